This design comes from an exercise in tuning for small area, a short achievable clock period and few clock cycles per item on the open sky130 flow, not from production work.
In this exercise RTL edits were held to simulation tests only and were not proved equivalent to the original.
Runs are listed by start time; runs that overlapped did not see each other's results, and the first one shown may already differ from the original design.
The series may have gaps, and a smaller design here may also do less where the tests do not look.
No activity file was given, so power comes from the tool's default toggle rates.

--- config.mk ---
export PLATFORM = sky130hd
export DESIGN_NAME = exprgrad_matmul
export DESIGN_NICKNAME = exprgrad_matmul
export VERILOG_FILES = /design/flow/design.v
export SDC_FILE = /design/flow/constraint.sdc
export NUM_CORES = 4
export LEC_CHECK = 0
export CAP_MARGIN = 20
export CORE_MARGIN = 2
export CORE_UTILIZATION = 40
export PLACE_DENSITY = 0.6
export SLEW_MARGIN = 20
--- constraint.sdc ---
create_clock -name core_clock -period 11.0 [get_ports {clock}]
set_input_delay 2.2000 -clock core_clock [delete_from_list [all_inputs] [get_ports {clock}]]
set_output_delay 2.2000 -clock core_clock [all_outputs]
set_load 0.01 [all_outputs]
--- design.v ---
module exprgrad_matmul(
  input  wire        clock,
  input  wire        reset,
  input  wire        start,
  input  wire        wr_en,
  input  wire        wr_sel,
  input  wire [3:0]  wr_addr,
  input  wire [15:0] wr_data,
  input  wire [3:0]  rd_addr,
  output wire [15:0] rd_data,
  output wire        done
);
  wire [0:0] value35;
  wire [1:0] value37;
  wire [0:0] value38;
  wire [15:0] value39;
  wire [0:0] value40;
  wire [15:0] value41;
  wire [0:0] value42;
  wire [15:0] value43;
  wire [0:0] value44;
  wire [0:0] value45;
  wire [0:0] value46;
  wire [0:0] value47;
  wire [0:0] value48;
  wire [1:0] value49;
  wire [1:0] value50;
  wire [1:0] value51;
  wire [15:0] value52;
  wire [15:0] value53;
  wire [15:0] value54;
  wire [15:0] value55;
  wire [15:0] value56;
  wire [15:0] value57;
  wire [15:0] value58;
  wire [15:0] value59;
  wire [0:0] value60;
  wire [31:0] value61;
  wire [15:0] value62;
  wire [15:0] value63;
  wire [31:0] value64;
  wire [15:0] value65;
  wire [15:0] value66;
  wire [15:0] value67;
  wire [31:0] value68;
  wire [15:0] value69;
  wire [15:0] value70;
  wire [15:0] value71;
  wire [31:0] value72;
  wire [31:0] value73;
  wire [15:0] value74;
  wire [15:0] value75;
  wire [15:0] value76;
  wire [0:0] value78;
  wire [0:0] value79;
  wire [0:0] value81;
  reg [1:0] value80;
  reg [15:0] value82_iter2;
  reg [15:0] value84_iter0;
  reg [15:0] value86_iter1;
  reg [15:0] mem0[15:0];
  reg [15:0] mem1[15:0];
  reg [15:0] mem2[15:0];
  integer i;
  assign value35 = (value80 == 2'b00);
  assign value81 = (value80 == 2'b10);
  assign value37 = (start ? 2'b01 : value80);
  assign value38 = (value80 == 2'b11);
  assign value39 = (value84_iter0 + 16'b0000000000000001);
  assign value40 = (value39 == 16'b0000000000000100);
  assign value41 = (value86_iter1 + 16'b0000000000000001);
  assign value42 = (value41 == 16'b0000000000000100);
  assign value43 = (value82_iter2 + 16'b0000000000000001);
  assign value44 = (value43 == 16'b0000000000000100);
  assign value45 = (value42 & value44);
  assign value46 = (value40 & value45);
  assign value47 = (value38 & value46);
  assign value48 = (value80 == 2'b01);
  assign value49 = (value48 ? 2'b11 : value80);
  assign value50 = (value47 ? 2'b10 : value49);
  assign value51 = ((value35 | value81) ? value37 : value50);
  assign value52 = (value44 ? 16'b0000000000000000 : value43);
  assign value53 = (value38 ? value52 : value82_iter2);
  assign value54 = (value40 ? 16'b0000000000000000 : value39);
  assign value55 = (value45 ? value54 : value84_iter0);
  assign value56 = (value38 ? value55 : value84_iter0);
  assign value57 = (value42 ? 16'b0000000000000000 : value41);
  assign value58 = (value44 ? value57 : value86_iter1);
  assign value59 = (value38 ? value58 : value86_iter1);
  assign value60 = (value80 == 2'b11);
  assign value61 = ($signed(value84_iter0) * $signed(16'b0000000000000100));
  assign value62 = value61[15:0];
  assign value63 = (value82_iter2 + value62);
  assign value64 = ($signed(value84_iter0) * $signed(16'b0000000000000100));
  assign value65 = value64[15:0];
  assign value66 = (value86_iter1 + value65);
  assign value67 = mem1[value66[3:0]];
  assign value68 = ($signed(value86_iter1) * $signed(16'b0000000000000100));
  assign value69 = value68[15:0];
  assign value70 = (value82_iter2 + value69);
  assign value71 = mem2[value70[3:0]];
  assign value72 = ($signed(value67) * $signed(value71));
  assign value73 = (value72 >> 8);
  assign value74 = value73[15:0];
  assign value75 = mem0[value63[3:0]];
  assign value76 = (value74 + value75);
  assign value78 = (wr_en & (value35 | value81) & ~wr_sel);
  assign value79 = (wr_en & (value35 | value81) & wr_sel);
  always @(posedge clock) begin
    if (reset) begin
      value80 <= 2'b00;
      value82_iter2 <= 16'b0000000000000000;
      value84_iter0 <= 16'b0000000000000000;
      value86_iter1 <= 16'b0000000000000000;
    end else begin
      value80 <= value51;
      value82_iter2 <= value53;
      value84_iter0 <= value56;
      value86_iter1 <= value59;
    end
  end
  always @(posedge clock) begin
    if (value48) begin
      for (i = 0; i < 16; i = i + 1)
        mem0[i] <= 16'b0000000000000000;
    end else if (value60) begin
      mem0[value63[3:0]] <= value76;
    end
    if (value78) begin
      mem1[wr_addr] <= wr_data;
    end
    if (value79) begin
      mem2[wr_addr] <= wr_data;
    end
  end
  assign rd_data = mem0[rd_addr];
  assign done = value81;
endmodule
--- run.sh ---
#!/bin/bash
# synth_recipe.tcl (not shown) runs the flow's synth.tcl, then flattens the netlist and writes it again
# the make line also repeats each setting of config.mk as NAME=value (left out here)
make -C /OpenROAD-flow-scripts/flow DESIGN_CONFIG=/design/flow/config.mk WORK_HOME=/design/flow/orfs CLKGATE_MAP_FILE= SYNTH_SCRIPT=/design/flow/synth_recipe.tcl finish
==> impl_results.html, run 1 <==
<table>
<tr><th>Metric</th><th>Value</th></tr>
<tr><th colspan="2">Outcome</th></tr>
<tr><td>Result of the run</td><td>timing/DRC/antenna clean</td></tr>
<tr><th colspan="2">Setup path</th></tr>
<tr><td>Max FO, Critical Path</td><td>28</td></tr>
<tr><td>Largest stage delay on the critical path</td><td>about 0.65 ns</td></tr>
<tr><td>Slowest library cell on the worst path</td><td>mux4_2</td></tr>
<tr><td>CP Data Required Time</td><td>11.40 ns</td></tr>
<tr><td>Worst Setup End Kind</td><td>register</td></tr>
<tr><td>Critical path buffers and inverters</td><td>9</td></tr>
<tr><td>Arrival time of the worst setup path</td><td>10.43 ns</td></tr>
<tr><td>Gate family responsible for the most delay along the worst path</td><td>adder cells</td></tr>
<tr><td>Critical Path Start Type</td><td>register</td></tr>
<tr><td>Crit Path Category</td><td>reg -&gt; reg</td></tr>
<tr><th colspan="2">Logic synthesis</th></tr>
<tr><td>Count of cell types in the netlist</td><td>approximately 70</td></tr>
<tr><td>Post-synthesis xor/xnor area fraction</td><td>1.66%</td></tr>
<tr><td>Proportion of synthesized area in mux cells</td><td>about 17%</td></tr>
<tr><td>Share of synthesized area occupied by flip-flops and latches</td><td>55.3%</td></tr>
<tr><td>Cells after synthesis</td><td>2950</td></tr>
<tr><td>Top FF cell, synth</td><td>edfxtp_1</td></tr>
<tr><td>Area fraction in compound gates after synthesis</td><td>2.43%</td></tr>
<tr><td>Post-synthesis adder-cell area fraction</td><td>11.3%</td></tr>
<tr><td>Synthesized area</td><td>0.0435 sq mm</td></tr>
<tr><td>Post-synth EDFFs</td><td>between 700 and 800</td></tr>
<tr><td>Number of synthesized register bits</td><td>818</td></tr>
<tr><td>Nets in the synthesized netlist</td><td>3260</td></tr>
<tr><td>Simple-gate portion of the synthesized area</td><td>between 8 and 9%</td></tr>
<tr><td>Largest family of logic cells by synthesized area</td><td>multiplexers</td></tr>
<tr><td>Count of warnings emitted by yosys</td><td>1</td></tr>
<tr><td>Async set-or-reset flop fraction in the synthesized netlist</td><td>0%</td></tr>
<tr><td>Mean Syn Cell Area</td><td>14.7 sq um</td></tr>
<tr><th colspan="2">Clock network</th></tr>
<tr><td># hold bufs at CTS</td><td>0</td></tr>
<tr><td>Cts bufs inserted</td><td>87</td></tr>
<tr><td># resized after CTS</td><td>0</td></tr>
<tr><td>CTS sink cnt</td><td>818</td></tr>
<tr><td>Root Buffer Master</td><td>clkbuf_16</td></tr>
<tr><td>Clock tree buffer depth</td><td>3</td></tr>
<tr><td>TritonCTS clock tree</td><td>built</td></tr>
<tr><td>Post-CTS Setup Repair Bufs</td><td>0</td></tr>
<tr><td>Clock latency of the later-clocked register in the worst-skew pair</td><td>0.68 ns</td></tr>
<tr><td>H-tree depth reported by CTS</td><td>3</td></tr>
<tr><td>Register clock-pin slew on the reported worst setup and hold paths</td><td>around 0.06 ns</td></tr>
<tr><th colspan="2">Timing</th></tr>
<tr><td>Post-route clock skew</td><td>0.0475 ns</td></tr>
<tr><td>Actual transition at the worst max-transition pin</td><td>1.12 ns</td></tr>
<tr><td>Number of endpoints with negative hold slack in the final report</td><td>0</td></tr>
<tr><td>Max Clk Rate</td><td>99.7 MHz</td></tr>
<tr><td>Number of endpoints failing setup at the final stage</td><td>0</td></tr>
<tr><td>Worst-case headroom to the max-slew limit</td><td>24.9%</td></tr>
<tr><td>Crit path time final</td><td>10.03 ns</td></tr>
<tr><td>Unrepaired setup endpoints after global routing</td><td>false</td></tr>
<tr><td>Portion of the clock cycle consumed by the worst path in the final layout</td><td>91.2%</td></tr>
<tr><td>Final count of pins violating max slew</td><td>0</td></tr>
<tr><td>Sum of negative setup slack</td><td>0 ns</td></tr>
<tr><th colspan="2">Routing</th></tr>
<tr><td>Remaining antenna violation count</td><td>0</td></tr>
<tr><td>WL met3</td><td>about 8500 um</td></tr>
<tr><td>Top sig layer</td><td>met5</td></tr>
<tr><td>Detailed Route WL</td><td>112000 um</td></tr>
<tr><td>Number of vias per cell after detailed routing</td><td>5.63</td></tr>
<tr><td>M1 wire length</td><td>45800 um</td></tr>
<tr><td>Routed via count</td><td>~25000</td></tr>
<tr><td>Met2 layer wire length in the routed design</td><td>54600 um</td></tr>
<tr><td>Drt first-iter violations</td><td>2877</td></tr>
<tr><td>DRC</td><td>0</td></tr>
<tr><td>Avg WL per Cell</td><td>24.7 um</td></tr>
<tr><td>Number of iterations in the first detailed-routing pass</td><td>7</td></tr>
<tr><th colspan="2">Global route</th></tr>
<tr><td>Remaining global-route overflow</td><td>0</td></tr>
<tr><td>Initial antenna violation count</td><td>1</td></tr>
<tr><td>Vias in the first global route</td><td>between 20000 and 30000</td></tr>
<tr><td>Wire length of the first global-routing pass</td><td>168000 um</td></tr>
<tr><td>Global router's overall resource usage</td><td>20.2%</td></tr>
<tr><td>Largest net degree at the start of global routing</td><td>69</td></tr>
<tr><th colspan="2">Run</th></tr>
<tr><td>Max capacitance violation total</td><td>0</td></tr>
<tr><th colspan="2">Cells and area</th></tr>
<tr><td>Count of fill cells added during filler insertion</td><td>between 9000 and 10000</td></tr>
<tr><td>Number of antenna cells inserted</td><td>0</td></tr>
<tr><td>Fraction of final layout cells sized beyond drive strength 1</td><td>about a fifth</td></tr>
<tr><td>Combined area of the multi-input logic cells</td><td>0.0177 sq mm</td></tr>
<tr><td>Area overhead of the layout relative to synthesis</td><td>11.8%</td></tr>
<tr><td>Register area</td><td>between 0.02 and 0.025 sq mm</td></tr>
<tr><td>Final nets</td><td>3344</td></tr>
<tr><td>Most frequent standard cell in the layout excluding fill and tap cells</td><td>edfxtp_1</td></tr>
<tr><td>Most used cells in the layout excluding fill and tap cells</td><td>768 x edfxtp_1, 419 x nor2_1, 281 x inv_1</td></tr>
<tr><th colspan="2">Place</th></tr>
<tr><td>Routability Congestion</td><td>a little under 0.9</td></tr>
<tr><td>HPWL Detailed</td><td>71900 um</td></tr>
<tr><td># port buffers</td><td>45</td></tr>
<tr><th colspan="2">Floorplanning</th></tr>
<tr><td>Boundary Pins</td><td>46</td></tr>
<tr><td>Die ar.</td><td>0.111 sq mm</td></tr>
<tr><td>Placement Rows</td><td>120</td></tr>
<tr><td>Total core area</td><td>0.108 sq mm</td></tr>
<tr><td>Die Y-Extent</td><td>roughly 330 um</td></tr>
<tr><td>Width of the chip</td><td>around 330 um</td></tr>
<tr><td>Initial cell density of the core</td><td>40.4%</td></tr>
<tr><th colspan="2">Power and ir drop</th></tr>
<tr><td>Post-layout total power</td><td>11.4 mW</td></tr>
<tr><td>Cell Pwr Density</td><td>234 mW/mm^2</td></tr>
<tr><td>Worst ir drop on vdd</td><td>0.931 mV</td></tr>
<tr><td>Leakage power figure</td><td>17.3 nW</td></tr>
<tr><th colspan="2">Min path</th></tr>
<tr><td>Tightest Hold Check Type</td><td>reg -&gt; reg</td></tr>
</table>
cells in the mapped netlist (all sizes together) (4+ instances only):
library cell | number | area [sq um]
nor4 | 7 | 43.8
or2 | 8 | 50.1
nand2 | 184 | 691
a21oi | 43 | 219
and3 | 30 | 188
mux4 | 298 | 6790
xnor2 | 43 | 399
nor2 | 441 | 1680
nand3 | 26 | 135
fa | 187 | 3740
mux2i | 27 | 270
nand4 | 11 | 68.8
a31oi | 7 | 43.8
or3 | 9 | 56.3
edfxtp | 768 | 23100
xor2 | 29 | 254
and2 | 14 | 87.6
nand2b | 30 | 188
nor2b | 25 | 156
dfxtp | 50 | 1000
mux2 | 23 | 259
nand3b | 4 | 30.0
a211oi | 8 | 65.1
o211ai | 6 | 45.0
buf | 62 | 392
o31ai | 5 | 37.5
o21ai | 63 | 338
nor3 | 16 | 85.1
clkbuf | 96 | 362
a2111oi | 4 | 41.3
ha | 94 | 1180
inv | 281 | 1050
a21o | 7 | 52.6
o21a | 13 | 97.6
path summary, 6_finish.rpt:
path,slack (ns),depth (start not counted),end,from
worst max-delay path,0.97,34,mem0[4][15],value86_iter1[1]
worst min-delay path,0.51,2,value86_iter1[7],value86_iter1[7]
worst max register to register,0.97,34,mem0[4][15],value86_iter1[1]
worst min register to register,0.51,2,value86_iter1[7],value86_iter1[7]
per-stage QoR:
stage / worst slack [ns] / instances / instance area (sq um) / hold slack [ns] / util (%)
2_1_floorplan: 1.12 / 2950 / 43500 / 0.470 / -
3_3_place_gp: 1.20 / 4343 / 45800 / 0.485 / 42.6
3_5_place_dp: 1.04 / 4346 / 45900 / 0.497 / 42.7
4_1_cts: 1.01 / 4504 / 48600 / 0.504 / 45.2
5_1_grt: 0.563 / 4506 / 48600 / 0.551 / 45.2
6_report: 0.970 / 4506 / 48600 / 0.509 / 45.2
final cells by class:
class	instances	share of cell area (%)
clock inverters	44	0.906
clock buffers	114	4.77
repair buffers	153	2.63
inverters	281	2.17
well taps	1403	3.61
flip-flops and latches	818	49.5
multi-input cells	1693	36.4
per-layer routing:
metal,up-vias,GRT usage (%)
met3,183,3.12
met5,-,0
met4,2,5.61
met2,1121,33.9
met1,13170,27.5
li1,10914,-
where the power goes:
part           switching [mW]  leakage, nW  internal, mW
Combinational            3.37         8.46          1.67
Clock                    1.23         1.33          1.62
Sequential             0.0365         7.51          3.48
Total                    4.64         17.3          6.76
state kept, by name, indices dropped and copies added (netlist names):
register and count:
mem0 256, mem1 256, mem2 256, value80 2
value82_iter2 16, value84_iter0 16, value86_iter1 16
cell families (layout without fill, tap and decap cells):
family | count (synthesis) | count (layout)
and+or+nand+nor | 820 | 820
DFF | 818 | 818
buffers and inverters | 439 | 592
muxes | 348 | 348
adders and majority gates | 281 | 281
AOI/OAI and AO/OA | 169 | 169
xor gates and xnor gates | 75 | 75
worst min-delay path, cell delays in order, from the launching register on:
cell	delay (ns)
dfxtp_1	0.34
nand2_1	0.06
o21ai_0	0.06
Testbench counts, summed over its fixed seeds: cycles 4,812, jobs 48.
==> run 2: changes to the inputs <==
==> design.v (replaced) <==
module exprgrad_matmul(
  input  wire        clock,
  input  wire        reset,
  input  wire        start,
  input  wire        wr_en,
  input  wire        wr_sel,
  input  wire [3:0]  wr_addr,
  input  wire [15:0] wr_data,
  input  wire [3:0]  rd_addr,
  output wire [15:0] rd_data,
  output wire        done
);
  reg [15:0] ma  [0:15];    
  reg [15:0] mb  [0:15];    
  reg [15:0] mc  [0:15];    
  reg [15:0] acc [0:15];    
  reg        busy;          
  reg        done_r;
  reg        slow;          
  reg [3:0]  rp;            
  reg [15:0] mask;          
  reg        poison;        
  reg [3:0]  empty;         
  reg        v0;
  reg [1:0]  k0, j0;
  reg [15:0] d0;
  reg        fin0;
  reg        v1;
  reg [1:0]  j1;
  reg [15:0] p1 [0:3];
  reg        fin1;
  wire ready = ~busy;
  wire we    = wr_en & ready;
  wire we_a  = we & ~wr_sel;
  wire we_b  = we & wr_sel;
  wire go    = start & ready;
  wire fast  = ~poison & (&mask);
  wire copy  = fin1;
  integer i, n;
  function [15:0] fxmul(input [15:0] a, input [15:0] b);
    reg [31:0] p;
    begin
      p = $signed(a) * $signed(b);
      fxmul = p[23:8];
    end
  endfunction
  reg [15:0] acc_d [0:15];
  always @* begin
    for (n = 0; n < 16; n = n + 1)
      acc_d[n] = acc[n];
    if (v1)
      for (i = 0; i < 4; i = i + 1)
        acc_d[i*4+j1] = (empty[j1] ? 16'd0 : acc[i*4+j1]) + p1[i];
  end
  always @(posedge clock) begin
    if (reset) begin
      busy <= 1'b0;
      done_r <= 1'b0;
      slow <= 1'b0;
      mask <= 16'd0;
      poison <= 1'b0;
      empty <= 4'hf;
      v0 <= 1'b0;
      v1 <= 1'b0;
      fin0 <= 1'b0;
      fin1 <= 1'b0;
    end else begin
      v0 <= we_b | slow;
      fin0 <= slow & (rp == 4'd15);
      v1 <= v0;
      fin1 <= fin0;
      if (v1) empty[j1] <= 1'b0;
      if (we_a && (mask[{wr_addr[1:0], 2'b00} +: 4] != 4'd0)) poison <= 1'b1;
      if (we_b) begin
        if (mask[wr_addr]) poison <= 1'b1;
        mask[wr_addr] <= 1'b1;
      end
      if (slow && rp == 4'd15) slow <= 1'b0;
      if (go) begin
        busy <= 1'b1;
        done_r <= 1'b0;
        if (fast) begin
          fin1 <= 1'b1;
        end else begin
          slow <= 1'b1;
          v1 <= 1'b0;
          empty <= 4'hf;
        end
      end
      if (copy) begin
        busy <= 1'b0;
        done_r <= 1'b1;
        mask <= 16'd0;
        poison <= 1'b0;
        empty <= 4'hf;
      end
    end
  end
  always @(posedge clock) begin
    if (go) rp <= 4'd0;
    else if (slow) rp <= rp + 4'd1;
  end
  always @(posedge clock) begin
    if (slow) begin
      k0 <= rp[3:2];
      j0 <= rp[1:0];
      d0 <= mb[rp];
    end else begin
      k0 <= wr_addr[3:2];
      j0 <= wr_addr[1:0];
      d0 <= wr_data;
    end
  end
  always @(posedge clock) begin
    j1 <= j0;
    for (i = 0; i < 4; i = i + 1)
      p1[i] <= fxmul(ma[i*4+k0], d0);
  end
  always @(posedge clock) begin
    if (we_a) ma[wr_addr] <= wr_data;
    if (we_b) mb[wr_addr] <= wr_data;
    for (n = 0; n < 16; n = n + 1) begin
      acc[n] <= acc_d[n];
      if (copy) mc[n] <= acc_d[n];
    end
  end
  assign rd_data = mc[rd_addr];
  assign done = done_r;
endmodule
==> run 2 against run 1 <==
Net effect:
- still clean on timing, DRC and antenna
- routed wire length grew 76%
- synthesized cell count grew 110%
- critical path depth shrank 10
- via count grew 82%
- clock skew shrank 0.0073 ns
==> impl_results.html, run 2 <==
<table>
<tr><th>Metric</th><th>Value</th></tr>
<tr><th colspan="2">Cells and area</th></tr>
<tr><td>Register area</td><td>0.0307 sq mm (+27%)</td></tr>
<tr><td>Fraction of final layout cells sized beyond drive strength 1</td><td>8.79% (-10 points)</td></tr>
<tr><td>Combined area of the multi-input logic cells</td><td>0.0383 sq mm (+120%)</td></tr>
<tr><td>Final nets</td><td>7396 (+120%)</td></tr>
<tr><td>Post-layout util</td><td>44.0% (-1.2 points)</td></tr>
<tr><td>Count of fill cells added during filler insertion</td><td>16841 (+80%)</td></tr>
<tr><td>Area overhead of the layout relative to synthesis</td><td>9.33%</td></tr>
<tr><td>Most used cells in the layout excluding fill and tap cells</td><td>1009 x inv_1, 776 x nand2_1, 768 x edfxtp_1</td></tr>
<tr><td>Most frequent standard cell in the layout excluding fill and tap cells</td><td>inv_1</td></tr>
<tr><th colspan="2">Timing</th></tr>
<tr><td>Unrepaired setup endpoints after global routing</td><td>false</td></tr>
<tr><td>Crit path time final</td><td>8.01 ns (-2.03 ns)</td></tr>
<tr><td>Max Clk Rate</td><td>125 MHz (+25%)</td></tr>
<tr><td>Number of endpoints with negative hold slack in the final report</td><td>0 (unchanged)</td></tr>
<tr><td>Actual transition at the worst max-transition pin</td><td>1.19 ns (+0.0652 ns)</td></tr>
<tr><td>Post-route clock skew</td><td>0.0402 ns (-0.00731 ns)</td></tr>
<tr><td>Worst-case headroom to the max-slew limit</td><td>20.7% (-4.2 points)</td></tr>
<tr><td>Sum of negative setup slack</td><td>0 ns (unchanged)</td></tr>
<tr><td>Final count of pins violating max slew</td><td>0 (unchanged)</td></tr>
<tr><td>Portion of the clock cycle consumed by the worst path in the final layout</td><td>72.8% (-18 points)</td></tr>
<tr><td>Number of endpoints failing setup at the final stage</td><td>0 (unchanged)</td></tr>
<tr><th colspan="2">Floorplanning</th></tr>
<tr><td>Initial cell density of the core</td><td>40.3% (-0.18 points)</td></tr>
<tr><td>Boundary Pins</td><td>46 (unchanged)</td></tr>
<tr><td>Width of the chip</td><td>434 um (+30%)</td></tr>
<tr><td>Die Y-Extent</td><td>434 um (+30%)</td></tr>
<tr><td>Placement Rows</td><td>157 (+31%)</td></tr>
<tr><td>Total core area</td><td>0.183 sq mm (+70%)</td></tr>
<tr><td>Die ar.</td><td>0.188 sq mm (+69%)</td></tr>
<tr><th colspan="2">Setup path</th></tr>
<tr><td>Arrival time of the worst setup path</td><td>8.64 ns (-1.79 ns)</td></tr>
<tr><td>Crit Path Category</td><td>reg -&gt; reg</td></tr>
<tr><td>Critical Path Start Type</td><td>register</td></tr>
<tr><td>Start point of the critical path</td><td>k0[0]</td></tr>
<tr><td>CP Data Required Time</td><td>11.63 ns (+0.23 ns)</td></tr>
<tr><td>Max FO, Critical Path</td><td>37 (+32%)</td></tr>
<tr><td>Worst Setup End Kind</td><td>register</td></tr>
<tr><td>Reg-to-Reg Start</td><td>k0[0]</td></tr>
<tr><th colspan="2">Routing</th></tr>
<tr><td>WL met3</td><td>11500 um (+36%)</td></tr>
<tr><td>Routed via count</td><td>46145 (+82%)</td></tr>
<tr><td>Avg WL per Cell</td><td>22.2 um (-10%)</td></tr>
<tr><td>Met2 layer wire length in the routed design</td><td>95100 um (+74%)</td></tr>
<tr><td>Remaining antenna violation count</td><td>0 (unchanged)</td></tr>
<tr><td>Detailed Route WL</td><td>196000 um (+76%)</td></tr>
<tr><td>Number of iterations in the first detailed-routing pass</td><td>5 (-2)</td></tr>
<tr><td>DRC</td><td>0 (unchanged)</td></tr>
<tr><td>M1 wire length</td><td>83100 um (+81%)</td></tr>
<tr><td>Top sig layer</td><td>met5</td></tr>
<tr><td>Drt first-iter violations</td><td>3693 (+28%)</td></tr>
<tr><td>Number of vias per cell after detailed routing</td><td>5.22 (-7.3%)</td></tr>
<tr><th colspan="2">Clock network</th></tr>
<tr><td># hold bufs at CTS</td><td>0 (unchanged)</td></tr>
<tr><td>Post-CTS Setup Repair Bufs</td><td>0 (unchanged)</td></tr>
<tr><td>CTS sink cnt</td><td>1146 (+40%)</td></tr>
<tr><td>Clock tree buffer depth</td><td>3 (unchanged)</td></tr>
<tr><td>Clock latency of the later-clocked register in the worst-skew pair</td><td>0.76 ns (+0.08 ns)</td></tr>
<tr><td># resized after CTS</td><td>0 (unchanged)</td></tr>
<tr><td>Register clock-pin slew on the reported worst setup and hold paths</td><td>0.07 ns (about the same)</td></tr>
<tr><td>Cts bufs inserted</td><td>113 (+30%)</td></tr>
<tr><td>H-tree depth reported by CTS</td><td>3 (unchanged)</td></tr>
<tr><td>TritonCTS clock tree</td><td>built</td></tr>
<tr><td>Root Buffer Master</td><td>clkbuf_16</td></tr>
<tr><th colspan="2">Global route</th></tr>
<tr><td>Wire length of the first global-routing pass</td><td>299000 um (+78%)</td></tr>
<tr><td>Global router's overall resource usage</td><td>21.2% (+0.96 points)</td></tr>
<tr><td>Vias in the first global route</td><td>48563 (+83%)</td></tr>
<tr><td>Largest net degree at the start of global routing</td><td>144 (+110%)</td></tr>
<tr><td>Initial antenna violation count</td><td>9 (+8)</td></tr>
<tr><td>Remaining global-route overflow</td><td>0 (unchanged)</td></tr>
<tr><th colspan="2">Run</th></tr>
<tr><td>Max capacitance violation total</td><td>0 (unchanged)</td></tr>
<tr><th colspan="2">Min path</th></tr>
<tr><td>Worst Hold Launch</td><td>j0[0]</td></tr>
<tr><td>Tightest Hold Check Type</td><td>reg -&gt; reg</td></tr>
<tr><th colspan="2">Place</th></tr>
<tr><td>HPWL Detailed</td><td>134000 um (+86%)</td></tr>
<tr><td>Routability Congestion</td><td>0.844 (-3.4%)</td></tr>
<tr><td># port buffers</td><td>45 (unchanged)</td></tr>
<tr><th colspan="2">Logic synthesis</th></tr>
<tr><td>Area share of the largest cell type after synthesis</td><td>31.2% (-22 points)</td></tr>
<tr><td>Dominant cell by count in the synthesized netlist</td><td>inv_1</td></tr>
<tr><td>Count of cell types in the netlist</td><td>72 (+1.4%)</td></tr>
<tr><td>Mean Syn Cell Area</td><td>11.7 sq um (-21%)</td></tr>
<tr><td>Number of synthesized register bits</td><td>1146 (+40%)</td></tr>
<tr><td>Post-synth EDFFs</td><td>768 (unchanged)</td></tr>
<tr><td>Cell type with the largest total area after synthesis</td><td>edfxtp_1</td></tr>
<tr><td>Top FF cell, synth</td><td>edfxtp_1</td></tr>
<tr><td>Top cells by area in the synthesized netlist</td><td>edfxtp_1 31%, fa_1 20%, dfxtp_1 10%</td></tr>
<tr><td>Count of warnings emitted by yosys</td><td>5 (+4)</td></tr>
<tr><td>Share of synthesized area occupied by flip-flops and latches</td><td>41.5% (-14 points)</td></tr>
<tr><td>Async set-or-reset flop fraction in the synthesized netlist</td><td>0% (unchanged)</td></tr>
<tr><td>Commonest cells post-synth</td><td>1007 x inv_1, 776 x nand2_1, 768 x edfxtp_1</td></tr>
<tr><td>Synthesized area</td><td>0.0738 sq mm (+70%)</td></tr>
<tr><td>Cells after synthesis</td><td>6320 (+110%)</td></tr>
<tr><td>Nets in the synthesized netlist</td><td>7443 (+130%)</td></tr>
<tr><th colspan="2">Outcome</th></tr>
<tr><td>Result of the run</td><td>timing/DRC/antenna clean</td></tr>
</table>
[run 2: final cells by class]
| type | count | area share [%] |
|---|---|---|
| tap | 2464 | 3.82 |
| clock inverter | 52 | 0.516 |
| sequential | 1146 | 38.0 |
| inverter | 1009 | 4.69 |
| timing repair buffer | 142 | 1.48 |
| antenna | 2 | 0.00620 |
| multi-input combinational | 3861 | 47.5 |
| clock buffer | 159 | 4.00 |
[run 2: worst paths after layout]
| path | to | slack [ns] | depth (start not counted) |
|---|---|---|---|
| setup / recovery | p1[2][15] | 2.99 | 24 |
| hold / removal | j1[0] | 0.34 | 0 |
| hold reg to reg | j1[0] | 0.34 | 0 |
| setup reg to reg | p1[2][15] | 2.99 | 24 |
[run 2: worst max-delay path: stages (launching register included)]
cell and delay, ns:
dfxtp_4 0.85, buf_4 0.53, mux4_2 0.75, and2_1 0.25, fa_1 0.53, inv_1 0.05
fa_1 0.46, fa_1 0.51, fa_1 0.56, inv_1 0.05, fa_1 0.47, inv_1 0.05
fa_1 0.47, inv_1 0.04, ha_1 0.35, a21o_1 0.18, a221o_1 0.37, a41o_1 0.24
nand2_1 0.08, nand3_1 0.16, a311oi_1 0.37, nor2b_1 0.11, o21a_1 0.20, nor2_1 0.11
xnor2_1 0.07
[run 2: layer usage]
| layer | vias to the layer above | GRT usage, % |
|---|---|---|
| met5 | - | 0 |
| met4 | 2 | 6.92 |
| met3 | 298 | 2.77 |
| met2 | 1469 | 35.6 |
| met1 | 23697 | 28.3 |
| li1 | 20679 | - |
[run 2: cells by family after synthesis]
logic type / share of synthesized area (%)
mux: 6.80
xor+xnor: 2.21
buf+inv: 6.70
simple gates: 11.2
flops: 41.5
fa+ha+maj: 26.2
compound gates: 5.48
[run 2: stage by stage]
step | hold slack, ns | worst slack, ns | cell area (sq um) | instances
after detailed placement | 0.331 | 2.91 | 77000 | 8621
after global routing | 0.347 | 2.51 | 80700 | 8833
final | 0.344 | 2.99 | 80700 | 8835
after global placement | 0.316 | 2.95 | 77000 | 8621
after CTS | 0.340 | 2.90 | 80700 | 8832
after floorplan | 0.310 | 3.30 | 73800 | 6320
Testbench counts for the RTL of run 2, summed over its fixed seeds: cycles 1,740, jobs 48.
Power of run 2 is not shown: default switching activity piles up to over one toggle a cycle in this logic, so the estimate is an artifact.
==> run 3: changes to the inputs <==
--- a/design.v
+++ b/design.v
@@ -25,32 +25,51 @@
   reg [1:0]  k0, j0;
   reg [15:0] d0;
   reg        fin0;
-  reg        v1;
-  reg [1:0]  j1;
-  reg [15:0] p1 [0:3];
-  reg        fin1;
+  reg        copy;          
   wire ready = ~busy;
   wire we    = wr_en & ready;
   wire we_a  = we & ~wr_sel;
   wire we_b  = we & wr_sel;
   wire go    = start & ready;
   wire fast  = ~poison & (&mask);
-  wire copy  = fin1;
   integer i, n;
-  function [15:0] fxmul(input [15:0] a, input [15:0] b);
-    reg [31:0] p;
+  reg [7:0] b_one, b_two, b_neg;
+  always @* begin
+    for (i = 0; i < 8; i = i + 1) begin : enc
+      reg bm1, bb0, bb1;
+      bm1 = (i == 0) ? 1'b0 : d0[2*i-1];
+      bb0 = d0[2*i];
+      bb1 = d0[2*i+1];
+      b_one[i] = bb0 ^ bm1;
+      b_two[i] = (bb1 & ~bb0 & ~bm1) | (~bb1 & bb0 & bm1);
+      b_neg[i] = bb1 & ~(bb0 & bm1);
+    end
+  end
+  localparam [23:0] SIGN_K = 24'd0 - 24'd5570560;  
+  function [15:0] mac(input [15:0] a, input [15:0] c,
+                      input [7:0] one, input [7:0] two, input [7:0] neg);
+    reg [16:0] ae;
+    reg [16:0] r;
+    reg [23:0] s;
+    integer p, q;
     begin
-      p = $signed(a) * $signed(b);
-      fxmul = p[23:8];
+      ae = {a[15], a};
+      s = SIGN_K + {c, 8'd0};
+      for (p = 0; p < 8; p = p + 1) begin
+        for (q = 0; q < 17; q = q + 1)
+          r[q] = ((one[p] & ae[q]) | (two[p] & ((q == 0) ? 1'b0 : ae[q-1]))) ^ neg[p];
+        s = s + ({7'd0, ~r[16], r[15:0]} << (2*p)) + ({23'd0, neg[p]} << (2*p));
+      end
+      mac = s[23:8];
     end
   endfunction
   reg [15:0] acc_d [0:15];
   always @* begin
     for (n = 0; n < 16; n = n + 1)
       acc_d[n] = acc[n];
-    if (v1)
+    if (v0)
       for (i = 0; i < 4; i = i + 1)
-        acc_d[i*4+j1] = (empty[j1] ? 16'd0 : acc[i*4+j1]) + p1[i];
+        acc_d[i*4+j0] = mac(ma[i*4+k0], empty[j0] ? 16'd0 : acc[i*4+j0], b_one, b_two, b_neg);
   end
   always @(posedge clock) begin
     if (reset) begin
@@ -61,15 +80,13 @@
       poison <= 1'b0;
       empty <= 4'hf;
       v0 <= 1'b0;
-      v1 <= 1'b0;
       fin0 <= 1'b0;
-      fin1 <= 1'b0;
+      copy <= 1'b0;
     end else begin
       v0 <= we_b | slow;
       fin0 <= slow & (rp == 4'd15);
-      v1 <= v0;
-      fin1 <= fin0;
-      if (v1) empty[j1] <= 1'b0;
+      copy <= fin0;
+      if (v0) empty[j0] <= 1'b0;
       if (we_a && (mask[{wr_addr[1:0], 2'b00} +: 4] != 4'd0)) poison <= 1'b1;
       if (we_b) begin
         if (mask[wr_addr]) poison <= 1'b1;
@@ -80,10 +97,9 @@
         busy <= 1'b1;
         done_r <= 1'b0;
         if (fast) begin
-          fin1 <= 1'b1;
+          copy <= 1'b1;
         end else begin
           slow <= 1'b1;
-          v1 <= 1'b0;
           empty <= 4'hf;
         end
       end
@@ -112,16 +128,11 @@
     end
   end
   always @(posedge clock) begin
-    j1 <= j0;
-    for (i = 0; i < 4; i = i + 1)
-      p1[i] <= fxmul(ma[i*4+k0], d0);
-  end
-  always @(posedge clock) begin
     if (we_a) ma[wr_addr] <= wr_data;
     if (we_b) mb[wr_addr] <= wr_data;
     for (n = 0; n < 16; n = n + 1) begin
       acc[n] <= acc_d[n];
-      if (copy) mc[n] <= acc_d[n];
+      if (copy) mc[n] <= acc[n];
     end
   end
   assign rd_data = mc[rd_addr];
==> run 3 against run 2 <==
Net effect:
- hold slack gained 0.070 ns
- first-iteration DRC count grew 14%
- still clean
- synthesized cell count shrank 28%
- sequential cell count shrank 67
- die area shrank 14%
==> impl_results.html, run 3 <==
<table>
<tr><th>Metric</th><th>Value</th></tr>
<tr><th colspan="2">Place</th></tr>
<tr><td>Worst setup timing slack at the placement stage</td><td>3.26 ns (+0.347 ns)</td></tr>
<tr><td># port buffers</td><td>45 (unchanged)</td></tr>
<tr><td>HPWL Detailed</td><td>124000 um (-7.7%)</td></tr>
<tr><td>Routability Congestion</td><td>0.886 (+4.9%)</td></tr>
<tr><th colspan="2">Cells and area</th></tr>
<tr><td>Most frequent standard cell in the layout excluding fill and tap cells</td><td>edfxtp_1</td></tr>
<tr><td>Fraction of final layout cells sized beyond drive strength 1</td><td>13.1% (+4.3 points)</td></tr>
<tr><td>Final nets</td><td>5170 (-30%)</td></tr>
<tr><td>Count of fill cells added during filler insertion</td><td>13912 (-17%)</td></tr>
<tr><td>Most used cells in the layout excluding fill and tap cells</td><td>1024 x edfxtp_1, 462 x a22oi_1, 368 x fa_1</td></tr>
<tr><td>Area overhead of the layout relative to synthesis</td><td>10.1%</td></tr>
<tr><th colspan="2">Timing</th></tr>
<tr><td>Unrepaired setup endpoints after global routing</td><td>false</td></tr>
<tr><td>Setup ws final</td><td>3.33 ns (+0.339 ns)</td></tr>
<tr><td>Worst-case headroom to the max-slew limit</td><td>27.0% (+6.3 points)</td></tr>
<tr><td>Actual transition at the worst max-transition pin</td><td>1.09 ns (-0.0989 ns)</td></tr>
<tr><td>Final count of pins violating max slew</td><td>0 (unchanged)</td></tr>
<tr><td>Number of endpoints with negative hold slack in the final report</td><td>0 (unchanged)</td></tr>
<tr><td>Worst hold slack across all endpoints</td><td>0.414 ns (+0.0702 ns)</td></tr>
<tr><td>Crit path time final</td><td>7.67 ns (-0.339 ns)</td></tr>
<tr><td>Post-route clock skew</td><td>0.0553 ns (+0.0151 ns)</td></tr>
<tr><td>Max Clk Rate</td><td>130 MHz (+4.4%)</td></tr>
<tr><td>Sum of negative setup slack</td><td>0 ns (unchanged)</td></tr>
<tr><td>Number of endpoints failing setup at the final stage</td><td>0 (unchanged)</td></tr>
<tr><td>Portion of the clock cycle consumed by the worst path in the final layout</td><td>69.7% (-3.1 points)</td></tr>
<tr><th colspan="2">Global route</th></tr>
<tr><td>Vias in the first global route</td><td>39462 (-19%)</td></tr>
<tr><td>Initial antenna violation count</td><td>5 (-4)</td></tr>
<tr><td>Largest net degree at the start of global routing</td><td>86 (-40%)</td></tr>
<tr><td>Remaining global-route overflow</td><td>0 (unchanged)</td></tr>
<tr><td>Global router's overall resource usage</td><td>22.6% (+1.5 points)</td></tr>
<tr><td>Wire length of the first global-routing pass</td><td>271000 um (-9.6%)</td></tr>
<tr><th colspan="2">Clock network</th></tr>
<tr><td>H-tree depth reported by CTS</td><td>3 (unchanged)</td></tr>
<tr><td># resized after CTS</td><td>0 (unchanged)</td></tr>
<tr><td>Clock tree buffer depth</td><td>3 (unchanged)</td></tr>
<tr><td>Register clock-pin slew on the reported worst setup and hold paths</td><td>0.06 ns (about the same)</td></tr>
<tr><td>Clock latency of the later-clocked register in the worst-skew pair</td><td>0.75 ns (about the same)</td></tr>
<tr><td>Root Buffer Master</td><td>clkbuf_16</td></tr>
<tr><td>TritonCTS clock tree</td><td>built</td></tr>
<tr><td>CTS sink cnt</td><td>1079 (-5.8%)</td></tr>
<tr><td>Post-CTS Setup Repair Bufs</td><td>0 (unchanged)</td></tr>
<tr><td>Cts bufs inserted</td><td>106 (-6.2%)</td></tr>
<tr><td># hold bufs at CTS</td><td>0 (unchanged)</td></tr>
<tr><th colspan="2">Logic synthesis</th></tr>
<tr><td>Cell type with the largest total area after synthesis</td><td>edfxtp_1</td></tr>
<tr><td>Mean Syn Cell Area</td><td>13.8 sq um (+18%)</td></tr>
<tr><td>Share of synthesized area occupied by flip-flops and latches</td><td>50.4% (+8.9 points)</td></tr>
<tr><td>Dominant cell by count in the synthesized netlist</td><td>edfxtp_1</td></tr>
<tr><td>Commonest cells post-synth</td><td>1024 x edfxtp_1, 462 x a22oi_1, 368 x fa_1</td></tr>
<tr><td>Post-synth EDFFs</td><td>1024 (+33%)</td></tr>
<tr><td>Count of cell types in the netlist</td><td>76 (+5.6%)</td></tr>
<tr><td>Area share of the largest cell type after synthesis</td><td>48.6% (+17 points)</td></tr>
<tr><td>Async set-or-reset flop fraction in the synthesized netlist</td><td>0% (unchanged)</td></tr>
<tr><td>Number of synthesized register bits</td><td>1079 (-5.8%)</td></tr>
<tr><td>Top cells by area in the synthesized netlist</td><td>edfxtp_1 49%, fa_1 12%, mux4_2 7.5%</td></tr>
<tr><td>Cells after synthesis</td><td>4574 (-28%)</td></tr>
<tr><td>Count of warnings emitted by yosys</td><td>4 (-1)</td></tr>
<tr><td>Nets in the synthesized netlist</td><td>5204 (-30%)</td></tr>
<tr><td>Synthesized area</td><td>0.0633 sq mm (-14%)</td></tr>
<tr><td>Top FF cell, synth</td><td>edfxtp_1</td></tr>
<tr><th colspan="2">Floorplanning</th></tr>
<tr><td>Total core area</td><td>0.157 sq mm (-15%)</td></tr>
<tr><td>Boundary Pins</td><td>46 (unchanged)</td></tr>
<tr><td>Placement Rows</td><td>145 (-7.6%)</td></tr>
<tr><td>Die Y-Extent</td><td>402 um (-7.4%)</td></tr>
<tr><td>Initial cell density of the core</td><td>40.4% (+0.13 points)</td></tr>
<tr><td>Width of the chip</td><td>402 um (-7.4%)</td></tr>
<tr><td>Die ar.</td><td>0.161 sq mm (-14%)</td></tr>
<tr><th colspan="2">Setup path</th></tr>
<tr><td>Reg2Reg Capture Point</td><td>acc[11][12]</td></tr>
<tr><td>CP Data Required Time</td><td>11.41 ns (-0.22 ns)</td></tr>
<tr><td>Setup slack, reg-to-reg</td><td>3.33 ns (+0.34 ns)</td></tr>
<tr><td>Depth of the worst register-to-register path</td><td>20 (-17%)</td></tr>
<tr><td>Start point of the critical path</td><td>j0[0]</td></tr>
<tr><td>Reg-to-Reg Start</td><td>j0[0]</td></tr>
<tr><td>Worst Setup End Kind</td><td>register</td></tr>
<tr><td>Crit path to</td><td>acc[11][12]</td></tr>
<tr><td>Arrival time of the worst setup path</td><td>8.08 ns (-0.56 ns)</td></tr>
<tr><td>Max FO, Critical Path</td><td>31 (-16%)</td></tr>
<tr><td>Critical Path Start Type</td><td>register</td></tr>
<tr><td>Crit Path Category</td><td>reg -&gt; reg</td></tr>
<tr><th colspan="2">Routing</th></tr>
<tr><td>DRC</td><td>0 (unchanged)</td></tr>
<tr><td>Number of vias per cell after detailed routing</td><td>5.80 (+11%)</td></tr>
<tr><td>Number of iterations in the first detailed-routing pass</td><td>6 (+1)</td></tr>
<tr><td>Remaining antenna violation count</td><td>0 (unchanged)</td></tr>
<tr><td>Routed via count</td><td>38800 (-16%)</td></tr>
<tr><td>Drt first-iter violations</td><td>4212 (+14%)</td></tr>
<tr><td>Avg WL per Cell</td><td>27.4 um (+23%)</td></tr>
<tr><td>Detailed Route WL</td><td>183000 um (-6.8%)</td></tr>
<tr><th colspan="2">Outcome</th></tr>
<tr><td>Result of the run</td><td>timing/DRC/antenna clean</td></tr>
<tr><th colspan="2">Min path</th></tr>
<tr><td>Tightest Hold Check Type</td><td>reg -&gt; reg</td></tr>
<tr><td>Worst Hold Launch</td><td>acc[7][11]</td></tr>
<tr><th colspan="2">Run</th></tr>
<tr><td>Max capacitance violation total</td><td>0 (unchanged)</td></tr>
</table>
run 3: changes by cell type after synthesis, sizes merged, moves of 109 or more:
cell / previous run / this run
a22oi: 94 / 464
and2: 450 / 42
dfxtp: 378 / 55
edfxtp: 768 / 1024
fa: 748 / 368
ha: 346 / 233
inv: 1007 / 334
nand2: 776 / 279
xnor2: 130 / 325
xor2: 56 / 165
run 3: final cells by class:
| class | count | area (sq um) | area share (%) |
|---|---|---|---|
| tap | 2058 | 2570 | 3.70 |
| timing repair buffer | 180 | 1470 | 2.11 |
| inverter | 334 | 1260 | 1.80 |
| clock inverter | 63 | 576 | 0.827 |
| antenna | 1 | 2.50 | 0.00359 |
| clock buffer | 132 | 2810 | 4.04 |
| multi-input combinational | 2839 | 29100 | 41.7 |
| sequential | 1079 | 31900 | 45.8 |
run 3: metal layers:
| metal | global-route usage (%) | part of all wire [%] | routed length [um] |
|---|---|---|---|
| met1 | 31.4 | 42 | 76900 |
| met2 | 36.6 | 47 | 86700 |
| met3 | 3.68 | 7.5 | 13700 |
| met4 | 6.76 | 3.1 | 5660 |
| met5 | 0 | 0.015 | 28 |
run 3: kinds of logic after synthesis:
group                    Yosys count  synth area share, %
buffers and inverters            656                 4.02
XOR/XNOR                         492                 6.87
adder cells (fa/ha/maj)          601                 16.3
AO/OA/AOI/OAI                    848                 9.36
flip-flops                      1079                 50.4
multiplexers                     273                 8.60
AND/OR/NAND/NOR                  625                 4.54
run 3: worst min-delay path by stage:
| stage | slack, ns | cells past startpoint | endpoint |
|---|---|---|---|
| floorplan | 0.41 | 2 | copy |
| global placement | 0.41 | 2 | copy |
| detailed placement | 0.43 | 0 | mc[12][3] |
| CTS | 0.41 | 0 | mc[7][11] |
| global route | 0.43 | 0 | mc[10][2] |
| finish | 0.41 | 0 | mc[7][11] |
run 3: metrics by stage:
stage               area, sq um  std cells  utilization (%)
floorplan                 63300       4574                -
global placement          66200       6489             42.3
detailed placement        66200       6489             42.3
CTS                       69600       6684             44.5
global route              69600       6685             44.5
finish                    69600       6686             44.5
run 3: worst max-delay path, stage by stage (launching register included):
cell and delay, ns:
dfxtp_4 0.63, buf_4 0.55, buf_4 0.54, mux4_2 0.57, and2_1 0.27, fa_1 0.54, fa_1 0.55, inv_1 0.05
fa_1 0.35, inv_1 0.08, fa_1 0.41, ha_1 0.30, ha_1 0.32, a21oi_1 0.19, o21ai_0 0.12, o21ai_0 0.37
a211oi_4 0.08, o21ai_0 0.23, nand2_1 0.10, xnor2_1 0.76, o221ai_1 0.24
Testbench counts for the RTL of run 3, summed over its fixed seeds: cycles 1,740, jobs 48.
Power of run 3 is left out for the same reason.
==> run 4: changes to the inputs <==
--- a/config.mk
+++ b/config.mk
@@ -7,6 +7,7 @@
 export LEC_CHECK = 0
 export CAP_MARGIN = 20
 export CORE_MARGIN = 2
-export CORE_UTILIZATION = 40
-export PLACE_DENSITY = 0.6
+export CORE_UTILIZATION = 55
+export PLACE_DENSITY = 0.7
+export SETUP_SLACK_MARGIN = 4.8
 export SLEW_MARGIN = 20
==> run 4 against run 3 <==
Net effect:
- largest cell class unchanged
- critical path type unchanged
- first-iteration DRC count up 55%
- cell count shrank 3.7%
- non-clock buffer count up 279
- final area up 7.2%
- utilization rose by 21 points
- routed wire length rose by 8.5%
- highest routed layer is now met4
- synthesized cell count stayed put
==> impl_results.html, run 4 <==
<table>
<tr><th>Metric</th><th>Value</th></tr>
<tr><th colspan="2">Logic synthesis</th></tr>
<tr><td>Post-synthesis adder-cell area fraction</td><td>16.3% (unchanged)</td></tr>
<tr><td>Count of cell types in the netlist</td><td>76 (unchanged)</td></tr>
<tr><td>Cells after synthesis</td><td>4574 (unchanged)</td></tr>
<tr><td>Proportion of synthesized area in mux cells</td><td>8.60% (unchanged)</td></tr>
<tr><td>Count of warnings emitted by yosys</td><td>4 (unchanged)</td></tr>
<tr><td>Async set-or-reset flop fraction in the synthesized netlist</td><td>0% (unchanged)</td></tr>
<tr><td>Top FF cell, synth</td><td>edfxtp_1</td></tr>
<tr><td>Share of synthesized area occupied by flip-flops and latches</td><td>50.4% (unchanged)</td></tr>
<tr><td>Top cells by area in the synthesized netlist</td><td>edfxtp_1 49%, fa_1 12%, mux4_2 7.5%</td></tr>
<tr><td>Post-synthesis xor/xnor area fraction</td><td>6.87% (unchanged)</td></tr>
<tr><td>Number of synthesized register bits</td><td>1079 (unchanged)</td></tr>
<tr><td>Mean Syn Cell Area</td><td>13.8 sq um (unchanged)</td></tr>
<tr><td>Cell type with the largest total area after synthesis</td><td>edfxtp_1</td></tr>
<tr><td>Largest family of logic cells by synthesized area</td><td>adder cells</td></tr>
<tr><td>Synthesized area</td><td>0.0633 sq mm (unchanged)</td></tr>
<tr><td>Commonest cells post-synth</td><td>1024 x edfxtp_1, 462 x a22oi_1, 368 x fa_1</td></tr>
<tr><td>Simple-gate portion of the synthesized area</td><td>4.54% (unchanged)</td></tr>
<tr><td>Area fraction in compound gates after synthesis</td><td>9.36% (unchanged)</td></tr>
<tr><td>Dominant cell by count in the synthesized netlist</td><td>edfxtp_1</td></tr>
<tr><td>Area share of the largest cell type after synthesis</td><td>48.6% (unchanged)</td></tr>
<tr><td>Post-synth EDFFs</td><td>1024 (unchanged)</td></tr>
<tr><td>Nets in the synthesized netlist</td><td>5204 (unchanged)</td></tr>
<tr><th colspan="2">Floorplanning</th></tr>
<tr><td>Die Y-Extent</td><td>343 um (-15%)</td></tr>
<tr><td>Boundary Pins</td><td>46 (unchanged)</td></tr>
<tr><td>Die ar.</td><td>0.118 sq mm (-27%)</td></tr>
<tr><td>Width of the chip</td><td>343 um (-15%)</td></tr>
<tr><td>Placement Rows</td><td>124 (-14%)</td></tr>
<tr><td>Initial cell density of the core</td><td>55.4% (+15 points)</td></tr>
<tr><td>Total core area</td><td>0.114 sq mm (-27%)</td></tr>
<tr><th colspan="2">Timing</th></tr>
<tr><td>Max Clk Rate</td><td>154 MHz (+18%)</td></tr>
<tr><td>Sum of negative setup slack</td><td>0 ns (unchanged)</td></tr>
<tr><td>Actual transition at the worst max-transition pin</td><td>1.11 ns (+0.0184 ns)</td></tr>
<tr><td>Crit path time final</td><td>6.48 ns (-1.19 ns)</td></tr>
<tr><td>Worst-case headroom to the max-slew limit</td><td>26.1% (-0.95 points)</td></tr>
<tr><td>Number of endpoints with negative hold slack in the final report</td><td>0 (unchanged)</td></tr>
<tr><td>Unrepaired setup endpoints after global routing</td><td>true</td></tr>
<tr><td>Post-route clock skew</td><td>0.0525 ns (-0.00276 ns)</td></tr>
<tr><td>Number of endpoints failing setup at the final stage</td><td>0 (unchanged)</td></tr>
<tr><td>Portion of the clock cycle consumed by the worst path in the final layout</td><td>58.9% (-11 points)</td></tr>
<tr><td>Final count of pins violating max slew</td><td>0 (unchanged)</td></tr>
<tr><th colspan="2">Setup path</th></tr>
<tr><td>Reg-to-Reg Start</td><td>d0[13]</td></tr>
<tr><td>Worst Setup End Kind</td><td>register</td></tr>
<tr><td>Start point of the critical path</td><td>d0[13]</td></tr>
<tr><td>Max FO, Critical Path</td><td>25 (-19%)</td></tr>
<tr><td>CP Data Required Time</td><td>11.46 ns (+0.05 ns)</td></tr>
<tr><td>CP cell instances</td><td>ha_1 -&gt; buf_4 -&gt; buf_4 -&gt; a22oi_1 -&gt; xor2_1 -&gt; fa_2 -&gt; fa_1 -&gt; fa_2 -&gt; fa_1 -&gt; inv_1 -&gt; fa_1 -&gt; inv_1 -&gt; ha_4 -&gt; nand4_1 -&gt; a211oi_4 -&gt; o2111ai_4 -&gt; and2_4 -&gt; o31a_1 -&gt; mux2_2</td></tr>
<tr><td>Slowest library cell on the worst path</td><td>fa_2</td></tr>
<tr><td>Critical Path Start Type</td><td>register</td></tr>
<tr><td>Largest stage delay on the critical path</td><td>0.59 ns (-0.17 ns)</td></tr>
<tr><td>Crit Path Category</td><td>reg -&gt; reg</td></tr>
<tr><td>Arrival time of the worst setup path</td><td>6.94 ns (-1.14 ns)</td></tr>
<tr><td>Crit path top cell by count</td><td>fa_1</td></tr>
<tr><td>Reg2Reg Capture Point</td><td>acc[12][13]</td></tr>
<tr><td>Setup slack, reg-to-reg</td><td>4.52 ns (+1.19 ns)</td></tr>
<tr><td>Depth of the worst register-to-register path</td><td>19 (-5.0%)</td></tr>
<tr><td>Crit path to</td><td>acc[12][13]</td></tr>
<tr><th colspan="2">Global route</th></tr>
<tr><td>Remaining global-route overflow</td><td>0 (unchanged)</td></tr>
<tr><td>Vias in the first global route</td><td>41872 (+6.1%)</td></tr>
<tr><td>Initial antenna violation count</td><td>3 (-2)</td></tr>
<tr><td>Largest net degree at the start of global routing</td><td>83 (-3.5%)</td></tr>
<tr><td>Wire length of the first global-routing pass</td><td>282000 um (+4.2%)</td></tr>
<tr><td>Global router's overall resource usage</td><td>32.9% (+10 points)</td></tr>
<tr><th colspan="2">Routing</th></tr>
<tr><td>Met2 layer wire length in the routed design</td><td>90700 um (+4.5%)</td></tr>
<tr><td>Number of iterations in the first detailed-routing pass</td><td>7 (+1)</td></tr>
<tr><td>Avg WL per Cell</td><td>30.8 um (+13%)</td></tr>
<tr><td>Drt first-iter violations</td><td>6523 (+55%)</td></tr>
<tr><td>Detailed Route WL</td><td>199000 um (+8.5%)</td></tr>
<tr><td>Routed via count</td><td>42763 (+10%)</td></tr>
<tr><td>Remaining antenna violation count</td><td>0 (unchanged)</td></tr>
<tr><td>Number of vias per cell after detailed routing</td><td>6.64 (+14%)</td></tr>
<tr><td>Top sig layer</td><td>met4</td></tr>
<tr><td>DRC</td><td>0 (unchanged)</td></tr>
<tr><td>M1 wire length</td><td>73200 um (-4.9%)</td></tr>
<tr><td>WL met3</td><td>24400 um (+79%)</td></tr>
<tr><th colspan="2">Clock network</th></tr>
<tr><td>Clock tree buffer depth</td><td>3 (unchanged)</td></tr>
<tr><td>Root Buffer Master</td><td>clkbuf_16</td></tr>
<tr><td>Cts bufs inserted</td><td>103 (-2.8%)</td></tr>
<tr><td>CTS sink cnt</td><td>1079 (unchanged)</td></tr>
<tr><td>Clock latency of the later-clocked register in the worst-skew pair</td><td>0.72 ns (-0.03 ns)</td></tr>
<tr><td>Register clock-pin slew on the reported worst setup and hold paths</td><td>0.06 ns (about the same)</td></tr>
<tr><td># hold bufs at CTS</td><td>0 (unchanged)</td></tr>
<tr><td>H-tree depth reported by CTS</td><td>3 (unchanged)</td></tr>
<tr><td>TritonCTS clock tree</td><td>built</td></tr>
<tr><th colspan="2">Place</th></tr>
<tr><td># port buffers</td><td>45 (unchanged)</td></tr>
<tr><td>HPWL Detailed</td><td>119000 um (-3.5%)</td></tr>
<tr><td>Routability Congestion</td><td>0.896 (+1.2%)</td></tr>
<tr><th colspan="2">Cells and area</th></tr>
<tr><td>Area overhead of the layout relative to synthesis</td><td>18.0%</td></tr>
<tr><td>Count of fill cells added during filler insertion</td><td>8018 (-42%)</td></tr>
<tr><td>Most used cells in the layout excluding fill and tap cells</td><td>1024 x edfxtp_1, 389 x a22oi_1, 355 x fa_1</td></tr>
<tr><td>Fraction of final layout cells sized beyond drive strength 1</td><td>24.1% (+11 points)</td></tr>
<tr><td>Most frequent standard cell in the layout excluding fill and tap cells</td><td>edfxtp_1</td></tr>
<tr><td>Final nets</td><td>5471 (+5.8%)</td></tr>
<tr><th colspan="2">Min path</th></tr>
<tr><td>Tightest Hold Check Type</td><td>reg -&gt; reg</td></tr>
<tr><th colspan="2">Outcome</th></tr>
<tr><td>Result of the run</td><td>timing/DRC/antenna clean</td></tr>
<tr><th colspan="2">Run</th></tr>
<tr><td>Max capacitance violation total</td><td>0 (unchanged)</td></tr>
</table>
run 4: cell types whose count changed in the layout (fill, tap and decap cells not counted), sizes merged:
cell	change
buf	+274
bufinv	+1
clkbuf	+7
clkdlybuf4s50	-17
clkinv	-8
clkinvlp	+2
diode	+2
dlygate4sd2	+10
dlymetal6s2s	+4
mux4	+21
nand2b	+2
o31a	+1
xnor2	+1
run 4: worst min path at each step:
stage | from | end | cells past startpoint
after detailed placement | acc[6][2] | mc[6][2] | 0
after CTS | acc[4][5] | mc[4][5] | 0
after global placement | acc[8][10] | mc[8][10] | 0
final | acc[4][5] | mc[4][5] | 0
after global routing | acc[4][5] | mc[4][5] | 0
after floorplan | fin0 | copy | 2
run 4: final cells by class:
type                       count  area, sq um  area share, %
clock inverter                58          593          0.794
tap                         1512         1890           2.53
antenna                        3         7.51         0.0101
inverter                     334         1280           1.72
timing repair buffer         459         4680           6.26
multi-input combinational   2864        31600           42.4
sequential                  1079        31900           42.7
clock buffer                 131         2690           3.61
run 4: cell families after synthesis:
family                   Yosys count
flip-flops                      1079
adder cells (fa/ha/maj)          601
buffers and inverters            656
AO/OA/AOI/OAI                    848
multiplexers                     273
AND/OR/NAND/NOR                  625
XOR/XNOR                         492
run 4: metrics by stage:
step                      setup slack (ns)  instances  util (%)  cell area, sq um  hold WS [ns]
after floorplan                       4.55       4574         -             63900         0.413
after global placement                3.41       5939      57.8             66000         0.425
after detailed placement              3.29       5940      57.8             66000         0.427
after CTS                             4.62       6333      63.4             72400         0.423
after global routing                  4.29       6437      65.4             74700         0.447
final                                 4.52       6440      65.4             74700         0.426
run 4: timing repair:
| action | 4_1_cts | 5_1_grt |
|---|---|---|
| buffers inserted | 183 | 90 |
| endpoints found under the setup margin | 268 | 231 |
| gates cloned | 21 | 14 |
| endpoints found under the hold margin | 0 | 0 |
| gates resized for setup | 246 | 247 |
| pin swaps | 24 | 78 |
run 4: layer usage:
layer / GRT usage, % / vias to the layer above
met5: 0 / -
met1: 45.4 / 21537
met4: 13.3 / 0
li1: - / 17495
met3: 7.35 / 610
met2: 51.1 / 3121
run 4: critical path, delay by kind of cell, from the launching register on:
family	cells	cell delay, ns
fa+ha+maj	7	3.00
compound gates	4	0.87
buf+inv	4	0.84
flops	1	0.57
simple gates	2	0.41
mux	1	0.31
xor+xnor	1	0.19
Power of run 4 is left out for the same reason.
==> run 5: changes to the inputs <==
--- a/design.v
+++ b/design.v
@@ -22,8 +22,9 @@
   reg        poison;        
   reg [3:0]  empty;         
   reg        v0;
-  reg [1:0]  k0, j0;
+  reg [1:0]  j0;
   reg [15:0] d0;
+  reg [15:0] a0 [0:3];      
   reg        fin0;
   reg        copy;          
   wire ready = ~busy;
@@ -32,6 +33,7 @@
   wire we_b  = we & wr_sel;
   wire go    = start & ready;
   wire fast  = ~poison & (&mask);
+  wire [3:0] sel = slow ? rp : wr_addr;    
   integer i, n;
   reg [7:0] b_one, b_two, b_neg;
   always @* begin
@@ -45,31 +47,21 @@
       b_neg[i] = bb1 & ~(bb0 & bm1);
     end
   end
-  localparam [23:0] SIGN_K = 24'd0 - 24'd5570560;  
-  function [15:0] mac(input [15:0] a, input [15:0] c,
-                      input [7:0] one, input [7:0] two, input [7:0] neg);
-    reg [16:0] ae;
-    reg [16:0] r;
-    reg [23:0] s;
-    integer p, q;
-    begin
-      ae = {a[15], a};
-      s = SIGN_K + {c, 8'd0};
-      for (p = 0; p < 8; p = p + 1) begin
-        for (q = 0; q < 17; q = q + 1)
-          r[q] = ((one[p] & ae[q]) | (two[p] & ((q == 0) ? 1'b0 : ae[q-1]))) ^ neg[p];
-        s = s + ({7'd0, ~r[16], r[15:0]} << (2*p)) + ({23'd0, neg[p]} << (2*p));
-      end
-      mac = s[23:8];
+  wire [15:0] mac_y [0:3];
+  genvar g;
+  generate
+    for (g = 0; g < 4; g = g + 1) begin : unit
+      fxmac m(.a(a0[g]), .c(empty[j0] ? 16'd0 : acc[g*4+j0]),
+              .one(b_one), .two(b_two), .neg(b_neg), .y(mac_y[g]));
     end
-  endfunction
+  endgenerate
   reg [15:0] acc_d [0:15];
   always @* begin
     for (n = 0; n < 16; n = n + 1)
       acc_d[n] = acc[n];
     if (v0)
       for (i = 0; i < 4; i = i + 1)
-        acc_d[i*4+j0] = mac(ma[i*4+k0], empty[j0] ? 16'd0 : acc[i*4+j0], b_one, b_two, b_neg);
+        acc_d[i*4+j0] = mac_y[i];
   end
   always @(posedge clock) begin
     if (reset) begin
@@ -117,15 +109,10 @@
     else if (slow) rp <= rp + 4'd1;
   end
   always @(posedge clock) begin
-    if (slow) begin
-      k0 <= rp[3:2];
-      j0 <= rp[1:0];
-      d0 <= mb[rp];
-    end else begin
-      k0 <= wr_addr[3:2];
-      j0 <= wr_addr[1:0];
-      d0 <= wr_data;
-    end
+    j0 <= sel[1:0];
+    d0 <= slow ? mb[rp] : wr_data;
+    for (i = 0; i < 4; i = i + 1)
+      a0[i] <= ma[i*4+sel[3:2]];
   end
   always @(posedge clock) begin
     if (we_a) ma[wr_addr] <= wr_data;
@@ -138,3 +125,720 @@
   assign rd_data = mc[rd_addr];
   assign done = done_r;
 endmodule
+module fxmac(
+  input  wire [15:0] a,
+  input  wire [15:0] c,
+  input  wire [7:0]  one,
+  input  wire [7:0]  two,
+  input  wire [7:0]  neg,
+  output wire [15:0] y
+);
+  wire pp0_0;
+  wire pp0_1;
+  wire pp0_2;
+  wire pp0_3;
+  wire pp0_4;
+  wire pp0_5;
+  wire pp0_6;
+  wire pp0_7;
+  wire pp0_8;
+  wire pp0_9;
+  wire pp0_10;
+  wire pp0_11;
+  wire pp0_12;
+  wire pp0_13;
+  wire pp0_14;
+  wire pp0_15;
+  wire pp0_16;
+  wire pp1_0;
+  wire pp1_1;
+  wire pp1_2;
+  wire pp1_3;
+  wire pp1_4;
+  wire pp1_5;
+  wire pp1_6;
+  wire pp1_7;
+  wire pp1_8;
+  wire pp1_9;
+  wire pp1_10;
+  wire pp1_11;
+  wire pp1_12;
+  wire pp1_13;
+  wire pp1_14;
+  wire pp1_15;
+  wire pp1_16;
+  wire pp2_0;
+  wire pp2_1;
+  wire pp2_2;
+  wire pp2_3;
+  wire pp2_4;
+  wire pp2_5;
+  wire pp2_6;
+  wire pp2_7;
+  wire pp2_8;
+  wire pp2_9;
+  wire pp2_10;
+  wire pp2_11;
+  wire pp2_12;
+  wire pp2_13;
+  wire pp2_14;
+  wire pp2_15;
+  wire pp2_16;
+  wire pp3_0;
+  wire pp3_1;
+  wire pp3_2;
+  wire pp3_3;
+  wire pp3_4;
+  wire pp3_5;
+  wire pp3_6;
+  wire pp3_7;
+  wire pp3_8;
+  wire pp3_9;
+  wire pp3_10;
+  wire pp3_11;
+  wire pp3_12;
+  wire pp3_13;
+  wire pp3_14;
+  wire pp3_15;
+  wire pp3_16;
+  wire pp4_0;
+  wire pp4_1;
+  wire pp4_2;
+  wire pp4_3;
+  wire pp4_4;
+  wire pp4_5;
+  wire pp4_6;
+  wire pp4_7;
+  wire pp4_8;
+  wire pp4_9;
+  wire pp4_10;
+  wire pp4_11;
+  wire pp4_12;
+  wire pp4_13;
+  wire pp4_14;
+  wire pp4_15;
+  wire pp5_0;
+  wire pp5_1;
+  wire pp5_2;
+  wire pp5_3;
+  wire pp5_4;
+  wire pp5_5;
+  wire pp5_6;
+  wire pp5_7;
+  wire pp5_8;
+  wire pp5_9;
+  wire pp5_10;
+  wire pp5_11;
+  wire pp5_12;
+  wire pp5_13;
+  wire pp6_0;
+  wire pp6_1;
+  wire pp6_2;
+  wire pp6_3;
+  wire pp6_4;
+  wire pp6_5;
+  wire pp6_6;
+  wire pp6_7;
+  wire pp6_8;
+  wire pp6_9;
+  wire pp6_10;
+  wire pp6_11;
+  wire pp7_0;
+  wire pp7_1;
+  wire pp7_2;
+  wire pp7_3;
+  wire pp7_4;
+  wire pp7_5;
+  wire pp7_6;
+  wire pp7_7;
+  wire pp7_8;
+  wire pp7_9;
+  wire s1;
+  wire k2;
+  wire s3;
+  wire k4;
+  wire s5;
+  wire k6;
+  wire s7;
+  wire k8;
+  wire s9;
+  wire k10;
+  wire s11;
+  wire k12;
+  wire s13;
+  wire k14;
+  wire s15;
+  wire k16;
+  wire s17;
+  wire k18;
+  wire s19;
+  wire k20;
+  wire s21;
+  wire k22;
+  wire s23;
+  wire k24;
+  wire s25;
+  wire k26;
+  wire s27;
+  wire k28;
+  wire s29;
+  wire k30;
+  wire s31;
+  wire k32;
+  wire s33;
+  wire k34;
+  wire s35;
+  wire k36;
+  wire s37;
+  wire k38;
+  wire s39;
+  wire k40;
+  wire s41;
+  wire k42;
+  wire s43;
+  wire k44;
+  wire s45;
+  wire k46;
+  wire s47;
+  wire k48;
+  wire s49;
+  wire k50;
+  wire s51;
+  wire k52;
+  wire s53;
+  wire k54;
+  wire s55;
+  wire k56;
+  wire s57;
+  wire k58;
+  wire s59;
+  wire k60;
+  wire s61;
+  wire k62;
+  wire s63;
+  wire k64;
+  wire s65;
+  wire k66;
+  wire s67;
+  wire k68;
+  wire s69;
+  wire k70;
+  wire s71;
+  wire k72;
+  wire s73;
+  wire k74;
+  wire s75;
+  wire k76;
+  wire s77;
+  wire k78;
+  wire s79;
+  wire k80;
+  wire s81;
+  wire k82;
+  wire s83;
+  wire k84;
+  wire s85;
+  wire k86;
+  wire s87;
+  wire k88;
+  wire s89;
+  wire k90;
+  wire s91;
+  wire k92;
+  wire s93;
+  wire k94;
+  wire s95;
+  wire k96;
+  wire s97;
+  wire k98;
+  wire s99;
+  wire k100;
+  wire s101;
+  wire k102;
+  wire s103;
+  wire k104;
+  wire s105;
+  wire k106;
+  wire s107;
+  wire k108;
+  wire s109;
+  wire k110;
+  wire s111;
+  wire k112;
+  wire s113;
+  wire k114;
+  wire s115;
+  wire k116;
+  wire s117;
+  wire k118;
+  wire s119;
+  wire k120;
+  wire s121;
+  wire k122;
+  wire s123;
+  wire k124;
+  wire s125;
+  wire k126;
+  wire s127;
+  wire k128;
+  wire s129;
+  wire k130;
+  wire s131;
+  wire k132;
+  wire s133;
+  wire k134;
+  wire s135;
+  wire k136;
+  wire s137;
+  wire k138;
+  wire s139;
+  wire k140;
+  wire s141;
+  wire k142;
+  wire s143;
+  wire k144;
+  wire s145;
+  wire k146;
+  wire s147;
+  wire k148;
+  wire s149;
+  wire k150;
+  wire s151;
+  wire k152;
+  wire s153;
+  wire k154;
+  wire s155;
+  wire k156;
+  wire s157;
+  wire k158;
+  wire s159;
+  wire k160;
+  wire s161;
+  wire k162;
+  wire s163;
+  wire k164;
+  wire s165;
+  wire k166;
+  wire s167;
+  wire k168;
+  wire s169;
+  wire k170;
+  wire s171;
+  wire k172;
+  wire s173;
+  wire k174;
+  wire s175;
+  wire k176;
+  wire s177;
+  wire k178;
+  wire s179;
+  wire k180;
+  wire s181;
+  wire k182;
+  wire s183;
+  wire k184;
+  wire s185;
+  wire k186;
+  wire s187;
+  wire k188;
+  wire s189;
+  wire k190;
+  wire s191;
+  wire k192;
+  wire s193;
+  wire k194;
+  wire s195;
+  wire k196;
+  wire s197;
+  wire k198;
+  wire s199;
+  wire k200;
+  wire s201;
+  wire k202;
+  wire s203;
+  wire k204;
+  wire s205;
+  wire k206;
+  wire s207;
+  wire k208;
+  wire s209;
+  wire k210;
+  wire s211;
+  wire k212;
+  wire s213;
+  wire k214;
+  wire s215;
+  wire k216;
+  wire s217;
+  wire k218;
+  wire s219;
+  wire k220;
+  wire s221;
+  wire k222;
+  wire s223;
+  wire k224;
+  wire s225;
+  wire k226;
+  wire s227;
+  wire k228;
+  wire s229;
+  wire k230;
+  wire s231;
+  wire k232;
+  assign pp0_0 = ((one[0] & a[0]) ^ neg[0]);
+  assign pp0_1 = (((one[0] & a[1]) | (two[0] & a[0])) ^ neg[0]);
+  assign pp0_2 = (((one[0] & a[2]) | (two[0] & a[1])) ^ neg[0]);
+  assign pp0_3 = (((one[0] & a[3]) | (two[0] & a[2])) ^ neg[0]);
+  assign pp0_4 = (((one[0] & a[4]) | (two[0] & a[3])) ^ neg[0]);
+  assign pp0_5 = (((one[0] & a[5]) | (two[0] & a[4])) ^ neg[0]);
+  assign pp0_6 = (((one[0] & a[6]) | (two[0] & a[5])) ^ neg[0]);
+  assign pp0_7 = (((one[0] & a[7]) | (two[0] & a[6])) ^ neg[0]);
+  assign pp0_8 = (((one[0] & a[8]) | (two[0] & a[7])) ^ neg[0]);
+  assign pp0_9 = (((one[0] & a[9]) | (two[0] & a[8])) ^ neg[0]);
+  assign pp0_10 = (((one[0] & a[10]) | (two[0] & a[9])) ^ neg[0]);
+  assign pp0_11 = (((one[0] & a[11]) | (two[0] & a[10])) ^ neg[0]);
+  assign pp0_12 = (((one[0] & a[12]) | (two[0] & a[11])) ^ neg[0]);
+  assign pp0_13 = (((one[0] & a[13]) | (two[0] & a[12])) ^ neg[0]);
+  assign pp0_14 = (((one[0] & a[14]) | (two[0] & a[13])) ^ neg[0]);
+  assign pp0_15 = (((one[0] & a[15]) | (two[0] & a[14])) ^ neg[0]);
+  assign pp0_16 = ~(((one[0] | two[0]) & a[15]) ^ neg[0]);
+  assign pp1_0 = ((one[1] & a[0]) ^ neg[1]);
+  assign pp1_1 = (((one[1] & a[1]) | (two[1] & a[0])) ^ neg[1]);
+  assign pp1_2 = (((one[1] & a[2]) | (two[1] & a[1])) ^ neg[1]);
+  assign pp1_3 = (((one[1] & a[3]) | (two[1] & a[2])) ^ neg[1]);
+  assign pp1_4 = (((one[1] & a[4]) | (two[1] & a[3])) ^ neg[1]);
+  assign pp1_5 = (((one[1] & a[5]) | (two[1] & a[4])) ^ neg[1]);
+  assign pp1_6 = (((one[1] & a[6]) | (two[1] & a[5])) ^ neg[1]);
+  assign pp1_7 = (((one[1] & a[7]) | (two[1] & a[6])) ^ neg[1]);
+  assign pp1_8 = (((one[1] & a[8]) | (two[1] & a[7])) ^ neg[1]);
+  assign pp1_9 = (((one[1] & a[9]) | (two[1] & a[8])) ^ neg[1]);
+  assign pp1_10 = (((one[1] & a[10]) | (two[1] & a[9])) ^ neg[1]);
+  assign pp1_11 = (((one[1] & a[11]) | (two[1] & a[10])) ^ neg[1]);
+  assign pp1_12 = (((one[1] & a[12]) | (two[1] & a[11])) ^ neg[1]);
+  assign pp1_13 = (((one[1] & a[13]) | (two[1] & a[12])) ^ neg[1]);
+  assign pp1_14 = (((one[1] & a[14]) | (two[1] & a[13])) ^ neg[1]);
+  assign pp1_15 = (((one[1] & a[15]) | (two[1] & a[14])) ^ neg[1]);
+  assign pp1_16 = ~(((one[1] | two[1]) & a[15]) ^ neg[1]);
+  assign pp2_0 = ((one[2] & a[0]) ^ neg[2]);
+  assign pp2_1 = (((one[2] & a[1]) | (two[2] & a[0])) ^ neg[2]);
+  assign pp2_2 = (((one[2] & a[2]) | (two[2] & a[1])) ^ neg[2]);
+  assign pp2_3 = (((one[2] & a[3]) | (two[2] & a[2])) ^ neg[2]);
+  assign pp2_4 = (((one[2] & a[4]) | (two[2] & a[3])) ^ neg[2]);
+  assign pp2_5 = (((one[2] & a[5]) | (two[2] & a[4])) ^ neg[2]);
+  assign pp2_6 = (((one[2] & a[6]) | (two[2] & a[5])) ^ neg[2]);
+  assign pp2_7 = (((one[2] & a[7]) | (two[2] & a[6])) ^ neg[2]);
+  assign pp2_8 = (((one[2] & a[8]) | (two[2] & a[7])) ^ neg[2]);
+  assign pp2_9 = (((one[2] & a[9]) | (two[2] & a[8])) ^ neg[2]);
+  assign pp2_10 = (((one[2] & a[10]) | (two[2] & a[9])) ^ neg[2]);
+  assign pp2_11 = (((one[2] & a[11]) | (two[2] & a[10])) ^ neg[2]);
+  assign pp2_12 = (((one[2] & a[12]) | (two[2] & a[11])) ^ neg[2]);
+  assign pp2_13 = (((one[2] & a[13]) | (two[2] & a[12])) ^ neg[2]);
+  assign pp2_14 = (((one[2] & a[14]) | (two[2] & a[13])) ^ neg[2]);
+  assign pp2_15 = (((one[2] & a[15]) | (two[2] & a[14])) ^ neg[2]);
+  assign pp2_16 = ~(((one[2] | two[2]) & a[15]) ^ neg[2]);
+  assign pp3_0 = ((one[3] & a[0]) ^ neg[3]);
+  assign pp3_1 = (((one[3] & a[1]) | (two[3] & a[0])) ^ neg[3]);
+  assign pp3_2 = (((one[3] & a[2]) | (two[3] & a[1])) ^ neg[3]);
+  assign pp3_3 = (((one[3] & a[3]) | (two[3] & a[2])) ^ neg[3]);
+  assign pp3_4 = (((one[3] & a[4]) | (two[3] & a[3])) ^ neg[3]);
+  assign pp3_5 = (((one[3] & a[5]) | (two[3] & a[4])) ^ neg[3]);
+  assign pp3_6 = (((one[3] & a[6]) | (two[3] & a[5])) ^ neg[3]);
+  assign pp3_7 = (((one[3] & a[7]) | (two[3] & a[6])) ^ neg[3]);
+  assign pp3_8 = (((one[3] & a[8]) | (two[3] & a[7])) ^ neg[3]);
+  assign pp3_9 = (((one[3] & a[9]) | (two[3] & a[8])) ^ neg[3]);
+  assign pp3_10 = (((one[3] & a[10]) | (two[3] & a[9])) ^ neg[3]);
+  assign pp3_11 = (((one[3] & a[11]) | (two[3] & a[10])) ^ neg[3]);
+  assign pp3_12 = (((one[3] & a[12]) | (two[3] & a[11])) ^ neg[3]);
+  assign pp3_13 = (((one[3] & a[13]) | (two[3] & a[12])) ^ neg[3]);
+  assign pp3_14 = (((one[3] & a[14]) | (two[3] & a[13])) ^ neg[3]);
+  assign pp3_15 = (((one[3] & a[15]) | (two[3] & a[14])) ^ neg[3]);
+  assign pp3_16 = ~(((one[3] | two[3]) & a[15]) ^ neg[3]);
+  assign pp4_0 = ((one[4] & a[0]) ^ neg[4]);
+  assign pp4_1 = (((one[4] & a[1]) | (two[4] & a[0])) ^ neg[4]);
+  assign pp4_2 = (((one[4] & a[2]) | (two[4] & a[1])) ^ neg[4]);
+  assign pp4_3 = (((one[4] & a[3]) | (two[4] & a[2])) ^ neg[4]);
+  assign pp4_4 = (((one[4] & a[4]) | (two[4] & a[3])) ^ neg[4]);
+  assign pp4_5 = (((one[4] & a[5]) | (two[4] & a[4])) ^ neg[4]);
+  assign pp4_6 = (((one[4] & a[6]) | (two[4] & a[5])) ^ neg[4]);
+  assign pp4_7 = (((one[4] & a[7]) | (two[4] & a[6])) ^ neg[4]);
+  assign pp4_8 = (((one[4] & a[8]) | (two[4] & a[7])) ^ neg[4]);
+  assign pp4_9 = (((one[4] & a[9]) | (two[4] & a[8])) ^ neg[4]);
+  assign pp4_10 = (((one[4] & a[10]) | (two[4] & a[9])) ^ neg[4]);
+  assign pp4_11 = (((one[4] & a[11]) | (two[4] & a[10])) ^ neg[4]);
+  assign pp4_12 = (((one[4] & a[12]) | (two[4] & a[11])) ^ neg[4]);
+  assign pp4_13 = (((one[4] & a[13]) | (two[4] & a[12])) ^ neg[4]);
+  assign pp4_14 = (((one[4] & a[14]) | (two[4] & a[13])) ^ neg[4]);
+  assign pp4_15 = (((one[4] & a[15]) | (two[4] & a[14])) ^ neg[4]);
+  assign pp5_0 = ((one[5] & a[0]) ^ neg[5]);
+  assign pp5_1 = (((one[5] & a[1]) | (two[5] & a[0])) ^ neg[5]);
+  assign pp5_2 = (((one[5] & a[2]) | (two[5] & a[1])) ^ neg[5]);
+  assign pp5_3 = (((one[5] & a[3]) | (two[5] & a[2])) ^ neg[5]);
+  assign pp5_4 = (((one[5] & a[4]) | (two[5] & a[3])) ^ neg[5]);
+  assign pp5_5 = (((one[5] & a[5]) | (two[5] & a[4])) ^ neg[5]);
+  assign pp5_6 = (((one[5] & a[6]) | (two[5] & a[5])) ^ neg[5]);
+  assign pp5_7 = (((one[5] & a[7]) | (two[5] & a[6])) ^ neg[5]);
+  assign pp5_8 = (((one[5] & a[8]) | (two[5] & a[7])) ^ neg[5]);
+  assign pp5_9 = (((one[5] & a[9]) | (two[5] & a[8])) ^ neg[5]);
+  assign pp5_10 = (((one[5] & a[10]) | (two[5] & a[9])) ^ neg[5]);
+  assign pp5_11 = (((one[5] & a[11]) | (two[5] & a[10])) ^ neg[5]);
+  assign pp5_12 = (((one[5] & a[12]) | (two[5] & a[11])) ^ neg[5]);
+  assign pp5_13 = (((one[5] & a[13]) | (two[5] & a[12])) ^ neg[5]);
+  assign pp6_0 = ((one[6] & a[0]) ^ neg[6]);
+  assign pp6_1 = (((one[6] & a[1]) | (two[6] & a[0])) ^ neg[6]);
+  assign pp6_2 = (((one[6] & a[2]) | (two[6] & a[1])) ^ neg[6]);
+  assign pp6_3 = (((one[6] & a[3]) | (two[6] & a[2])) ^ neg[6]);
+  assign pp6_4 = (((one[6] & a[4]) | (two[6] & a[3])) ^ neg[6]);
+  assign pp6_5 = (((one[6] & a[5]) | (two[6] & a[4])) ^ neg[6]);
+  assign pp6_6 = (((one[6] & a[6]) | (two[6] & a[5])) ^ neg[6]);
+  assign pp6_7 = (((one[6] & a[7]) | (two[6] & a[6])) ^ neg[6]);
+  assign pp6_8 = (((one[6] & a[8]) | (two[6] & a[7])) ^ neg[6]);
+  assign pp6_9 = (((one[6] & a[9]) | (two[6] & a[8])) ^ neg[6]);
+  assign pp6_10 = (((one[6] & a[10]) | (two[6] & a[9])) ^ neg[6]);
+  assign pp6_11 = (((one[6] & a[11]) | (two[6] & a[10])) ^ neg[6]);
+  assign pp7_0 = ((one[7] & a[0]) ^ neg[7]);
+  assign pp7_1 = (((one[7] & a[1]) | (two[7] & a[0])) ^ neg[7]);
+  assign pp7_2 = (((one[7] & a[2]) | (two[7] & a[1])) ^ neg[7]);
+  assign pp7_3 = (((one[7] & a[3]) | (two[7] & a[2])) ^ neg[7]);
+  assign pp7_4 = (((one[7] & a[4]) | (two[7] & a[3])) ^ neg[7]);
+  assign pp7_5 = (((one[7] & a[5]) | (two[7] & a[4])) ^ neg[7]);
+  assign pp7_6 = (((one[7] & a[6]) | (two[7] & a[5])) ^ neg[7]);
+  assign pp7_7 = (((one[7] & a[7]) | (two[7] & a[6])) ^ neg[7]);
+  assign pp7_8 = (((one[7] & a[8]) | (two[7] & a[7])) ^ neg[7]);
+  assign pp7_9 = (((one[7] & a[9]) | (two[7] & a[8])) ^ neg[7]);
+  assign s1 = neg[7] ^ c[6];
+  assign k2 = neg[7] & c[6];
+  assign s3 = c[7] ^ pp0_15;
+  assign k4 = c[7] & pp0_15;
+  assign s5 = 1'b1 ^ c[8] ^ pp0_16;
+  assign k6 = (1'b1 & c[8]) | (1'b1 & pp0_16) | (c[8] & pp0_16);
+  assign s7 = 1'b1 ^ c[9];
+  assign k8 = 1'b1 & c[9];
+  assign s9 = neg[4] ^ c[0];
+  assign k10 = neg[4] & c[0];
+  assign s11 = c[1] ^ pp0_9;
+  assign k12 = c[1] & pp0_9;
+  assign s13 = neg[5] ^ c[2] ^ pp0_10;
+  assign k14 = (neg[5] & c[2]) | (neg[5] & pp0_10) | (c[2] & pp0_10);
+  assign s15 = pp1_8 ^ pp2_6;
+  assign k16 = pp1_8 & pp2_6;
+  assign s17 = c[3] ^ pp0_11 ^ pp1_9;
+  assign k18 = (c[3] & pp0_11) | (c[3] & pp1_9) | (pp0_11 & pp1_9);
+  assign s19 = pp2_7 ^ pp3_5;
+  assign k20 = pp2_7 & pp3_5;
+  assign s21 = neg[6] ^ c[4] ^ pp0_12;
+  assign k22 = (neg[6] & c[4]) | (neg[6] & pp0_12) | (c[4] & pp0_12);
+  assign s23 = pp1_10 ^ pp2_8 ^ pp3_6;
+  assign k24 = (pp1_10 & pp2_8) | (pp1_10 & pp3_6) | (pp2_8 & pp3_6);
+  assign s25 = pp4_4 ^ pp5_2;
+  assign k26 = pp4_4 & pp5_2;
+  assign s27 = c[5] ^ pp0_13 ^ pp1_11;
+  assign k28 = (c[5] & pp0_13) | (c[5] & pp1_11) | (pp0_13 & pp1_11);
+  assign s29 = pp2_9 ^ pp3_7 ^ pp4_5;
+  assign k30 = (pp2_9 & pp3_7) | (pp2_9 & pp4_5) | (pp3_7 & pp4_5);
+  assign s31 = pp5_3 ^ pp6_1;
+  assign k32 = pp5_3 & pp6_1;
+  assign s33 = pp0_14 ^ pp1_12 ^ pp2_10;
+  assign k34 = (pp0_14 & pp1_12) | (pp0_14 & pp2_10) | (pp1_12 & pp2_10);
+  assign s35 = pp3_8 ^ pp4_6 ^ pp5_4;
+  assign k36 = (pp3_8 & pp4_6) | (pp3_8 & pp5_4) | (pp4_6 & pp5_4);
+  assign s37 = pp6_2 ^ pp7_0 ^ s1;
+  assign k38 = (pp6_2 & pp7_0) | (pp6_2 & s1) | (pp7_0 & s1);
+  assign s39 = k2 ^ pp1_13 ^ pp2_11;
+  assign k40 = (k2 & pp1_13) | (k2 & pp2_11) | (pp1_13 & pp2_11);
+  assign s41 = pp3_9 ^ pp4_7 ^ pp5_5;
+  assign k42 = (pp3_9 & pp4_7) | (pp3_9 & pp5_5) | (pp4_7 & pp5_5);
+  assign s43 = pp6_3 ^ pp7_1 ^ s3;
+  assign k44 = (pp6_3 & pp7_1) | (pp6_3 & s3) | (pp7_1 & s3);
+  assign s45 = pp1_14 ^ pp2_12 ^ pp3_10;
+  assign k46 = (pp1_14 & pp2_12) | (pp1_14 & pp3_10) | (pp2_12 & pp3_10);
+  assign s47 = pp4_8 ^ pp5_6 ^ pp6_4;
+  assign k48 = (pp4_8 & pp5_6) | (pp4_8 & pp6_4) | (pp5_6 & pp6_4);
+  assign s49 = pp7_2 ^ k4 ^ s5;
+  assign k50 = (pp7_2 & k4) | (pp7_2 & s5) | (k4 & s5);
+  assign s51 = pp1_15 ^ pp2_13 ^ pp3_11;
+  assign k52 = (pp1_15 & pp2_13) | (pp1_15 & pp3_11) | (pp2_13 & pp3_11);
+  assign s53 = pp4_9 ^ pp5_7 ^ pp6_5;
+  assign k54 = (pp4_9 & pp5_7) | (pp4_9 & pp6_5) | (pp5_7 & pp6_5);
+  assign s55 = pp7_3 ^ s7 ^ k6;
+  assign k56 = (pp7_3 & s7) | (pp7_3 & k6) | (s7 & k6);
+  assign s57 = c[10] ^ k8 ^ pp1_16;
+  assign k58 = (c[10] & k8) | (c[10] & pp1_16) | (k8 & pp1_16);
+  assign s59 = pp2_14 ^ pp3_12 ^ pp4_10;
+  assign k60 = (pp2_14 & pp3_12) | (pp2_14 & pp4_10) | (pp3_12 & pp4_10);
+  assign s61 = pp5_8 ^ pp6_6 ^ pp7_4;
+  assign k62 = (pp5_8 & pp6_6) | (pp5_8 & pp7_4) | (pp6_6 & pp7_4);
+  assign s63 = 1'b1 ^ c[11] ^ pp2_15;
+  assign k64 = (1'b1 & c[11]) | (1'b1 & pp2_15) | (c[11] & pp2_15);
+  assign s65 = pp3_13 ^ pp4_11 ^ pp5_9;
+  assign k66 = (pp3_13 & pp4_11) | (pp3_13 & pp5_9) | (pp4_11 & pp5_9);
+  assign s67 = pp6_7 ^ pp7_5;
+  assign k68 = pp6_7 & pp7_5;
+  assign s69 = c[12] ^ pp2_16 ^ pp3_14;
+  assign k70 = (c[12] & pp2_16) | (c[12] & pp3_14) | (pp2_16 & pp3_14);
+  assign s71 = pp4_12 ^ pp5_10 ^ pp6_8;
+  assign k72 = (pp4_12 & pp5_10) | (pp4_12 & pp6_8) | (pp5_10 & pp6_8);
+  assign s73 = 1'b1 ^ c[13] ^ pp3_15;
+  assign k74 = (1'b1 & c[13]) | (1'b1 & pp3_15) | (c[13] & pp3_15);
+  assign s75 = pp4_13 ^ pp5_11;
+  assign k76 = pp4_13 & pp5_11;
+  assign s77 = c[14] ^ pp3_16 ^ pp4_14;
+  assign k78 = (c[14] & pp3_16) | (c[14] & pp4_14) | (pp3_16 & pp4_14);
+  assign s79 = 1'b1 ^ c[15];
+  assign k80 = 1'b1 & c[15];
+  assign s81 = neg[3] ^ pp0_6;
+  assign k82 = neg[3] & pp0_6;
+  assign s83 = pp0_7 ^ pp1_5;
+  assign k84 = pp0_7 & pp1_5;
+  assign s85 = pp0_8 ^ pp1_6 ^ pp2_4;
+  assign k86 = (pp0_8 & pp1_6) | (pp0_8 & pp2_4) | (pp1_6 & pp2_4);
+  assign s87 = pp3_2 ^ pp4_0;
+  assign k88 = pp3_2 & pp4_0;
+  assign s89 = k10 ^ pp1_7 ^ pp2_5;
+  assign k90 = (k10 & pp1_7) | (k10 & pp2_5) | (pp1_7 & pp2_5);
+  assign s91 = pp3_3 ^ pp4_1 ^ s11;
+  assign k92 = (pp3_3 & pp4_1) | (pp3_3 & s11) | (pp4_1 & s11);
+  assign s93 = pp3_4 ^ pp4_2 ^ pp5_0;
+  assign k94 = (pp3_4 & pp4_2) | (pp3_4 & pp5_0) | (pp4_2 & pp5_0);
+  assign s95 = k12 ^ s15 ^ s13;
+  assign k96 = (k12 & s15) | (k12 & s13) | (s15 & s13);
+  assign s97 = pp4_3 ^ pp5_1 ^ k16;
+  assign k98 = (pp4_3 & pp5_1) | (pp4_3 & k16) | (pp5_1 & k16);
+  assign s99 = s19 ^ k14 ^ s17;
+  assign k100 = (s19 & k14) | (s19 & s17) | (k14 & s17);
+  assign s101 = pp6_0 ^ k20 ^ s25;
+  assign k102 = (pp6_0 & k20) | (pp6_0 & s25) | (k20 & s25);
+  assign s103 = k18 ^ s21 ^ s23;
+  assign k104 = (k18 & s21) | (k18 & s23) | (s21 & s23);
+  assign s105 = k26 ^ s31 ^ k22;
+  assign k106 = (k26 & s31) | (k26 & k22) | (s31 & k22);
+  assign s107 = k24 ^ s27 ^ s29;
+  assign k108 = (k24 & s27) | (k24 & s29) | (s27 & s29);
+  assign s109 = k32 ^ k28 ^ k30;
+  assign k110 = (k32 & k28) | (k32 & k30) | (k28 & k30);
+  assign s111 = s33 ^ s35 ^ s37;
+  assign k112 = (s33 & s35) | (s33 & s37) | (s35 & s37);
+  assign s113 = k34 ^ k36 ^ k38;
+  assign k114 = (k34 & k36) | (k34 & k38) | (k36 & k38);
+  assign s115 = s39 ^ s41 ^ s43;
+  assign k116 = (s39 & s41) | (s39 & s43) | (s41 & s43);
+  assign s117 = k40 ^ k42 ^ s45;
+  assign k118 = (k40 & k42) | (k40 & s45) | (k42 & s45);
+  assign s119 = s47 ^ k44 ^ s49;
+  assign k120 = (s47 & k44) | (s47 & s49) | (k44 & s49);
+  assign s121 = k46 ^ k48 ^ s51;
+  assign k122 = (k46 & k48) | (k46 & s51) | (k48 & s51);
+  assign s123 = s53 ^ k50 ^ s55;
+  assign k124 = (s53 & k50) | (s53 & s55) | (k50 & s55);
+  assign s125 = k52 ^ k54 ^ s57;
+  assign k126 = (k52 & k54) | (k52 & s57) | (k54 & s57);
+  assign s127 = s59 ^ s61 ^ k56;
+  assign k128 = (s59 & s61) | (s59 & k56) | (s61 & k56);
+  assign s129 = s67 ^ k58 ^ k60;
+  assign k130 = (s67 & k58) | (s67 & k60) | (k58 & k60);
+  assign s131 = k62 ^ s63 ^ s65;
+  assign k132 = (k62 & s63) | (k62 & s65) | (s63 & s65);
+  assign s133 = pp7_6 ^ k68 ^ k64;
+  assign k134 = (pp7_6 & k68) | (pp7_6 & k64) | (k68 & k64);
+  assign s135 = k66 ^ s69 ^ s71;
+  assign k136 = (k66 & s69) | (k66 & s71) | (s69 & s71);
+  assign s137 = pp6_9 ^ pp7_7 ^ s75;
+  assign k138 = (pp6_9 & pp7_7) | (pp6_9 & s75) | (pp7_7 & s75);
+  assign s139 = k70 ^ k72 ^ s73;
+  assign k140 = (k70 & k72) | (k70 & s73) | (k72 & s73);
+  assign s141 = pp5_12 ^ pp6_10 ^ pp7_8;
+  assign k142 = (pp5_12 & pp6_10) | (pp5_12 & pp7_8) | (pp6_10 & pp7_8);
+  assign s143 = k76 ^ k74 ^ s77;
+  assign k144 = (k76 & k74) | (k76 & s77) | (k74 & s77);
+  assign s145 = pp4_15 ^ pp5_13 ^ pp6_11;
+  assign k146 = (pp4_15 & pp5_13) | (pp4_15 & pp6_11) | (pp5_13 & pp6_11);
+  assign s147 = pp7_9 ^ s79 ^ k78;
+  assign k148 = (pp7_9 & s79) | (pp7_9 & k78) | (s79 & k78);
+  assign s149 = neg[2] ^ pp0_4;
+  assign k150 = neg[2] & pp0_4;
+  assign s151 = pp0_5 ^ pp1_3;
+  assign k152 = pp0_5 & pp1_3;
+  assign s153 = pp1_4 ^ pp2_2 ^ pp3_0;
+  assign k154 = (pp1_4 & pp2_2) | (pp1_4 & pp3_0) | (pp2_2 & pp3_0);
+  assign s155 = pp2_3 ^ pp3_1 ^ k82;
+  assign k156 = (pp2_3 & pp3_1) | (pp2_3 & k82) | (pp3_1 & k82);
+  assign s157 = s9 ^ k84 ^ s87;
+  assign k158 = (s9 & k84) | (s9 & s87) | (k84 & s87);
+  assign s159 = k88 ^ k86 ^ s89;
+  assign k160 = (k88 & k86) | (k88 & s89) | (k86 & s89);
+  assign s161 = k90 ^ s93 ^ k92;
+  assign k162 = (k90 & s93) | (k90 & k92) | (s93 & k92);
+  assign s163 = k94 ^ s97 ^ k96;
+  assign k164 = (k94 & s97) | (k94 & k96) | (s97 & k96);
+  assign s165 = k98 ^ s101 ^ k100;
+  assign k166 = (k98 & s101) | (k98 & k100) | (s101 & k100);
+  assign s167 = k102 ^ k104 ^ s105;
+  assign k168 = (k102 & k104) | (k102 & s105) | (k104 & s105);
+  assign s169 = k106 ^ k108 ^ s109;
+  assign k170 = (k106 & k108) | (k106 & s109) | (k108 & s109);
+  assign s171 = k110 ^ k112 ^ s113;
+  assign k172 = (k110 & k112) | (k110 & s113) | (k112 & s113);
+  assign s173 = k114 ^ s117 ^ k116;
+  assign k174 = (k114 & s117) | (k114 & k116) | (s117 & k116);
+  assign s175 = k118 ^ s121 ^ k120;
+  assign k176 = (k118 & s121) | (k118 & k120) | (s121 & k120);
+  assign s177 = k122 ^ s125 ^ k124;
+  assign k178 = (k122 & s125) | (k122 & k124) | (s125 & k124);
+  assign s179 = k126 ^ s129 ^ s131;
+  assign k180 = (k126 & s129) | (k126 & s131) | (s129 & s131);
+  assign s181 = k130 ^ k132 ^ s133;
+  assign k182 = (k130 & k132) | (k130 & s133) | (k132 & s133);
+  assign s183 = s137 ^ k134 ^ k136;
+  assign k184 = (s137 & k134) | (s137 & k136) | (k134 & k136);
+  assign s185 = s141 ^ k138 ^ k140;
+  assign k186 = (s141 & k138) | (s141 & k140) | (k138 & k140);
+  assign s187 = k142 ^ s145 ^ k144;
+  assign k188 = (k142 & s145) | (k142 & k144) | (s145 & k144);
+  assign s189 = neg[1] ^ pp0_2;
+  assign k190 = neg[1] & pp0_2;
+  assign s191 = pp0_3 ^ pp1_1;
+  assign k192 = pp0_3 & pp1_1;
+  assign s193 = pp1_2 ^ pp2_0 ^ s149;
+  assign k194 = (pp1_2 & pp2_0) | (pp1_2 & s149) | (pp2_0 & s149);
+  assign s195 = pp2_1 ^ k150 ^ s151;
+  assign k196 = (pp2_1 & k150) | (pp2_1 & s151) | (k150 & s151);
+  assign s197 = k152 ^ s81 ^ s153;
+  assign k198 = (k152 & s81) | (k152 & s153) | (s81 & s153);
+  assign s199 = s83 ^ k154 ^ s155;
+  assign k200 = (s83 & k154) | (s83 & s155) | (k154 & s155);
+  assign s201 = s85 ^ k156 ^ s157;
+  assign k202 = (s85 & k156) | (s85 & s157) | (k156 & s157);
+  assign s203 = k158 ^ s91 ^ s159;
+  assign k204 = (k158 & s91) | (k158 & s159) | (s91 & s159);
+  assign s205 = k160 ^ s95 ^ s161;
+  assign k206 = (k160 & s95) | (k160 & s161) | (s95 & s161);
+  assign s207 = s99 ^ k162 ^ s163;
+  assign k208 = (s99 & k162) | (s99 & s163) | (k162 & s163);
+  assign s209 = s103 ^ k164 ^ s165;
+  assign k210 = (s103 & k164) | (s103 & s165) | (k164 & s165);
+  assign s211 = s107 ^ k166 ^ s167;
+  assign k212 = (s107 & k166) | (s107 & s167) | (k166 & s167);
+  assign s213 = s111 ^ k168 ^ s169;
+  assign k214 = (s111 & k168) | (s111 & s169) | (k168 & s169);
+  assign s215 = s115 ^ k170 ^ s171;
+  assign k216 = (s115 & k170) | (s115 & s171) | (k170 & s171);
+  assign s217 = k172 ^ s119 ^ s173;
+  assign k218 = (k172 & s119) | (k172 & s173) | (s119 & s173);
+  assign s219 = s123 ^ k174 ^ s175;
+  assign k220 = (s123 & k174) | (s123 & s175) | (k174 & s175);
+  assign s221 = s127 ^ k176 ^ s177;
+  assign k222 = (s127 & k176) | (s127 & s177) | (k176 & s177);
+  assign s223 = k128 ^ s179 ^ k178;
+  assign k224 = (k128 & s179) | (k128 & k178) | (s179 & k178);
+  assign s225 = s135 ^ k180 ^ s181;
+  assign k226 = (s135 & k180) | (s135 & s181) | (k180 & s181);
+  assign s227 = s139 ^ k182 ^ s183;
+  assign k228 = (s139 & k182) | (s139 & s183) | (k182 & s183);
+  assign s229 = s143 ^ k184 ^ s185;
+  assign k230 = (s143 & k184) | (s143 & s185) | (k184 & s185);
+  assign s231 = s147 ^ k186 ^ s187;
+  assign k232 = (s147 & k186) | (s147 & s187) | (k186 & s187);
+  wire [23:0] rx = {s231, s229, s227, s225, s223, s221, s219, s217, s215, s213, s211, s209, s207, s205, s203, s201, s199, s197, s195, s193, s191, pp1_0, pp0_1, neg[0]};
+  wire [23:0] ry = {k230, k228, k226, k224, k222, k220, k218, k216, k214, k212, k210, k208, k206, k204, k202, k200, k198, k196, k194, k192, k190, s189, 1'b0, pp0_0};
+  wire [23:0] sum = rx + ry;
+  assign y = sum[23:8];
+endmodule
==> run 5 against run 4 <==
Net effect:
- still clean
- sequential cell count is 62 higher
- final area is 1.5% lower
- non-clock buffer count is 186 lower
- maximum frequency is 4.1% higher
- first-iteration DRC count is 11% lower
- routed wire length is 4.8% lower
- area after synthesis is 3.3% higher
- utilization is 3.0 points lower
==> impl_results.html, run 5 <==
<table>
<tr><th>Metric</th><th>Value</th></tr>
<tr><th colspan="2">Timing</th></tr>
<tr><td>Post-route clock skew</td><td>0.0588 ns (+0.00628 ns)</td></tr>
<tr><td>Worst-case headroom to the max-slew limit</td><td>27.0% (+0.86 points)</td></tr>
<tr><td>Sum of negative setup slack</td><td>0 ns (unchanged)</td></tr>
<tr><td>Actual transition at the worst max-transition pin</td><td>1.09 ns (-0.0207 ns)</td></tr>
<tr><td>Number of endpoints with negative hold slack in the final report</td><td>0 (unchanged)</td></tr>
<tr><td>Portion of the clock cycle consumed by the worst path in the final layout</td><td>56.6% (-2.3 points)</td></tr>
<tr><td>Max Clk Rate</td><td>161 MHz (+4.1%)</td></tr>
<tr><td>Final count of pins violating max slew</td><td>0 (unchanged)</td></tr>
<tr><td>Number of endpoints failing setup at the final stage</td><td>0 (unchanged)</td></tr>
<tr><td>Unrepaired setup endpoints after global routing</td><td>true</td></tr>
<tr><td>Crit path time final</td><td>6.22 ns (-0.255 ns)</td></tr>
<tr><th colspan="2">Logic synthesis</th></tr>
<tr><td>Simple-gate portion of the synthesized area</td><td>4.04% (-0.49 points)</td></tr>
<tr><td>Largest family of logic cells by synthesized area</td><td>adder cells</td></tr>
<tr><td>Dominant cell by count in the synthesized netlist</td><td>edfxtp_1</td></tr>
<tr><td>Nets in the synthesized netlist</td><td>5437 (+4.5%)</td></tr>
<tr><td>Post-synth EDFFs</td><td>1024 (unchanged)</td></tr>
<tr><td>Count of cell types in the netlist</td><td>83 (+9.2%)</td></tr>
<tr><td>Top FF cell, synth</td><td>edfxtp_1</td></tr>
<tr><td>Cells after synthesis</td><td>4871 (+6.5%)</td></tr>
<tr><td>Top cells by area in the synthesized netlist</td><td>edfxtp_1 47%, fa_1 11%, mux4_2 7.2%</td></tr>
<tr><td>Count of warnings emitted by yosys</td><td>9 (+5)</td></tr>
<tr><td>Commonest cells post-synth</td><td>1024 x edfxtp_1, 541 x inv_1, 437 x a22oi_1</td></tr>
<tr><td>Area share of the largest cell type after synthesis</td><td>47.0% (-1.6 points)</td></tr>
<tr><td>Cell type with the largest total area after synthesis</td><td>edfxtp_1</td></tr>
<tr><td>Mean Syn Cell Area</td><td>13.4 sq um (-3.0%)</td></tr>
<tr><td>Post-synthesis adder-cell area fraction</td><td>14.4% (-1.8 points)</td></tr>
<tr><td>Async set-or-reset flop fraction in the synthesized netlist</td><td>0% (unchanged)</td></tr>
<tr><td>Share of synthesized area occupied by flip-flops and latches</td><td>50.6% (+0.27 points)</td></tr>
<tr><td>Area fraction in compound gates after synthesis</td><td>9.29% (-0.067 points)</td></tr>
<tr><td>Number of synthesized register bits</td><td>1141 (+5.7%)</td></tr>
<tr><td>Post-synthesis xor/xnor area fraction</td><td>7.55% (+0.68 points)</td></tr>
<tr><td>Proportion of synthesized area in mux cells</td><td>8.78% (+0.19 points)</td></tr>
<tr><td>Synthesized area</td><td>0.0654 sq mm (+3.3%)</td></tr>
<tr><th colspan="2">Min path</th></tr>
<tr><td>Worst Hold Launch</td><td>acc[1][0]</td></tr>
<tr><td>Tightest Hold Check Type</td><td>reg -&gt; reg</td></tr>
<tr><td>Endpoint, Worst Hold</td><td>mc[1][0]</td></tr>
<tr><td>Number of cells traversed by the worst hold path</td><td>0 (unchanged)</td></tr>
<tr><th colspan="2">Floorplanning</th></tr>
<tr><td>Die ar.</td><td>0.122 sq mm (+3.3%)</td></tr>
<tr><td>Placement Rows</td><td>126 (+1.6%)</td></tr>
<tr><td>Die Y-Extent</td><td>349 um (+1.6%)</td></tr>
<tr><td>Total core area</td><td>0.118 sq mm (+3.3%)</td></tr>
<tr><td>Initial cell density of the core</td><td>55.4% (about the same)</td></tr>
<tr><td>Boundary Pins</td><td>46 (unchanged)</td></tr>
<tr><td>Width of the chip</td><td>349 um (+1.6%)</td></tr>
<tr><th colspan="2">Cells and area</th></tr>
<tr><td>Combined area of the multi-input logic cells</td><td>0.0297 sq mm (-6.0%)</td></tr>
<tr><td>Most frequent standard cell in the layout excluding fill and tap cells</td><td>edfxtp_1</td></tr>
<tr><td>Most used cells in the layout excluding fill and tap cells</td><td>1024 x edfxtp_1, 540 x inv_1, 430 x a22oi_1</td></tr>
<tr><td>Final nets</td><td>5459 (-0.22%)</td></tr>
<tr><td>Area overhead of the layout relative to synthesis</td><td>12.6%</td></tr>
<tr><td>Register area</td><td>0.0331 sq mm (+3.9%)</td></tr>
<tr><td>Count of fill cells added during filler insertion</td><td>8751 (+9.1%)</td></tr>
<tr><td>Fraction of final layout cells sized beyond drive strength 1</td><td>17.1% (-7.1 points)</td></tr>
<tr><td>Design Area, Final</td><td>0.0736 sq mm (-1.5%)</td></tr>
<tr><th colspan="2">Place</th></tr>
<tr><td>HPWL Detailed</td><td>124000 um (+3.7%)</td></tr>
<tr><td># port buffers</td><td>45 (unchanged)</td></tr>
<tr><td>Placed Instance Area</td><td>0.0675 sq mm (+2.2%)</td></tr>
<tr><td>Routability Congestion</td><td>0.942 (+5.1%)</td></tr>
<tr><th colspan="2">Setup path</th></tr>
<tr><td>Crit Path Category</td><td>in -&gt; out</td></tr>
<tr><td>Crit path top cell by count</td><td>buf_12</td></tr>
<tr><td>Critical path buffers and inverters</td><td>5 (+1)</td></tr>
<tr><td>Setup slack, reg-to-reg</td><td>4.93 ns (+0.41 ns)</td></tr>
<tr><td>CP cell instances</td><td>buf_12 -&gt; buf_12 -&gt; buf_4 -&gt; nand2b_4 -&gt; nor2_1 -&gt; buf_6 -&gt; a22oi_2 -&gt; nand4_1 -&gt; a211oi_4 -&gt; nor2_2 -&gt; buf_2</td></tr>
<tr><td>Gate family responsible for the most delay along the worst path</td><td>buffers and inverters</td></tr>
<tr><td>CP Data Required Time</td><td>8.80 ns (-2.66 ns)</td></tr>
<tr><td>Max FO, Critical Path</td><td>5 (-80%)</td></tr>
<tr><td>Slowest library cell on the worst path</td><td>a211oi_4</td></tr>
<tr><td>Reg2Reg Capture Point</td><td>acc[10][14]</td></tr>
<tr><td>Largest stage delay on the critical path</td><td>0.42 ns (-0.17 ns)</td></tr>
<tr><td>Arrival time of the worst setup path</td><td>4.02 ns (-2.92 ns)</td></tr>
<tr><td>Reg-to-Reg Start</td><td>j0[0]</td></tr>
<tr><td>Worst Setup End Kind</td><td>primary output</td></tr>
<tr><td>Depth of the worst register-to-register path</td><td>20 (+1)</td></tr>
<tr><td>Critical Path Start Type</td><td>input pin</td></tr>
<tr><th colspan="2">Global route</th></tr>
<tr><td>Largest net degree at the start of global routing</td><td>83 (unchanged)</td></tr>
<tr><td>Vias in the first global route</td><td>40940 (-2.2%)</td></tr>
<tr><td>Initial antenna violation count</td><td>2 (-1)</td></tr>
<tr><td>Remaining global-route overflow</td><td>0 (unchanged)</td></tr>
<tr><td>Most congested layer reported by global routing</td><td>met2</td></tr>
<tr><td>Met3 global-route usage</td><td>5.34% (-2.0 points)</td></tr>
<tr><td>Met1 Use GR</td><td>43.5% (-1.9 points)</td></tr>
<tr><td>Met2 track demand over resource</td><td>49.6% (-1.5 points)</td></tr>
<tr><td>Global router's overall resource usage</td><td>31.2% (-1.7 points)</td></tr>
<tr><td>Wire length of the first global-routing pass</td><td>278000 um (-1.4%)</td></tr>
<tr><th colspan="2">Clock network</th></tr>
<tr><td>Clock latency of the later-clocked register in the worst-skew pair</td><td>0.75 ns (+0.03 ns)</td></tr>
<tr><td>Root Buffer Master</td><td>clkbuf_16</td></tr>
<tr><td>Clock tree buffer depth</td><td>3 (unchanged)</td></tr>
<tr><td>H-tree depth reported by CTS</td><td>3 (unchanged)</td></tr>
<tr><td>Register clock-pin slew on the reported worst setup and hold paths</td><td>0.06 ns (about the same)</td></tr>
<tr><td>CTS sink cnt</td><td>1141 (+5.7%)</td></tr>
<tr><td>TritonCTS clock tree</td><td>built</td></tr>
<tr><td>Cts bufs inserted</td><td>113 (+9.7%)</td></tr>
<tr><th colspan="2">Routing</th></tr>
<tr><td>Avg WL per Cell</td><td>28.9 um (-6.2%)</td></tr>
<tr><td>Remaining antenna violation count</td><td>0 (unchanged)</td></tr>
<tr><td>Routed via count</td><td>41246 (-3.5%)</td></tr>
<tr><td>Drt first-iter violations</td><td>5787 (-11%)</td></tr>
<tr><td>DRC</td><td>0 (unchanged)</td></tr>
<tr><td>Detailed Route WL</td><td>189000 um (-4.8%)</td></tr>
<tr><td>Number of iterations in the first detailed-routing pass</td><td>6 (-1)</td></tr>
<tr><td>Number of vias per cell after detailed routing</td><td>6.31 (-4.9%)</td></tr>
<tr><th colspan="2">Run</th></tr>
<tr><td>Max capacitance violation total</td><td>0 (unchanged)</td></tr>
<tr><th colspan="2">Outcome</th></tr>
<tr><td>Result of the run</td><td>timing/DRC/antenna clean</td></tr>
</table>
[run 5: changes by cell type after synthesis, moves of 31 or more]
cell,change
nor2_1,+31
xnor2_1,-37
clkbuf_1,+55
xor2_1,+87
o21ai_0,-74
a21oi_1,+95
inv_1,+210
dfxtp_1,+62
ha_1,-56
nand2_1,-62
[run 5: worst max-delay path by stage]
stage                     startpoint           to  cells after the start
final                     rd_addr[3]   rd_data[4]                     11
after global routing           j0[0]   acc[9][14]                     18
after CTS                 rd_addr[3]  rd_data[11]                     10
after detailed placement  rd_addr[3]  rd_data[11]                     10
after global placement    rd_addr[3]  rd_data[11]                     10
after floorplan                j0[1]  acc[12][11]                     21
[run 5: cells by family (layout without fill, tap and decap cells)]
family,after synthesis,after routing
xor+xnor,550,550
compound gates,867,868
simple gates,563,564
fa+ha+maj,537,537
buf+inv,910,1028
mux,303,303
flops,1141,1141
other cells,0,5
[run 5: cell type report]
| cell class | instances | share of cell area, % |
|---|---|---|
| well taps | 1536 | 2.61 |
| repair buffers | 273 | 4.06 |
| clock inverters | 75 | 1.08 |
| inverters | 542 | 2.77 |
| multi-input cells | 2822 | 40.4 |
| clock buffers | 138 | 4.03 |
| diodes | 5 | 0.0170 |
| flip-flops and latches | 1141 | 45.0 |
[run 5: layer usage]
metal / up-vias / part of all wire [%]
met2: 2343 / 47
met1: 20947 / 39
li1: 17537 / -
met3: 419 / 9.5
met5: - / 0
met4: 0 / 4.6
[run 5: worst reg2reg max path, stage by stage, from the launching register on]
cell and delay (ns):
dfxtp_4 0.42, buf_12 0.16, buf_4 0.11, mux4_2 0.54, and2_1 0.26, ha_1 0.36, fa_1 0.53, inv_1 0.05
fa_1 0.44, fa_1 0.55, inv_1 0.07, fa_1 0.63, ha_4 0.24, a21o_1 0.16, a21o_1 0.18, a21oi_2 0.23
o211ai_1 0.10, o21bai_1 0.24, a21oi_2 0.19, xnor2_1 0.13, mux2_2 0.29
[run 5: through the flow]
stage | worst slack [ns] | cells | util (%) | hold slack [ns]
after floorplan | 4.84 | 4871 | - | 0.413
after global placement | 2.96 | 6207 | 57.2 | 0.415
after detailed placement | 3.01 | 6207 | 57.2 | 0.427
after CTS | 4.66 | 6495 | 61.8 | 0.405
after global routing | 4.75 | 6527 | 62.4 | 0.426
final | 4.78 | 6532 | 62.4 | 0.412
[run 5: timing repair]
item                                    in CTS  in global routing
hold buffers                                 0                  0
cloned                                       9                  4
gates resized for setup                    221                102
setup buffers                               66                 27
pin swaps                                   33                 39
endpoints found under the setup margin     188                127
Testbench counts for the RTL of run 5, summed over its fixed seeds: cycles 1,740, jobs 48.
Power of run 5 is left out for the same reason.
==> run 6: changes to the inputs <==
--- a/design.v
+++ b/design.v
@@ -23,7 +23,7 @@
   reg [3:0]  empty;         
   reg        v0;
   reg [1:0]  j0;
-  reg [15:0] d0;
+  reg [7:0]  b_one, b_two, b_neg;    
   reg [15:0] a0 [0:3];      
   reg        fin0;
   reg        copy;          
@@ -35,16 +35,17 @@
   wire fast  = ~poison & (&mask);
   wire [3:0] sel = slow ? rp : wr_addr;    
   integer i, n;
-  reg [7:0] b_one, b_two, b_neg;
+  wire [15:0] din = slow ? mb[rp] : wr_data;
+  reg  [7:0]  e_one, e_two, e_neg;
   always @* begin
     for (i = 0; i < 8; i = i + 1) begin : enc
       reg bm1, bb0, bb1;
-      bm1 = (i == 0) ? 1'b0 : d0[2*i-1];
-      bb0 = d0[2*i];
-      bb1 = d0[2*i+1];
-      b_one[i] = bb0 ^ bm1;
-      b_two[i] = (bb1 & ~bb0 & ~bm1) | (~bb1 & bb0 & bm1);
-      b_neg[i] = bb1 & ~(bb0 & bm1);
+      bm1 = (i == 0) ? 1'b0 : din[2*i-1];
+      bb0 = din[2*i];
+      bb1 = din[2*i+1];
+      e_one[i] = bb0 ^ bm1;
+      e_two[i] = (bb1 & ~bb0 & ~bm1) | (~bb1 & bb0 & bm1);
+      e_neg[i] = bb1 & ~(bb0 & bm1);
     end
   end
   wire [15:0] mac_y [0:3];
@@ -110,7 +111,9 @@
   end
   always @(posedge clock) begin
     j0 <= sel[1:0];
-    d0 <= slow ? mb[rp] : wr_data;
+    b_one <= e_one;
+    b_two <= e_two;
+    b_neg <= e_neg;
     for (i = 0; i < 4; i = i + 1)
       a0[i] <= ma[i*4+sel[3:2]];
   end
--- a/config.mk
+++ b/config.mk
@@ -8,6 +8,7 @@
 export CAP_MARGIN = 20
 export CORE_MARGIN = 2
 export CORE_UTILIZATION = 55
+export CTS_BUF_LIST = sky130_fd_sc_hd__clkbuf_4 sky130_fd_sc_hd__clkbuf_8
 export PLACE_DENSITY = 0.7
-export SETUP_SLACK_MARGIN = 4.8
+export SETUP_SLACK_MARGIN = 5.0
 export SLEW_MARGIN = 20
==> run 6 against run 5 <==
Net effect:
- still clean
- critical path depth rose by 11
- clock skew grew 0.014 ns
- utilization rose by 0.18 points
- count of clock-buffer cells in the layout up 104
- area after synthesis shrank 1.0%
- via count is 0.61% lower
- sequential share of layout area is 0.75 points higher
- non-clock buffer count fell by 15
- synthesized cell count fell by 2.9%
- global-route usage shrank 0.44 points
==> impl_results.html, run 6 <==
<table>
<tr><th>Metric</th><th>Value</th></tr>
<tr><th colspan="2">Outcome</th></tr>
<tr><td>Result of the run</td><td>timing/DRC/antenna clean</td></tr>
<tr><th colspan="2">Global route</th></tr>
<tr><td>Wire length of the first global-routing pass</td><td>272000 um (-2.1%)</td></tr>
<tr><td>Global router's overall resource usage</td><td>30.7% (-0.44 points)</td></tr>
<tr><td>Remaining global-route overflow</td><td>0 (unchanged)</td></tr>
<tr><td>Initial antenna violation count</td><td>3 (+1)</td></tr>
<tr><td>Vias in the first global route</td><td>40771 (-0.41%)</td></tr>
<tr><td>Largest net degree at the start of global routing</td><td>199 (+140%)</td></tr>
<tr><th colspan="2">Clock network</th></tr>
<tr><td>Clock tree buffer depth</td><td>3 (unchanged)</td></tr>
<tr><td>H-tree depth reported by CTS</td><td>4 (+1)</td></tr>
<tr><td>Root Buffer Master</td><td>clkbuf_8</td></tr>
<tr><td>CTS sink cnt</td><td>1149 (+0.70%)</td></tr>
<tr><td>TritonCTS clock tree</td><td>built</td></tr>
<tr><td>Cts bufs inserted</td><td>177 (+57%)</td></tr>
<tr><td>Register clock-pin slew on the reported worst setup and hold paths</td><td>0.08 ns (+0.02 ns)</td></tr>
<tr><td>Clock latency of the later-clocked register in the worst-skew pair</td><td>0.92 ns (+0.17 ns)</td></tr>
<tr><th colspan="2">Timing</th></tr>
<tr><td>Number of endpoints with negative hold slack in the final report</td><td>0 (unchanged)</td></tr>
<tr><td>Portion of the clock cycle consumed by the worst path in the final layout</td><td>55.2% (-1.4 points)</td></tr>
<tr><td>Worst-case headroom to the max-slew limit</td><td>16.6% (-10 points)</td></tr>
<tr><td>Actual transition at the worst max-transition pin</td><td>1.25 ns (+0.163 ns)</td></tr>
<tr><td>Unrepaired setup endpoints after global routing</td><td>true</td></tr>
<tr><td>Max Clk Rate</td><td>165 MHz (+2.4%)</td></tr>
<tr><td>Final count of pins violating max slew</td><td>0 (unchanged)</td></tr>
<tr><td>Crit path time final</td><td>6.07 ns (-0.149 ns)</td></tr>
<tr><td>Post-route clock skew</td><td>0.0730 ns (+0.0141 ns)</td></tr>
<tr><td>Sum of negative setup slack</td><td>0 ns (unchanged)</td></tr>
<tr><td>Number of endpoints failing setup at the final stage</td><td>0 (unchanged)</td></tr>
<tr><th colspan="2">Logic synthesis</th></tr>
<tr><td>Nets in the synthesized netlist</td><td>5294 (-2.6%)</td></tr>
<tr><td>Number of synthesized register bits</td><td>1149 (+0.70%)</td></tr>
<tr><td>Area share of the largest cell type after synthesis</td><td>47.5% (+0.50 points)</td></tr>
<tr><td>Post-synthesis adder-cell area fraction</td><td>14.6% (+0.15 points)</td></tr>
<tr><td>Post-synth EDFFs</td><td>1024 (unchanged)</td></tr>
<tr><td>Dominant cell by count in the synthesized netlist</td><td>edfxtp_1</td></tr>
<tr><td>Count of warnings emitted by yosys</td><td>9 (unchanged)</td></tr>
<tr><td>Mean Syn Cell Area</td><td>13.7 sq um (+1.9%)</td></tr>
<tr><td>Simple-gate portion of the synthesized area</td><td>3.62% (-0.43 points)</td></tr>
<tr><td>Cells after synthesis</td><td>4728 (-2.9%)</td></tr>
<tr><td>Share of synthesized area occupied by flip-flops and latches</td><td>51.4% (+0.78 points)</td></tr>
<tr><td>Post-synthesis xor/xnor area fraction</td><td>7.65% (+0.094 points)</td></tr>
<tr><td>Cell type with the largest total area after synthesis</td><td>edfxtp_1</td></tr>
<tr><td>Async set-or-reset flop fraction in the synthesized netlist</td><td>0% (unchanged)</td></tr>
<tr><td>Top FF cell, synth</td><td>edfxtp_1</td></tr>
<tr><td>Synthesized area</td><td>0.0647 sq mm (-1.0%)</td></tr>
<tr><td>Commonest cells post-synth</td><td>1024 x edfxtp_1, 515 x a22oi_1, 495 x inv_1</td></tr>
<tr><td>Largest family of logic cells by synthesized area</td><td>adder cells</td></tr>
<tr><td>Top cells by area in the synthesized netlist</td><td>edfxtp_1 48%, fa_1 11%, mux4_2 7.3%</td></tr>
<tr><td>Area fraction in compound gates after synthesis</td><td>9.30% (+0.0095 points)</td></tr>
<tr><td>Proportion of synthesized area in mux cells</td><td>8.37% (-0.41 points)</td></tr>
<tr><td>Count of cell types in the netlist</td><td>79 (-4.8%)</td></tr>
<tr><th colspan="2">Floorplanning</th></tr>
<tr><td>Width of the chip</td><td>347 um (-0.52%)</td></tr>
<tr><td>Die ar.</td><td>0.120 sq mm (-1.0%)</td></tr>
<tr><td>Boundary Pins</td><td>46 (unchanged)</td></tr>
<tr><td>Die Y-Extent</td><td>347 um (-0.52%)</td></tr>
<tr><td>Placement Rows</td><td>125 (-0.79%)</td></tr>
<tr><td>Total core area</td><td>0.116 sq mm (-1.3%)</td></tr>
<tr><td>Initial cell density of the core</td><td>55.6% (+0.15 points)</td></tr>
<tr><th colspan="2">Routing</th></tr>
<tr><td>Detailed Route WL</td><td>186000 um (-1.3%)</td></tr>
<tr><td>Number of iterations in the first detailed-routing pass</td><td>6 (unchanged)</td></tr>
<tr><td>Remaining antenna violation count</td><td>0 (unchanged)</td></tr>
<tr><td>Drt first-iter violations</td><td>5312 (-8.2%)</td></tr>
<tr><td>Routed via count</td><td>40995 (-0.61%)</td></tr>
<tr><td>Number of vias per cell after detailed routing</td><td>6.32 (+0.14%)</td></tr>
<tr><td>Avg WL per Cell</td><td>28.8 um (-0.59%)</td></tr>
<tr><td>DRC</td><td>0 (unchanged)</td></tr>
<tr><th colspan="2">Cells and area</th></tr>
<tr><td>Fraction of final layout cells sized beyond drive strength 1</td><td>20.1% (+3.0 points)</td></tr>
<tr><td>Area overhead of the layout relative to synthesis</td><td>12.6% (about the same)</td></tr>
<tr><td>Final nets</td><td>5372 (-1.6%)</td></tr>
<tr><td>Combined area of the multi-input logic cells</td><td>0.0292 sq mm (-1.8%)</td></tr>
<tr><td>Count of fill cells added during filler insertion</td><td>8519 (-2.7%)</td></tr>
<tr><td>Register area</td><td>0.0333 sq mm (+0.62%)</td></tr>
<tr><td>Most used cells in the layout excluding fill and tap cells</td><td>1024 x edfxtp_1, 511 x a22oi_1, 487 x inv_1</td></tr>
<tr><td>Most frequent standard cell in the layout excluding fill and tap cells</td><td>edfxtp_1</td></tr>
<tr><td>Post-layout util</td><td>62.6% (+0.18 points)</td></tr>
<tr><th colspan="2">Setup path</th></tr>
<tr><td>Worst Setup End Kind</td><td>register</td></tr>
<tr><td>Start point of the critical path</td><td>j0[0]</td></tr>
<tr><td>Crit Path Category</td><td>reg -&gt; reg</td></tr>
<tr><td>Critical Path Start Type</td><td>register</td></tr>
<tr><td>Max FO, Critical Path</td><td>20 (+15)</td></tr>
<tr><td>Arrival time of the worst setup path</td><td>6.68 ns (+2.66 ns)</td></tr>
<tr><td>Reg-to-Reg Start</td><td>j0[0]</td></tr>
<tr><td>CP Data Required Time</td><td>11.60 ns (+2.80 ns)</td></tr>
<tr><th colspan="2">Place</th></tr>
<tr><td>HPWL Detailed</td><td>117000 um (-5.3%)</td></tr>
<tr><td>Routability Congestion</td><td>0.909 (-3.5%)</td></tr>
<tr><td># port buffers</td><td>45 (unchanged)</td></tr>
<tr><th colspan="2">Min path</th></tr>
<tr><td>Tightest Hold Check Type</td><td>reg -&gt; reg</td></tr>
<tr><td>Worst Hold Launch</td><td>acc[1][0]</td></tr>
<tr><th colspan="2">Run</th></tr>
<tr><td>Max capacitance violation total</td><td>0 (unchanged)</td></tr>
</table>
-- run 6: cell types whose count changed in the layout (fill, tap and decap cells not counted), moves of 41 or more --
cell / delta
clkbuf_8: +178
clkbuf_16: -116
a21oi_1: -92
a22oi_1: +81
clkbuf_4: +61
inv_1: -53
xnor2_1: +41
-- run 6: critical path, stage by stage (launching register included) --
cell,delay [ns]
dfxtp_4,0.40
buf_6,0.14
buf_12,0.11
buf_4,0.12
bufbuf_16,0.34
mux2_2,0.37
o21ai_2,0.24
nor2_1,0.13
fa_1,0.54
inv_1,0.06
fa_1,0.53
inv_1,0.06
fa_1,0.49
fa_1,0.55
ha_2,0.33
o21ai_1,0.20
nand2b_1,0.13
a21oi_2,0.25
nor2_4,0.08
buf_6,0.13
xor2_4,0.15
buf_6,0.15
mux2_2,0.26
-- run 6: cells by family after synthesis --
kind of cell             after synthesis
flip-flops                          1149
adder cells (fa/ha/maj)              537
buffers and inverters                857
XOR/XNOR                             562
AND/OR/NAND/NOR                      503
AO/OA/AOI/OAI                        847
multiplexers                         273
-- run 6: timing repair --
item,CTS,global route
hold buffers,0,0
setup endpoints to repair,240,154
pin swaps,38,81
gates cloned,6,2
resized for setup,198,163
setup buffers,55,36
-- run 6: area by class of cell --
type | instances | area share [%]
flip-flops and latches | 1149 | 45.8
multi-input cells | 2722 | 40.1
clock buffers | 242 | 4.05
repair buffers | 258 | 3.68
well taps | 1524 | 2.62
inverters | 498 | 2.57
clock inverters | 88 | 1.19
diodes | 2 | 0.00687
-- run 6: through the flow --
step	hold slack (ns)	worst slack, ns	instance area [sq um]	instances
after global placement	0.424	3.50	66600	6048
after detailed placement	0.428	3.45	66700	6049
final	0.394	4.93	72800	6483
after global routing	0.399	4.79	72800	6482
after floorplan	0.413	5.03	64700	4728
after CTS	0.388	4.85	71800	6440
-- run 6: final timing paths --
check             slack, ns          to  depth (start not counted)
setup / recovery       4.93  acc[9][13]                         22
setup reg to reg       4.93  acc[9][13]                         22
hold / removal         0.39    mc[1][0]                          0
hold reg to reg        0.39    mc[1][0]                          0
-- run 6: routing by layer --
layer / track usage (%) / share of wire (%) / vias to the layer above
li1: - / - / 17241
met1: 42.5 / 39 / 20811
met2: 47.2 / 46 / 2491
met3: 6.51 / 10 / 450
met4: 13.7 / 4.9 / 2
met5: 0 / 0.0064 / -
Testbench counts for the RTL of run 6, summed over its fixed seeds: cycles 1,740, jobs 48.
Power of run 6 is left out for the same reason.
==> run 7: changes to the inputs <==
--- a/config.mk
+++ b/config.mk
@@ -12,3 +12,4 @@
 export PLACE_DENSITY = 0.7
 export SETUP_SLACK_MARGIN = 5.0
 export SLEW_MARGIN = 20
+export TNS_END_PERCENT = 5
==> run 7 against run 6 <==
Net effect:
- sequential share of layout area up 0.52 points
- routed wire length down 2.8%
- non-clock buffer count down 31
- synthesized cell count unchanged
- global-route usage down 0.75 points
- largest cell class unchanged
==> impl_results.html, run 7 <==
<table>
<tr><th>Metric</th><th>Value</th></tr>
<tr><th colspan="2">Routing</th></tr>
<tr><td>WL met3</td><td>18300 um (-5.4%)</td></tr>
<tr><td>Remaining antenna violation count</td><td>0 (unchanged)</td></tr>
<tr><td>Avg WL per Cell</td><td>28.1 um (-2.2%)</td></tr>
<tr><td>Drt first-iter violations</td><td>5343 (+0.58%)</td></tr>
<tr><td>Met2 layer wire length in the routed design</td><td>84600 um (-1.6%)</td></tr>
<tr><td>Number of iterations in the first detailed-routing pass</td><td>6 (unchanged)</td></tr>
<tr><td>Detailed Route WL</td><td>181000 um (-2.8%)</td></tr>
<tr><td>Top sig layer</td><td>met5</td></tr>
<tr><td>DRC</td><td>0 (unchanged)</td></tr>
<tr><td>Routed via count</td><td>40546 (-1.1%)</td></tr>
<tr><td>Number of vias per cell after detailed routing</td><td>6.29 (-0.48%)</td></tr>
<tr><td>M1 wire length</td><td>70400 um (-2.4%)</td></tr>
<tr><th colspan="2">Logic synthesis</th></tr>
<tr><td>Mean Syn Cell Area</td><td>13.7 sq um (unchanged)</td></tr>
<tr><td>Cells after synthesis</td><td>4728 (unchanged)</td></tr>
<tr><td>Top FF cell, synth</td><td>edfxtp_1</td></tr>
<tr><td>Nets in the synthesized netlist</td><td>5294 (unchanged)</td></tr>
<tr><td>Number of synthesized register bits</td><td>1149 (unchanged)</td></tr>
<tr><td>Share of synthesized area occupied by flip-flops and latches</td><td>51.4% (unchanged)</td></tr>
<tr><td>Cell type with the largest total area after synthesis</td><td>edfxtp_1</td></tr>
<tr><td>Area share of the largest cell type after synthesis</td><td>47.5% (unchanged)</td></tr>
<tr><td>Post-synth EDFFs</td><td>1024 (unchanged)</td></tr>
<tr><td>Commonest cells post-synth</td><td>1024 x edfxtp_1, 515 x a22oi_1, 495 x inv_1</td></tr>
<tr><td>Synthesized area</td><td>0.0647 sq mm (unchanged)</td></tr>
<tr><td>Async set-or-reset flop fraction in the synthesized netlist</td><td>0% (unchanged)</td></tr>
<tr><td>Count of warnings emitted by yosys</td><td>9 (unchanged)</td></tr>
<tr><td>Top cells by area in the synthesized netlist</td><td>edfxtp_1 48%, fa_1 11%, mux4_2 7.3%</td></tr>
<tr><td>Count of cell types in the netlist</td><td>79 (unchanged)</td></tr>
<tr><td>Dominant cell by count in the synthesized netlist</td><td>edfxtp_1</td></tr>
<tr><th colspan="2">Global route</th></tr>
<tr><td>Initial antenna violation count</td><td>6 (+3)</td></tr>
<tr><td>Largest net degree at the start of global routing</td><td>79 (-60%)</td></tr>
<tr><td>Vias in the first global route</td><td>40498 (-0.67%)</td></tr>
<tr><td>Remaining global-route overflow</td><td>0 (unchanged)</td></tr>
<tr><td>Global router's overall resource usage</td><td>30.0% (-0.75 points)</td></tr>
<tr><td>Wire length of the first global-routing pass</td><td>267000 um (-2.0%)</td></tr>
<tr><th colspan="2">Timing</th></tr>
<tr><td>Post-route clock skew</td><td>0.0671 ns (-0.00587 ns)</td></tr>
<tr><td>Portion of the clock cycle consumed by the worst path in the final layout</td><td>56.8% (+1.6 points)</td></tr>
<tr><td>Final count of pins violating max slew</td><td>0 (unchanged)</td></tr>
<tr><td>Sum of negative setup slack</td><td>0 ns (unchanged)</td></tr>
<tr><td>Worst-case headroom to the max-slew limit</td><td>21.2% (+4.6 points)</td></tr>
<tr><td>Number of endpoints with negative hold slack in the final report</td><td>0 (unchanged)</td></tr>
<tr><td>Number of endpoints failing setup at the final stage</td><td>0 (unchanged)</td></tr>
<tr><td>Crit path time final</td><td>6.25 ns (+0.176 ns)</td></tr>
<tr><td>Actual transition at the worst max-transition pin</td><td>1.17 ns (-0.0817 ns)</td></tr>
<tr><td>Max Clk Rate</td><td>160 MHz (-2.8%)</td></tr>
<tr><td>Unrepaired setup endpoints after global routing</td><td>true</td></tr>
<tr><th colspan="2">Setup path</th></tr>
<tr><td>Crit Path Category</td><td>in -&gt; out</td></tr>
<tr><td>CP Data Required Time</td><td>8.80 ns (-2.80 ns)</td></tr>
<tr><td>Depth of the worst register-to-register path</td><td>20 (-9.1%)</td></tr>
<tr><td>Max FO, Critical Path</td><td>11 (-45%)</td></tr>
<tr><td>Worst Setup End Kind</td><td>primary output</td></tr>
<tr><td>Arrival time of the worst setup path</td><td>4.05 ns (-2.63 ns)</td></tr>
<tr><td>Critical Path Start Type</td><td>input pin</td></tr>
<tr><th colspan="2">Clock network</th></tr>
<tr><td>H-tree depth reported by CTS</td><td>4 (unchanged)</td></tr>
<tr><td>Clock tree buffer depth</td><td>3 (unchanged)</td></tr>
<tr><td>CTS sink cnt</td><td>1149 (unchanged)</td></tr>
<tr><td>Root Buffer Master</td><td>clkbuf_8</td></tr>
<tr><td>Register clock-pin slew on the reported worst setup and hold paths</td><td>0.06 ns (-0.02 ns)</td></tr>
<tr><td>TritonCTS clock tree</td><td>built</td></tr>
<tr><td>Clock latency of the later-clocked register in the worst-skew pair</td><td>0.88 ns (-0.04 ns)</td></tr>
<tr><td># hold bufs at CTS</td><td>0 (unchanged)</td></tr>
<tr><td>Cts bufs inserted</td><td>178 (+0.56%)</td></tr>
<tr><th colspan="2">Floorplanning</th></tr>
<tr><td>Initial cell density of the core</td><td>55.6% (unchanged)</td></tr>
<tr><td>Total core area</td><td>0.116 sq mm (unchanged)</td></tr>
<tr><td>Boundary Pins</td><td>46 (unchanged)</td></tr>
<tr><td>Die ar.</td><td>0.120 sq mm (unchanged)</td></tr>
<tr><td>Placement Rows</td><td>125 (unchanged)</td></tr>
<tr><td>Die Y-Extent</td><td>347 um (unchanged)</td></tr>
<tr><td>Width of the chip</td><td>347 um (unchanged)</td></tr>
<tr><th colspan="2">Cells and area</th></tr>
<tr><td>Register area</td><td>0.0333 sq mm (about the same)</td></tr>
<tr><td>Most used cells in the layout excluding fill and tap cells</td><td>1024 x edfxtp_1, 514 x a22oi_1, 487 x inv_1</td></tr>
<tr><td>Final nets</td><td>5342 (-0.56%)</td></tr>
<tr><td>Combined area of the multi-input logic cells</td><td>0.0289 sq mm (-0.91%)</td></tr>
<tr><td>Count of fill cells added during filler insertion</td><td>8716 (+2.3%)</td></tr>
<tr><td>Fraction of final layout cells sized beyond drive strength 1</td><td>18.5% (-1.6 points)</td></tr>
<tr><td>Most frequent standard cell in the layout excluding fill and tap cells</td><td>edfxtp_1</td></tr>
<tr><td>Area overhead of the layout relative to synthesis</td><td>11.3%</td></tr>
<tr><th colspan="2">Place</th></tr>
<tr><td># port buffers</td><td>45 (unchanged)</td></tr>
<tr><td>Routability Congestion</td><td>0.915 (+0.62%)</td></tr>
<tr><td>HPWL Detailed</td><td>116000 um (-0.84%)</td></tr>
<tr><th colspan="2">Min path</th></tr>
<tr><td>Number of cells traversed by the worst hold path</td><td>0 (unchanged)</td></tr>
<tr><td>Tightest Hold Check Type</td><td>reg -&gt; reg</td></tr>
<tr><th colspan="2">Run</th></tr>
<tr><td>Max capacitance violation total</td><td>0 (unchanged)</td></tr>
<tr><th colspan="2">Outcome</th></tr>
<tr><td>Result of the run</td><td>timing/DRC/antenna clean</td></tr>
</table>
==> run 7: cell counts after synthesis <==
Identical to the previous run, type by type.
==> run 7: layout make-up <==
type	instances	share of cell area, %
sequential	1149	46.3
multi-input combinational	2722	40.2
clock buffer	246	4.18
timing repair buffer	227	3.23
tap	1524	2.65
inverter	498	2.60
clock inverter	75	0.841
antenna	2	0.00695
==> run 7: final timing paths <==
check,start,endpoint,slack [ns]
worst min-delay path,acc[4][15],mc[4][15],0.42
worst max register to register,j0[1],acc[3][15],4.90
worst min register to register,acc[4][15],mc[4][15],0.42
worst max-delay path,rd_addr[2],rd_data[3],4.75
==> run 7: layer usage <==
metal | up-vias | GRT usage, %
met4 | 8 | 11.9
met5 | - | 0
li1 | 17171 | -
met2 | 2469 | 46.8
met3 | 450 | 6.04
met1 | 20448 | 41.6
==> run 7: critical path, cell delays in order <==
cell	delay, ns
buf_4	0.16
nand2b_2	0.19
nor2_1	0.07
buf_6	0.17
buf_4	0.16
a22o_1	0.22
a221oi_1	0.21
nand3_1	0.11
o22a_1	0.23
dlygate4sd2_1	0.31
==> run 7: repair_timing <==
item                                    in CTS  in global routing
resized for setup                          119                129
pin swaps                                   10                 39
endpoints found under the setup margin     216                188
cloned                                       4                  3
buffers inserted                            34                 27
==> run 7: through the flow <==
| stage | util, % | std cells | worst slack, ns | cell area, sq um | hold slack (ns) |
|---|---|---|---|---|---|
| CTS | 61.1 | 6410 | 4.75 | 71100 | 0.420 |
| finish | 61.9 | 6443 | 4.75 | 72000 | 0.423 |
| global placement | 57.3 | 6051 | 3.68 | 66600 | 0.416 |
| detailed placement | 57.3 | 6051 | 3.56 | 66600 | 0.429 |
| global route | 61.9 | 6442 | 4.68 | 72000 | 0.438 |
| floorplan | - | 4728 | 4.21 | 64700 | 0.413 |
==> run 7: cell families after synthesis <==
group                      synth area share [%]
DFF                                        51.4
and+or+nand+nor                            3.62
xor gates and xnor gates                   7.65
adders and majority gates                  14.6
buffers and inverters                      5.08
AOI/OAI and AO/OA                          9.30
muxes                                      8.37
Power of run 7 is left out for the same reason.
==> run 8: changes to the inputs <==
--- a/design.v
+++ b/design.v
@@ -608,122 +608,122 @@
   assign pp7_7 = (((one[7] & a[7]) | (two[7] & a[6])) ^ neg[7]);
   assign pp7_8 = (((one[7] & a[8]) | (two[7] & a[7])) ^ neg[7]);
   assign pp7_9 = (((one[7] & a[9]) | (two[7] & a[8])) ^ neg[7]);
-  assign s1 = neg[7] ^ c[6];
-  assign k2 = neg[7] & c[6];
-  assign s3 = c[7] ^ pp0_15;
-  assign k4 = c[7] & pp0_15;
-  assign s5 = 1'b1 ^ c[8] ^ pp0_16;
-  assign k6 = (1'b1 & c[8]) | (1'b1 & pp0_16) | (c[8] & pp0_16);
-  assign s7 = 1'b1 ^ c[9];
-  assign k8 = 1'b1 & c[9];
-  assign s9 = neg[4] ^ c[0];
-  assign k10 = neg[4] & c[0];
-  assign s11 = c[1] ^ pp0_9;
-  assign k12 = c[1] & pp0_9;
-  assign s13 = neg[5] ^ c[2] ^ pp0_10;
-  assign k14 = (neg[5] & c[2]) | (neg[5] & pp0_10) | (c[2] & pp0_10);
-  assign s15 = pp1_8 ^ pp2_6;
-  assign k16 = pp1_8 & pp2_6;
-  assign s17 = c[3] ^ pp0_11 ^ pp1_9;
-  assign k18 = (c[3] & pp0_11) | (c[3] & pp1_9) | (pp0_11 & pp1_9);
-  assign s19 = pp2_7 ^ pp3_5;
-  assign k20 = pp2_7 & pp3_5;
-  assign s21 = neg[6] ^ c[4] ^ pp0_12;
-  assign k22 = (neg[6] & c[4]) | (neg[6] & pp0_12) | (c[4] & pp0_12);
-  assign s23 = pp1_10 ^ pp2_8 ^ pp3_6;
-  assign k24 = (pp1_10 & pp2_8) | (pp1_10 & pp3_6) | (pp2_8 & pp3_6);
-  assign s25 = pp4_4 ^ pp5_2;
-  assign k26 = pp4_4 & pp5_2;
-  assign s27 = c[5] ^ pp0_13 ^ pp1_11;
-  assign k28 = (c[5] & pp0_13) | (c[5] & pp1_11) | (pp0_13 & pp1_11);
-  assign s29 = pp2_9 ^ pp3_7 ^ pp4_5;
-  assign k30 = (pp2_9 & pp3_7) | (pp2_9 & pp4_5) | (pp3_7 & pp4_5);
-  assign s31 = pp5_3 ^ pp6_1;
-  assign k32 = pp5_3 & pp6_1;
-  assign s33 = pp0_14 ^ pp1_12 ^ pp2_10;
-  assign k34 = (pp0_14 & pp1_12) | (pp0_14 & pp2_10) | (pp1_12 & pp2_10);
-  assign s35 = pp3_8 ^ pp4_6 ^ pp5_4;
-  assign k36 = (pp3_8 & pp4_6) | (pp3_8 & pp5_4) | (pp4_6 & pp5_4);
-  assign s37 = pp6_2 ^ pp7_0 ^ s1;
-  assign k38 = (pp6_2 & pp7_0) | (pp6_2 & s1) | (pp7_0 & s1);
-  assign s39 = k2 ^ pp1_13 ^ pp2_11;
-  assign k40 = (k2 & pp1_13) | (k2 & pp2_11) | (pp1_13 & pp2_11);
-  assign s41 = pp3_9 ^ pp4_7 ^ pp5_5;
-  assign k42 = (pp3_9 & pp4_7) | (pp3_9 & pp5_5) | (pp4_7 & pp5_5);
-  assign s43 = pp6_3 ^ pp7_1 ^ s3;
-  assign k44 = (pp6_3 & pp7_1) | (pp6_3 & s3) | (pp7_1 & s3);
-  assign s45 = pp1_14 ^ pp2_12 ^ pp3_10;
-  assign k46 = (pp1_14 & pp2_12) | (pp1_14 & pp3_10) | (pp2_12 & pp3_10);
-  assign s47 = pp4_8 ^ pp5_6 ^ pp6_4;
-  assign k48 = (pp4_8 & pp5_6) | (pp4_8 & pp6_4) | (pp5_6 & pp6_4);
-  assign s49 = pp7_2 ^ k4 ^ s5;
-  assign k50 = (pp7_2 & k4) | (pp7_2 & s5) | (k4 & s5);
-  assign s51 = pp1_15 ^ pp2_13 ^ pp3_11;
-  assign k52 = (pp1_15 & pp2_13) | (pp1_15 & pp3_11) | (pp2_13 & pp3_11);
-  assign s53 = pp4_9 ^ pp5_7 ^ pp6_5;
-  assign k54 = (pp4_9 & pp5_7) | (pp4_9 & pp6_5) | (pp5_7 & pp6_5);
-  assign s55 = pp7_3 ^ s7 ^ k6;
-  assign k56 = (pp7_3 & s7) | (pp7_3 & k6) | (s7 & k6);
-  assign s57 = c[10] ^ k8 ^ pp1_16;
-  assign k58 = (c[10] & k8) | (c[10] & pp1_16) | (k8 & pp1_16);
-  assign s59 = pp2_14 ^ pp3_12 ^ pp4_10;
-  assign k60 = (pp2_14 & pp3_12) | (pp2_14 & pp4_10) | (pp3_12 & pp4_10);
-  assign s61 = pp5_8 ^ pp6_6 ^ pp7_4;
-  assign k62 = (pp5_8 & pp6_6) | (pp5_8 & pp7_4) | (pp6_6 & pp7_4);
-  assign s63 = 1'b1 ^ c[11] ^ pp2_15;
-  assign k64 = (1'b1 & c[11]) | (1'b1 & pp2_15) | (c[11] & pp2_15);
-  assign s65 = pp3_13 ^ pp4_11 ^ pp5_9;
-  assign k66 = (pp3_13 & pp4_11) | (pp3_13 & pp5_9) | (pp4_11 & pp5_9);
-  assign s67 = pp6_7 ^ pp7_5;
-  assign k68 = pp6_7 & pp7_5;
-  assign s69 = c[12] ^ pp2_16 ^ pp3_14;
-  assign k70 = (c[12] & pp2_16) | (c[12] & pp3_14) | (pp2_16 & pp3_14);
-  assign s71 = pp4_12 ^ pp5_10 ^ pp6_8;
-  assign k72 = (pp4_12 & pp5_10) | (pp4_12 & pp6_8) | (pp5_10 & pp6_8);
-  assign s73 = 1'b1 ^ c[13] ^ pp3_15;
-  assign k74 = (1'b1 & c[13]) | (1'b1 & pp3_15) | (c[13] & pp3_15);
-  assign s75 = pp4_13 ^ pp5_11;
-  assign k76 = pp4_13 & pp5_11;
-  assign s77 = c[14] ^ pp3_16 ^ pp4_14;
-  assign k78 = (c[14] & pp3_16) | (c[14] & pp4_14) | (pp3_16 & pp4_14);
-  assign s79 = 1'b1 ^ c[15];
-  assign k80 = 1'b1 & c[15];
+  assign s1 = neg[7] ^ pp0_14;
+  assign k2 = neg[7] & pp0_14;
+  assign s3 = pp0_15 ^ pp1_13;
+  assign k4 = pp0_15 & pp1_13;
+  assign s5 = 1'b1 ^ pp0_16 ^ pp1_14;
+  assign k6 = (1'b1 & pp0_16) | (1'b1 & pp1_14) | (pp0_16 & pp1_14);
+  assign s7 = 1'b1 ^ pp1_15;
+  assign k8 = 1'b1 & pp1_15;
+  assign s9 = neg[4] ^ pp0_8;
+  assign k10 = neg[4] & pp0_8;
+  assign s11 = pp0_9 ^ pp1_7;
+  assign k12 = pp0_9 & pp1_7;
+  assign s13 = neg[5] ^ pp0_10 ^ pp1_8;
+  assign k14 = (neg[5] & pp0_10) | (neg[5] & pp1_8) | (pp0_10 & pp1_8);
+  assign s15 = pp2_6 ^ pp3_4;
+  assign k16 = pp2_6 & pp3_4;
+  assign s17 = pp0_11 ^ pp1_9 ^ pp2_7;
+  assign k18 = (pp0_11 & pp1_9) | (pp0_11 & pp2_7) | (pp1_9 & pp2_7);
+  assign s19 = pp3_5 ^ pp4_3;
+  assign k20 = pp3_5 & pp4_3;
+  assign s21 = neg[6] ^ pp0_12 ^ pp1_10;
+  assign k22 = (neg[6] & pp0_12) | (neg[6] & pp1_10) | (pp0_12 & pp1_10);
+  assign s23 = pp2_8 ^ pp3_6 ^ pp4_4;
+  assign k24 = (pp2_8 & pp3_6) | (pp2_8 & pp4_4) | (pp3_6 & pp4_4);
+  assign s25 = pp5_2 ^ pp6_0;
+  assign k26 = pp5_2 & pp6_0;
+  assign s27 = pp0_13 ^ pp1_11 ^ pp2_9;
+  assign k28 = (pp0_13 & pp1_11) | (pp0_13 & pp2_9) | (pp1_11 & pp2_9);
+  assign s29 = pp3_7 ^ pp4_5 ^ pp5_3;
+  assign k30 = (pp3_7 & pp4_5) | (pp3_7 & pp5_3) | (pp4_5 & pp5_3);
+  assign s31 = pp6_1 ^ c[5];
+  assign k32 = pp6_1 & c[5];
+  assign s33 = pp1_12 ^ pp2_10 ^ pp3_8;
+  assign k34 = (pp1_12 & pp2_10) | (pp1_12 & pp3_8) | (pp2_10 & pp3_8);
+  assign s35 = pp4_6 ^ pp5_4 ^ pp6_2;
+  assign k36 = (pp4_6 & pp5_4) | (pp4_6 & pp6_2) | (pp5_4 & pp6_2);
+  assign s37 = pp7_0 ^ s1 ^ c[6];
+  assign k38 = (pp7_0 & s1) | (pp7_0 & c[6]) | (s1 & c[6]);
+  assign s39 = pp2_11 ^ pp3_9 ^ pp4_7;
+  assign k40 = (pp2_11 & pp3_9) | (pp2_11 & pp4_7) | (pp3_9 & pp4_7);
+  assign s41 = pp5_5 ^ pp6_3 ^ pp7_1;
+  assign k42 = (pp5_5 & pp6_3) | (pp5_5 & pp7_1) | (pp6_3 & pp7_1);
+  assign s43 = k2 ^ s3 ^ c[7];
+  assign k44 = (k2 & s3) | (k2 & c[7]) | (s3 & c[7]);
+  assign s45 = pp2_12 ^ pp3_10 ^ pp4_8;
+  assign k46 = (pp2_12 & pp3_10) | (pp2_12 & pp4_8) | (pp3_10 & pp4_8);
+  assign s47 = pp5_6 ^ pp6_4 ^ pp7_2;
+  assign k48 = (pp5_6 & pp6_4) | (pp5_6 & pp7_2) | (pp6_4 & pp7_2);
+  assign s49 = k4 ^ c[8] ^ s5;
+  assign k50 = (k4 & c[8]) | (k4 & s5) | (c[8] & s5);
+  assign s51 = pp2_13 ^ pp3_11 ^ pp4_9;
+  assign k52 = (pp2_13 & pp3_11) | (pp2_13 & pp4_9) | (pp3_11 & pp4_9);
+  assign s53 = pp5_7 ^ pp6_5 ^ pp7_3;
+  assign k54 = (pp5_7 & pp6_5) | (pp5_7 & pp7_3) | (pp6_5 & pp7_3);
+  assign s55 = s7 ^ c[9] ^ k6;
+  assign k56 = (s7 & c[9]) | (s7 & k6) | (c[9] & k6);
+  assign s57 = pp1_16 ^ pp2_14 ^ pp3_12;
+  assign k58 = (pp1_16 & pp2_14) | (pp1_16 & pp3_12) | (pp2_14 & pp3_12);
+  assign s59 = pp4_10 ^ pp5_8 ^ pp6_6;
+  assign k60 = (pp4_10 & pp5_8) | (pp4_10 & pp6_6) | (pp5_8 & pp6_6);
+  assign s61 = pp7_4 ^ k8 ^ c[10];
+  assign k62 = (pp7_4 & k8) | (pp7_4 & c[10]) | (k8 & c[10]);
+  assign s63 = 1'b1 ^ pp2_15 ^ pp3_13;
+  assign k64 = (1'b1 & pp2_15) | (1'b1 & pp3_13) | (pp2_15 & pp3_13);
+  assign s65 = pp4_11 ^ pp5_9 ^ pp6_7;
+  assign k66 = (pp4_11 & pp5_9) | (pp4_11 & pp6_7) | (pp5_9 & pp6_7);
+  assign s67 = pp7_5 ^ c[11];
+  assign k68 = pp7_5 & c[11];
+  assign s69 = pp2_16 ^ pp3_14 ^ pp4_12;
+  assign k70 = (pp2_16 & pp3_14) | (pp2_16 & pp4_12) | (pp3_14 & pp4_12);
+  assign s71 = pp5_10 ^ pp6_8 ^ pp7_6;
+  assign k72 = (pp5_10 & pp6_8) | (pp5_10 & pp7_6) | (pp6_8 & pp7_6);
+  assign s73 = 1'b1 ^ pp3_15 ^ pp4_13;
+  assign k74 = (1'b1 & pp3_15) | (1'b1 & pp4_13) | (pp3_15 & pp4_13);
+  assign s75 = pp5_11 ^ pp6_9;
+  assign k76 = pp5_11 & pp6_9;
+  assign s77 = pp3_16 ^ pp4_14 ^ pp5_12;
+  assign k78 = (pp3_16 & pp4_14) | (pp3_16 & pp5_12) | (pp4_14 & pp5_12);
+  assign s79 = 1'b1 ^ pp4_15;
+  assign k80 = 1'b1 & pp4_15;
   assign s81 = neg[3] ^ pp0_6;
   assign k82 = neg[3] & pp0_6;
   assign s83 = pp0_7 ^ pp1_5;
   assign k84 = pp0_7 & pp1_5;
-  assign s85 = pp0_8 ^ pp1_6 ^ pp2_4;
-  assign k86 = (pp0_8 & pp1_6) | (pp0_8 & pp2_4) | (pp1_6 & pp2_4);
-  assign s87 = pp3_2 ^ pp4_0;
-  assign k88 = pp3_2 & pp4_0;
-  assign s89 = k10 ^ pp1_7 ^ pp2_5;
-  assign k90 = (k10 & pp1_7) | (k10 & pp2_5) | (pp1_7 & pp2_5);
-  assign s91 = pp3_3 ^ pp4_1 ^ s11;
-  assign k92 = (pp3_3 & pp4_1) | (pp3_3 & s11) | (pp4_1 & s11);
-  assign s93 = pp3_4 ^ pp4_2 ^ pp5_0;
-  assign k94 = (pp3_4 & pp4_2) | (pp3_4 & pp5_0) | (pp4_2 & pp5_0);
-  assign s95 = k12 ^ s15 ^ s13;
-  assign k96 = (k12 & s15) | (k12 & s13) | (s15 & s13);
-  assign s97 = pp4_3 ^ pp5_1 ^ k16;
-  assign k98 = (pp4_3 & pp5_1) | (pp4_3 & k16) | (pp5_1 & k16);
-  assign s99 = s19 ^ k14 ^ s17;
-  assign k100 = (s19 & k14) | (s19 & s17) | (k14 & s17);
-  assign s101 = pp6_0 ^ k20 ^ s25;
-  assign k102 = (pp6_0 & k20) | (pp6_0 & s25) | (k20 & s25);
+  assign s85 = pp1_6 ^ pp2_4 ^ pp3_2;
+  assign k86 = (pp1_6 & pp2_4) | (pp1_6 & pp3_2) | (pp2_4 & pp3_2);
+  assign s87 = pp4_0 ^ s9;
+  assign k88 = pp4_0 & s9;
+  assign s89 = pp2_5 ^ pp3_3 ^ pp4_1;
+  assign k90 = (pp2_5 & pp3_3) | (pp2_5 & pp4_1) | (pp3_3 & pp4_1);
+  assign s91 = k10 ^ s11 ^ c[1];
+  assign k92 = (k10 & s11) | (k10 & c[1]) | (s11 & c[1]);
+  assign s93 = pp4_2 ^ pp5_0 ^ k12;
+  assign k94 = (pp4_2 & pp5_0) | (pp4_2 & k12) | (pp5_0 & k12);
+  assign s95 = s15 ^ c[2] ^ s13;
+  assign k96 = (s15 & c[2]) | (s15 & s13) | (c[2] & s13);
+  assign s97 = pp5_1 ^ k16 ^ s19;
+  assign k98 = (pp5_1 & k16) | (pp5_1 & s19) | (k16 & s19);
+  assign s99 = c[3] ^ k14 ^ s17;
+  assign k100 = (c[3] & k14) | (c[3] & s17) | (k14 & s17);
+  assign s101 = k20 ^ s25 ^ c[4];
+  assign k102 = (k20 & s25) | (k20 & c[4]) | (s25 & c[4]);
   assign s103 = k18 ^ s21 ^ s23;
   assign k104 = (k18 & s21) | (k18 & s23) | (s21 & s23);
-  assign s105 = k26 ^ s31 ^ k22;
-  assign k106 = (k26 & s31) | (k26 & k22) | (s31 & k22);
-  assign s107 = k24 ^ s27 ^ s29;
-  assign k108 = (k24 & s27) | (k24 & s29) | (s27 & s29);
-  assign s109 = k32 ^ k28 ^ k30;
-  assign k110 = (k32 & k28) | (k32 & k30) | (k28 & k30);
-  assign s111 = s33 ^ s35 ^ s37;
-  assign k112 = (s33 & s35) | (s33 & s37) | (s35 & s37);
-  assign s113 = k34 ^ k36 ^ k38;
-  assign k114 = (k34 & k36) | (k34 & k38) | (k36 & k38);
-  assign s115 = s39 ^ s41 ^ s43;
-  assign k116 = (s39 & s41) | (s39 & s43) | (s41 & s43);
+  assign s105 = k26 ^ k22 ^ k24;
+  assign k106 = (k26 & k22) | (k26 & k24) | (k22 & k24);
+  assign s107 = s27 ^ s29 ^ s31;
+  assign k108 = (s27 & s29) | (s27 & s31) | (s29 & s31);
+  assign s109 = k28 ^ k30 ^ s33;
+  assign k110 = (k28 & k30) | (k28 & s33) | (k30 & s33);
+  assign s111 = s35 ^ k32 ^ s37;
+  assign k112 = (s35 & k32) | (s35 & s37) | (k32 & s37);
+  assign s113 = k34 ^ k36 ^ s39;
+  assign k114 = (k34 & k36) | (k34 & s39) | (k36 & s39);
+  assign s115 = s41 ^ k38 ^ s43;
+  assign k116 = (s41 & k38) | (s41 & s43) | (k38 & s43);
   assign s117 = k40 ^ k42 ^ s45;
   assign k118 = (k40 & k42) | (k40 & s45) | (k42 & s45);
   assign s119 = s47 ^ k44 ^ s49;
@@ -734,28 +734,28 @@
   assign k124 = (s53 & k50) | (s53 & s55) | (k50 & s55);
   assign s125 = k52 ^ k54 ^ s57;
   assign k126 = (k52 & k54) | (k52 & s57) | (k54 & s57);
-  assign s127 = s59 ^ s61 ^ k56;
-  assign k128 = (s59 & s61) | (s59 & k56) | (s61 & k56);
-  assign s129 = s67 ^ k58 ^ k60;
-  assign k130 = (s67 & k58) | (s67 & k60) | (k58 & k60);
-  assign s131 = k62 ^ s63 ^ s65;
-  assign k132 = (k62 & s63) | (k62 & s65) | (s63 & s65);
-  assign s133 = pp7_6 ^ k68 ^ k64;
-  assign k134 = (pp7_6 & k68) | (pp7_6 & k64) | (k68 & k64);
-  assign s135 = k66 ^ s69 ^ s71;
-  assign k136 = (k66 & s69) | (k66 & s71) | (s69 & s71);
-  assign s137 = pp6_9 ^ pp7_7 ^ s75;
-  assign k138 = (pp6_9 & pp7_7) | (pp6_9 & s75) | (pp7_7 & s75);
+  assign s127 = s59 ^ k56 ^ s61;
+  assign k128 = (s59 & k56) | (s59 & s61) | (k56 & s61);
+  assign s129 = k58 ^ k60 ^ s63;
+  assign k130 = (k58 & k60) | (k58 & s63) | (k60 & s63);
+  assign s131 = s65 ^ s67 ^ k62;
+  assign k132 = (s65 & s67) | (s65 & k62) | (s67 & k62);
+  assign s133 = c[12] ^ k64 ^ k66;
+  assign k134 = (c[12] & k64) | (c[12] & k66) | (k64 & k66);
+  assign s135 = s69 ^ s71 ^ k68;
+  assign k136 = (s69 & s71) | (s69 & k68) | (s71 & k68);
+  assign s137 = pp7_7 ^ s75 ^ c[13];
+  assign k138 = (pp7_7 & s75) | (pp7_7 & c[13]) | (s75 & c[13]);
   assign s139 = k70 ^ k72 ^ s73;
   assign k140 = (k70 & k72) | (k70 & s73) | (k72 & s73);
-  assign s141 = pp5_12 ^ pp6_10 ^ pp7_8;
-  assign k142 = (pp5_12 & pp6_10) | (pp5_12 & pp7_8) | (pp6_10 & pp7_8);
-  assign s143 = k76 ^ k74 ^ s77;
-  assign k144 = (k76 & k74) | (k76 & s77) | (k74 & s77);
-  assign s145 = pp4_15 ^ pp5_13 ^ pp6_11;
-  assign k146 = (pp4_15 & pp5_13) | (pp4_15 & pp6_11) | (pp5_13 & pp6_11);
-  assign s147 = pp7_9 ^ s79 ^ k78;
-  assign k148 = (pp7_9 & s79) | (pp7_9 & k78) | (s79 & k78);
+  assign s141 = pp6_10 ^ pp7_8 ^ k76;
+  assign k142 = (pp6_10 & pp7_8) | (pp6_10 & k76) | (pp7_8 & k76);
+  assign s143 = c[14] ^ k74 ^ s77;
+  assign k144 = (c[14] & k74) | (c[14] & s77) | (k74 & s77);
+  assign s145 = pp5_13 ^ pp6_11 ^ pp7_9;
+  assign k146 = (pp5_13 & pp6_11) | (pp5_13 & pp7_9) | (pp6_11 & pp7_9);
+  assign s147 = s79 ^ c[15] ^ k78;
+  assign k148 = (s79 & c[15]) | (s79 & k78) | (c[15] & k78);
   assign s149 = neg[2] ^ pp0_4;
   assign k150 = neg[2] & pp0_4;
   assign s151 = pp0_5 ^ pp1_3;
@@ -764,38 +764,38 @@
   assign k154 = (pp1_4 & pp2_2) | (pp1_4 & pp3_0) | (pp2_2 & pp3_0);
   assign s155 = pp2_3 ^ pp3_1 ^ k82;
   assign k156 = (pp2_3 & pp3_1) | (pp2_3 & k82) | (pp3_1 & k82);
-  assign s157 = s9 ^ k84 ^ s87;
-  assign k158 = (s9 & k84) | (s9 & s87) | (k84 & s87);
-  assign s159 = k88 ^ k86 ^ s89;
-  assign k160 = (k88 & k86) | (k88 & s89) | (k86 & s89);
+  assign s157 = k84 ^ c[0] ^ s85;
+  assign k158 = (k84 & c[0]) | (k84 & s85) | (c[0] & s85);
+  assign s159 = k86 ^ k88 ^ s89;
+  assign k160 = (k86 & k88) | (k86 & s89) | (k88 & s89);
   assign s161 = k90 ^ s93 ^ k92;
   assign k162 = (k90 & s93) | (k90 & k92) | (s93 & k92);
   assign s163 = k94 ^ s97 ^ k96;
   assign k164 = (k94 & s97) | (k94 & k96) | (s97 & k96);
-  assign s165 = k98 ^ s101 ^ k100;
-  assign k166 = (k98 & s101) | (k98 & k100) | (s101 & k100);
+  assign s165 = k98 ^ k100 ^ s101;
+  assign k166 = (k98 & k100) | (k98 & s101) | (k100 & s101);
   assign s167 = k102 ^ k104 ^ s105;
   assign k168 = (k102 & k104) | (k102 & s105) | (k104 & s105);
-  assign s169 = k106 ^ k108 ^ s109;
-  assign k170 = (k106 & k108) | (k106 & s109) | (k108 & s109);
-  assign s171 = k110 ^ k112 ^ s113;
-  assign k172 = (k110 & k112) | (k110 & s113) | (k112 & s113);
+  assign s169 = k106 ^ s109 ^ k108;
+  assign k170 = (k106 & s109) | (k106 & k108) | (s109 & k108);
+  assign s171 = k110 ^ s113 ^ k112;
+  assign k172 = (k110 & s113) | (k110 & k112) | (s113 & k112);
   assign s173 = k114 ^ s117 ^ k116;
   assign k174 = (k114 & s117) | (k114 & k116) | (s117 & k116);
   assign s175 = k118 ^ s121 ^ k120;
   assign k176 = (k118 & s121) | (k118 & k120) | (s121 & k120);
   assign s177 = k122 ^ s125 ^ k124;
   assign k178 = (k122 & s125) | (k122 & k124) | (s125 & k124);
-  assign s179 = k126 ^ s129 ^ s131;
-  assign k180 = (k126 & s129) | (k126 & s131) | (s129 & s131);
-  assign s181 = k130 ^ k132 ^ s133;
-  assign k182 = (k130 & k132) | (k130 & s133) | (k132 & s133);
-  assign s183 = s137 ^ k134 ^ k136;
-  assign k184 = (s137 & k134) | (s137 & k136) | (k134 & k136);
+  assign s179 = k126 ^ s129 ^ k128;
+  assign k180 = (k126 & s129) | (k126 & k128) | (s129 & k128);
+  assign s181 = k130 ^ s133 ^ s135;
+  assign k182 = (k130 & s133) | (k130 & s135) | (s133 & s135);
+  assign s183 = k134 ^ s137 ^ s139;
+  assign k184 = (k134 & s137) | (k134 & s139) | (s137 & s139);
   assign s185 = s141 ^ k138 ^ k140;
   assign k186 = (s141 & k138) | (s141 & k140) | (k138 & k140);
-  assign s187 = k142 ^ s145 ^ k144;
-  assign k188 = (k142 & s145) | (k142 & k144) | (s145 & k144);
+  assign s187 = s145 ^ k142 ^ k144;
+  assign k188 = (s145 & k142) | (s145 & k144) | (k142 & k144);
   assign s189 = neg[1] ^ pp0_2;
   assign k190 = neg[1] & pp0_2;
   assign s191 = pp0_3 ^ pp1_1;
@@ -808,10 +808,10 @@
   assign k198 = (k152 & s81) | (k152 & s153) | (s81 & s153);
   assign s199 = s83 ^ k154 ^ s155;
   assign k200 = (s83 & k154) | (s83 & s155) | (k154 & s155);
-  assign s201 = s85 ^ k156 ^ s157;
-  assign k202 = (s85 & k156) | (s85 & s157) | (k156 & s157);
-  assign s203 = k158 ^ s91 ^ s159;
-  assign k204 = (k158 & s91) | (k158 & s159) | (s91 & s159);
+  assign s201 = s87 ^ k156 ^ s157;
+  assign k202 = (s87 & k156) | (s87 & s157) | (k156 & s157);
+  assign s203 = k158 ^ s159 ^ s91;
+  assign k204 = (k158 & s159) | (k158 & s91) | (s159 & s91);
   assign s205 = k160 ^ s95 ^ s161;
   assign k206 = (k160 & s95) | (k160 & s161) | (s95 & s161);
   assign s207 = s99 ^ k162 ^ s163;
@@ -820,22 +820,22 @@
   assign k210 = (s103 & k164) | (s103 & s165) | (k164 & s165);
   assign s211 = s107 ^ k166 ^ s167;
   assign k212 = (s107 & k166) | (s107 & s167) | (k166 & s167);
-  assign s213 = s111 ^ k168 ^ s169;
-  assign k214 = (s111 & k168) | (s111 & s169) | (k168 & s169);
+  assign s213 = k168 ^ s111 ^ s169;
+  assign k214 = (k168 & s111) | (k168 & s169) | (s111 & s169);
   assign s215 = s115 ^ k170 ^ s171;
   assign k216 = (s115 & k170) | (s115 & s171) | (k170 & s171);
-  assign s217 = k172 ^ s119 ^ s173;
-  assign k218 = (k172 & s119) | (k172 & s173) | (s119 & s173);
+  assign s217 = s119 ^ k172 ^ s173;
+  assign k218 = (s119 & k172) | (s119 & s173) | (k172 & s173);
   assign s219 = s123 ^ k174 ^ s175;
   assign k220 = (s123 & k174) | (s123 & s175) | (k174 & s175);
   assign s221 = s127 ^ k176 ^ s177;
   assign k222 = (s127 & k176) | (s127 & s177) | (k176 & s177);
-  assign s223 = k128 ^ s179 ^ k178;
-  assign k224 = (k128 & s179) | (k128 & k178) | (s179 & k178);
-  assign s225 = s135 ^ k180 ^ s181;
-  assign k226 = (s135 & k180) | (s135 & s181) | (k180 & s181);
-  assign s227 = s139 ^ k182 ^ s183;
-  assign k228 = (s139 & k182) | (s139 & s183) | (k182 & s183);
+  assign s223 = s131 ^ k178 ^ s179;
+  assign k224 = (s131 & k178) | (s131 & s179) | (k178 & s179);
+  assign s225 = k132 ^ s181 ^ k180;
+  assign k226 = (k132 & s181) | (k132 & k180) | (s181 & k180);
+  assign s227 = k136 ^ s183 ^ k182;
+  assign k228 = (k136 & s183) | (k136 & k182) | (s183 & k182);
   assign s229 = s143 ^ k184 ^ s185;
   assign k230 = (s143 & k184) | (s143 & s185) | (k184 & s185);
   assign s231 = s147 ^ k186 ^ s187;
--- a/config.mk
+++ b/config.mk
@@ -12,4 +12,3 @@
 export PLACE_DENSITY = 0.7
 export SETUP_SLACK_MARGIN = 5.0
 export SLEW_MARGIN = 20
-export TNS_END_PERCENT = 5
==> run 8 against run 7 <==
Net effect:
- routed wire length shrank 1.7%
- non-clock buffer count grew 34
- worst setup slack gained 0.15 ns
- sequential cell count is the same
- register-to-register slack gained 0.19 ns
- area after synthesis shrank 0.69%
==> impl_results.html, run 8 <==
<table>
<tr><th>Metric</th><th>Value</th></tr>
<tr><th colspan="2">Place</th></tr>
<tr><td>Worst setup timing slack at the placement stage</td><td>3.65 ns (+0.0959 ns)</td></tr>
<tr><td>HPWL Detailed</td><td>112000 um (-3.6%)</td></tr>
<tr><td>Routability Congestion</td><td>0.880 (-3.8%)</td></tr>
<tr><td># port buffers</td><td>45 (unchanged)</td></tr>
<tr><th colspan="2">Routing</th></tr>
<tr><td>Detailed Route WL</td><td>178000 um (-1.7%)</td></tr>
<tr><td>Remaining antenna violation count</td><td>0 (unchanged)</td></tr>
<tr><td>Drt first-iter violations</td><td>4955 (-7.3%)</td></tr>
<tr><td>Number of vias per cell after detailed routing</td><td>6.27 (-0.41%)</td></tr>
<tr><td>DRC</td><td>0 (unchanged)</td></tr>
<tr><td>Number of iterations in the first detailed-routing pass</td><td>8 (+2)</td></tr>
<tr><td>Routed via count</td><td>40093 (-1.1%)</td></tr>
<tr><td>Avg WL per Cell</td><td>27.8 um (-1.0%)</td></tr>
<tr><th colspan="2">Setup path</th></tr>
<tr><td>Largest stage delay on the critical path</td><td>0.22 ns (-0.09 ns)</td></tr>
<tr><td>Arrival time of the worst setup path</td><td>3.90 ns (-0.15 ns)</td></tr>
<tr><td>Depth of the worst register-to-register path</td><td>18 (-10%)</td></tr>
<tr><td>CP cell instances</td><td>buf_12 -&gt; nand2b_4 -&gt; buf_4 -&gt; nor3_4 -&gt; buf_4 -&gt; buf_6 -&gt; buf_6 -&gt; a22oi_1 -&gt; nand4_1 -&gt; o22a_1 -&gt; buf_2</td></tr>
<tr><td>Critical Path Start Type</td><td>input pin</td></tr>
<tr><td>Max FO, Critical Path</td><td>10 (-1)</td></tr>
<tr><td>Slowest library cell on the worst path</td><td>o22a_1</td></tr>
<tr><td>CP Data Required Time</td><td>8.80 ns (about the same)</td></tr>
<tr><td>Crit Path Category</td><td>in -&gt; out</td></tr>
<tr><td>Worst Setup End Kind</td><td>primary output</td></tr>
<tr><th colspan="2">Floorplanning</th></tr>
<tr><td>Die Y-Extent</td><td>346 um (-0.34%)</td></tr>
<tr><td>Initial cell density of the core</td><td>55.3% (-0.24 points)</td></tr>
<tr><td>Placement Rows</td><td>125 (unchanged)</td></tr>
<tr><td>Boundary Pins</td><td>46 (unchanged)</td></tr>
<tr><td>Die ar.</td><td>0.120 sq mm (-0.68%)</td></tr>
<tr><td>Width of the chip</td><td>346 um (-0.34%)</td></tr>
<tr><td>Total core area</td><td>0.116 sq mm (-0.27%)</td></tr>
<tr><th colspan="2">Cells and area</th></tr>
<tr><td>Most frequent standard cell in the layout excluding fill and tap cells</td><td>edfxtp_1</td></tr>
<tr><td>Most used cells in the layout excluding fill and tap cells</td><td>1024 x edfxtp_1, 521 x a22oi_1, 461 x inv_1</td></tr>
<tr><td>Post-layout util</td><td>62.0% (+0.15 points)</td></tr>
<tr><td>Final nets</td><td>5288 (-1.0%)</td></tr>
<tr><td>Area overhead of the layout relative to synthesis</td><td>12.0%</td></tr>
<tr><td>Fraction of final layout cells sized beyond drive strength 1</td><td>18.4% (-0.023 points)</td></tr>
<tr><th colspan="2">Clock network</th></tr>
<tr><td>H-tree depth reported by CTS</td><td>4 (unchanged)</td></tr>
<tr><td>Clock latency of the later-clocked register in the worst-skew pair</td><td>0.89 ns (about the same)</td></tr>
<tr><td>Root Buffer Master</td><td>clkbuf_8</td></tr>
<tr><td>Register clock-pin slew on the reported worst setup and hold paths</td><td>0.05 ns (about the same)</td></tr>
<tr><td>CTS sink cnt</td><td>1149 (unchanged)</td></tr>
<tr><td>Clock tree buffer depth</td><td>3 (unchanged)</td></tr>
<tr><td>TritonCTS clock tree</td><td>built</td></tr>
<tr><td>Cts bufs inserted</td><td>180 (+1.1%)</td></tr>
<tr><th colspan="2">Logic synthesis</th></tr>
<tr><td>Synthesized area</td><td>0.0642 sq mm (-0.69%)</td></tr>
<tr><td>Cells after synthesis</td><td>4631 (-2.1%)</td></tr>
<tr><td>Count of cell types in the netlist</td><td>78 (-1.3%)</td></tr>
<tr><td>Area share of the largest cell type after synthesis</td><td>47.9% (+0.33 points)</td></tr>
<tr><td>Post-synth EDFFs</td><td>1024 (unchanged)</td></tr>
<tr><td>Share of synthesized area occupied by flip-flops and latches</td><td>51.8% (+0.36 points)</td></tr>
<tr><td>Top FF cell, synth</td><td>edfxtp_1</td></tr>
<tr><td>Nets in the synthesized netlist</td><td>5197 (-1.8%)</td></tr>
<tr><td>Count of warnings emitted by yosys</td><td>9 (unchanged)</td></tr>
<tr><td>Mean Syn Cell Area</td><td>13.9 sq um (+1.4%)</td></tr>
<tr><td>Cell type with the largest total area after synthesis</td><td>edfxtp_1</td></tr>
<tr><td>Commonest cells post-synth</td><td>1024 x edfxtp_1, 524 x a22oi_1, 461 x inv_1</td></tr>
<tr><td>Dominant cell by count in the synthesized netlist</td><td>edfxtp_1</td></tr>
<tr><td>Top cells by area in the synthesized netlist</td><td>edfxtp_1 48%, fa_1 11%, mux4_2 7.3%</td></tr>
<tr><td>Number of synthesized register bits</td><td>1149 (unchanged)</td></tr>
<tr><td>Async set-or-reset flop fraction in the synthesized netlist</td><td>0% (unchanged)</td></tr>
<tr><th colspan="2">Timing</th></tr>
<tr><td>Max Clk Rate</td><td>164 MHz (+2.4%)</td></tr>
<tr><td>Final count of pins violating max slew</td><td>0 (unchanged)</td></tr>
<tr><td>Number of endpoints with negative hold slack in the final report</td><td>0 (unchanged)</td></tr>
<tr><td>Actual transition at the worst max-transition pin</td><td>1.16 ns (-0.0123 ns)</td></tr>
<tr><td>Sum of negative setup slack</td><td>0 ns (unchanged)</td></tr>
<tr><td>Portion of the clock cycle consumed by the worst path in the final layout</td><td>55.4% (-1.4 points)</td></tr>
<tr><td>Post-route clock skew</td><td>0.0587 ns (-0.00841 ns)</td></tr>
<tr><td>Unrepaired setup endpoints after global routing</td><td>true</td></tr>
<tr><td>Number of endpoints failing setup at the final stage</td><td>0 (unchanged)</td></tr>
<tr><td>Setup ws final</td><td>4.90 ns (+0.149 ns)</td></tr>
<tr><td>Crit path time final</td><td>6.10 ns (-0.149 ns)</td></tr>
<tr><td>Worst-case headroom to the max-slew limit</td><td>22.9% (+1.6 points)</td></tr>
<tr><th colspan="2">Outcome</th></tr>
<tr><td>Result of the run</td><td>timing/DRC/antenna clean</td></tr>
<tr><th colspan="2">Global route</th></tr>
<tr><td>Vias in the first global route</td><td>40033 (-1.1%)</td></tr>
<tr><td>Initial antenna violation count</td><td>8 (+2)</td></tr>
<tr><td>Wire length of the first global-routing pass</td><td>261000 um (-2.3%)</td></tr>
<tr><td>Largest net degree at the start of global routing</td><td>86 (+8.9%)</td></tr>
<tr><td>Remaining global-route overflow</td><td>0 (unchanged)</td></tr>
<tr><td>Global router's overall resource usage</td><td>29.2% (-0.74 points)</td></tr>
<tr><th colspan="2">Min path</th></tr>
<tr><td>Number of cells traversed by the worst hold path</td><td>0 (unchanged)</td></tr>
<tr><td>Tightest Hold Check Type</td><td>reg -&gt; reg</td></tr>
<tr><th colspan="2">Run</th></tr>
<tr><td>Max capacitance violation total</td><td>0 (unchanged)</td></tr>
</table>
==> run 8: worst paths after layout <==
kind	to	startpoint	slack (ns)
hold / removal	mc[3][1]	acc[3][1]	0.43
setup / recovery	rd_data[8]	rd_addr[2]	4.90
setup reg to reg	acc[14][15]	j0[0]	5.09
hold reg to reg	mc[3][1]	acc[3][1]	0.43
==> run 8: cell families after synthesis <==
| kind of cell | count (synthesis) | share of synthesized area [%] |
|---|---|---|
| muxes | 259 | 8.35 |
| DFF | 1149 | 51.8 |
| buffers and inverters | 816 | 4.89 |
| adders and majority gates | 537 | 14.7 |
| AOI/OAI and AO/OA | 864 | 9.38 |
| xor gates and xnor gates | 563 | 7.70 |
| and+or+nand+nor | 443 | 3.25 |
==> run 8: metrics by stage <==
step           area [sq um]  cells  hold WS, ns
2_1_floorplan         64200   4631        0.413
3_3_place_gp          66100   5943        0.418
3_5_place_dp          66100   5943        0.430
4_1_cts               70800   6322        0.426
5_1_grt               72000   6395        0.437
6_report              72000   6397        0.434
==> run 8: final cells by class <==
| cell class | count | area, sq um |
|---|---|---|
| Fill cell | 8548 | 44100 |
| Inverter | 462 | 1730 |
| Sequential cell | 1149 | 33400 |
| Multi-Input combinational cell | 2668 | 28400 |
| Clock buffer | 240 | 2950 |
| Antenna cell | 4 | 10.0 |
| Timing Repair Buffer | 261 | 2830 |
| Tap cell | 1524 | 1910 |
| Clock inverter | 89 | 727 |
==> run 8: repair_timing <==
action	CTS	global route
setup endpoints to repair	158	107
setup buffers	47	61
pin swaps	16	23
resized for setup	179	112
hold buffers	0	0
cloned	3	9
==> run 8: critical path: cells and delay by family <==
kind,cells,cell delay (ns)
compound gates,2,0.29
buf+inv,6,0.92
simple gates,3,0.47
==> run 8: layer usage <==
layer | track usage [%] | routed length [um] | share of wire, %
met5 | 0 | 74 | 0.042
met4 | 12.9 | 9510 | 5.3
met3 | 5.32 | 16400 | 9.2
met2 | 45.4 | 82700 | 46
met1 | 40.7 | 69400 | 39
Testbench counts for the RTL of run 8, summed over its fixed seeds: cycles 1,740, jobs 48.
Power of run 8 is left out for the same reason.
==> run 9: changes to the inputs <==
--- a/config.mk
+++ b/config.mk
@@ -9,6 +9,8 @@
 export CORE_MARGIN = 2
 export CORE_UTILIZATION = 55
 export CTS_BUF_LIST = sky130_fd_sc_hd__clkbuf_4 sky130_fd_sc_hd__clkbuf_8
+export CTS_CLUSTER_DIAMETER = 50
+export CTS_CLUSTER_SIZE = 16
 export PLACE_DENSITY = 0.7
 export SETUP_SLACK_MARGIN = 5.0
 export SLEW_MARGIN = 20
==> run 9 against run 8 <==
Net effect:
- via count shrank 1.8%
- critical path depth fell by 2
- sequential share of layout area is 1.2 points higher
- synthesized cell count is the same
- area after synthesis stayed put
- final area down 2.4%
- critical path type unchanged
- worst setup slack better by 0.057 ns
- utilization down 1.5 points
- clock skew decreased by 0.015 ns
- maximum frequency is 0.94% higher
- non-clock buffer count decreased by 2
==> impl_results.html, run 9 <==
<table>
<tr><th>Metric</th><th>Value</th></tr>
<tr><th colspan="2">Floorplanning</th></tr>
<tr><td>Die ar.</td><td>0.120 sq mm (unchanged)</td></tr>
<tr><td>Placement Rows</td><td>125 (unchanged)</td></tr>
<tr><td>Boundary Pins</td><td>46 (unchanged)</td></tr>
<tr><td>Initial cell density of the core</td><td>55.3% (unchanged)</td></tr>
<tr><td>Total core area</td><td>0.116 sq mm (unchanged)</td></tr>
<tr><td>Die Y-Extent</td><td>346 um (unchanged)</td></tr>
<tr><td>Width of the chip</td><td>346 um (unchanged)</td></tr>
<tr><th colspan="2">Cells and area</th></tr>
<tr><td>Count of fill cells added during filler insertion</td><td>8690 (+1.7%)</td></tr>
<tr><td>Most frequent standard cell in the layout excluding fill and tap cells</td><td>edfxtp_1</td></tr>
<tr><td>Fraction of final layout cells sized beyond drive strength 1</td><td>16.5% (-1.9 points)</td></tr>
<tr><td>Final nets</td><td>5204 (-1.6%)</td></tr>
<tr><td>Most used cells in the layout excluding fill and tap cells</td><td>1024 x edfxtp_1, 520 x a22oi_1, 461 x inv_1</td></tr>
<tr><td>Area overhead of the layout relative to synthesis</td><td>9.30%</td></tr>
<tr><th colspan="2">Setup path</th></tr>
<tr><td>CP cell instances</td><td>buf_8 -&gt; nand2b_4 -&gt; nor2_4 -&gt; buf_4 -&gt; a22o_1 -&gt; a221oi_1 -&gt; nand3_1 -&gt; o22a_1 -&gt; dlygate4sd2_1</td></tr>
<tr><td>Reg-to-Reg Start</td><td>j0[0]</td></tr>
<tr><td>Max FO, Critical Path</td><td>10 (unchanged)</td></tr>
<tr><td>Arrival time of the worst setup path</td><td>3.84 ns (-0.06 ns)</td></tr>
<tr><td>CP Data Required Time</td><td>8.80 ns (about the same)</td></tr>
<tr><td>Largest stage delay on the critical path</td><td>0.30 ns (+0.08 ns)</td></tr>
<tr><td>Worst Setup End Kind</td><td>primary output</td></tr>
<tr><td>Crit Path Category</td><td>in -&gt; out</td></tr>
<tr><td>Start point of the critical path</td><td>rd_addr[3]</td></tr>
<tr><td>Slowest library cell on the worst path</td><td>dlygate4sd2_1</td></tr>
<tr><td>Critical Path Start Type</td><td>input pin</td></tr>
<tr><td>Depth of the worst register-to-register path</td><td>18 (unchanged)</td></tr>
<tr><th colspan="2">Logic synthesis</th></tr>
<tr><td>Top cells by area in the synthesized netlist</td><td>edfxtp_1 48%, fa_1 11%, mux4_2 7.3%</td></tr>
<tr><td>Post-synthesis xor/xnor area fraction</td><td>7.70% (unchanged)</td></tr>
<tr><td>Area fraction in compound gates after synthesis</td><td>9.38% (unchanged)</td></tr>
<tr><td>Post-synthesis adder-cell area fraction</td><td>14.7% (unchanged)</td></tr>
<tr><td>Commonest cells post-synth</td><td>1024 x edfxtp_1, 524 x a22oi_1, 461 x inv_1</td></tr>
<tr><td>Share of synthesized area occupied by flip-flops and latches</td><td>51.8% (unchanged)</td></tr>
<tr><td>Simple-gate portion of the synthesized area</td><td>3.25% (unchanged)</td></tr>
<tr><td>Count of warnings emitted by yosys</td><td>9 (unchanged)</td></tr>
<tr><td>Cells after synthesis</td><td>4631 (unchanged)</td></tr>
<tr><td>Number of synthesized register bits</td><td>1149 (unchanged)</td></tr>
<tr><td>Async set-or-reset flop fraction in the synthesized netlist</td><td>0% (unchanged)</td></tr>
<tr><td>Area share of the largest cell type after synthesis</td><td>47.9% (unchanged)</td></tr>
<tr><td>Largest family of logic cells by synthesized area</td><td>adder cells</td></tr>
<tr><td>Mean Syn Cell Area</td><td>13.9 sq um (unchanged)</td></tr>
<tr><td>Post-synth EDFFs</td><td>1024 (unchanged)</td></tr>
<tr><td>Count of cell types in the netlist</td><td>78 (unchanged)</td></tr>
<tr><td>Nets in the synthesized netlist</td><td>5197 (unchanged)</td></tr>
<tr><td>Top FF cell, synth</td><td>edfxtp_1</td></tr>
<tr><td>Cell type with the largest total area after synthesis</td><td>edfxtp_1</td></tr>
<tr><td>Synthesized area</td><td>0.0642 sq mm (unchanged)</td></tr>
<tr><td>Proportion of synthesized area in mux cells</td><td>8.35% (unchanged)</td></tr>
<tr><td>Dominant cell by count in the synthesized netlist</td><td>edfxtp_1</td></tr>
<tr><th colspan="2">Clock network</th></tr>
<tr><td>CTS sink cnt</td><td>1149 (unchanged)</td></tr>
<tr><td>Register clock-pin slew on the reported worst setup and hold paths</td><td>0.10 ns (+0.05 ns)</td></tr>
<tr><td>Clock latency of the later-clocked register in the worst-skew pair</td><td>0.80 ns (-0.09 ns)</td></tr>
<tr><td>Clock tree buffer depth</td><td>3 (unchanged)</td></tr>
<tr><td>Cts bufs inserted</td><td>98 (-46%)</td></tr>
<tr><td>TritonCTS clock tree</td><td>built</td></tr>
<tr><td>H-tree depth reported by CTS</td><td>3 (-1)</td></tr>
<tr><td>Root Buffer Master</td><td>clkbuf_8</td></tr>
<tr><th colspan="2">Place</th></tr>
<tr><td>Routability Congestion</td><td>0.880 (unchanged)</td></tr>
<tr><td># port buffers</td><td>45 (unchanged)</td></tr>
<tr><td>HPWL Detailed</td><td>112000 um (unchanged)</td></tr>
<tr><th colspan="2">Timing</th></tr>
<tr><td>Final count of pins violating max slew</td><td>0 (unchanged)</td></tr>
<tr><td>Post-route clock skew</td><td>0.0436 ns (-0.0151 ns)</td></tr>
<tr><td>Portion of the clock cycle consumed by the worst path in the final layout</td><td>54.9% (-0.52 points)</td></tr>
<tr><td>Sum of negative setup slack</td><td>0 ns (unchanged)</td></tr>
<tr><td>Worst-case headroom to the max-slew limit</td><td>19.9% (-3.0 points)</td></tr>
<tr><td>Number of endpoints failing setup at the final stage</td><td>0 (unchanged)</td></tr>
<tr><td>Unrepaired setup endpoints after global routing</td><td>true</td></tr>
<tr><td>Crit path time final</td><td>6.04 ns (-0.0569 ns)</td></tr>
<tr><td>Number of endpoints with negative hold slack in the final report</td><td>0 (unchanged)</td></tr>
<tr><td>Max Clk Rate</td><td>166 MHz (+0.94%)</td></tr>
<tr><td>Actual transition at the worst max-transition pin</td><td>1.19 ns (+0.0358 ns)</td></tr>
<tr><th colspan="2">Routing</th></tr>
<tr><td>Routed via count</td><td>39358 (-1.8%)</td></tr>
<tr><td>Number of vias per cell after detailed routing</td><td>6.31 (+0.73%)</td></tr>
<tr><td>Avg WL per Cell</td><td>28.3 um (+1.6%)</td></tr>
<tr><td>Remaining antenna violation count</td><td>0 (unchanged)</td></tr>
<tr><td>Detailed Route WL</td><td>176000 um (-0.96%)</td></tr>
<tr><td>Number of iterations in the first detailed-routing pass</td><td>8 (unchanged)</td></tr>
<tr><td>DRC</td><td>0 (unchanged)</td></tr>
<tr><td>Drt first-iter violations</td><td>5081 (+2.5%)</td></tr>
<tr><th colspan="2">Global route</th></tr>
<tr><td>Global router's overall resource usage</td><td>29.1% (-0.11 points)</td></tr>
<tr><td>Largest net degree at the start of global routing</td><td>86 (unchanged)</td></tr>
<tr><td>Remaining global-route overflow</td><td>0 (unchanged)</td></tr>
<tr><td>Vias in the first global route</td><td>39276 (-1.9%)</td></tr>
<tr><td>Wire length of the first global-routing pass</td><td>260000 um (-0.41%)</td></tr>
<tr><td>Initial antenna violation count</td><td>9 (+1)</td></tr>
<tr><th colspan="2">Min path</th></tr>
<tr><td>Tightest Hold Check Type</td><td>reg -&gt; reg</td></tr>
<tr><td>Worst Hold Launch</td><td>acc[13][0]</td></tr>
<tr><td>Number of cells traversed by the worst hold path</td><td>0 (unchanged)</td></tr>
<tr><th colspan="2">Run</th></tr>
<tr><td>Max capacitance violation total</td><td>0 (unchanged)</td></tr>
<tr><th colspan="2">Outcome</th></tr>
<tr><td>Result of the run</td><td>timing/DRC/antenna clean</td></tr>
</table>
## run 9: cell types whose count changed in the layout (fill, tap and decap cells not counted), moves of 4 or more
cell,before,now
inv_16,6,0
clkbuf_2,6,2
inv_12,4,0
inv_6,4,10
inv_8,1,9
clkbuf_8,184,101
clkinv_2,16,6
clkinv_1,45,4
bufinv_16,6,2
clkbuf_4,57,23
## run 9: worst paths after layout
check	slack [ns]	endpoint
setup / recovery	4.96	rd_data[7]
hold reg to reg	0.43	mc[13][0]
setup reg to reg	5.12	acc[14][15]
hold / removal	0.43	mc[13][0]
## run 9: critical path: cells and delay by family
family                 cells  cell delay, ns
AOI/OAI and AO/OA          3            0.65
buffers and inverters      3            0.60
and+or+nand+nor            3            0.37
## run 9: routing by layer
metal	global-route usage [%]	vias to the layer above	wire length, um
li1	-	16793	-
met1	40.4	19951	68500
met2	45.8	2167	82200
met3	5.14	435	16600
met4	12.3	12	8960
met5	0	-	71
## run 9: final cells by class
type	instances	area, sq um	area share [%]
clock buffers	123	1550	2.21
well taps	1524	1910	2.72
multi-input cells	2668	28400	40.5
inverters	462	1730	2.47
clock inverters	44	430	0.613
repair buffers	259	2770	3.95
diodes	5	12.5	0.0178
flip-flops and latches	1149	33400	47.5
## run 9: cell families (layout without fill, tap and decap cells)
| kind of cell | after synthesis | count (layout) |
|---|---|---|
| simple gates | 443 | 444 |
| compound gates | 864 | 864 |
| other cells | 0 | 5 |
| buf+inv | 816 | 888 |
| flops | 1149 | 1149 |
| mux | 259 | 259 |
| fa+ha+maj | 537 | 537 |
| xor+xnor | 563 | 564 |
## run 9: through the flow
stage | cell area [sq um] | hold slack, ns | util (%) | setup slack, ns | instances
after floorplan | 64200 | 0.413 | - | 5.09 | 4631
after global routing | 70200 | 0.422 | 60.5 | 4.86 | 6231
after CTS | 69300 | 0.420 | 59.7 | 4.84 | 6172
after global placement | 66100 | 0.418 | 56.9 | 3.66 | 5943
final | 70200 | 0.430 | 60.5 | 4.96 | 6234
after detailed placement | 66100 | 0.430 | 57.0 | 3.65 | 5943
## run 9: what timing repair did
action	4_1_cts	5_1_grt
gates cloned	4	8
pin swaps	15	24
resized for setup	185	102
setup buffers	58	49
hold buffers	0	0
setup endpoints to repair	161	102
Power of run 9 is left out for the same reason.
==> run 10: changes to the inputs <==
==> flow/run.sh (new file) <==
#!/bin/bash
# Standard synthesis, then polfix.py removes inverters around the full adders
# (polarity flips of self-dual full adders, no register touched), then the rest
# of the standard flow from the rewritten netlist.
set -euo pipefail
res=orfs/results/${FLOW_PLATFORM}/exprgrad_matmul/base
bash standard.sh synth > synth.log 2>&1
cp "$res/1_2_yosys.v" yosys_standard.v
python3 flow/polfix.py yosys_standard.v "$res/1_2_yosys.v" > polfix.log 2>&1
rm -f "$res/1_synth.odb" "$res/1_synth.sdc"
bash standard.sh finish > finish.log 2>&1
==> flow/polfix.py (new file) <==
#!/usr/bin/env python3
"""Remove inverters around full adders in a mapped sky130hd netlist.

A full adder is self-dual: FA(~a, ~b, ~c) = (~sum, ~cout). Yosys's full-adder
extraction leaves many inverters between full adders; flipping the polarity of
some adders (feeding them complemented inputs and taking complemented outputs)
makes most of those inverters unnecessary. This script chooses the flips by
local search and rewrites the netlist with at most one inverter per signal whose
two polarities are both needed. Registers and every other cell are left as they
are.

usage: polfix.py in.v out.v
"""
import re
import sys

OUTS = {"X", "Y", "Q", "Q_N", "SUM", "COUT", "HI", "LO"}
FA_IN = ("A", "B", "CIN")
FA_OUT = ("SUM", "COUT")


def main(src, dst):
    text = open(src).read()
    m = re.search(r"^module\s+(\S+)\s*\(([^)]*)\);", text, re.M)
    ports = {p.strip() for p in m.group(2).split(",")}
    inst_re = re.compile(r"^  (sky130_fd_sc_hd__\w+) (\S+)\s+\((.*?)\n  \);\n", re.M | re.S)
    insts = []
    first = None
    last = None
    for im in inst_re.finditer(text):
        if first is None:
            first = im.start()
        last = im.end()
        pins = [(p, n.strip()) for p, n in re.findall(r"\.(\w+)\(([^()]*)\)", im.group(3))]
        insts.append([im.group(1), im.group(2), pins])
    head, tail = text[:first], text[last:]
    between = inst_re.sub("", text[first:last])
    assert between.strip() == "", "unexpected text between instances"
    assert tail.strip() == "endmodule", tail[:200]

    def base(n):
        n = n.strip()
        if n.startswith("\\"):
            return n
        return n.split("[")[0]

    driver = {}
    loads = {}
    for i, (ct, nm, pins) in enumerate(insts):
        for p, n in pins:
            if p in OUTS:
                driver[n] = (i, p)
            else:
                loads.setdefault(n, []).append((i, p))

    def is_inv(i):
        return re.fullmatch(r"sky130_fd_sc_hd__inv_\d+", insts[i][0]) is not None

    def is_fa(i):
        return re.fullmatch(r"sky130_fd_sc_hd__fa_\d+", insts[i][0]) is not None

    def pin(i, p):
        for q, n in insts[i][2]:
            if q == p:
                return n
        return None

    # signal classes: nets joined by inverters, relative to a root net
    root = {}
    pol = {}

    def find(n):
        if n in root:
            return root[n], pol[n]
        d = driver.get(n)
        if d is not None and is_inv(d[0]):
            r, q = find(pin(d[0], "A"))
            root[n], pol[n] = r, q ^ 1
        else:
            root[n], pol[n] = n, 0
        return root[n], pol[n]

    nets = set(driver) | set(loads)
    for n in nets:
        find(n)
    classes = {}
    for n in nets:
        classes.setdefault(root[n], []).append(n)

    fa = [i for i in range(len(insts)) if is_fa(i)]
    fa_set = set(fa)
    # xor2/xnor2 of equal size: the output polarity is free (swap the cell type)
    xr = [i for i in range(len(insts))
          if re.fullmatch(r"sky130_fd_sc_hd__x(n)?or2_\d+", insts[i][0])]
    xr_set = set(xr)

    # consumers of each class: (inst, pin, polarity relative to root)
    cons = {}
    touch = {}
    for r, members in classes.items():
        c = []
        ok = True
        fa_involved = False
        for n in members:
            if n != r and base(n) in ports:
                ok = False
            if n != r and n.startswith("1'"):
                ok = False
            for (i, p) in loads.get(n, []):
                if is_inv(i) and pin(i, "Y") in root and root[pin(i, "Y")] == r:
                    continue
                c.append((i, p, pol[n]))
                if i in fa_set:
                    fa_involved = True
            if base(n) in ports and n != r:
                ok = False
        if base(r) in ports and any(base(n) in ports for n in members if n != r):
            ok = False
        d = driver.get(r)
        if d is not None and d[0] in fa_set:
            fa_involved = True
        if d is not None and d[0] in xr_set:
            fa_involved = True
        if len(members) > 1:
            fa_involved = True
        if r.startswith("1'"):
            ok = False
        cons[r] = c
        touch[r] = ok and fa_involved

    flip = {i: 0 for i in fa + xr}

    def rootpol(r):
        d = driver.get(r)
        if d is not None and (d[0] in fa_set or d[0] in xr_set):
            return flip[d[0]]
        return 0

    def need(r):
        rp = rootpol(r)
        for (i, p, q) in cons[r]:
            req = q ^ (flip[i] if (i in fa_set and p in FA_IN) else 0)
            if req != rp:
                return 1
        return 0

    def cost_orig(r):
        # inverters currently in the class
        return sum(1 for n in classes[r] if n != r)

    fa_classes = {}
    for i in fa:
        s = set()
        for p in FA_IN + FA_OUT:
            n = pin(i, p)
            if n is not None and n in root:
                s.add(root[n])
        if all(touch[r] for r in s) and len(s) > 0 and all(pin(i, p) in root for p in FA_IN + FA_OUT):
            fa_classes[i] = list(s)
        else:
            fa_classes[i] = []  # frozen: some of its signals cannot be rewired

    for i in xr:
        n = pin(i, "Y")
        r = root.get(n)
        fa_classes[i] = [r] if (r == n and touch.get(r)) else []
    before = sum(cost_orig(r) for r in classes if touch[r])
    cur = {r: need(r) for r in classes if touch[r]}
    improved = True
    rounds = 0
    while improved and rounds < 50:
        improved = False
        rounds += 1
        for i in fa + xr:
            rs = fa_classes[i]
            if not rs:
                continue
            old = sum(cur[r] for r in rs)
            flip[i] ^= 1
            new = {r: need(r) for r in rs}
            if sum(new.values()) < old:
                cur.update(new)
                improved = True
            else:
                flip[i] ^= 1
    after = sum(cur.values())

    # rewrite
    dead = set()
    newinst = []
    newwires = []
    k = 0
    conn = {}  # (inst, pin) -> net
    for r in classes:
        if not touch[r]:
            continue
        for n in classes[r]:
            if n != r:
                dead.add(driver[n][0])
        rp = rootpol(r)
        inv_net = None
        for (i, p, q) in cons[r]:
            req = q ^ (flip[i] if (i in fa_set and p in FA_IN) else 0)
            if req == rp:
                conn[(i, p)] = r
            else:
                if inv_net is None:
                    k += 1
                    inv_net = f"polnet_{k}"
                    newwires.append(inv_net)
                    newinst.append(["sky130_fd_sc_hd__inv_1", f"polinv_{k}", [("A", r), ("Y", inv_net)]])
                conn[(i, p)] = inv_net
    def esc(n):
        return n + " " if n.startswith("\\") else n

    out = [head.rstrip("\n") + "\n"]
    for w in newwires:
        out.append(f"  wire {w};\n")
    for i, (ct, nm, pins) in enumerate(insts):
        if i in dead:
            continue
        if i in xr_set and flip[i]:
            ct = ct.replace("__xor2_", "__XX_").replace("__xnor2_", "__xor2_").replace("__XX_", "__xnor2_")
        ps = [(p, conn.get((i, p), n)) for p, n in pins]
        out.append(f"  {ct} {esc(nm)} (\n" + ",\n".join(f"    .{p}({esc(n)})" for p, n in ps) + "\n  );\n")
    for ct, nm, ps in newinst:
        out.append(f"  {ct} {esc(nm)} (\n" + ",\n".join(f"    .{p}({esc(n)})" for p, n in ps) + "\n  );\n")
    out.append("endmodule\n")
    open(dst, "w").write("".join(out))
    nflip = sum(flip[i] for i in fa)
    sys.stderr.write(f"polfix: {sum(flip[i] for i in xr)} of {len(xr)} xor/xnor swapped\n")
    sys.stderr.write(f"polfix: {len(fa)} full adders, {nflip} flipped; inverters in touched signals {before} -> {after}; rounds {rounds}\n")


if __name__ == "__main__":
    main(sys.argv[1], sys.argv[2])
==> standard.sh (new file) <==
#!/bin/bash
# synth_recipe.tcl (not shown) runs the flow's synth.tcl, then flattens the netlist and writes it again
# the make line also repeats each setting of config.mk as NAME=value (left out here)
make -C /OpenROAD-flow-scripts/flow DESIGN_CONFIG=/design/flow/config.mk WORK_HOME=/design/flow/orfs CLKGATE_MAP_FILE= SYNTH_SCRIPT=/design/flow/synth_recipe.tcl "${@:-finish}"
removed: run.sh
==> run 10 against run 9 <==
Net effect:
- cell count fell by 4.7%
- sequential share of layout area is 0.88 points higher
- clock skew is 0.021 ns higher
==> impl_results.html, run 10 <==
<table>
<tr><th>Metric</th><th>Value</th></tr>
<tr><th colspan="2">Logic synthesis</th></tr>
<tr><td>Synthesized area</td><td>0.0633 sq mm (-1.5%)</td></tr>
<tr><td>Count of warnings emitted by yosys</td><td>9 (unchanged)</td></tr>
<tr><td>Mean Syn Cell Area</td><td>14.4 sq um (+4.2%)</td></tr>
<tr><td>Cells after synthesis</td><td>4380 (-5.4%)</td></tr>
<tr><td>Nets in the synthesized netlist</td><td>4946 (-4.8%)</td></tr>
<tr><th colspan="2">Timing</th></tr>
<tr><td>Number of endpoints with negative hold slack in the final report</td><td>0 (unchanged)</td></tr>
<tr><td>Post-route clock skew</td><td>0.0643 ns (+0.0208 ns)</td></tr>
<tr><td>Max Clk Rate</td><td>166 MHz (+0.59%)</td></tr>
<tr><td>Unrepaired setup endpoints after global routing</td><td>true</td></tr>
<tr><td>Sum of negative setup slack</td><td>0 ns (unchanged)</td></tr>
<tr><td>Number of endpoints failing setup at the final stage</td><td>0 (unchanged)</td></tr>
<tr><td>Crit path time final</td><td>6.01 ns (-0.0353 ns)</td></tr>
<tr><td>Actual transition at the worst max-transition pin</td><td>1.12 ns (-0.0705 ns)</td></tr>
<tr><td>Worst-case headroom to the max-slew limit</td><td>24.0% (+4.1 points)</td></tr>
<tr><td>Portion of the clock cycle consumed by the worst path in the final layout</td><td>54.6% (-0.32 points)</td></tr>
<tr><td>Final count of pins violating max slew</td><td>0 (unchanged)</td></tr>
<tr><th colspan="2">Routing</th></tr>
<tr><td>Remaining antenna violation count</td><td>0 (unchanged)</td></tr>
<tr><td>Number of vias per cell after detailed routing</td><td>6.45 (+2.2%)</td></tr>
<tr><td>Drt first-iter violations</td><td>4971 (-2.2%)</td></tr>
<tr><td>Routed via count</td><td>38320 (-2.6%)</td></tr>
<tr><td>Number of iterations in the first detailed-routing pass</td><td>6 (-2)</td></tr>
<tr><td>Avg WL per Cell</td><td>29.2 um (+3.1%)</td></tr>
<tr><td>DRC</td><td>0 (unchanged)</td></tr>
<tr><td>Detailed Route WL</td><td>173000 um (-1.8%)</td></tr>
<tr><th colspan="2">Clock network</th></tr>
<tr><td>Clock tree buffer depth</td><td>3 (unchanged)</td></tr>
<tr><td># hold bufs at CTS</td><td>0 (unchanged)</td></tr>
<tr><td>Root Buffer Master</td><td>clkbuf_8</td></tr>
<tr><td>H-tree depth reported by CTS</td><td>3 (unchanged)</td></tr>
<tr><td>CTS sink cnt</td><td>1149 (unchanged)</td></tr>
<tr><td>Clock latency of the later-clocked register in the worst-skew pair</td><td>0.84 ns (+0.04 ns)</td></tr>
<tr><td>Cts bufs inserted</td><td>101 (+3.1%)</td></tr>
<tr><td>Register clock-pin slew on the reported worst setup and hold paths</td><td>0.10 ns (about the same)</td></tr>
<tr><td>TritonCTS clock tree</td><td>built</td></tr>
<tr><th colspan="2">Floorplanning</th></tr>
<tr><td>Die Y-Extent</td><td>343 um (-0.73%)</td></tr>
<tr><td>Width of the chip</td><td>343 um (-0.73%)</td></tr>
<tr><td>Total core area</td><td>0.114 sq mm (-1.6%)</td></tr>
<tr><td>Die ar.</td><td>0.118 sq mm (-1.4%)</td></tr>
<tr><td>Placement Rows</td><td>124 (-0.80%)</td></tr>
<tr><td>Boundary Pins</td><td>46 (unchanged)</td></tr>
<tr><td>Initial cell density of the core</td><td>55.4% (+0.076 points)</td></tr>
<tr><th colspan="2">Setup path</th></tr>
<tr><td>Critical Path Start Type</td><td>register</td></tr>
<tr><td>Arrival time of the worst setup path</td><td>6.53 ns (+2.69 ns)</td></tr>
<tr><td>CP Data Required Time</td><td>11.52 ns (+2.72 ns)</td></tr>
<tr><td>Reg2Reg Capture Point</td><td>acc[10][14]</td></tr>
<tr><td>Max FO, Critical Path</td><td>22 (+12)</td></tr>
<tr><td>Crit Path Category</td><td>reg -&gt; reg</td></tr>
<tr><td>Worst Setup End Kind</td><td>register</td></tr>
<tr><td>Depth of the worst register-to-register path</td><td>16 (-2)</td></tr>
<tr><td>Setup slack, reg-to-reg</td><td>4.99 ns (-0.13 ns)</td></tr>
<tr><td>Reg-to-Reg Start</td><td>j0[0]</td></tr>
<tr><th colspan="2">Min path</th></tr>
<tr><td>Number of cells traversed by the worst hold path</td><td>0 (unchanged)</td></tr>
<tr><td>Tightest Hold Check Type</td><td>reg -&gt; reg</td></tr>
<tr><td>Worst Hold Launch</td><td>acc[14][15]</td></tr>
<tr><td>Endpoint, Worst Hold</td><td>mc[14][15]</td></tr>
<tr><th colspan="2">Global route</th></tr>
<tr><td>Largest net degree at the start of global routing</td><td>81 (-5.8%)</td></tr>
<tr><td>Vias in the first global route</td><td>38231 (-2.7%)</td></tr>
<tr><td>Wire length of the first global-routing pass</td><td>255000 um (-1.6%)</td></tr>
<tr><td>Initial antenna violation count</td><td>6 (-3)</td></tr>
<tr><td>Remaining global-route overflow</td><td>0 (unchanged)</td></tr>
<tr><td>Global router's overall resource usage</td><td>29.4% (+0.29 points)</td></tr>
<tr><th colspan="2">Cells and area</th></tr>
<tr><td>Most frequent standard cell in the layout excluding fill and tap cells</td><td>edfxtp_1</td></tr>
<tr><td>Count of fill cells added during filler insertion</td><td>8569 (-1.4%)</td></tr>
<tr><td>Fraction of final layout cells sized beyond drive strength 1</td><td>16.4% (-0.16 points)</td></tr>
<tr><td>Area overhead of the layout relative to synthesis</td><td>8.88%</td></tr>
<tr><td>Most used cells in the layout excluding fill and tap cells</td><td>1024 x edfxtp_1, 521 x a22oi_1, 360 x fa_1</td></tr>
<tr><td>Combined area of the multi-input logic cells</td><td>0.0284 sq mm (-0.27%)</td></tr>
<tr><td>Register area</td><td>0.0334 sq mm (about the same)</td></tr>
<tr><td>Final nets</td><td>4917 (-5.5%)</td></tr>
<tr><th colspan="2">Run</th></tr>
<tr><td>Max capacitance violation total</td><td>0 (unchanged)</td></tr>
<tr><th colspan="2">Place</th></tr>
<tr><td>HPWL Detailed</td><td>112000 um (about the same)</td></tr>
<tr><td># port buffers</td><td>45 (unchanged)</td></tr>
<tr><td>Routability Congestion</td><td>0.933 (+6.0%)</td></tr>
<tr><th colspan="2">Outcome</th></tr>
<tr><td>Result of the run</td><td>timing/DRC/antenna clean</td></tr>
</table>
run 10: layout make-up:
type / instances / share of cell area [%]
diodes: 1 / 0.00363
clock buffers: 118 / 2.22
clock inverters: 61 / 1.01
inverters: 211 / 1.15
multi-input cells: 2667 / 41.2
flip-flops and latches: 1149 / 48.4
well taps: 1512 / 2.75
repair buffers: 221 / 3.31
run 10: through the flow:
stage | instance area, sq um | setup slack, ns | hold slack (ns) | utilization (%) | std cells
final | 68900 | 4.99 | 0.445 | 60.3 | 5940
after global routing | 68900 | 4.87 | 0.449 | 60.3 | 5940
after CTS | 68200 | 4.90 | 0.443 | 59.7 | 5896
after detailed placement | 65200 | 3.61 | 0.428 | 57.1 | 5684
after global placement | 65200 | 3.68 | 0.417 | 57.1 | 5684
after floorplan | 63300 | 5.06 | 0.413 | - | 4380
run 10: worst max-delay path, cell delays in order, from the launching register on:
cell	delay (ns)
dfxtp_4	0.48
buf_16	0.26
mux4_2	0.62
and2_1	0.27
fa_1	0.54
fa_1	0.47
fa_1	0.54
fa_1	0.49
ha_1	0.39
and4_1	0.26
nor2b_1	0.13
o21ai_0	0.24
o21a_1	0.15
o31ai_1	0.14
a21oi_1	0.29
xor2_2	0.28
o21ai_0	0.15
run 10: worst max-delay path by stage:
stage,from,end,slack [ns],cells after the start
2_1_floorplan,j0[0],acc[12][15],5.06,19
4_1_cts,rd_addr[1],rd_data[8],4.90,9
3_5_place_dp,rd_addr[2],rd_data[8],3.61,9
5_1_grt,j0[0],acc[9][14],4.87,16
6_report,j0[0],acc[10][14],4.99,16
3_3_place_gp,rd_addr[2],rd_data[15],3.68,8
run 10: what timing repair did:
item / 4_1_cts / 5_1_grt
pin swaps: 14 / 21
resized for setup: 174 / 77
gates cloned: 0 / 2
setup buffers: 33 / 41
endpoints found under the setup margin: 192 / 133
run 10: layer usage:
metal	GRT usage [%]	routed length, um	vias to the layer above
met3	5.76	17200	358
met2	45.9	81400	2241
li1	-	-	16220
met5	0	44	-
met1	41.6	68200	19495
met4	10.4	6380	6
Power of run 10 is left out for the same reason.
==> run 11: changes to the inputs <==
==> run.sh (new file) <==
#!/bin/bash
# synth_recipe.tcl (not shown) runs the flow's synth.tcl, then flattens the netlist and writes it again
# the make line also repeats each setting of config.mk as NAME=value (left out here)
make -C /OpenROAD-flow-scripts/flow DESIGN_CONFIG=/design/flow/config.mk WORK_HOME=/design/flow/orfs CLKGATE_MAP_FILE= SYNTH_SCRIPT=/design/flow/synth_recipe.tcl finish
--- a/config.mk
+++ b/config.mk
@@ -7,10 +7,10 @@
 export LEC_CHECK = 0
 export CAP_MARGIN = 20
 export CORE_MARGIN = 2
-export CORE_UTILIZATION = 55
+export CORE_UTILIZATION = 68
 export CTS_BUF_LIST = sky130_fd_sc_hd__clkbuf_4 sky130_fd_sc_hd__clkbuf_8
 export CTS_CLUSTER_DIAMETER = 50
 export CTS_CLUSTER_SIZE = 16
-export PLACE_DENSITY = 0.7
+export PLACE_DENSITY = 0.8
 export SETUP_SLACK_MARGIN = 5.0
 export SLEW_MARGIN = 20
removed: flow/run.sh
removed: flow/polfix.py
removed: standard.sh
==> run 11 against run 10 <==
Net effect:
- still clean
- die area decreased by 18%
- via count up 5.4%
- non-clock buffer count is 7 higher
- cell count is 0.17% lower
- highest routed layer unchanged
==> impl_results.html, run 11 <==
<table>
<tr><th>Metric</th><th>Value</th></tr>
<tr><th colspan="2">Timing</th></tr>
<tr><td>Crit path time final</td><td>6.12 ns (+0.116 ns)</td></tr>
<tr><td>Number of endpoints failing setup at the final stage</td><td>0 (unchanged)</td></tr>
<tr><td>Max Clk Rate</td><td>163 MHz (-1.9%)</td></tr>
<tr><td>Unrepaired setup endpoints after global routing</td><td>true</td></tr>
<tr><td>Worst-case headroom to the max-slew limit</td><td>19.6% (-4.4 points)</td></tr>
<tr><td>Number of endpoints with negative hold slack in the final report</td><td>0 (unchanged)</td></tr>
<tr><td>Final count of pins violating max slew</td><td>0 (unchanged)</td></tr>
<tr><td>Portion of the clock cycle consumed by the worst path in the final layout</td><td>55.7% (+1.1 points)</td></tr>
<tr><td>Post-route clock skew</td><td>0.0460 ns (-0.0183 ns)</td></tr>
<tr><td>Actual transition at the worst max-transition pin</td><td>1.19 ns (+0.0685 ns)</td></tr>
<tr><td>Sum of negative setup slack</td><td>0 ns (unchanged)</td></tr>
<tr><th colspan="2">Setup path</th></tr>
<tr><td>CP cell instances</td><td>buf_8 -&gt; nor4_2 -&gt; buf_4 -&gt; a21oi_1 -&gt; nand4_1 -&gt; o22a_1 -&gt; clkdlybuf4s50_1</td></tr>
<tr><td>Reg2Reg Capture Point</td><td>acc[10][9]</td></tr>
<tr><td>Start point of the critical path</td><td>rd_addr[3]</td></tr>
<tr><td>Arrival time of the worst setup path</td><td>3.92 ns (-2.61 ns)</td></tr>
<tr><td>Worst Setup End Kind</td><td>primary output</td></tr>
<tr><td>Largest stage delay on the critical path</td><td>0.57 ns (-0.05 ns)</td></tr>
<tr><td>Slowest library cell on the worst path</td><td>clkdlybuf4s50_1</td></tr>
<tr><td>Critical Path Start Type</td><td>input pin</td></tr>
<tr><td>Reg-to-Reg Start</td><td>j0[0]</td></tr>
<tr><td>Crit path to</td><td>rd_data[15]</td></tr>
<tr><td>Max FO, Critical Path</td><td>15 (-32%)</td></tr>
<tr><td>Setup slack, reg-to-reg</td><td>5.02 ns (+0.03 ns)</td></tr>
<tr><td>Depth of the worst register-to-register path</td><td>16 (unchanged)</td></tr>
<tr><td>Crit Path Category</td><td>in -&gt; out</td></tr>
<tr><td>CP Data Required Time</td><td>8.80 ns (-2.72 ns)</td></tr>
<tr><th colspan="2">Place</th></tr>
<tr><td>Placed Instance Area</td><td>0.0658 sq mm (+0.94%)</td></tr>
<tr><td># port buffers</td><td>45 (unchanged)</td></tr>
<tr><td>HPWL Detailed</td><td>112000 um (-0.41%)</td></tr>
<tr><td>Routability Congestion</td><td>0.946 (+1.3%)</td></tr>
<tr><th colspan="2">Logic synthesis</th></tr>
<tr><td>Nets in the synthesized netlist</td><td>5197 (+5.1%)</td></tr>
<tr><td>Cells after synthesis</td><td>4631 (+5.7%)</td></tr>
<tr><td>Area share of the largest cell type after synthesis</td><td>~48%</td></tr>
<tr><td>Cell type with the largest total area after synthesis</td><td>edfxtp_1</td></tr>
<tr><td>Count of warnings emitted by yosys</td><td>9 (unchanged)</td></tr>
<tr><td>Synthesized area</td><td>0.0642 sq mm (+1.5%)</td></tr>
<tr><td>Share of synthesized area occupied by flip-flops and latches</td><td>51.8%</td></tr>
<tr><td>Commonest cells post-synth</td><td>1024 x edfxtp_1, 524 x a22oi_1, 461 x inv_1</td></tr>
<tr><td>Post-synth EDFFs</td><td>1024</td></tr>
<tr><td>Number of synthesized register bits</td><td>1149</td></tr>
<tr><td>Top cells by area in the synthesized netlist</td><td>edfxtp_1 48%, fa_1 11%, mux4_2 7.3%</td></tr>
<tr><td>Top FF cell, synth</td><td>edfxtp_1</td></tr>
<tr><td>Count of cell types in the netlist</td><td>78</td></tr>
<tr><td>Async set-or-reset flop fraction in the synthesized netlist</td><td>0%</td></tr>
<tr><td>Dominant cell by count in the synthesized netlist</td><td>edfxtp_1</td></tr>
<tr><td>Mean Syn Cell Area</td><td>13.9 sq um (-4.0%)</td></tr>
<tr><th colspan="2">Global route</th></tr>
<tr><td>Initial antenna violation count</td><td>4 (-2)</td></tr>
<tr><td>Vias in the first global route</td><td>39821 (+4.2%)</td></tr>
<tr><td>Remaining global-route overflow</td><td>0 (unchanged)</td></tr>
<tr><td>Wire length of the first global-routing pass</td><td>254000 um (-0.55%)</td></tr>
<tr><td>Largest net degree at the start of global routing</td><td>93 (+15%)</td></tr>
<tr><td>Global router's overall resource usage</td><td>35.4% (+5.9 points)</td></tr>
<tr><th colspan="2">Cells and area</th></tr>
<tr><td>Design Area, Final</td><td>0.0695 sq mm (+0.88%)</td></tr>
<tr><td>Count of fill cells added during filler insertion</td><td>5668 (-34%)</td></tr>
<tr><td>Most frequent standard cell in the layout excluding fill and tap cells</td><td>edfxtp_1</td></tr>
<tr><td>Fraction of final layout cells sized beyond drive strength 1</td><td>15.5% (-0.86 points)</td></tr>
<tr><td>Most used cells in the layout excluding fill and tap cells</td><td>1024 x edfxtp_1, 516 x a22oi_1, 461 x inv_1</td></tr>
<tr><td>Area overhead of the layout relative to synthesis</td><td>8.23%</td></tr>
<tr><td>Final nets</td><td>5169 (+5.1%)</td></tr>
<tr><th colspan="2">Routing</th></tr>
<tr><td>Detailed Route WL</td><td>175000 um (+0.86%)</td></tr>
<tr><td>Routed via count</td><td>40386 (+5.4%)</td></tr>
<tr><td>Avg WL per Cell</td><td>29.5 um (+1.0%)</td></tr>
<tr><td>Number of vias per cell after detailed routing</td><td>6.81 (+5.6%)</td></tr>
<tr><td>Drt first-iter violations</td><td>6340 (+28%)</td></tr>
<tr><td>Number of iterations in the first detailed-routing pass</td><td>9 (+3)</td></tr>
<tr><td>Remaining antenna violation count</td><td>0 (unchanged)</td></tr>
<tr><td>DRC</td><td>0 (unchanged)</td></tr>
<tr><th colspan="2">Floorplanning</th></tr>
<tr><td>Die Y-Extent</td><td>311 um (-9.3%)</td></tr>
<tr><td>Width of the chip</td><td>311 um (-9.3%)</td></tr>
<tr><td>Placement Rows</td><td>112 (-9.7%)</td></tr>
<tr><td>Total core area</td><td>0.0935 sq mm (-18%)</td></tr>
<tr><td>Die ar.</td><td>0.0969 sq mm (-18%)</td></tr>
<tr><td>Initial cell density of the core</td><td>68.7% (+13 points)</td></tr>
<tr><td>Boundary Pins</td><td>46 (unchanged)</td></tr>
<tr><th colspan="2">Clock network</th></tr>
<tr><td>Register clock-pin slew on the reported worst setup and hold paths</td><td>0.10 ns (about the same)</td></tr>
<tr><td>Cts bufs inserted</td><td>95 (-5.9%)</td></tr>
<tr><td>H-tree depth reported by CTS</td><td>3 (unchanged)</td></tr>
<tr><td>Clock tree buffer depth</td><td>3 (unchanged)</td></tr>
<tr><td>Root Buffer Master</td><td>clkbuf_8</td></tr>
<tr><td>Clock latency of the later-clocked register in the worst-skew pair</td><td>0.79 ns (-0.05 ns)</td></tr>
<tr><td>CTS sink cnt</td><td>1149 (unchanged)</td></tr>
<tr><td>TritonCTS clock tree</td><td>built</td></tr>
<tr><th colspan="2">Run</th></tr>
<tr><td>Max capacitance violation total</td><td>0 (unchanged)</td></tr>
<tr><th colspan="2">Min path</th></tr>
<tr><td>Tightest Hold Check Type</td><td>reg -&gt; reg</td></tr>
<tr><th colspan="2">Outcome</th></tr>
<tr><td>Result of the run</td><td>timing/DRC/antenna clean</td></tr>
</table>
==> run 11: cell types whose count changed in the layout (fill, tap and decap cells not counted), sizes merged <==
cell           delta
buf               -1
bufbuf            +2
bufinv            -2
clkbuf           +13
clkdlybuf4s15     +1
clkdlybuf4s50     +1
clkinv           -12
clkinvlp          +4
diode             +2
dlygate4sd2       -6
dlymetal6s2s      +2
inv             +244
==> run 11: timing repair <==
item                                    in CTS  in global routing
pin swaps                                   14                 15
cloned                                       3                  5
hold buffers                                 0                  0
buffers inserted                            39                 35
resized for setup                          158                100
endpoints found under the setup margin     196                126
==> run 11: layout make-up <==
cell class / count / area, sq um / area share [%]
flip-flops and latches: 1149 / 33400 / 48.0
multi-input cells: 2667 / 28400 / 40.8
repair buffers: 228 / 2460 / 3.55
inverters: 462 / 1730 / 2.49
well taps: 1254 / 1570 / 2.26
clock buffers: 123 / 1550 / 2.23
clock inverters: 44 / 469 / 0.675
diodes: 3 / 7.51 / 0.0108
==> run 11: stage by stage <==
| step | std cells | worst slack (ns) | utilization, % | hold slack (ns) |
|---|---|---|---|---|
| after detailed placement | 5678 | 3.31 | 70.4 | 0.430 |
| after global routing | 5928 | 4.85 | 74.4 | 0.444 |
| final | 5930 | 4.88 | 74.4 | 0.436 |
| after CTS | 5887 | 4.78 | 73.5 | 0.433 |
| after floorplan | 4631 | 5.09 | - | 0.413 |
| after global placement | 5678 | 3.47 | 70.4 | 0.414 |
==> run 11: cells by family (layout without fill, tap and decap cells) <==
kind of cell / count (synthesis) / after routing / synth area share (%)
muxes: 259 / 259 / 8.35
xor gates and xnor gates: 563 / 564 / 7.70
DFF: 1149 / 1149 / 51.8
buffers and inverters: 816 / 857 / 4.89
AOI/OAI and AO/OA: 864 / 864 / 9.38
other: 0 / 3 / 0
adders and majority gates: 537 / 537 / 14.7
and+or+nand+nor: 443 / 443 / 3.25
==> run 11: layer usage <==
| layer | global-route usage (%) | share of wire [%] | up-vias |
|---|---|---|---|
| met2 | 56.0 | 47 | 2970 |
| met4 | 17.5 | 6.4 | 2 |
| met5 | 0 | 0.0069 | - |
| met3 | 6.41 | 11 | 560 |
| met1 | 47.9 | 35 | 20147 |
| li1 | - | - | 16707 |
==> run 11: how the worst min path moves through the flow <==
stage,depth (start not counted),start,end,slack [ns]
after global placement,2,fin0,copy,0.41
after detailed placement,2,fin0,copy,0.43
final,0,acc[10][11],mc[10][11],0.44
after CTS,0,acc[10][11],mc[10][11],0.43
after global routing,0,acc[10][11],mc[10][11],0.44
after floorplan,2,fin0,copy,0.41
==> run 11: critical path: cells and delay by family <==
kind	cells	cell delay (ns)
AND/OR/NAND/NOR	2	0.38
AO/OA/AOI/OAI	2	0.27
buffers and inverters	3	1.06
Power of run 11 is left out for the same reason.
==> run 12: changes to the inputs <==
--- a/design.v
+++ b/design.v
@@ -23,6 +23,7 @@
   reg [3:0]  empty;         
   reg        v0;
   reg [1:0]  j0;
+  reg [3:0]  cs [0:3];      
   reg [7:0]  b_one, b_two, b_neg;    
   reg [15:0] a0 [0:3];      
   reg        fin0;
@@ -32,7 +33,7 @@
   wire we_a  = we & ~wr_sel;
   wire we_b  = we & wr_sel;
   wire go    = start & ready;
-  wire fast  = ~poison & (&mask);
+  wire fast  = ~poison & (&mask) & ~wr_en;
   wire [3:0] sel = slow ? rp : wr_addr;    
   integer i, n;
   wire [15:0] din = slow ? mb[rp] : wr_data;
@@ -52,7 +53,8 @@
   genvar g;
   generate
     for (g = 0; g < 4; g = g + 1) begin : unit
-      fxmac m(.a(a0[g]), .c(empty[j0] ? 16'd0 : acc[g*4+j0]),
+      fxmac m(.a(a0[g]), .c(({16{cs[g][0]}} & acc[g*4+0]) | ({16{cs[g][1]}} & acc[g*4+1]) |
+                           ({16{cs[g][2]}} & acc[g*4+2]) | ({16{cs[g][3]}} & acc[g*4+3])),
               .one(b_one), .two(b_two), .neg(b_neg), .y(mac_y[g]));
     end
   endgenerate
@@ -76,7 +78,7 @@
       fin0 <= 1'b0;
       copy <= 1'b0;
     end else begin
-      v0 <= we_b | slow;
+      v0 <= (we_b & ~start) | slow;
       fin0 <= slow & (rp == 4'd15);
       copy <= fin0;
       if (v0) empty[j0] <= 1'b0;
@@ -109,7 +111,14 @@
     if (go) rp <= 4'd0;
     else if (slow) rp <= rp + 4'd1;
   end
+  reg [3:0] empty_nx;
+  always @* begin
+    for (i = 0; i < 4; i = i + 1)
+      empty_nx[i] = copy | (go & ~fast) | (empty[i] & ~(v0 && j0 == i));
+  end
   always @(posedge clock) begin
+    for (i = 0; i < 4; i = i + 1)
+      cs[i] <= (4'b0001 << sel[1:0]) & ~empty_nx;
     j0 <= sel[1:0];
     b_one <= e_one;
     b_two <= e_two;
==> flow/run.sh (new file) <==
#!/bin/bash
# Standard synthesis, then polfix.py removes inverters around the full adders
# (polarity flips of self-dual full adders, no register touched), then the rest
# of the standard flow from the rewritten netlist.
set -euo pipefail
res=orfs/results/${FLOW_PLATFORM}/exprgrad_matmul/base
bash standard.sh synth > synth.log 2>&1
cp "$res/1_2_yosys.v" yosys_standard.v
python3 flow/polfix.py yosys_standard.v "$res/1_2_yosys.v" > polfix.log 2>&1
rm -f "$res/1_synth.odb" "$res/1_synth.sdc"
bash standard.sh finish > finish.log 2>&1
==> flow/polfix.py (new file) <==
#!/usr/bin/env python3
"""Remove inverters around full adders in a mapped sky130hd netlist.

A full adder is self-dual: FA(~a, ~b, ~c) = (~sum, ~cout). Yosys's full-adder
extraction leaves many inverters between full adders; flipping the polarity of
some adders (feeding them complemented inputs and taking complemented outputs)
makes most of those inverters unnecessary. This script chooses the flips by
local search and rewrites the netlist with at most one inverter per signal whose
two polarities are both needed. Registers and every other cell are left as they
are.

usage: polfix.py in.v out.v
"""
import re
import sys

OUTS = {"X", "Y", "Q", "Q_N", "SUM", "COUT", "HI", "LO"}
FA_IN = ("A", "B", "CIN")
FA_OUT = ("SUM", "COUT")


def main(src, dst):
    text = open(src).read()
    m = re.search(r"^module\s+(\S+)\s*\(([^)]*)\);", text, re.M)
    ports = {p.strip() for p in m.group(2).split(",")}
    inst_re = re.compile(r"^  (sky130_fd_sc_hd__\w+) (\S+)\s+\((.*?)\n  \);\n", re.M | re.S)
    insts = []
    first = None
    last = None
    for im in inst_re.finditer(text):
        if first is None:
            first = im.start()
        last = im.end()
        pins = [(p, n.strip()) for p, n in re.findall(r"\.(\w+)\(([^()]*)\)", im.group(3))]
        insts.append([im.group(1), im.group(2), pins])
    head, tail = text[:first], text[last:]
    between = inst_re.sub("", text[first:last])
    assert between.strip() == "", "unexpected text between instances"
    assert tail.strip() == "endmodule", tail[:200]

    def base(n):
        n = n.strip()
        if n.startswith("\\"):
            return n
        return n.split("[")[0]

    driver = {}
    loads = {}
    for i, (ct, nm, pins) in enumerate(insts):
        for p, n in pins:
            if p in OUTS:
                driver[n] = (i, p)
            else:
                loads.setdefault(n, []).append((i, p))

    def is_inv(i):
        return re.fullmatch(r"sky130_fd_sc_hd__inv_\d+", insts[i][0]) is not None

    def is_fa(i):
        return re.fullmatch(r"sky130_fd_sc_hd__fa_\d+", insts[i][0]) is not None

    def pin(i, p):
        for q, n in insts[i][2]:
            if q == p:
                return n
        return None

    # signal classes: nets joined by inverters, relative to a root net
    root = {}
    pol = {}

    def find(n):
        if n in root:
            return root[n], pol[n]
        d = driver.get(n)
        if d is not None and is_inv(d[0]):
            r, q = find(pin(d[0], "A"))
            root[n], pol[n] = r, q ^ 1
        else:
            root[n], pol[n] = n, 0
        return root[n], pol[n]

    nets = set(driver) | set(loads)
    for n in nets:
        find(n)
    classes = {}
    for n in nets:
        classes.setdefault(root[n], []).append(n)

    fa = [i for i in range(len(insts)) if is_fa(i)]
    fa_set = set(fa)
    # xor2/xnor2 of equal size: the output polarity is free (swap the cell type)
    xr = [i for i in range(len(insts))
          if re.fullmatch(r"sky130_fd_sc_hd__x(n)?or2_\d+", insts[i][0])]
    xr_set = set(xr)

    # consumers of each class: (inst, pin, polarity relative to root)
    cons = {}
    touch = {}
    for r, members in classes.items():
        c = []
        ok = True
        fa_involved = False
        for n in members:
            if n != r and base(n) in ports:
                ok = False
            if n != r and n.startswith("1'"):
                ok = False
            for (i, p) in loads.get(n, []):
                if is_inv(i) and pin(i, "Y") in root and root[pin(i, "Y")] == r:
                    continue
                c.append((i, p, pol[n]))
                if i in fa_set:
                    fa_involved = True
            if base(n) in ports and n != r:
                ok = False
        if base(r) in ports and any(base(n) in ports for n in members if n != r):
            ok = False
        d = driver.get(r)
        if d is not None and d[0] in fa_set:
            fa_involved = True
        if d is not None and d[0] in xr_set:
            fa_involved = True
        if len(members) > 1:
            fa_involved = True
        if r.startswith("1'"):
            ok = False
        cons[r] = c
        touch[r] = ok and fa_involved

    flip = {i: 0 for i in fa + xr}

    def rootpol(r):
        d = driver.get(r)
        if d is not None and (d[0] in fa_set or d[0] in xr_set):
            return flip[d[0]]
        return 0

    def need(r):
        rp = rootpol(r)
        for (i, p, q) in cons[r]:
            req = q ^ (flip[i] if (i in fa_set and p in FA_IN) else 0)
            if req != rp:
                return 1
        return 0

    def cost_orig(r):
        # inverters currently in the class
        return sum(1 for n in classes[r] if n != r)

    fa_classes = {}
    for i in fa:
        s = set()
        for p in FA_IN + FA_OUT:
            n = pin(i, p)
            if n is not None and n in root:
                s.add(root[n])
        if all(touch[r] for r in s) and len(s) > 0 and all(pin(i, p) in root for p in FA_IN + FA_OUT):
            fa_classes[i] = list(s)
        else:
            fa_classes[i] = []  # frozen: some of its signals cannot be rewired

    for i in xr:
        n = pin(i, "Y")
        r = root.get(n)
        fa_classes[i] = [r] if (r == n and touch.get(r)) else []
    before = sum(cost_orig(r) for r in classes if touch[r])
    cur = {r: need(r) for r in classes if touch[r]}
    improved = True
    rounds = 0
    while improved and rounds < 50:
        improved = False
        rounds += 1
        for i in fa + xr:
            rs = fa_classes[i]
            if not rs:
                continue
            old = sum(cur[r] for r in rs)
            flip[i] ^= 1
            new = {r: need(r) for r in rs}
            if sum(new.values()) < old:
                cur.update(new)
                improved = True
            else:
                flip[i] ^= 1
    after = sum(cur.values())

    # rewrite
    dead = set()
    newinst = []
    newwires = []
    k = 0
    conn = {}  # (inst, pin) -> net
    for r in classes:
        if not touch[r]:
            continue
        for n in classes[r]:
            if n != r:
                dead.add(driver[n][0])
        rp = rootpol(r)
        inv_net = None
        for (i, p, q) in cons[r]:
            req = q ^ (flip[i] if (i in fa_set and p in FA_IN) else 0)
            if req == rp:
                conn[(i, p)] = r
            else:
                if inv_net is None:
                    k += 1
                    inv_net = f"polnet_{k}"
                    newwires.append(inv_net)
                    newinst.append(["sky130_fd_sc_hd__inv_1", f"polinv_{k}", [("A", r), ("Y", inv_net)]])
                conn[(i, p)] = inv_net
    def esc(n):
        return n + " " if n.startswith("\\") else n

    out = [head.rstrip("\n") + "\n"]
    for w in newwires:
        out.append(f"  wire {w};\n")
    for i, (ct, nm, pins) in enumerate(insts):
        if i in dead:
            continue
        if i in xr_set and flip[i]:
            # xor2 drives X, xnor2 drives Y
            ct = ct.replace("__xor2_", "__XX_").replace("__xnor2_", "__xor2_").replace("__XX_", "__xnor2_")
            pins = [({"X": "Y", "Y": "X"}.get(p, p), n) for p, n in pins]
        ps = [(p, conn.get((i, p), n)) for p, n in pins]
        out.append(f"  {ct} {esc(nm)} (\n" + ",\n".join(f"    .{p}({esc(n)})" for p, n in ps) + "\n  );\n")
    for ct, nm, ps in newinst:
        out.append(f"  {ct} {esc(nm)} (\n" + ",\n".join(f"    .{p}({esc(n)})" for p, n in ps) + "\n  );\n")
    out.append("endmodule\n")
    open(dst, "w").write("".join(out))
    nflip = sum(flip[i] for i in fa)
    sys.stderr.write(f"polfix: {sum(flip[i] for i in xr)} of {len(xr)} xor/xnor swapped\n")
    sys.stderr.write(f"polfix: {len(fa)} full adders, {nflip} flipped; inverters in touched signals {before} -> {after}; rounds {rounds}\n")


if __name__ == "__main__":
    main(sys.argv[1], sys.argv[2])
==> standard.sh (new file) <==
#!/bin/bash
# synth_recipe.tcl (not shown) runs the flow's synth.tcl, then flattens the netlist and writes it again
# the make line also repeats each setting of config.mk as NAME=value (left out here)
make -C /OpenROAD-flow-scripts/flow DESIGN_CONFIG=/design/flow/config.mk WORK_HOME=/design/flow/orfs CLKGATE_MAP_FILE= SYNTH_SCRIPT=/design/flow/synth_recipe.tcl "${@:-finish}"
--- a/config.mk
+++ b/config.mk
@@ -7,10 +7,10 @@
 export LEC_CHECK = 0
 export CAP_MARGIN = 20
 export CORE_MARGIN = 2
-export CORE_UTILIZATION = 68
+export CORE_UTILIZATION = 55
 export CTS_BUF_LIST = sky130_fd_sc_hd__clkbuf_4 sky130_fd_sc_hd__clkbuf_8
 export CTS_CLUSTER_DIAMETER = 50
 export CTS_CLUSTER_SIZE = 16
-export PLACE_DENSITY = 0.8
+export PLACE_DENSITY = 0.7
 export SETUP_SLACK_MARGIN = 5.0
 export SLEW_MARGIN = 20
removed: run.sh
==> run 12 against run 11 <==
Net effect:
- hold slack worse by 0.019 ns
- die area up 21%
- clock skew up 0.047 ns
- still clean
- critical endpoint is now rd_data[3]
==> impl_results.html, run 12 <==
<table>
<tr><th>Metric</th><th>Value</th></tr>
<tr><th colspan="2">Clock network</th></tr>
<tr><td>Cts bufs inserted</td><td>98 (+3.2%)</td></tr>
<tr><td>Clock tree buffer depth</td><td>3 (unchanged)</td></tr>
<tr><td>CTS sink cnt</td><td>1153 (+0.35%)</td></tr>
<tr><td>Root Buffer Master</td><td>clkbuf_8</td></tr>
<tr><td>Clock latency of the later-clocked register in the worst-skew pair</td><td>0.85 ns (+0.06 ns)</td></tr>
<tr><td>TritonCTS clock tree</td><td>built</td></tr>
<tr><td>H-tree depth reported by CTS</td><td>3 (unchanged)</td></tr>
<tr><td>Register clock-pin slew on the reported worst setup and hold paths</td><td>0.10 ns (about the same)</td></tr>
<tr><th colspan="2">Routing</th></tr>
<tr><td>Routed via count</td><td>38974 (-3.5%)</td></tr>
<tr><td>Number of vias per cell after detailed routing</td><td>6.47 (-5.0%)</td></tr>
<tr><td>Drt first-iter violations</td><td>5332 (-16%)</td></tr>
<tr><td>Number of iterations in the first detailed-routing pass</td><td>6 (-3)</td></tr>
<tr><td>Detailed Route WL</td><td>177000 um (+1.3%)</td></tr>
<tr><td>WL met3</td><td>17600 um (-9.3%)</td></tr>
<tr><td>DRC</td><td>0 (unchanged)</td></tr>
<tr><td>Top sig layer</td><td>met4</td></tr>
<tr><td>Remaining antenna violation count</td><td>0 (unchanged)</td></tr>
<tr><td>M1 wire length</td><td>69600 um (+13%)</td></tr>
<tr><td>Avg WL per Cell</td><td>29.4 um (-0.30%)</td></tr>
<tr><td>Met2 layer wire length in the routed design</td><td>82000 um (-0.50%)</td></tr>
<tr><th colspan="2">Min path</th></tr>
<tr><td>Tightest Hold Check Type</td><td>reg -&gt; reg</td></tr>
<tr><th colspan="2">Place</th></tr>
<tr><td>Placed Instance Area</td><td>0.0652 sq mm (-0.92%)</td></tr>
<tr><td># port buffers</td><td>45 (unchanged)</td></tr>
<tr><td>HPWL Detailed</td><td>118000 um (+5.6%)</td></tr>
<tr><td># placed instances</td><td>5781 (+1.8%)</td></tr>
<tr><td>Routability Congestion</td><td>0.925 (-2.3%)</td></tr>
<tr><th colspan="2">Cells and area</th></tr>
<tr><td>Most used cells in the layout excluding fill and tap cells</td><td>1024 x edfxtp_1, 560 x a22oi_1, 360 x fa_1</td></tr>
<tr><td>Count of fill cells added during filler insertion</td><td>8497 (+50%)</td></tr>
<tr><td>Area overhead of the layout relative to synthesis</td><td>9.05%</td></tr>
<tr><td>Most frequent standard cell in the layout excluding fill and tap cells</td><td>edfxtp_1</td></tr>
<tr><td>Fraction of final layout cells sized beyond drive strength 1</td><td>15.5% (+0.024 points)</td></tr>
<tr><td>Post-route non-filler standard cell count</td><td>6025 (+1.6%)</td></tr>
<tr><td>Final nets</td><td>5000 (-3.3%)</td></tr>
<tr><td>Design Area, Final</td><td>0.0688 sq mm (-1.1%)</td></tr>
<tr><th colspan="2">Setup path</th></tr>
<tr><td>Arrival time of the worst setup path</td><td>3.82 ns (-0.10 ns)</td></tr>
<tr><td>CP Data Required Time</td><td>8.80 ns (about the same)</td></tr>
<tr><td>Critical Path Start Type</td><td>input pin</td></tr>
<tr><td>Max FO, Critical Path</td><td>8 (-7)</td></tr>
<tr><td>Worst Setup End Kind</td><td>primary output</td></tr>
<tr><td>Crit Path Category</td><td>in -&gt; out</td></tr>
<tr><th colspan="2">Timing</th></tr>
<tr><td>Worst-case headroom to the max-slew limit</td><td>16.1% (-3.5 points)</td></tr>
<tr><td>Post-route clock skew</td><td>0.0929 ns (+0.0469 ns)</td></tr>
<tr><td>Unrepaired setup endpoints after global routing</td><td>true</td></tr>
<tr><td>Crit path time final</td><td>6.02 ns (-0.106 ns)</td></tr>
<tr><td>Sum of negative setup slack</td><td>0 ns (unchanged)</td></tr>
<tr><td>Final count of pins violating max slew</td><td>0 (unchanged)</td></tr>
<tr><td>Portion of the clock cycle consumed by the worst path in the final layout</td><td>54.7% (-0.96 points)</td></tr>
<tr><td>Number of endpoints with negative hold slack in the final report</td><td>0 (unchanged)</td></tr>
<tr><td>Worst hold slack across all endpoints</td><td>0.417 ns (-0.0193 ns)</td></tr>
<tr><td>Actual transition at the worst max-transition pin</td><td>1.26 ns (+0.0680 ns)</td></tr>
<tr><td>Number of endpoints failing setup at the final stage</td><td>0 (unchanged)</td></tr>
<tr><td>Max Clk Rate</td><td>166 MHz (+1.8%)</td></tr>
<tr><th colspan="2">Logic synthesis</th></tr>
<tr><td>Nets in the synthesized netlist</td><td>5018 (-3.4%)</td></tr>
<tr><td>Cells after synthesis</td><td>4452 (-3.9%)</td></tr>
<tr><td>Mean Syn Cell Area</td><td>14.2 sq um (+2.1%)</td></tr>
<tr><td>Synthesized area</td><td>0.0631 sq mm (-1.8%)</td></tr>
<tr><td>Count of warnings emitted by yosys</td><td>11 (+2)</td></tr>
<tr><th colspan="2">Run</th></tr>
<tr><td>Max capacitance violation total</td><td>0 (unchanged)</td></tr>
<tr><th colspan="2">Floorplanning</th></tr>
<tr><td>Initial cell density of the core</td><td>55.3% (-13 points)</td></tr>
<tr><td>Boundary Pins</td><td>46 (unchanged)</td></tr>
<tr><td>Total core area</td><td>0.114 sq mm (+22%)</td></tr>
<tr><td>Placement Rows</td><td>124 (+11%)</td></tr>
<tr><td>Die ar.</td><td>0.117 sq mm (+21%)</td></tr>
<tr><td>Width of the chip</td><td>343 um (+10%)</td></tr>
<tr><td>Die Y-Extent</td><td>343 um (+10%)</td></tr>
<tr><th colspan="2">Global route</th></tr>
<tr><td>Wire length of the first global-routing pass</td><td>259000 um (+2.1%)</td></tr>
<tr><td>Largest net degree at the start of global routing</td><td>192 (+110%)</td></tr>
<tr><td>Vias in the first global route</td><td>38048 (-4.5%)</td></tr>
<tr><td>Initial antenna violation count</td><td>2 (-2)</td></tr>
<tr><td>Global router's overall resource usage</td><td>30.1% (-5.3 points)</td></tr>
<tr><td>Remaining global-route overflow</td><td>0 (unchanged)</td></tr>
<tr><th colspan="2">Outcome</th></tr>
<tr><td>Result of the run</td><td>timing/DRC/antenna clean</td></tr>
</table>
run 12: repair_timing:
item | in CTS | in global routing
gates resized for setup | 189 | 60
pin swaps | 16 | 7
setup buffers | 32 | 30
cloned | 1 | 1
hold buffers | 0 | 0
endpoints found under the setup margin | 152 | 80
run 12: final timing paths:
check / from / end / slack (ns) / cells after the start
worst max-delay path: rd_addr[1] / rd_data[3] / 4.98 / 9
worst min-delay path: acc[14][10] / mc[14][10] / 0.42 / 0
worst max register to register: cs[3][1] / acc[10][14] / 5.12 / 18
worst min register to register: acc[14][10] / mc[14][10] / 0.42 / 0
run 12: worst max-delay path: stages:
cell	delay (ns)
buf_6	0.14
nand2b_4	0.20
buf_4	0.14
nor2_4	0.05
a22o_1	0.25
a221oi_2	0.21
nand3_1	0.12
o22a_1	0.21
dlygate4sd2_1	0.29
run 12: through the flow:
stage | utilization, % | setup slack [ns]
after floorplan | - | 5.20
after global placement | 57.1 | 3.77
after detailed placement | 57.1 | 3.68
after CTS | 59.8 | 4.98
after global routing | 60.3 | 4.95
final | 60.3 | 4.98
run 12: final cells by class:
class                      count  area (sq um)  area share, %
clock buffer                 121          1530           2.22
clock inverter                56           647          0.941
inverter                     218           826           1.20
timing repair buffer         238          2420           3.51
multi-input combinational   2725         28000           40.8
sequential                  1153         33400           48.6
tap                         1512          1890           2.75
antenna                        2          5.00        0.00728
run 12: layer usage:
metal	vias to the layer above	track usage, %
met3	378	5.76
met4	0	11.1
met1	19736	42.1
met2	2288	47.2
met5	-	0
li1	16572	-
Testbench counts for the RTL of run 12, summed over its fixed seeds: cycles 1,740, jobs 48.
Power of run 12 is left out for the same reason.
==> run 13: changes to the inputs <==
--- a/config.mk
+++ b/config.mk
@@ -9,8 +9,8 @@
 export CORE_MARGIN = 2
 export CORE_UTILIZATION = 55
 export CTS_BUF_LIST = sky130_fd_sc_hd__clkbuf_4 sky130_fd_sc_hd__clkbuf_8
-export CTS_CLUSTER_DIAMETER = 50
-export CTS_CLUSTER_SIZE = 16
+export CTS_CLUSTER_DIAMETER = 40
+export CTS_CLUSTER_SIZE = 20
 export PLACE_DENSITY = 0.7
 export SETUP_SLACK_MARGIN = 5.0
 export SLEW_MARGIN = 20
==> run 13 against run 12 <==
Net effect:
- hold slack worse by 0.020 ns
- first-iteration DRC count fell by 12%
- maximum frequency increased by 0.13%
- sequential share of layout area fell by 0.76 points
- sequential cell count unchanged
- area after synthesis stayed put
- register-to-register slack worse by 0.06 ns
- cell count rose by 1.1%
- critical path depth increased by 2
- still clean
- utilization grew 0.99 points
==> impl_results.html, run 13 <==
<table>
<tr><th>Metric</th><th>Value</th></tr>
<tr><th colspan="2">Clock network</th></tr>
<tr><td>Cts bufs inserted</td><td>117 (+19%)</td></tr>
<tr><td>Root Buffer Master</td><td>clkbuf_8</td></tr>
<tr><td>CTS sink cnt</td><td>1153 (unchanged)</td></tr>
<tr><td># hold bufs at CTS</td><td>0 (unchanged)</td></tr>
<tr><td>H-tree depth reported by CTS</td><td>3 (unchanged)</td></tr>
<tr><td>Clock latency of the later-clocked register in the worst-skew pair</td><td>0.87 ns (+0.02 ns)</td></tr>
<tr><td>TritonCTS clock tree</td><td>built</td></tr>
<tr><td>Register clock-pin slew on the reported worst setup and hold paths</td><td>0.10 ns (about the same)</td></tr>
<tr><td>Clock tree buffer depth</td><td>3 (unchanged)</td></tr>
<tr><th colspan="2">Setup path</th></tr>
<tr><td>Worst Setup End Kind</td><td>primary output</td></tr>
<tr><td>Largest stage delay on the critical path</td><td>0.24 ns (-0.05 ns)</td></tr>
<tr><td>Crit path top cell by count</td><td>buf_4</td></tr>
<tr><td>CP cell instances</td><td>buf_12 -&gt; nand2b_4 -&gt; buf_4 -&gt; nor3_4 -&gt; buf_6 -&gt; buf_4 -&gt; buf_4 -&gt; a221oi_2 -&gt; nand3_1 -&gt; o22a_1 -&gt; buf_2</td></tr>
<tr><td>Arrival time of the worst setup path</td><td>3.81 ns (about the same)</td></tr>
<tr><td>Critical path buffers and inverters</td><td>6 (+3)</td></tr>
<tr><td>Max FO, Critical Path</td><td>8 (unchanged)</td></tr>
<tr><td>CP Data Required Time</td><td>8.80 ns (about the same)</td></tr>
<tr><td>Critical Path Start Type</td><td>input pin</td></tr>
<tr><td>Slowest library cell on the worst path</td><td>a221oi_2</td></tr>
<tr><td>Crit Path Category</td><td>in -&gt; out</td></tr>
<tr><td>Gate family responsible for the most delay along the worst path</td><td>buffers and inverters</td></tr>
<tr><th colspan="2">Timing</th></tr>
<tr><td>Portion of the clock cycle consumed by the worst path in the final layout</td><td>54.6% (-0.073 points)</td></tr>
<tr><td>Final count of pins violating max slew</td><td>0 (unchanged)</td></tr>
<tr><td>Actual transition at the worst max-transition pin</td><td>1.22 ns (-0.0412 ns)</td></tr>
<tr><td>Crit path time final</td><td>6.01 ns (-0.00801 ns)</td></tr>
<tr><td>Unrepaired setup endpoints after global routing</td><td>true</td></tr>
<tr><td>Number of endpoints with negative hold slack in the final report</td><td>0 (unchanged)</td></tr>
<tr><td>Sum of negative setup slack</td><td>0 ns (unchanged)</td></tr>
<tr><td>Post-route clock skew</td><td>0.0655 ns (-0.0274 ns)</td></tr>
<tr><td>Worst-case headroom to the max-slew limit</td><td>18.6% (+2.5 points)</td></tr>
<tr><td>Number of endpoints failing setup at the final stage</td><td>0 (unchanged)</td></tr>
<tr><td>Max Clk Rate</td><td>166 MHz (+0.13%)</td></tr>
<tr><th colspan="2">Routing</th></tr>
<tr><td>Drt first-iter violations</td><td>4679 (-12%)</td></tr>
<tr><td>Routed via count</td><td>39503 (+1.4%)</td></tr>
<tr><td>Avg WL per Cell</td><td>29.7 um (+1.2%)</td></tr>
<tr><td>Detailed Route WL</td><td>181000 um (+2.3%)</td></tr>
<tr><td>Remaining antenna violation count</td><td>0 (unchanged)</td></tr>
<tr><td>DRC</td><td>0 (unchanged)</td></tr>
<tr><td>Number of iterations in the first detailed-routing pass</td><td>7 (+1)</td></tr>
<tr><td>Number of vias per cell after detailed routing</td><td>6.48 (+0.23%)</td></tr>
<tr><th colspan="2">Floorplanning</th></tr>
<tr><td>Width of the chip</td><td>343 um (unchanged)</td></tr>
<tr><td>Initial cell density of the core</td><td>55.3% (unchanged)</td></tr>
<tr><td>Die Y-Extent</td><td>343 um (unchanged)</td></tr>
<tr><td>Total core area</td><td>0.114 sq mm (unchanged)</td></tr>
<tr><td>Boundary Pins</td><td>46 (unchanged)</td></tr>
<tr><td>Die ar.</td><td>0.117 sq mm (unchanged)</td></tr>
<tr><td>Placement Rows</td><td>124 (unchanged)</td></tr>
<tr><th colspan="2">Min path</th></tr>
<tr><td>Tightest Hold Check Type</td><td>reg -&gt; reg</td></tr>
<tr><th colspan="2">Global route</th></tr>
<tr><td>Largest net degree at the start of global routing</td><td>71 (-63%)</td></tr>
<tr><td>Global router's overall resource usage</td><td>30.9% (+0.80 points)</td></tr>
<tr><td>Initial antenna violation count</td><td>2 (unchanged)</td></tr>
<tr><td>Remaining global-route overflow</td><td>0 (unchanged)</td></tr>
<tr><td>Vias in the first global route</td><td>39122 (+2.8%)</td></tr>
<tr><td>Wire length of the first global-routing pass</td><td>265000 um (+2.4%)</td></tr>
<tr><th colspan="2">Cells and area</th></tr>
<tr><td>Area overhead of the layout relative to synthesis</td><td>10.8%</td></tr>
<tr><td>Post-layout util</td><td>61.3% (+0.99 points)</td></tr>
<tr><td>Final nets</td><td>5040 (+0.80%)</td></tr>
<tr><td>Fraction of final layout cells sized beyond drive strength 1</td><td>17.6% (+2.0 points)</td></tr>
<tr><td>Post-route non-filler standard cell count</td><td>6093 (+1.1%)</td></tr>
<tr><td>Most used cells in the layout excluding fill and tap cells</td><td>1024 x edfxtp_1, 558 x a22oi_1, 360 x fa_1</td></tr>
<tr><td>Most frequent standard cell in the layout excluding fill and tap cells</td><td>edfxtp_1</td></tr>
<tr><th colspan="2">Outcome</th></tr>
<tr><td>Result of the run</td><td>timing/DRC/antenna clean</td></tr>
<tr><th colspan="2">Logic synthesis</th></tr>
<tr><td>Count of warnings emitted by yosys</td><td>11 (unchanged)</td></tr>
<tr><td>Nets in the synthesized netlist</td><td>5018 (unchanged)</td></tr>
<tr><td>Synthesized area</td><td>0.0631 sq mm (unchanged)</td></tr>
<tr><td>Cells after synthesis</td><td>4452 (unchanged)</td></tr>
<tr><td>Mean Syn Cell Area</td><td>14.2 sq um (unchanged)</td></tr>
<tr><th colspan="2">Place</th></tr>
<tr><td>Routability Congestion</td><td>0.931 (+0.69%)</td></tr>
<tr><td># placed instances</td><td>5776 (-0.086%)</td></tr>
<tr><td>HPWL Detailed</td><td>118000 um (about the same)</td></tr>
<tr><td># port buffers</td><td>45 (unchanged)</td></tr>
<tr><th colspan="2">Run</th></tr>
<tr><td>Max capacitance violation total</td><td>0 (unchanged)</td></tr>
</table>
[run 13: cell count changes in the layout (fill, tap and decap cells not counted), moves of 7 or more]
cell           delta
clkbuf_8         +20
clkbuf_4         -18
inv_6            +14
inv_8            +13
buf_4            +12
inv_12            +9
clkbuf_2          +8
clkinv_4          +8
dlygate4sd2_1     -8
clkinv_1          -7
clkinv_8          +7
[run 13: final timing paths]
kind                            depth (start not counted)  slack (ns)  startpoint          end
worst max-delay path                                   11        4.99  rd_addr[1]  rd_data[14]
worst min-delay path                                    0        0.40   acc[1][5]     mc[1][5]
worst max register to register                         16        5.06    b_one[2]   acc[8][14]
worst min register to register                          0        0.40   acc[1][5]     mc[1][5]
[run 13: stage by stage]
stage | worst slack (ns) | instance area, sq um | hold WS (ns)
5_1_grt | 4.93 | 69900 | 0.399
2_1_floorplan | 5.20 | 63100 | 0.413
3_5_place_dp | 3.35 | 65100 | 0.431
3_3_place_gp | 3.38 | 65100 | 0.418
4_1_cts | 4.86 | 69300 | 0.401
6_report | 4.99 | 69900 | 0.397
[run 13: timing repair]
action                                  CTS  global route
setup buffers                            58            27
gates resized for setup                 201            88
pin swaps                                17            24
cloned                                    1             2
hold endpoints to repair                  0             0
endpoints found under the setup margin  173           124
[run 13: worst register-to-register path: cells and delay by family (launching register included)]
family / cells / cell delay, ns
fa+ha+maj: 5 / 2.45
xor+xnor: 2 / 0.43
buf+inv: 1 / 0.34
simple gates: 3 / 0.85
flops: 1 / 0.57
compound gates: 4 / 0.74
mux: 1 / 0.32
[run 13: final cells by class]
type / instances / area, sq um
multi-input combinational: 2725 / 28200
fill: 8490 / 44100
inverter: 218 / 826
sequential: 1153 / 33400
timing repair buffer: 259 / 2670
clock inverter: 101 / 1200
tap: 1512 / 1890
clock buffer: 123 / 1670
antenna: 2 / 5.00
[run 13: metal layers]
| layer | share of wire [%] | global-route usage [%] |
|---|---|---|
| met4 | 5.2 | 13.2 |
| met1 | 39 | 43.0 |
| met3 | 10 | 6.05 |
| met2 | 46 | 47.8 |
| met5 | 0.0072 | 0 |
Power of run 13 is left out for the same reason.
==> run 14: changes to the inputs <==
==> config.mk (replaced) <==
export PLATFORM = sky130hd
export DESIGN_NAME = exprgrad_matmul
export DESIGN_NICKNAME = exprgrad_matmul
export VERILOG_FILES = /design/flow/design.v
export SDC_FILE = /design/flow/constraint.sdc
export NUM_CORES = 4
export LEC_CHECK = 0
export CAP_MARGIN = 10
export CORE_MARGIN = 2
export CORE_UTILIZATION = 55
export CTS_BUF_LIST = sky130_fd_sc_hd__clkbuf_4 sky130_fd_sc_hd__clkbuf_8
export CTS_CLUSTER_DIAMETER = 50
export CTS_CLUSTER_SIZE = 16
export PLACE_DENSITY = 0.7
export SETUP_SLACK_MARGIN = 5.0
export SLEW_MARGIN = 10
==> run 14 against run 13 <==
Net effect:
- non-clock buffer count increased by 7
- hold slack improved by 0.024 ns
- critical path depth decreased by 2
- register-to-register slack improved by 0.04 ns
- critical endpoint is now rd_data[7]
- largest cell class unchanged
==> impl_results.html, run 14 <==
<table>
<tr><th>Metric</th><th>Value</th></tr>
<tr><th colspan="2">Outcome</th></tr>
<tr><td>Result of the run</td><td>timing/DRC/antenna clean</td></tr>
<tr><th colspan="2">Timing</th></tr>
<tr><td>Post-route clock skew</td><td>0.0670 ns (+0.00155 ns)</td></tr>
<tr><td>Max Clk Rate</td><td>168 MHz (+0.92%)</td></tr>
<tr><td>Unrepaired setup endpoints after global routing</td><td>false</td></tr>
<tr><td>Worst-case headroom to the max-slew limit</td><td>18.3% (-0.29 points)</td></tr>
<tr><td>Number of endpoints failing setup at the final stage</td><td>0 (unchanged)</td></tr>
<tr><td>Final count of pins violating max slew</td><td>0 (unchanged)</td></tr>
<tr><td>Portion of the clock cycle consumed by the worst path in the final layout</td><td>54.1% (-0.50 points)</td></tr>
<tr><td>Crit path time final</td><td>5.95 ns (-0.0546 ns)</td></tr>
<tr><td>Number of endpoints with negative hold slack in the final report</td><td>0 (unchanged)</td></tr>
<tr><td>Actual transition at the worst max-transition pin</td><td>1.22 ns (+0.00436 ns)</td></tr>
<tr><td>Sum of negative setup slack</td><td>0 ns (unchanged)</td></tr>
<tr><th colspan="2">Routing</th></tr>
<tr><td>Detailed Route WL</td><td>181000 um (-0.31%)</td></tr>
<tr><td>Remaining antenna violation count</td><td>0 (unchanged)</td></tr>
<tr><td>Routed via count</td><td>39369 (-0.34%)</td></tr>
<tr><td>Number of vias per cell after detailed routing</td><td>6.50 (+0.30%)</td></tr>
<tr><td>Drt first-iter violations</td><td>4740 (+1.3%)</td></tr>
<tr><td>Number of iterations in the first detailed-routing pass</td><td>6 (-1)</td></tr>
<tr><td>Avg WL per Cell</td><td>29.8 um (+0.34%)</td></tr>
<tr><td>DRC</td><td>0 (unchanged)</td></tr>
<tr><th colspan="2">Global route</th></tr>
<tr><td>Wire length of the first global-routing pass</td><td>264000 um (-0.52%)</td></tr>
<tr><td>Remaining global-route overflow</td><td>0 (unchanged)</td></tr>
<tr><td>Vias in the first global route</td><td>39016 (-0.27%)</td></tr>
<tr><td>Global router's overall resource usage</td><td>30.7% (-0.14 points)</td></tr>
<tr><td>Largest net degree at the start of global routing</td><td>149 (+110%)</td></tr>
<tr><td>Initial antenna violation count</td><td>3 (+1)</td></tr>
<tr><th colspan="2">Setup path</th></tr>
<tr><td>Reg-to-Reg Start</td><td>b_one[6]</td></tr>
<tr><td>Worst Setup End Kind</td><td>primary output</td></tr>
<tr><td>Reg2Reg Capture Point</td><td>acc[11][14]</td></tr>
<tr><td>Crit Path Category</td><td>in -&gt; out</td></tr>
<tr><td>Depth of the worst register-to-register path</td><td>17 (+1)</td></tr>
<tr><td>Critical Path Start Type</td><td>input pin</td></tr>
<tr><td>Setup slack, reg-to-reg</td><td>5.10 ns (+0.04 ns)</td></tr>
<tr><td>Arrival time of the worst setup path</td><td>3.75 ns (-0.06 ns)</td></tr>
<tr><td>Start point of the critical path</td><td>rd_addr[0]</td></tr>
<tr><td>CP Data Required Time</td><td>8.80 ns (about the same)</td></tr>
<tr><td>Max FO, Critical Path</td><td>8 (unchanged)</td></tr>
<tr><th colspan="2">Logic synthesis</th></tr>
<tr><td>Mean Syn Cell Area</td><td>14.2 sq um (unchanged)</td></tr>
<tr><td>Cells after synthesis</td><td>4452 (unchanged)</td></tr>
<tr><td>Synthesized area</td><td>0.0631 sq mm (unchanged)</td></tr>
<tr><td>Nets in the synthesized netlist</td><td>5018 (unchanged)</td></tr>
<tr><td>Count of warnings emitted by yosys</td><td>11 (unchanged)</td></tr>
<tr><th colspan="2">Place</th></tr>
<tr><td>Routability Congestion</td><td>0.939 (+0.83%)</td></tr>
<tr><td>HPWL Detailed</td><td>117000 um (-0.52%)</td></tr>
<tr><td># port buffers</td><td>45 (unchanged)</td></tr>
<tr><th colspan="2">Clock network</th></tr>
<tr><td>Clock tree buffer depth</td><td>3 (unchanged)</td></tr>
<tr><td>Clock latency of the later-clocked register in the worst-skew pair</td><td>0.83 ns (-0.04 ns)</td></tr>
<tr><td>Cts bufs inserted</td><td>102 (-13%)</td></tr>
<tr><td>H-tree depth reported by CTS</td><td>3 (unchanged)</td></tr>
<tr><td>CTS sink cnt</td><td>1153 (unchanged)</td></tr>
<tr><td>TritonCTS clock tree</td><td>built</td></tr>
<tr><td>Register clock-pin slew on the reported worst setup and hold paths</td><td>0.10 ns (about the same)</td></tr>
<tr><td>Root Buffer Master</td><td>clkbuf_8</td></tr>
<tr><th colspan="2">Floorplanning</th></tr>
<tr><td>Width of the chip</td><td>343 um (unchanged)</td></tr>
<tr><td>Total core area</td><td>0.114 sq mm (unchanged)</td></tr>
<tr><td>Die ar.</td><td>0.117 sq mm (unchanged)</td></tr>
<tr><td>Placement Rows</td><td>124 (unchanged)</td></tr>
<tr><td>Initial cell density of the core</td><td>55.3% (unchanged)</td></tr>
<tr><td>Die Y-Extent</td><td>343 um (unchanged)</td></tr>
<tr><td>Boundary Pins</td><td>46 (unchanged)</td></tr>
<tr><th colspan="2">Min path</th></tr>
<tr><td>Endpoint, Worst Hold</td><td>mc[15][9]</td></tr>
<tr><td>Number of cells traversed by the worst hold path</td><td>0 (unchanged)</td></tr>
<tr><td>Tightest Hold Check Type</td><td>reg -&gt; reg</td></tr>
<tr><td>Worst Hold Launch</td><td>acc[15][9]</td></tr>
<tr><th colspan="2">Cells and area</th></tr>
<tr><td>Fraction of final layout cells sized beyond drive strength 1</td><td>16.7% (-0.89 points)</td></tr>
<tr><td>Area overhead of the layout relative to synthesis</td><td>9.83%</td></tr>
<tr><td>Most frequent standard cell in the layout excluding fill and tap cells</td><td>edfxtp_1</td></tr>
<tr><td>Most used cells in the layout excluding fill and tap cells</td><td>1024 x edfxtp_1, 559 x a22oi_1, 360 x fa_1</td></tr>
<tr><td>Final nets</td><td>5032 (-0.16%)</td></tr>
<tr><th colspan="2">Run</th></tr>
<tr><td>Max capacitance violation total</td><td>0 (unchanged)</td></tr>
</table>
[run 14: timing repair]
item | CTS | global route
pin swaps | 9 | 19
gates cloned | 2 | 2
resized for setup | 161 | 112
endpoints found under the setup margin | 160 | 127
setup buffers | 47 | 45
hold buffers | 0 | 0
[run 14: stage by stage]
stage | hold WS, ns | cell area (sq um) | setup WS, ns | util [%] | instances
6_report | 0.421 | 69300 | 5.05 | 60.7 | 6054
5_1_grt | 0.430 | 69300 | 4.99 | 60.7 | 6054
4_1_cts | 0.427 | 68500 | 4.80 | 60.1 | 6006
3_5_place_dp | 0.428 | 65100 | 3.93 | 57.1 | 5778
3_3_place_gp | 0.419 | 65100 | 3.91 | 57.1 | 5778
2_1_floorplan | 0.413 | 63100 | 5.20 | - | 4452
[run 14: area by class of cell]
| class | instances | area (sq um) |
|---|---|---|
| fillers | 8504 | 44800 |
| flip-flops and latches | 1153 | 33400 |
| multi-input cells | 2725 | 28000 |
| repair buffers | 266 | 2780 |
| well taps | 1512 | 1890 |
| clock buffers | 127 | 1610 |
| inverters | 218 | 826 |
| clock inverters | 52 | 673 |
| diodes | 1 | 2.50 |
[run 14: worst max-delay path, stage by stage]
cell             delay, ns
buf_6                 0.14
nand2b_4              0.16
nor2_1                0.06
buf_6                 0.14
buf_12                0.14
a22oi_1               0.26
nand4_1               0.15
o22a_1                0.24
clkdlybuf4s15_1       0.25
[run 14: layer usage]
| layer | up-vias | track usage (%) | routed length (um) |
|---|---|---|---|
| met5 | - | 0 | 22 |
| met4 | 4 | 14.1 | 9800 |
| met3 | 483 | 6.07 | 17500 |
| met2 | 2373 | 47.5 | 82600 |
| met1 | 19854 | 42.5 | 70600 |
| li1 | 16655 | - | - |
[run 14: worst max path at each step]
stage | slack, ns | cells after the start | to
after detailed placement | 3.93 | 4 | rd_data[9]
after global placement | 3.91 | 4 | rd_data[9]
after floorplan | 5.20 | 16 | acc[10][14]
after global routing | 4.99 | 9 | rd_data[1]
final | 5.05 | 9 | rd_data[7]
after CTS | 4.80 | 8 | rd_data[6]
Power of run 14 is left out for the same reason.
==> run 15: changes to the inputs <==
==> config.mk (replaced) <==
export PLATFORM = sky130hd
export DESIGN_NAME = exprgrad_matmul
export DESIGN_NICKNAME = exprgrad_matmul
export VERILOG_FILES = /design/flow/design.v
export SDC_FILE = /design/flow/constraint.sdc
export NUM_CORES = 4
export LEC_CHECK = 0
export CAP_MARGIN = 20
export CORE_MARGIN = 2
export CORE_UTILIZATION = 60
export CTS_BUF_LIST = sky130_fd_sc_hd__clkbuf_4 sky130_fd_sc_hd__clkbuf_8
export CTS_CLUSTER_DIAMETER = 50
export CTS_CLUSTER_SIZE = 16
export PLACE_DENSITY = 0.75
export SETUP_SLACK_MARGIN = 5.0
export SLEW_MARGIN = 20
==> run 15 against run 14 <==
Net effect:
- still clean on timing, DRC and antenna
- utilization is 5.3 points higher
- global-route usage is 2.1 points higher
- maximum frequency is 2.8% lower
- via count is 0.87% higher
- die area is 8.2% lower
- first-iteration DRC count is 23% higher
==> impl_results.html, run 15 <==
<table>
<tr><th>Metric</th><th>Value</th></tr>
<tr><th colspan="2">Setup path</th></tr>
<tr><td>Critical Path Start Type</td><td>input pin</td></tr>
<tr><td>CP cell instances</td><td>buf_8 -&gt; nand2_2 -&gt; nor2_1 -&gt; buf_4 -&gt; a22o_1 -&gt; a221oi_1 -&gt; nand3_1 -&gt; o22a_1 -&gt; dlygate4sd2_1</td></tr>
<tr><td>Reg-to-Reg Start</td><td>b_neg[0]</td></tr>
<tr><td>Slowest library cell on the worst path</td><td>dlygate4sd2_1</td></tr>
<tr><td>Crit Path Category</td><td>in -&gt; out</td></tr>
<tr><td>Setup slack, reg-to-reg</td><td>5.10 ns (about the same)</td></tr>
<tr><td>Arrival time of the worst setup path</td><td>3.93 ns (+0.18 ns)</td></tr>
<tr><td>Max FO, Critical Path</td><td>16 (+8)</td></tr>
<tr><td>Reg2Reg Capture Point</td><td>acc[12][9]</td></tr>
<tr><td>Depth of the worst register-to-register path</td><td>15 (-2)</td></tr>
<tr><td>CP Data Required Time</td><td>8.80 ns (about the same)</td></tr>
<tr><td>Largest stage delay on the critical path</td><td>0.29 ns (+0.03 ns)</td></tr>
<tr><td>Worst Setup End Kind</td><td>primary output</td></tr>
<tr><th colspan="2">Timing</th></tr>
<tr><td>Number of endpoints with negative hold slack in the final report</td><td>0 (unchanged)</td></tr>
<tr><td>Portion of the clock cycle consumed by the worst path in the final layout</td><td>55.7% (+1.6 points)</td></tr>
<tr><td>Worst-case headroom to the max-slew limit</td><td>21.4% (+3.1 points)</td></tr>
<tr><td>Number of endpoints failing setup at the final stage</td><td>0 (unchanged)</td></tr>
<tr><td>Post-route clock skew</td><td>0.0509 ns (-0.0162 ns)</td></tr>
<tr><td>Max Clk Rate</td><td>163 MHz (-2.8%)</td></tr>
<tr><td>Final count of pins violating max slew</td><td>0 (unchanged)</td></tr>
<tr><td>Unrepaired setup endpoints after global routing</td><td>true</td></tr>
<tr><td>Crit path time final</td><td>6.13 ns (+0.171 ns)</td></tr>
<tr><td>Actual transition at the worst max-transition pin</td><td>1.18 ns (-0.0427 ns)</td></tr>
<tr><td>Sum of negative setup slack</td><td>0 ns (unchanged)</td></tr>
<tr><th colspan="2">Cells and area</th></tr>
<tr><td>Most frequent standard cell in the layout excluding fill and tap cells</td><td>edfxtp_1</td></tr>
<tr><td>Most used cells in the layout excluding fill and tap cells</td><td>1024 x edfxtp_1, 559 x a22oi_1, 360 x fa_1</td></tr>
<tr><td>Register area</td><td>0.0335 sq mm (about the same)</td></tr>
<tr><td>Fraction of final layout cells sized beyond drive strength 1</td><td>16.4% (-0.32 points)</td></tr>
<tr><td>Post-layout util</td><td>66.1% (+5.3 points)</td></tr>
<tr><td>Final nets</td><td>5009 (-0.46%)</td></tr>
<tr><td>Count of fill cells added during filler insertion</td><td>7201 (-15%)</td></tr>
<tr><td>Design Area, Final</td><td>0.0687 sq mm (-0.88%)</td></tr>
<tr><td>Combined area of the multi-input logic cells</td><td>0.0281 sq mm (about the same)</td></tr>
<tr><td>Area overhead of the layout relative to synthesis</td><td>8.87%</td></tr>
<tr><th colspan="2">Routing</th></tr>
<tr><td>Detailed Route WL</td><td>176000 um (-2.4%)</td></tr>
<tr><td>Number of iterations in the first detailed-routing pass</td><td>8 (+2)</td></tr>
<tr><td>DRC</td><td>0 (unchanged)</td></tr>
<tr><td>Remaining antenna violation count</td><td>0 (unchanged)</td></tr>
<tr><td>Avg WL per Cell</td><td>29.9 um (+0.23%)</td></tr>
<tr><td>Number of vias per cell after detailed routing</td><td>6.74 (+3.6%)</td></tr>
<tr><td>Routed via count</td><td>39712 (+0.87%)</td></tr>
<tr><td>Drt first-iter violations</td><td>5851 (+23%)</td></tr>
<tr><th colspan="2">Floorplanning</th></tr>
<tr><td>Placement Rows</td><td>118 (-4.8%)</td></tr>
<tr><td>Die ar.</td><td>0.108 sq mm (-8.2%)</td></tr>
<tr><td>Width of the chip</td><td>328 um (-4.2%)</td></tr>
<tr><td>Boundary Pins</td><td>46 (unchanged)</td></tr>
<tr><td>Initial cell density of the core</td><td>60.7% (+5.4 points)</td></tr>
<tr><td>Total core area</td><td>0.104 sq mm (-8.9%)</td></tr>
<tr><td>Die Y-Extent</td><td>328 um (-4.2%)</td></tr>
<tr><th colspan="2">Global route</th></tr>
<tr><td>Vias in the first global route</td><td>39274 (+0.66%)</td></tr>
<tr><td>Global router's overall resource usage</td><td>32.8% (+2.1 points)</td></tr>
<tr><td>Remaining global-route overflow</td><td>0 (unchanged)</td></tr>
<tr><td>Initial antenna violation count</td><td>4 (+1)</td></tr>
<tr><td>Wire length of the first global-routing pass</td><td>260000 um (-1.5%)</td></tr>
<tr><td>Largest net degree at the start of global routing</td><td>204 (+37%)</td></tr>
<tr><th colspan="2">Place</th></tr>
<tr><td>Placed Instance Area</td><td>0.0649 sq mm (-0.31%)</td></tr>
<tr><td>HPWL Detailed</td><td>116000 um (-1.4%)</td></tr>
<tr><td>Routability Congestion</td><td>0.958 (+2.1%)</td></tr>
<tr><td># port buffers</td><td>45 (unchanged)</td></tr>
<tr><th colspan="2">Clock network</th></tr>
<tr><td>Cts bufs inserted</td><td>96 (-5.9%)</td></tr>
<tr><td>Clock latency of the later-clocked register in the worst-skew pair</td><td>0.81 ns (-0.02 ns)</td></tr>
<tr><td>TritonCTS clock tree</td><td>built</td></tr>
<tr><td># hold bufs at CTS</td><td>0 (unchanged)</td></tr>
<tr><td>CTS sink cnt</td><td>1153 (unchanged)</td></tr>
<tr><td>H-tree depth reported by CTS</td><td>3 (unchanged)</td></tr>
<tr><td>Root Buffer Master</td><td>clkbuf_8</td></tr>
<tr><td>Clock tree buffer depth</td><td>3 (unchanged)</td></tr>
<tr><td>Register clock-pin slew on the reported worst setup and hold paths</td><td>0.10 ns (about the same)</td></tr>
<tr><th colspan="2">Min path</th></tr>
<tr><td>Number of cells traversed by the worst hold path</td><td>0 (unchanged)</td></tr>
<tr><td>Tightest Hold Check Type</td><td>reg -&gt; reg</td></tr>
<tr><td>Endpoint, Worst Hold</td><td>mc[5][0]</td></tr>
<tr><td>Worst Hold Launch</td><td>acc[5][0]</td></tr>
<tr><th colspan="2">Logic synthesis</th></tr>
<tr><td>Mean Syn Cell Area</td><td>14.2 sq um (unchanged)</td></tr>
<tr><td>Count of warnings emitted by yosys</td><td>11 (unchanged)</td></tr>
<tr><td>Synthesized area</td><td>0.0631 sq mm (unchanged)</td></tr>
<tr><td>Nets in the synthesized netlist</td><td>5018 (unchanged)</td></tr>
<tr><td>Cells after synthesis</td><td>4452 (unchanged)</td></tr>
<tr><th colspan="2">Run</th></tr>
<tr><td>Max capacitance violation total</td><td>0 (unchanged)</td></tr>
<tr><th colspan="2">Outcome</th></tr>
<tr><td>Result of the run</td><td>timing/DRC/antenna clean</td></tr>
</table>
-- run 15: changes by cell type in the layout (fill, tap and decap cells not counted), moves of 6 or more --
cell,delta
buf_8,+11
buf_12,-10
buf_4,-9
dfxtp_1,-8
nor2_1,-8
buf_6,-6
nor2_4,+6
-- run 15: timing repair --
item,4_1_cts,5_1_grt
gates cloned,1,0
setup endpoints to repair,156,109
gates resized for setup,176,114
buffers inserted,41,40
pin swaps,17,23
-- run 15: worst max-delay path, delay by kind of cell --
kind / cells / cell delay [ns]
compound gates: 3 / 0.66
buf+inv: 3 / 0.66
simple gates: 3 / 0.39
-- run 15: area by class of cell --
cell class | instances | area share [%]
Clock buffer | 125 | 2.28
Clock inverter | 43 | 0.696
Antenna cell | 1 | 0.00364
Tap cell | 1380 | 2.52
Timing Repair Buffer | 249 | 3.70
Inverter | 218 | 1.20
Multi-Input combinational cell | 2725 | 40.9
Sequential cell | 1153 | 48.7
-- run 15: worst max path at each step --
stage,cells past startpoint,endpoint,from
after floorplan,16,acc[10][14],b_neg[3]
after global placement,8,rd_data[6],rd_addr[2]
after detailed placement,8,rd_data[15],rd_addr[3]
after CTS,9,rd_data[15],rd_addr[0]
after global routing,9,rd_data[4],rd_addr[0]
final,9,rd_data[4],rd_addr[0]
-- run 15: layer usage --
| metal | up-vias | GRT usage, % | share of wire, % |
|---|---|---|---|
| met5 | - | 0 | 0.025 |
| met4 | 6 | 14.8 | 5.2 |
| met3 | 488 | 7.42 | 11 |
| met2 | 2620 | 50.6 | 46 |
| met1 | 20017 | 45.1 | 38 |
| li1 | 16581 | - | - |
-- run 15: metrics by stage --
stage	hold WS, ns	cells	setup slack [ns]
after floorplan	0.413	4452	5.20
after global placement	0.419	5643	3.65
after detailed placement	0.429	5643	3.49
after CTS	0.418	5853	4.84
after global routing	0.422	5894	4.84
final	0.426	5894	4.87
Power of run 15 is left out for the same reason.
==> run 16: changes to the inputs <==
==> flow/run.sh (replaced) <==
#!/bin/bash
# Standard synthesis, then polfix.py removes inverters around the full adders
# (polarity flips of self-dual full adders, no register touched), then the rest
# of the standard flow from the rewritten netlist, with repair aiming at a
# setup slack of 5.4 ns.
set -euo pipefail
res=orfs/results/${FLOW_PLATFORM}/exprgrad_matmul/base
bash standard.sh synth > synth.log 2>&1
cp "$res/1_2_yosys.v" yosys_standard.v
python3 flow/polfix.py yosys_standard.v "$res/1_2_yosys.v" > polfix.log 2>&1
rm -f "$res/1_synth.odb" "$res/1_synth.sdc"
bash standard.sh SETUP_SLACK_MARGIN=5.4 finish > finish.log 2>&1
==> config.mk (replaced) <==
export PLATFORM = sky130hd
export DESIGN_NAME = exprgrad_matmul
export DESIGN_NICKNAME = exprgrad_matmul
export VERILOG_FILES = /design/flow/design.v
export SDC_FILE = /design/flow/constraint.sdc
export NUM_CORES = 4
export LEC_CHECK = 0
export CAP_MARGIN = 10
export CORE_MARGIN = 2
export CORE_UTILIZATION = 55
export CTS_BUF_LIST = sky130_fd_sc_hd__clkbuf_4 sky130_fd_sc_hd__clkbuf_8
export CTS_CLUSTER_DIAMETER = 50
export CTS_CLUSTER_SIZE = 16
export PLACE_DENSITY = 0.7
export SETUP_SLACK_MARGIN = 5.0
export SLEW_MARGIN = 10
==> run 16 against run 15 <==
Net effect:
- still clean
- via count rose by 0.23%
- final area increased by 3.0%
- critical path depth unchanged
- first-iteration DRC count down 21%
- cell count grew 3.5%
- critical endpoint is now rd_data[6]
==> impl_results.html, run 16 <==
<table>
<tr><th>Metric</th><th>Value</th></tr>
<tr><th colspan="2">Timing</th></tr>
<tr><td>Unrepaired setup endpoints after global routing</td><td>true</td></tr>
<tr><td>Post-route clock skew</td><td>0.0766 ns (+0.0257 ns)</td></tr>
<tr><td>Number of endpoints failing setup at the final stage</td><td>0 (unchanged)</td></tr>
<tr><td>Actual transition at the worst max-transition pin</td><td>1.27 ns (+0.0904 ns)</td></tr>
<tr><td>Crit path time final</td><td>5.97 ns (-0.154 ns)</td></tr>
<tr><td>Final count of pins violating max slew</td><td>0 (unchanged)</td></tr>
<tr><td>Sum of negative setup slack</td><td>0 ns (unchanged)</td></tr>
<tr><td>Max Clk Rate</td><td>167 MHz (+2.6%)</td></tr>
<tr><td>Worst-case headroom to the max-slew limit</td><td>15.4% (-6.0 points)</td></tr>
<tr><td>Portion of the clock cycle consumed by the worst path in the final layout</td><td>54.3% (-1.4 points)</td></tr>
<tr><td>Number of endpoints with negative hold slack in the final report</td><td>0 (unchanged)</td></tr>
<tr><th colspan="2">Clock network</th></tr>
<tr><td>CTS sink cnt</td><td>1153 (unchanged)</td></tr>
<tr><td>TritonCTS clock tree</td><td>built</td></tr>
<tr><td>H-tree depth reported by CTS</td><td>3 (unchanged)</td></tr>
<tr><td>Cts bufs inserted</td><td>100 (+4.2%)</td></tr>
<tr><td>Clock latency of the later-clocked register in the worst-skew pair</td><td>0.84 ns (+0.03 ns)</td></tr>
<tr><td>Register clock-pin slew on the reported worst setup and hold paths</td><td>0.10 ns (about the same)</td></tr>
<tr><td># hold bufs at CTS</td><td>0 (unchanged)</td></tr>
<tr><td>Clock tree buffer depth</td><td>3 (unchanged)</td></tr>
<tr><td>Root Buffer Master</td><td>clkbuf_8</td></tr>
<tr><th colspan="2">Cells and area</th></tr>
<tr><td>Final nets</td><td>5089 (+1.6%)</td></tr>
<tr><td>Post-route non-filler standard cell count</td><td>6098 (+3.5%)</td></tr>
<tr><td>Register area</td><td>0.0335 sq mm (+0.11%)</td></tr>
<tr><td>Most used cells in the layout excluding fill and tap cells</td><td>1024 x edfxtp_1, 540 x a22oi_1, 356 x fa_1</td></tr>
<tr><td>Post-layout util</td><td>62.0% (-4.0 points)</td></tr>
<tr><td>Count of fill cells added during filler insertion</td><td>8383 (+16%)</td></tr>
<tr><td>Combined area of the multi-input logic cells</td><td>0.0286 sq mm (+1.9%)</td></tr>
<tr><td>Fraction of final layout cells sized beyond drive strength 1</td><td>19.6% (+3.2 points)</td></tr>
<tr><td>Design Area, Final</td><td>0.0707 sq mm (+3.0%)</td></tr>
<tr><td>Area overhead of the layout relative to synthesis</td><td>12.2%</td></tr>
<tr><td>Most frequent standard cell in the layout excluding fill and tap cells</td><td>edfxtp_1</td></tr>
<tr><th colspan="2">Global route</th></tr>
<tr><td>Remaining global-route overflow</td><td>0 (unchanged)</td></tr>
<tr><td>Wire length of the first global-routing pass</td><td>267000 um (+2.8%)</td></tr>
<tr><td>Largest net degree at the start of global routing</td><td>80 (-61%)</td></tr>
<tr><td>Global router's overall resource usage</td><td>31.1% (-1.7 points)</td></tr>
<tr><td>Initial antenna violation count</td><td>3 (-1)</td></tr>
<tr><td>Vias in the first global route</td><td>39181 (-0.24%)</td></tr>
<tr><th colspan="2">Floorplanning</th></tr>
<tr><td>Placement Rows</td><td>124 (+5.1%)</td></tr>
<tr><td>Boundary Pins</td><td>46 (unchanged)</td></tr>
<tr><td>Width of the chip</td><td>343 um (+4.4%)</td></tr>
<tr><td>Die Y-Extent</td><td>343 um (+4.4%)</td></tr>
<tr><td>Total core area</td><td>0.114 sq mm (+9.7%)</td></tr>
<tr><td>Die ar.</td><td>0.117 sq mm (+9.0%)</td></tr>
<tr><td>Initial cell density of the core</td><td>55.3% (-5.4 points)</td></tr>
<tr><th colspan="2">Setup path</th></tr>
<tr><td>Worst Setup End Kind</td><td>primary output</td></tr>
<tr><td>CP Data Required Time</td><td>8.80 ns (about the same)</td></tr>
<tr><td>Crit Path Category</td><td>in -&gt; out</td></tr>
<tr><td>Crit path top cell by count</td><td>buf_6</td></tr>
<tr><td>Critical path buffers and inverters</td><td>4 (+1)</td></tr>
<tr><td>Setup slack, reg-to-reg</td><td>5.44 ns (+0.34 ns)</td></tr>
<tr><td>Max FO, Critical Path</td><td>7 (-9)</td></tr>
<tr><td>Largest stage delay on the critical path</td><td>0.29 ns (about the same)</td></tr>
<tr><td>Slowest library cell on the worst path</td><td>nor3_4</td></tr>
<tr><td>CP cell instances</td><td>buf_12 -&gt; nand2b_4 -&gt; buf_6 -&gt; nor3_4 -&gt; buf_6 -&gt; a22oi_1 -&gt; nand4_1 -&gt; o22a_1 -&gt; buf_2</td></tr>
<tr><td>Gate family responsible for the most delay along the worst path</td><td>buffers and inverters</td></tr>
<tr><td>Critical Path Start Type</td><td>input pin</td></tr>
<tr><td>Arrival time of the worst setup path</td><td>3.77 ns (-0.16 ns)</td></tr>
<tr><th colspan="2">Outcome</th></tr>
<tr><td>Result of the run</td><td>timing/DRC/antenna clean</td></tr>
<tr><th colspan="2">Routing</th></tr>
<tr><td>Remaining antenna violation count</td><td>0 (unchanged)</td></tr>
<tr><td>Number of iterations in the first detailed-routing pass</td><td>6 (-2)</td></tr>
<tr><td>Routed via count</td><td>39804 (+0.23%)</td></tr>
<tr><td>Number of vias per cell after detailed routing</td><td>6.53 (-3.1%)</td></tr>
<tr><td>Drt first-iter violations</td><td>4600 (-21%)</td></tr>
<tr><td>Detailed Route WL</td><td>185000 um (+5.1%)</td></tr>
<tr><td>DRC</td><td>0 (unchanged)</td></tr>
<tr><td>Avg WL per Cell</td><td>30.4 um (+1.6%)</td></tr>
<tr><th colspan="2">Logic synthesis</th></tr>
<tr><td>Count of warnings emitted by yosys</td><td>11 (unchanged)</td></tr>
<tr><td>Nets in the synthesized netlist</td><td>5018 (unchanged)</td></tr>
<tr><td>Synthesized area</td><td>0.0631 sq mm (unchanged)</td></tr>
<tr><td>Cells after synthesis</td><td>4452 (unchanged)</td></tr>
<tr><td>Mean Syn Cell Area</td><td>14.2 sq um (unchanged)</td></tr>
<tr><th colspan="2">Place</th></tr>
<tr><td>Routability Congestion</td><td>0.910 (-5.1%)</td></tr>
<tr><td>HPWL Detailed</td><td>118000 um (+1.7%)</td></tr>
<tr><td># port buffers</td><td>45 (unchanged)</td></tr>
<tr><td>Placed Instance Area</td><td>0.0651 sq mm (+0.18%)</td></tr>
<tr><td># placed instances</td><td>5767 (+2.2%)</td></tr>
<tr><th colspan="2">Min path</th></tr>
<tr><td>Tightest Hold Check Type</td><td>reg -&gt; reg</td></tr>
<tr><th colspan="2">Run</th></tr>
<tr><td>Max capacitance violation total</td><td>0 (unchanged)</td></tr>
</table>
run 16: repair_timing:
item / in CTS / in global routing
pin swaps: 49 / 52
setup endpoints to repair: 191 / 149
gates cloned: 10 / 6
buffers inserted: 105 / 45
gates resized for setup: 363 / 112
run 16: stage by stage:
stage	hold WS [ns]	setup WS (ns)
after global placement	0.423	3.52
after detailed placement	0.435	3.48
final	0.433	5.03
after global routing	0.445	5.04
after floorplan	0.413	5.40
after CTS	0.424	5.09
run 16: cell type report:
| class | count | area share, % |
|---|---|---|
| flip-flops and latches | 1153 | 47.4 |
| multi-input cells | 2725 | 40.4 |
| repair buffers | 325 | 5.31 |
| well taps | 1512 | 2.67 |
| clock buffers | 106 | 2.02 |
| inverters | 218 | 1.18 |
| clock inverters | 58 | 1.06 |
| diodes | 1 | 0.00354 |
run 16: final timing paths:
check        startpoint     endpoint  depth (start not counted)
max          rd_addr[2]   rd_data[6]                          9
min          acc[3][15]    mc[3][15]                          0
max reg2reg    b_two[4]  acc[10][14]                         17
min reg2reg  acc[3][15]    mc[3][15]                          0
run 16: layer usage:
| metal | share of wire, % | routed length [um] | track usage (%) | up-vias |
|---|---|---|---|---|
| li1 | - | - | - | 16738 |
| met1 | 38 | 70700 | 42.0 | 20176 |
| met2 | 47 | 86700 | 49.6 | 2390 |
| met3 | 9.4 | 17300 | 6.04 | 498 |
| met4 | 5.6 | 10400 | 13.5 | 2 |
| met5 | 0.0043 | 8 | 0 | - |
Power of run 16 is left out for the same reason.

what the ideal ports hide:
The results above use ideal ports. As a check the final layouts listed here were re-extracted and re-timed, cells and wires unchanged. Step 1 (the two cells are an assumption about what drives the block):
set clk [get_ports {clock}]
set_driving_cell -lib_cell sky130_fd_sc_hd__clkbuf_16 $clk
set_driving_cell -lib_cell sky130_fd_sc_hd__buf_2 [delete_from_list [all_inputs] $clk]
Step 2 times the ports against the registers' clock, not the clock port: input delays grow and output delays shrink by t, the midpoint of the rising clock arrivals with the driver on. Slacks: no drivers / after step 1 / after step 2; pairs: no drivers / after step 1.
run | t (ns) | setup WS [ns] | worst setup path after step 2 | cell pins on the clock port's net
run 1 | 0.730 | 0.970 / 0.970 / 0.970 | register to register | 1
run 2 | 0.811 | 2.995 / 2.995 / 2.995 | register to register | 1
run 3 | 0.794 | 3.334 / 3.334 / 3.334 | register to register | 1
run 4 | 0.770 | 4.524 / 4.524 / 4.524 | register to register | 1
run 5 | 0.799 | 4.779 / 4.729 / 4.729 | input to output | 1
run 6 | 0.944 | 4.928 / 4.928 / 4.928 | register to register | 1
run 7 | 0.915 | 4.752 / 4.725 / 4.725 | input to output | 1
run 8 | 0.933 | 4.901 / 4.847 / 4.847 | input to output | 1
run 9 | 0.845 | 4.958 / 4.902 / 4.902 | input to output | 1
run 10 | 0.866 | 4.993 / 4.955 / 4.955 | input to output | 1
run 11 | 0.843 | 4.877 / 4.835 / 4.835 | input to output | 1
run 12 | 0.871 | 4.983 / 4.941 / 4.941 | input to output | 1
run 13 | 0.905 | 4.991 / 4.923 / 4.923 | input to output | 1
run 14 | 0.874 | 5.046 / 4.982 / 4.982 | input to output | 1
run 15 | 0.857 | 4.875 / 4.835 / 4.835 | input to output | 1
run 16 | 0.865 | 5.028 / 4.973 / 4.973 | input to output | 1
After both steps setup and hold are still met in every run listed. The setup slack of run 13, which loses most, moves by -0.068 ns with the drivers and by -0.068 ns with both steps.
